What follows belongs to an exercise in optimizing a design on an open flow for small area, a short achievable clock period and few clock cycles per item; a production flow would make more cautious choices. In this exercise RTL edits were held to simulation tests only and were not proved equivalent to the original. Order is by start time. A run may have started before the one above it ended, and the first run may already hold edits. The series may have gaps, and a smaller design here may also do less where the tests do not look.

### flow/run.sh
#!/bin/bash
# synth_recipe.tcl (not shown) runs the flow's synth.tcl, then flattens the netlist and writes it again
# the make line also repeats each setting of config.mk as NAME=value (left out here)
make -C /OpenROAD-flow-scripts/flow DESIGN_CONFIG=/design/flow/config.mk WORK_HOME=/design/flow/orfs CLKGATE_MAP_FILE= SYNTH_SCRIPT=/design/flow/synth_recipe.tcl finish
### flow/config.mk
export PLATFORM = sky130hd
export DESIGN_NAME = JAM
export DESIGN_NICKNAME = JAM
export VERILOG_FILES = /design/flow/design.v
export SDC_FILE = /design/flow/constraint.sdc
export NUM_CORES = 4
export LEC_CHECK = 0
export CAP_MARGIN = 20
export CORE_MARGIN = 2
export CORE_UTILIZATION = 40
export SLEW_MARGIN = 20
### flow/constraint.sdc
create_clock -name core_clock -period 20.0 [get_ports {CLK}]
set_input_delay 4.0000 -clock core_clock [delete_from_list [all_inputs] [get_ports {CLK}]]
set_output_delay 4.0000 -clock core_clock [all_outputs]
set_load 0.01 [all_outputs]
### flow/design.v
module JAM(
	input wire CLK,
	input wire RST,
	input wire [6:0] Cost,
	output reg [2:0] W,
	output reg [2:0] J,
	output reg [3:0] MatchCount,
	output reg [9:0] MinCost,
	output reg  Valid 
);
	localparam size = 8;
	reg [2:0] P 		[size-1:0];
	reg [7:0] READ_DATA;
	reg [2:0] REG_P	[size-1:0];
	reg [2:0] NEXT_P 	[size-1:0];
	reg [7:0] NEXT_READ_DATA;
	reg [2:0] swap_position1,swap_position2;
	reg [2:0] value;
	reg [2:0] NEXT_W; 
	reg Data_Finish;
	parameter 	Loading_Data 		= 0,
							Calculate_Cost	= 1,
							Refresh_Data		= 2,
							Data_Out				= 3;
	reg [9:0] Data_Cost;
	reg [6:0] Data [size-1:0];
	reg [1:0] state;
	integer j;
	always@(posedge CLK or posedge RST) begin : proc_state
		if(RST) begin
			state <= Loading_Data;
			for(j=0;j<size;j=j+1) P[j] <= $unsigned(j);
			W <= 0;
			MatchCount <= 1;
			MinCost <= 1023;
		end else begin
			case(state)
				Loading_Data 			:begin
					if(W==7)begin
						state <= Calculate_Cost;
					end
					else begin
						W <= W + 1;
					end
					Data[W] <= Cost;
				end
				Calculate_Cost 			:begin
					if( Data_Cost < MinCost)begin
						MinCost <= Data_Cost;
						MatchCount <= 1;
					end
					else if(Data_Cost==MinCost)begin
						MatchCount <= MatchCount+1;
					end
					if(P[0]==7&&P[1]==6&&P[2]==5&&P[3]==4&&P[4]==3&&P[5]==2&&P[6]==1) state <= Data_Out;
					else state <= Refresh_Data;
					for(j=0;j<size;j=j+1) P[j] <= NEXT_P[j];
					READ_DATA <= NEXT_READ_DATA;
					W <= 7;
				end
				Refresh_Data			:begin
					W <= NEXT_W;
					Data[W] <= Cost;
					if(Data_Finish) state <= Calculate_Cost;
					else state <= Refresh_Data;
				end
				default state <= Data_Out;
			endcase
		end
	end
	always@(*) begin
		Valid <= state==Data_Out?1:0;
	end
	always@(*)begin
		case(state)
			Loading_Data: J <= W;
			default J <= P[W];
		endcase
	end
	always@(*)  begin : proc_Data_Cost
		Data_Cost = Data[0]+Data[1]+Data[2]+Data[3]+Data[4]+Data[5]+Data[6]+Data[7];
	end
	integer i;
	always@(*)  begin : proc_NEXT_P 
		swap_position1 = 0;
		for(i=0;i<(size-1);i=i+1)begin
			if(P[i] < P[i+1])
				swap_position1 = $unsigned(i);
		end
		swap_position2 = (size-1);
		value = (size-1);
		for(i=0;i<size;i=i+1)begin
			if(i>swap_position1)begin
				if( P[i] > P[swap_position1] && P[i] <= value)begin
					swap_position2 = $unsigned(i);
					value = P[swap_position2];
				end
			end
		end
	end
	always @(*) begin
		for(i=0;i<size;i=i+1)begin
			if(i==swap_position1) REG_P[i] <= P[swap_position2];
			else if(i==swap_position2) REG_P[i] <= P[swap_position1];
			else REG_P[i] <= P[i];
		end
		for(i=0;i<size;i=i+1)begin 
			if(i>swap_position1)
				NEXT_P[i] <= REG_P[ size-i+swap_position1 ];
			else
				NEXT_P[i] <= REG_P[i];
		end
		for(i=0;i<size;i=i+1)	NEXT_READ_DATA[i] <= NEXT_P[i]==P[i]?0:1;
	end
	integer k;
	always@(*)  begin :proc_Next_Read
		Data_Finish = 1;
		NEXT_W = W;
		if(READ_DATA[7] && 7<W) begin
			NEXT_W = 7;
			Data_Finish = 0;
		end
		else if(READ_DATA[6] && 6<W) begin
			NEXT_W = 6;
			Data_Finish = 0;
		end
		else if(READ_DATA[5] && 5<W) begin
			NEXT_W = 5;
			Data_Finish = 0;
		end
		else if(READ_DATA[4] && 4<W) begin
			NEXT_W = 4;
			Data_Finish = 0;
		end
		else if(READ_DATA[3] && 3<W) begin
			NEXT_W = 3;
			Data_Finish = 0;
		end
		else if(READ_DATA[2] && 2<W) begin
			NEXT_W = 2;
			Data_Finish = 0;
		end
		else if(READ_DATA[1] && 1<W) begin
			NEXT_W = 1;
			Data_Finish = 0;
		end
		else if(READ_DATA[0] && 0<W) begin
			NEXT_W = 0;
			Data_Finish = 0;
		end
	end
endmodule 
==> results.sh, run 1 <==
export IMPL_required_ns=20.09
export IMPL_cp_max_fo=14
export IMPL_r2r_slack_ns=1.01
export IMPL_clock_sinks=106
export IMPL_arrival_ns=19.08
export IMPL_async_flop_share=0.4057
export IMPL_min_period_over_period=0.9497
export IMPL_coreArea_um2=27930
export IMPL_vias=11490
export IMPL_status="finished clean"
export IMPL_min_from="MinCost[0]"
export IMPL_period_minus_slack_ns=18.99
export IMPL_htreeDepth=3
export IMPL_grt_ovfl_total=0
export IMPL_cts_setup_buffers=0
export IMPL_hold_class="register to register"
export IMPL_fin_skew_ns=0.02505
export IMPL_path_clk_slew_ns=0.08
export IMPL_antenna_cells=0
export IMPL_drive_gt1_frac=0.1339
export IMPL_max_stage_delay_ns=0.76
export IMPL_grt_pass1_vias=10980
export IMPL_clockBufferDepth=2
export IMPL_viasPerCell=6.617
export IMPL_io_pins=30
export IMPL_postCtsHoldBufs=0
export IMPL_grt_pass1_wl_mm=72.53
export IMPL_hpwlAfterDp_mm=37.41
export IMPL_clock_tree_root_cell="clkbuf_16"
export IMPL_end_kind="register"
export IMPL_die_area_um2=29820
export IMPL_yosys_warnings=5
export IMPL_rsz0062_at_grt="false"
export IMPL_gp_congestion=1.074
export IMPL_wl_per_cell_um=28.34
export IMPL_rr_startpoint="P[5][1]"
export IMPL_cts_buffers=9
export IMPL_synth_ff_type="edfxtp_1"
export IMPL_crit_slowest_cell="o311ai_0"
export IMPL_io_buffers=29
export IMPL_slew_viol_final=0
export IMPL_syn_to_final_growth_pct=11.80
export IMPL_setup_tns_ns=0
export IMPL_final_nets=1492
export IMPL_setup_viol=0
export IMPL_hold_path_depth=2
export IMPL_final_common_cell="inv_1"
export IMPL_grt_antenna_before_repair=0
export IMPL_netlist_area_um2=11380
export IMPL_fmax_mhz=52.65
export IMPL_start_util=0.4074
export IMPL_yosysSeqAreaShare=0.2633
export IMPL_slew_headroom=0.3327
export IMPL_ant_nets=0
export IMPL_min_to="MinCost[0]"
export IMPL_grt_usage=0.3232
export IMPL_drt_iter0_drc=1812
export IMPL_rows=61
export IMPL_wl_mm=49.22
export IMPL_netlist_instances=1310
export IMPL_timing_rr_end="READ_DATA[5]"
export IMPL_cts_tree="done"
export IMPL_cp_start_kind="register"
export IMPL_synth_edf_count=63
export IMPL_hold_violations=0
export IMPL_clk_latency_ns=0.37
export IMPL_ys_types=94
export IMPL_reg2reg_depth=84
export IMPL_critPathKind="register to register"
export IMPL_syn_avg_cell_area_um2=8.688
export IMPL_die_w_um=172.7
export IMPL_most_common_layout_cells="inv_1, a21oi_1, nand2_1, o21ai_0, nor2_1"
export IMPL_ctsResizeCount=0
export IMPL_ys_ff_latch=106
export IMPL_fp_dieH_um=172.7
export IMPL_maxCapViolations=0
export IMPL_firstDrtPassIters=9
export IMPL_drc=0
export IMPL_grt_max_degree=45
export IMPL_tightest_slew_ns=1.001
==> worst max path at each step <==
| stage | from | to | slack (ns) | cells after the start |
|---|---|---|---|---|
| 6_report | P[5][1] | READ_DATA[5] | 1.01 | 84 |
| 5_1_grt | P[5][2] | READ_DATA[5] | 0.08 | 85 |
| 4_1_cts | P[5][1] | READ_DATA[5] | 1.03 | 83 |
| 3_5_place_dp | P[5][1] | READ_DATA[5] | 1.07 | 83 |
| 3_3_place_gp | P[5][1] | READ_DATA[5] | 1.44 | 81 |
| 2_1_floorplan | P[3][1] | READ_DATA[5] | 2.21 | 89 |
==> critical path, delay by kind of cell (launching register included) <==
kind	cells	cell delay [ns]
fa+ha+maj	10	2.74
flops	1	0.75
compound gates	44	8.90
simple gates	16	3.50
buf+inv	9	1.14
xor+xnor	1	0.08
mux	4	1.58
==> cell type report <==
type                            count  area [um^2]
Clock buffer                        9        225.2
Clock inverter                      7        86.33
Fill cell                        2796        15210
Inverter                          120        452.9
Multi-Input combinational cell   1022         7704
Sequential cell                   106         2997
Tap cell                          378        473.0
Timing Repair Buffer               95        785.8
==> registers in the layout, indices dropped and copies added, names as in the netlist <==
register / count
P: 24
state: 2
Data: 56
W: 3
MatchCount: 4
READ_DATA: 7
MinCost: 10
==> cell usage after synthesis, types with 22 or more instances <==
| cell | count | area, um^2 |
|---|---|---|
| inv_1 | 114 | 427.9 |
| a21oi_1 | 105 | 525.5 |
| nand2_1 | 92 | 345.3 |
| nor2_1 | 89 | 334.1 |
| o21ai_0 | 89 | 445.4 |
| ha_1 | 88 | 1101 |
| edfxtp_1 | 63 | 1892 |
| clkbuf_1 | 46 | 172.7 |
| fa_1 | 41 | 820.8 |
| nor3_1 | 36 | 180.2 |
| nand3_1 | 35 | 175.2 |
| a21o_1 | 31 | 232.7 |
| mux2_2 | 29 | 326.6 |
| mux2i_1 | 24 | 240.2 |
| o211ai_1 | 24 | 180.2 |
| dfstp_2 | 23 | 604.3 |
| a31oi_1 | 22 | 137.6 |
==> metrics by stage <==
stage | setup slack, ns | util | instances | hold slack, ns | cell area [um^2]
CTS | 1.027 | 0.4548 | 1737 | 0.4968 | 12700
finish | 1.005 | 0.4555 | 1737 | 0.4905 | 12720
global route | 0.07957 | 0.4555 | 1737 | 0.5188 | 12720
detailed placement | 1.071 | 0.4436 | 1721 | 0.4843 | 12390
global placement | 1.436 | 0.4436 | 1721 | 0.4789 | 12390
floorplan | 2.207 | - | 1310 | 0.4911 | 11380
==> metal layers <==
| metal | vias to the layer above | global-route usage | wire, um |
|---|---|---|---|
| met4 | 0 | 0.1871 | 3459 |
| met1 | 5498 | 0.4494 | 20820 |
| met5 | - | 0 | 0 |
| met2 | 765 | 0.4618 | 19790 |
| met3 | 219 | 0.07014 | 5139 |
| li1 | 5011 | - | - |
==> logic make-up after synthesis <==
kind of cell,Yosys count,share of synthesized area
multiplexers,53,0.04980
flip-flops,106,0.2633
AO/OA/AOI/OAI,466,0.2868
adder cells (fa/ha/maj),129,0.1689
XOR/XNOR,23,0.01770
buffers and inverters,182,0.06201
AND/OR/NAND/NOR,351,0.1515
Testbench counts, summed over its fixed seeds: cycles 3,511,920, items 24.
Power of run 1 is not shown: default switching activity piles up to over one toggle a cycle in this logic, so the estimate is an artifact.
==> run 2: changes to the inputs <==
==> flow/design.v (replaced) <==
module JAM(
	input wire CLK,
	input wire RST,
	input wire [6:0] Cost,
	output reg [2:0] W,
	output reg [2:0] J,
	output reg [3:0] MatchCount,
	output reg [9:0] MinCost,
	output reg  Valid
);
	localparam [2:0] ST_P1 = 3'd0, ST_P2 = 3'd1, ST_X = 3'd2,
	                 ST_SRCH = 3'd3, ST_POP = 3'd4, ST_DONE = 3'd5;
	reg [2:0] st;
	reg [5:0] cnt;
	reg [6:0] v [0:7];      
	reg [6:0] u [0:7];      
	reg [2:0] s [0:7];      
	reg [4:0] key [0:7];    
	reg [2:0] id [0:7];     
	reg [2:0] jsel [0:6];   
	reg [6:0] mn, m2;
	reg [2:0] am;
	reg [2:0] d;
	reg [2:0] j;
	reg [7:0] mask;
	reg [9:0] S;
	integer k;
	wire [2:0] dm1 = d - 3'd1;
	wire       pop = (st == ST_POP);
	wire [2:0] lvl = pop ? dm1 : d;
	wire [2:0] row = id[lvl];
	wire [2:0] col = pop ? jsel[dm1] : j;
	always @(*) begin
		case (st)
			ST_P1:   begin W = cnt[2:0]; J = cnt[5:3]; end
			ST_P2:   begin W = cnt[5:3]; J = cnt[2:0]; end
			default: begin W = row;      J = col;      end
		endcase
	end
	always @(*) Valid = (st == ST_DONE);
	wire [6:0] x  = (st == ST_P1) ? Cost : (Cost - v[cnt[2:0]]);
	wire       first = (cnt[2:0] == 3'd0);
	wire       lt1 = x < mn;
	wire       lt2 = x < m2;
	wire [6:0] gap  = m2 - mn;
	wire [4:0] kn   = (gap > 7'd31) ? 5'd31 : gap[4:0];
	wire [2:0] rn   = (st == ST_X) ? 3'd7 : (cnt[5:3] - 3'd1);
	wire       ins  = (st == ST_X) || (st == ST_P2 && first && cnt[5:3] != 3'd0);
	wire       addm = (st == ST_X) || (st == ST_P2 && first) || (st == ST_P1 && first && cnt != 6'd0);
	reg [7:0] ge;
	reg [2:0] id_n [0:7];
	reg [4:0] key_n [0:7];
	always @(*) begin
		for (k = 0; k < 8; k = k + 1)
			ge[k] = (k < rn) && (key[k] >= kn);
		for (k = 0; k < 8; k = k + 1) begin
			if (ge[k]) begin
				id_n[k] = id[k]; key_n[k] = key[k];
			end else if (k == 0) begin
				id_n[k] = rn; key_n[k] = kn;
			end else if (ge[k-1]) begin
				id_n[k] = rn; key_n[k] = kn;
			end else begin
				id_n[k] = id[k-1]; key_n[k] = key[k-1];
			end
		end
	end
	function [3:0] nextcol;
		input [7:0] m;
		input [2:0] s0;
		input [2:0] c0;
		input       from0;
		reg [7:0] rm;
		reg [2:0] off;
		reg [2:0] q;
		reg       f;
		integer n;
		begin
			rm = (m >> s0) | (m << (4'd8 - s0));
			off = c0 - s0;
			f = 1'b0;
			q = 3'd0;
			for (n = 7; n >= 0; n = n - 1)
				if (!rm[n] && (from0 || n > off)) begin
					f = 1'b1;
					q = n;
				end
			nextcol = {f, q + s0};
		end
	endfunction
	wire [7:0] onej   = 8'd1 << col;
	wire [7:0] mask_l = pop ? (mask & ~onej) : mask;     
	wire [3:0] nx     = nextcol(mask_l, s[row], col, 1'b0);
	wire [2:0] dp1    = d + 3'd1;
	wire [3:0] fc     = nextcol(mask | onej, s[id[dp1]], 3'd0, 1'b1);
	wire [7:0] uv  = u[row] + v[col];
	wire [9:0] A   = pop ? (S + {2'b00, uv}) : (S - {2'b00, uv});
	wire [9:0] nw  = pop ? (A - {3'b000, Cost}) : (A + {3'b000, Cost});
	wire [10:0] thr = {1'b0, MinCost} - {1'b0, A};
	wire gt = thr[10] || ({3'b000, Cost} > thr[9:0]);
	wire eq = !thr[10] && ({3'b000, Cost} == thr[9:0]);
	wire leaf = (d == 3'd7);
	always @(posedge CLK or posedge RST) begin
		if (RST) begin
			st <= ST_P1;
			cnt <= 6'd0;
			d <= 3'd0;
			mask <= 8'd0;
			MinCost <= 10'h3ff;
			MatchCount <= 4'd0;
		end else begin
			case (st)
				ST_P1: begin
					cnt <= cnt + 6'd1;
					if (cnt == 6'd63) st <= ST_P2;
				end
				ST_P2: begin
					cnt <= cnt + 6'd1;
					if (cnt == 6'd63) st <= ST_X;
				end
				ST_X: begin
					st <= ST_SRCH;
				end
				ST_SRCH: begin
					if (!gt && !leaf) begin
						mask <= mask | onej;
						d <= dp1;
					end else if (!nx[3]) begin
						st <= ST_POP;
					end
					if (!gt && leaf) begin
						if (eq) MatchCount <= MatchCount + 4'd1;
						else begin
							MinCost <= nw;
							MatchCount <= 4'd1;
						end
					end
				end
				ST_POP: begin
					if (d == 3'd0) st <= ST_DONE;
					else begin
						d <= dm1;
						mask <= mask_l;
						if (nx[3]) st <= ST_SRCH;
					end
				end
				default: ;
			endcase
		end
	end
	always @(posedge CLK) begin
		if (st == ST_P1 || st == ST_P2) begin
			if (first) begin
				mn <= x; m2 <= 7'h7f; am <= 3'd0;
			end else if (lt1) begin
				mn <= x; m2 <= mn; am <= cnt[2:0];
			end else if (lt2) begin
				m2 <= x;
			end
		end
		if (st == ST_P1 && cnt[2:0] == 3'd7)
			v[cnt[5:3]] <= lt1 ? x : mn;
		if (st == ST_P1 && cnt == 6'd0)
			S <= 10'd0;
		else if (addm)
			S <= S + {3'b000, mn};
		if (ins) begin
			u[rn] <= mn;
			s[rn] <= am;
			for (k = 0; k < 8; k = k + 1) begin
				id[k] <= id_n[k];
				key[k] <= key_n[k];
			end
		end
		if (st == ST_X)
			j <= (id_n[0] == 3'd7) ? am : s[id_n[0]];
		if (st == ST_SRCH) begin
			if (!gt && !leaf) begin
				jsel[d] <= j;
				S <= nw;
				j <= fc[2:0];
			end else if (nx[3]) begin
				j <= nx[2:0];
			end
		end
		if (st == ST_POP && d != 3'd0) begin
			S <= nw;
			j <= nx[2:0];
		end
	end
endmodule
==> run 2 against run 1 <==
Against the previous run: register-to-register slack better by 8.5 ns; clock skew is 0.0039 ns higher; area after synthesis is 71% higher; global-route usage is 12 points lower.
==> results.sh, run 2 <==
export IMPL_status="finished clean"
export IMPL_hold_class="register to register"
export IMPL_wl_mm=52.70
export IMPL_grt_pass1_vias=14790
export IMPL_yosysMostFrequentCell="nand2_1"
export IMPL_grt_antenna_before_repair=1
export IMPL_drive_gt1_frac=0.09091
export IMPL_ant_nets=0
export IMPL_ys_ff_latch=280
export IMPL_hold_violations=0
export IMPL_io_pins=30
export IMPL_viasPerCell=5.802
export IMPL_firstDrtPassIters=8
export IMPL_path_clk_slew_ns=0.07
export IMPL_end_kind="register"
export IMPL_postLayoutCellArea_um2=21480
export IMPL_synth_top_cell_area_share=0.3597
export IMPL_multi_input_area_um2=10620
export IMPL_critPathKind="register to register"
export IMPL_worst_slack_ns=9.512
export IMPL_yosysTopAreaCell="edfxtp_1"
export IMPL_cts_tree="done"
export IMPL_register_area_um2=8120
export IMPL_grt_ovfl_total=0
export IMPL_async_flop_share=0.1214
export IMPL_start_util=0.4065
export IMPL_cts_buffers=30
export IMPL_crit_slowest_cell="xnor2_1"
export IMPL_vias=15190
export IMPL_yosys_warnings=5
export IMPL_ys_top_cells_by_count="nand2_1, edfxtp_1, nor2_1, o21ai_0, ha_1"
export IMPL_clock_tree_root_cell="clkbuf_16"
export IMPL_synth_ff_type="edfxtp_1"
export IMPL_syn_avg_cell_area_um2=9.819
export IMPL_cp_start_kind="register"
export IMPL_fin_skew_ns=0.02895
export IMPL_worstSetupStartpoint="d[0]"
export IMPL_crit_buf_inv=2
export IMPL_tightest_slew_ns=1.094
export IMPL_fillers=4486
export IMPL_arrival_ns=10.95
export IMPL_ys_types=101
export IMPL_fp_dieH_um=224.5
export IMPL_postCtsHoldBufs=0
export IMPL_drc=0
export IMPL_min_period_over_period=0.5244
export IMPL_synth_edf_count=233
export IMPL_min_from="MatchCount[3]"
export IMPL_final_common_cell="nand2_1"
export IMPL_period_minus_slack_ns=10.49
export IMPL_setup_viol=0
export IMPL_setup_tns_ns=0
export IMPL_die_area_um2=50410
export IMPL_maxCapViolations=0
export IMPL_fmax_mhz=95.35
export IMPL_slew_headroom=0.2653
export IMPL_ctsResizeCount=0
export IMPL_clockBufferDepth=3
export IMPL_dpl_cell_area_um2=20410
export IMPL_netlist_area_um2=19450
export IMPL_max_stage_delay_ns=0.85
export IMPL_holdWs_ns=0.4890
export IMPL_required_ns=20.46
export IMPL_most_common_layout_cells="nand2_1, edfxtp_1, o21ai_0, nor2_1, ha_1"
export IMPL_coreArea_um2=47850
export IMPL_clock_sinks=280
export IMPL_die_w_um=224.5
export IMPL_grt_max_degree=38
export IMPL_rows=80
export IMPL_antenna_cells=0
export IMPL_cp_max_fo=28
export IMPL_gp_congestion=0.8708
export IMPL_htreeDepth=1
export IMPL_rr_startpoint="d[0]"
export IMPL_netlist_instances=1981
export IMPL_grt_usage=0.2081
export IMPL_final_nets=2123
export IMPL_cts_setup_buffers=0
export IMPL_post_place_ws_ns=9.654
export IMPL_rsz0062_at_grt="false"
export IMPL_yosysSeqAreaShare=0.4175
export IMPL_wl_per_cell_um=20.14
export IMPL_ys_top_cells_by_area="edfxtp_1, ha_1, nand2_1"
export IMPL_syn_to_final_growth_pct=10.42
export IMPL_grt_pass1_wl_mm=82.60
export IMPL_cp_top_family="compound AO/OA/AOI/OAI gates"
export IMPL_hpwlAfterDp_mm=39.03
export IMPL_clk_latency_ns=0.60
export IMPL_slew_viol_final=0
export IMPL_io_buffers=29
export IMPL_drt_iter0_drc=1227
-- run 2: cell types whose count changed after synthesis, moves of 33 or more --
| cell | previous run | this run |
|---|---|---|
| edfxtp_1 | 63 | 233 |
| ha_1 | 88 | 126 |
| nand2_1 | 92 | 246 |
| o21ai_0 | 89 | 139 |
| nand2b_1 | 9 | 48 |
| mux2i_1 | 24 | 72 |
| nor2_1 | 89 | 139 |
| nand3_1 | 35 | 68 |
| xnor2_1 | 19 | 54 |
-- run 2: logic make-up after synthesis --
logic type,synth area share
adders and majority gates,0.09237
muxes,0.07931
and+or+nand+nor,0.1615
xor gates and xnor gates,0.03705
buffers and inverters,0.04091
AOI/OAI and AO/OA,0.1714
DFF,0.4175
-- run 2: per-layer routing --
metal / global-route usage / share of wire / vias to the layer above
li1: - / - / 7319
met5: 0 / 0 / -
met4: 0.06259 / 0.027 / 0
met3: 0.02613 / 0.056 / 75
met2: 0.3547 / 0.48 / 428
met1: 0.2769 / 0.44 / 7363
-- run 2: area by class of cell --
cell class	instances	area share
inverters	104	0.01829
multi-input cells	1503	0.4945
flip-flops and latches	280	0.3781
well taps	615	0.03583
clock inverters	18	0.01293
repair buffers	59	0.02400
clock buffers	38	0.03635
-- run 2: per-stage QoR --
stage,utilization,std cells
after global placement,0.4266,2561
after floorplan,-,1981
after detailed placement,0.4266,2561
final,0.4489,2617
after global routing,0.4489,2617
after CTS,0.4488,2617
-- run 2: path summary, 6_finish.rpt --
kind                                  to  slack, ns  depth (start not counted)
min in group asynchronous  MatchCount[2]       3.84                          3
hold / removal             MatchCount[3]       0.49                          1
hold reg to reg            MatchCount[3]       0.49                          1
setup / recovery                register       9.51                         36
max in group asynchronous           d[0]      15.77                          3
setup reg to reg                register       9.51                         36
-- run 2: worst reg2reg max path: cells and delay by family, from the launching register on --
| family | cells | cell delay (ns) |
|---|---|---|
| adders and majority gates | 6 | 1.96 |
| DFF | 1 | 0.67 |
| xor gates and xnor gates | 2 | 1.04 |
| and+or+nand+nor | 10 | 1.97 |
| AOI/OAI and AO/OA | 15 | 4.21 |
| buffers and inverters | 2 | 0.33 |
| muxes | 1 | 0.20 |
Testbench counts for the RTL of run 2, summed over its fixed seeds: cycles 5,747, items 24.
Power of run 2 is not shown: the default activity estimate is doubtful for this run.
==> run 3: changes to the inputs <==
==> flow/design.v (replaced) <==
module JAM(
	input wire CLK,
	input wire RST,
	input wire [6:0] Cost,
	output reg [2:0] W,
	output reg [2:0] J,
	output reg [3:0] MatchCount,
	output reg [9:0] MinCost,
	output reg  Valid
);
	localparam [2:0] ST_P1 = 3'd0, ST_P2 = 3'd1, ST_X = 3'd2,
	                 ST_SRCH = 3'd3, ST_POP = 3'd4, ST_DONE = 3'd5;
	reg [2:0] st;
	reg [5:0] cnt;
	reg [6:0] v [0:7];      
	reg [2:0] sid [0:7];
	reg [6:0] su  [0:7];
	reg [2:0] ss  [0:7];
	reg [2:0] sj  [0:7];
	reg [4:0] sk  [0:7];    
	reg [6:0] mn, m2;
	reg [2:0] am;
	reg [2:0] d;
	reg [2:0] j;
	reg [7:0] mask;
	reg [9:0] S;
	integer k;
	wire p1  = (st == ST_P1);
	wire p2  = (st == ST_P2);
	wire sx  = (st == ST_X);
	wire srch = (st == ST_SRCH);
	wire pop = (st == ST_POP);
	wire [2:0] col = pop ? sj[7] : j;
	always @(*) begin
		case (st)
			ST_P1:   begin W = cnt[2:0]; J = cnt[5:3]; end
			ST_P2:   begin W = cnt[5:3]; J = cnt[2:0]; end
			ST_POP:  begin W = sid[7];   J = col;      end
			default: begin W = sid[0];   J = col;      end
		endcase
	end
	always @(*) Valid = (st == ST_DONE);
	wire [6:0] vc  = v[p2 ? cnt[2:0] : col];
	wire [6:0] vp  = p2 ? vc : 7'd0;
	wire [6:0] x   = Cost - vp;
	wire [7:0] mnv = mn + vp;
	wire [7:0] m2v = m2 + vp;
	wire       first = (cnt[2:0] == 3'd0);
	wire       lt1 = {1'b0, Cost} < mnv;
	wire       lt2 = {1'b0, Cost} < m2v;
	wire [6:0] gap  = m2 - mn;
	wire [4:0] kn   = (gap > 7'd31) ? 5'd31 : gap[4:0];
	wire [2:0] rn   = sx ? 3'd7 : (cnt[5:3] - 3'd1);
	wire       ins  = sx || (p2 && first && cnt[5:3] != 3'd0);
	wire       addm = sx || (p2 && first) || (p1 && first && cnt != 6'd0);
	reg [7:0] ge;
	reg [7:0] put;    
	reg [7:0] shr;    
	always @(*) begin
		for (k = 0; k < 8; k = k + 1)
			ge[k] = (k < rn) && (sk[k] >= kn);
		for (k = 0; k < 8; k = k + 1) begin
			put[k] = !ge[k] && (k == 0 || ge[k-1]);
			shr[k] = !ge[k] && !put[k];
		end
	end
	function [3:0] nextcol;
		input [7:0] m;
		input [2:0] s0;
		input [2:0] c0;
		input       from0;
		reg [7:0] rm;
		reg [2:0] off;
		reg [2:0] q;
		reg       f;
		integer n;
		begin
			rm = (m >> s0) | (m << (4'd8 - s0));
			off = c0 - s0;
			f = 1'b0;
			q = 3'd0;
			for (n = 7; n >= 0; n = n - 1)
				if (!rm[n] && (from0 || n > off)) begin
					f = 1'b1;
					q = n;
				end
			nextcol = {f, q + s0};
		end
	endfunction
	wire [7:0] onej   = 8'd1 << col;
	wire [7:0] mask_l = pop ? (mask & ~onej) : mask;     
	wire [3:0] nx     = nextcol(mask_l, pop ? ss[7] : ss[0], col, 1'b0);
	wire [3:0] fc     = nextcol(mask | onej, ss[1], 3'd0, 1'b1);
	wire [7:0]  uvx = (pop ? su[7] : su[0]) + vc;
	wire [10:0] thr = {1'b0, MinCost} - {1'b0, S} + {3'b000, uvx};
	wire [9:0]  F   = pop ? (S + {2'b00, uvx}) : (S - {2'b00, uvx});
	wire [9:0]  nw  = pop ? (F - {3'b000, Cost}) : (F + {3'b000, Cost});
	wire gt   = {4'b0000, Cost} > thr;
	wire eq   = {4'b0000, Cost} == thr;
	wire leaf = (d == 3'd7);
	wire down = srch && !gt && !leaf;
	wire back = pop && (d != 3'd0);
	always @(posedge CLK or posedge RST) begin
		if (RST) begin
			st <= ST_P1;
			cnt <= 6'd0;
			d <= 3'd0;
			mask <= 8'd0;
			MinCost <= 10'h3ff;
			MatchCount <= 4'd0;
		end else begin
			case (st)
				ST_P1: begin
					cnt <= cnt + 6'd1;
					if (cnt == 6'd63) st <= ST_P2;
				end
				ST_P2: begin
					cnt <= cnt + 6'd1;
					if (cnt == 6'd63) st <= ST_X;
				end
				ST_X: begin
					st <= ST_SRCH;
				end
				ST_SRCH: begin
					if (down) begin
						mask <= mask | onej;
						d <= d + 3'd1;
					end else begin
						if (!nx[3]) st <= ST_POP;
						if (!gt) begin
							if (eq) MatchCount <= MatchCount + 4'd1;
							else begin
								MinCost <= nw;
								MatchCount <= 4'd1;
							end
						end
					end
				end
				ST_POP: begin
					if (d == 3'd0) st <= ST_DONE;
					else begin
						d <= d - 3'd1;
						mask <= mask_l;
						if (nx[3]) st <= ST_SRCH;
					end
				end
				default: ;
			endcase
		end
	end
	always @(posedge CLK) begin
		if (p1 || p2) begin
			if (first) begin
				mn <= x; m2 <= 7'h7f; am <= 3'd0;
			end else if (lt1) begin
				mn <= x; m2 <= mn; am <= cnt[2:0];
			end else if (lt2) begin
				m2 <= x;
			end
		end
		if (p1 && cnt[2:0] == 3'd7)
			v[cnt[5:3]] <= lt1 ? x : mn;
		if (p1 && cnt == 6'd0)
			S <= 10'd0;
		else if (addm)
			S <= S + {3'b000, mn};
		else if (down || back)
			S <= nw;
		for (k = 0; k < 8; k = k + 1) begin
			if (ins) begin
				if (put[k]) begin
					sid[k] <= rn; su[k] <= mn; ss[k] <= am; sk[k] <= kn;
				end else if (shr[k]) begin
					sid[k] <= sid[(k+7)%8]; su[k] <= su[(k+7)%8];
					ss[k] <= ss[(k+7)%8];   sk[k] <= sk[(k+7)%8];
				end
			end else if (down) begin
				sid[k] <= sid[(k+1)%8]; su[k] <= su[(k+1)%8];
				ss[k] <= ss[(k+1)%8];
				sj[k] <= (k == 7) ? j : sj[(k+1)%8];
			end else if (back) begin
				sid[k] <= sid[(k+7)%8]; su[k] <= su[(k+7)%8];
				ss[k] <= ss[(k+7)%8];   sj[k] <= sj[(k+7)%8];
			end
		end
		if (sx)
			j <= put[0] ? am : ss[0];
		else if (down)
			j <= fc[2:0];
		else if ((srch && nx[3]) || back)
			j <= nx[2:0];
	end
endmodule
==> run 3 against run 2 <==
Against the previous run: first-iteration DRC count grew 26%; global-route usage up 2.0 points; register-to-register slack better by 1.0 ns; non-clock buffer count down 5; hold slack hardly changed; largest cell class unchanged.
==> results.sh, run 3 <==
export IMPL_holdWs_ns=0.4890
export IMPL_yosysMostFrequentCell="edfxtp_1"
export IMPL_synth_top_family_by_area="compound AO/OA/AOI/OAI gates"
export IMPL_synth_compound_area_frac=0.1768
export IMPL_final_common_cell="edfxtp_1"
export IMPL_most_common_layout_cells="edfxtp_1, nand2_1, nor2_1, inv_1, a21oi_1"
export IMPL_maxCapViolations=0
export IMPL_fin_skew_ns=0.03619
export IMPL_yosys_warnings=7
export IMPL_critPathKind="register to register"
export IMPL_slew_headroom=0.2963
export IMPL_cp_max_fo=81
export IMPL_setup_viol=0
export IMPL_status="finished clean"
export IMPL_drive_gt1_frac=0.08591
export IMPL_drt_iter0_drc=1546
export IMPL_io_pins=30
export IMPL_ant_nets=0
export IMPL_period_minus_slack_ns=9.487
export IMPL_max_stage_delay_ns=0.81
export IMPL_final_nets=2181
export IMPL_wl_per_cell_um=21.41
export IMPL_yosys_area_share_adder=0.1090
export IMPL_syn_avg_cell_area_um2=9.631
export IMPL_synth_mux_area_frac=0.06700
export IMPL_grt_max_degree=82
export IMPL_min_period_over_period=0.4744
export IMPL_ctsResizeCount=0
export IMPL_setup_tns_ns=0
export IMPL_netlist_area_um2=19630
export IMPL_hpwlAfterDp_mm=40.51
export IMPL_clock_sinks=283
export IMPL_synth_top_cell_area_share=0.3657
export IMPL_postLayoutCellArea_um2=21550
export IMPL_fillers=4600
export IMPL_crit_slowest_cell="dfrtp_1"
export IMPL_grt_pass1_wl_mm=89.49
export IMPL_grt_ovfl_total=0
export IMPL_tightest_slew_ns=1.049
export IMPL_cts_setup_buffers=0
export IMPL_die_w_um=225.5
export IMPL_coreArea_um2=48650
export IMPL_synth_xor_area_frac=0.03659
export IMPL_start_util=0.4035
export IMPL_clockBufferDepth=3
export IMPL_synth_edf_count=239
export IMPL_end_kind="register"
export IMPL_antenna_cells=0
export IMPL_hold_violations=0
export IMPL_slew_viol_final=0
export IMPL_cts_tree="done"
export IMPL_rows=81
export IMPL_syn_to_final_growth_pct=9.817
export IMPL_grt_pass1_vias=15510
export IMPL_grt_antenna_before_repair=0
export IMPL_hold_class="register to register"
export IMPL_viasPerCell=5.842
export IMPL_postCtsHoldBufs=0
export IMPL_clock_tree_root_cell="clkbuf_16"
export IMPL_vias=15530
export IMPL_die_area_um2=50860
export IMPL_rsz0062_at_grt="false"
export IMPL_async_flop_share=0.1201
export IMPL_ys_top_cells_by_count="edfxtp_1, nand2_1, nor2_1"
export IMPL_htreeDepth=2
export IMPL_firstDrtPassIters=5
export IMPL_cp_start_kind="register"
export IMPL_wl_mm=56.92
export IMPL_cts_buffers=35
export IMPL_ys_types=81
export IMPL_ys_top_cells_by_area="edfxtp_1, ha_1, a21oi_1"
export IMPL_drc=0
export IMPL_required_ns=20.27
export IMPL_ys_ff_latch=283
export IMPL_path_clk_slew_ns=0.06
export IMPL_grt_usage=0.2276
export IMPL_io_buffers=29
export IMPL_crit_buf_inv=4
export IMPL_cp_top_family="multiplexers"
export IMPL_gp_congestion=0.9243
export IMPL_netlist_instances=2038
export IMPL_arrival_ns=9.76
export IMPL_clk_latency_ns=0.57
export IMPL_dpl_cell_area_um2=20470
export IMPL_synth_ff_type="edfxtp_1"
export IMPL_fmax_mhz=105.4
export IMPL_yosysTopAreaCell="edfxtp_1"
export IMPL_yosysSeqAreaShare=0.4198
export IMPL_fp_dieH_um=225.5
export IMPL_final_util=0.4431
export IMPL_synth_simple_area_share=0.1367
## run 3: changes by cell type after synthesis, sizes merged, moves of 13 or more
cell / delta
a21oi: +43
clkbuf: +24
ha: +13
inv: +62
mux2i: -25
nand2: -53
nand3: -46
nor2: +44
o21ai: -44
o22ai: +76
## run 3: area by class of cell
cell class / instances / area (um^2) / area share
well taps: 622 / 778.2 / 0.03611
flip-flops and latches: 283 / 8240 / 0.3823
repair buffers: 54 / 478.0 / 0.02217
clock buffers: 48 / 934.6 / 0.04336
inverters: 163 / 614.3 / 0.02850
multi-input cells: 1476 / 10370 / 0.4812
clock inverters: 13 / 136.4 / 0.006327
## run 3: routing by layer
metal | track usage | wire [um]
met1 | 0.3135 | 25630
met2 | 0.3623 | 25780
met3 | 0.03611 | 3509
met4 | 0.08289 | 2001
met5 | 0 | 0
## run 3: worst min-delay path, stage by stage (launching register included)
cell,delay [ns]
dfstp_2,0.38
inv_1,0.05
mux2i_1,0.06
## run 3: logic make-up (layout without fill, tap and decap cells)
group	after synthesis	after routing
AND/OR/NAND/NOR	582	582
AO/OA/AOI/OAI	549	549
flip-flops	283	283
buffers and inverters	279	278
adder cells (fa/ha/maj)	159	159
multiplexers	104	104
XOR/XNOR	82	82
## run 3: stage by stage
step / instances / setup slack, ns
after floorplan: 2038 / 12.15
after global placement: 2598 / 10.46
after detailed placement: 2598 / 10.23
after CTS: 2659 / 10.18
after global routing: 2659 / 9.779
final: 2659 / 10.51
## run 3: final timing paths
kind	start	endpoint	slack (ns)	cells after the start
worst max-delay path	st[0]	j[0]	10.51	27
worst min-delay path	MinCost[8]	MinCost[8]	0.49	2
worst max register to register	st[0]	j[0]	10.51	27
worst min register to register	MinCost[8]	MinCost[8]	0.49	2
max in group asynchronous	RST	MinCost[0]	15.75	3
min in group asynchronous	RST	cnt[3]	3.87	3
Testbench counts for the RTL of run 3, summed over its fixed seeds: cycles 5,747, items 24.
Power of run 3 is not shown: default switching activity piles up to over one toggle a cycle in this logic, so the estimate is an artifact.
==> run 4: changes to the inputs <==
--- a/flow/design.v
+++ b/flow/design.v
@@ -25,3 +25,3 @@
 	reg [7:0] mask;
-	reg [9:0] S;
+	reg [9:0] D;        
 	integer k;
@@ -94,5 +94,4 @@
 	wire [7:0]  uvx = (pop ? su[7] : su[0]) + vc;
-	wire [10:0] thr = {1'b0, MinCost} - {1'b0, S} + {3'b000, uvx};
-	wire [9:0]  F   = pop ? (S + {2'b00, uvx}) : (S - {2'b00, uvx});
-	wire [9:0]  nw  = pop ? (F - {3'b000, Cost}) : (F + {3'b000, Cost});
+	wire [10:0] thr = {1'b0, D} + {3'b000, uvx};
+	wire [9:0]  DmU = D - {2'b00, uvx};
 	wire gt   = {4'b0000, Cost} > thr;
@@ -108,3 +107,3 @@
 			mask <= 8'd0;
-			MinCost <= 10'h3ff;
+			D <= 10'h3ff;
 			MatchCount <= 4'd0;
@@ -125,2 +124,3 @@
 					if (down) begin
+						D <= thr[9:0] - {3'b000, Cost};
 						mask <= mask | onej;
@@ -132,3 +132,3 @@
 							else begin
-								MinCost <= nw;
+								D <= {3'b000, Cost} - {2'b00, uvx};
 								MatchCount <= 4'd1;
@@ -141,2 +141,3 @@
 					else begin
+						D <= DmU + {3'b000, Cost};
 						d <= d - 3'd1;
@@ -163,7 +164,7 @@
 		if (p1 && cnt == 6'd0)
-			S <= 10'd0;
+			MinCost <= 10'd0;
 		else if (addm)
-			S <= S + {3'b000, mn};
-		else if (down || back)
-			S <= nw;
+			MinCost <= MinCost + {3'b000, mn};
+		else if (pop && d == 3'd0)
+			MinCost <= MinCost + D;
 		for (k = 0; k < 8; k = k + 1) begin
==> run 4 against run 3 <==
Against the previous run: setup slack improved by 0.94 ns; cell area rose by 1.0%; clock skew about the same; largest cell class unchanged; hold slack gained 0.014 ns; critical endpoint is now sid[2][1].
==> results.sh, run 4 <==
export IMPL_cts_buffers=35
export IMPL_hpwlAfterDp_mm=41.13
export IMPL_synth_top_cell_area_share=0.3653
export IMPL_drc=0
export IMPL_dpl_cell_area_um2=20600
export IMPL_grt_max_degree=71
export IMPL_antenna_cells=0
export IMPL_grt_antenna_before_repair=0
export IMPL_grt_pass1_wl_mm=88.10
export IMPL_postLayoutCellArea_um2=21780
export IMPL_drive_gt1_frac=0.09198
export IMPL_maxCapViolations=0
export IMPL_yosysTopAreaCell="edfxtp_1"
export IMPL_synth_ff_type="edfxtp_1"
export IMPL_cts_setup_buffers=0
export IMPL_grt_usage=0.2219
export IMPL_end_kind="register"
export IMPL_min_period_over_period=0.4275
export IMPL_drt_iter0_drc=1419
export IMPL_ys_top_cells_by_area="edfxtp_1, ha_1, nor2_1"
export IMPL_rsz0062_at_grt="false"
export IMPL_io_pins=30
export IMPL_setup_viol=0
export IMPL_synth_edf_count=239
export IMPL_netlist_area_um2=19650
export IMPL_setup_tns_ns=0
export IMPL_most_common_layout_cells="edfxtp_1, nor2_1, nand2_1, a21oi_1, ha_1"
export IMPL_crit_slowest_cell="dfrtp_1"
export IMPL_status="finished clean"
export IMPL_worst_slack_ns=11.45
export IMPL_path_clk_slew_ns=0.06
export IMPL_clockBufferDepth=3
export IMPL_final_nets=2180
export IMPL_netlist_instances=2022
export IMPL_required_ns=20.33
export IMPL_wl_per_cell_um=20.92
export IMPL_gp_congestion=0.8851
export IMPL_syn_avg_cell_area_um2=9.716
export IMPL_fp_dieH_um=225.6
export IMPL_synth_top_family_by_area="compound AO/OA/AOI/OAI gates"
export IMPL_vias=15740
export IMPL_critPathKind="register to register"
export IMPL_async_flop_share=0.1201
export IMPL_htreeDepth=2
export IMPL_postCtsHoldBufs=0
export IMPL_syn_to_final_growth_pct=10.86
export IMPL_yosys_area_share_adder=0.1115
export IMPL_max_stage_delay_ns=0.97
export IMPL_coreArea_um2=48750
export IMPL_grt_pass1_vias=15530
export IMPL_synth_mux_area_frac=0.08114
export IMPL_rows=81
export IMPL_die_area_um2=50900
export IMPL_cp_start_kind="register"
export IMPL_die_w_um=225.6
export IMPL_arrival_ns=8.88
export IMPL_reg2reg_depth=27
export IMPL_slew_viol_final=0
export IMPL_slew_headroom=0.2547
export IMPL_ctsResizeCount=0
export IMPL_ys_top_cells_by_count="edfxtp_1, nor2_1, nand2_1"
export IMPL_synth_xor_area_frac=0.03433
export IMPL_fmax_mhz=117.0
export IMPL_synth_simple_area_share=0.1292
export IMPL_hold_violations=0
export IMPL_ant_nets=0
export IMPL_yosysSeqAreaShare=0.4194
export IMPL_cts_tree="done"
export IMPL_clk_latency_ns=0.57
export IMPL_cp_max_fo=70
export IMPL_viasPerCell=5.836
export IMPL_ys_types=85
export IMPL_period_minus_slack_ns=8.549
export IMPL_post_place_ws_ns=11.23
export IMPL_fin_skew_ns=0.03659
export IMPL_hold_path_depth=1
export IMPL_wl_mm=56.43
export IMPL_hold_class="register to register"
export IMPL_final_common_cell="edfxtp_1"
export IMPL_clock_sinks=283
export IMPL_start_util=0.4030
export IMPL_crit_top_cell="ha_1"
export IMPL_synth_compound_area_frac=0.1784
export IMPL_firstDrtPassIters=5
export IMPL_yosys_warnings=7
export IMPL_tightest_slew_ns=1.087
export IMPL_ys_ff_latch=283
export IMPL_io_buffers=29
export IMPL_clock_tree_root_cell="clkbuf_16"
export IMPL_grt_ovfl_total=0
==> run 4: cell count changes in the layout (fill, tap and decap cells not counted), moves of 15 or more <==
cell     delta
mux2_2     +16
nor2_1     +56
inv_1      -40
a31oi_1    -15
nand2_1    -17
mux2i_1    +32
==> run 4: logic make-up (layout without fill, tap and decap cells) <==
group / after synthesis / in the layout
multiplexers: 144 / 144
adder cells (fa/ha/maj): 163 / 163
AND/OR/NAND/NOR: 570 / 570
XOR/XNOR: 77 / 77
buffers and inverters: 235 / 246
AO/OA/AOI/OAI: 550 / 550
flip-flops: 283 / 283
==> run 4: layer usage <==
layer | global-route usage | routed length, um | share of wire | up-vias
li1 | - | - | - | 7339
met1 | 0.2944 | 24710 | 0.44 | 7711
met2 | 0.3715 | 26950 | 0.48 | 581
met3 | 0.02576 | 3024 | 0.054 | 110
met4 | 0.08567 | 1747 | 0.031 | 0
met5 | 0 | 0 | 0 | -
==> run 4: path summary, 6_finish.rpt <==
check	end	slack, ns	startpoint
worst max register to register	sid[2][1]	11.45	st[0]
min in group asynchronous	cnt[0]	3.89	RST
worst min-delay path	d[2]	0.50	d[2]
worst min register to register	d[2]	0.50	d[2]
max in group asynchronous	asynchronous set/reset pin	15.68	RST
worst max-delay path	sid[2][1]	11.45	st[0]
==> run 4: critical path, delay by kind of cell, from the launching register on <==
family | cells | cell delay [ns]
flip-flops | 1 | 0.97
adder cells (fa/ha/maj) | 4 | 1.34
XOR/XNOR | 2 | 0.33
multiplexers | 2 | 0.89
buffers and inverters | 3 | 1.02
AO/OA/AOI/OAI | 11 | 2.96
AND/OR/NAND/NOR | 5 | 0.74
==> run 4: cell type report <==
class | count | area, um^2
fillers | 4643 | 26970
inverters | 127 | 476.7
clock buffers | 42 | 902.1
repair buffers | 57 | 524.3
flip-flops and latches | 283 | 8240
well taps | 664 | 830.8
clock inverters | 20 | 224.0
multi-input cells | 1504 | 10580
==> run 4: metrics by stage <==
stage	hold slack [ns]	util	std cells
floorplan	0.4671	-	2022
global placement	0.4843	0.4222	2633
detailed placement	0.4934	0.4225	2634
CTS	0.5054	0.4456	2696
global route	0.5286	0.4468	2697
finish	0.5029	0.4468	2697
Testbench counts for the RTL of run 4, summed over its fixed seeds: cycles 5,747, items 24.
Power of run 4 is left out for the same reason.
==> run 5: changes to the inputs <==
--- a/flow/design.v
+++ b/flow/design.v
@@ -11,3 +11,4 @@
 	localparam [2:0] ST_P1 = 3'd0, ST_P2 = 3'd1, ST_X = 3'd2,
-	                 ST_SRCH = 3'd3, ST_POP = 3'd4, ST_DONE = 3'd5;
+	                 ST_SRCH = 3'd3, ST_POP = 3'd4, ST_FIN = 3'd5,
+	                 ST_DONE = 3'd6;
 	reg [2:0] st;
@@ -26,2 +27,3 @@
 	reg [9:0] D;        
+	reg rl, rr;         
 	integer k;
@@ -32,3 +34,7 @@
 	wire pop = (st == ST_POP);
-	wire [2:0] col = pop ? sj[7] : j;
+	wire [2:0] sid0 = rl ? sid[1] : rr ? sid[7] : sid[0];
+	wire [6:0] su0  = rl ? su[1]  : rr ? su[7]  : su[0];
+	wire [2:0] ss0  = rl ? ss[1]  : rr ? ss[7]  : ss[0];
+	wire [2:0] ss1  = rl ? ss[2]  : rr ? ss[0]  : ss[1];
+	wire [2:0] sj7  = rl ? sj[0]  : rr ? sj[6]  : sj[7];
 	always @(*) begin
@@ -37,4 +43,3 @@
 			ST_P2:   begin W = cnt[5:3]; J = cnt[2:0]; end
-			ST_POP:  begin W = sid[7];   J = col;      end
-			default: begin W = sid[0];   J = col;      end
+			default: begin W = sid0;     J = j;        end
 		endcase
@@ -42,4 +47,4 @@
 	always @(*) Valid = (st == ST_DONE);
-	wire [6:0] vc  = v[p2 ? cnt[2:0] : col];
-	wire [6:0] vp  = p2 ? vc : 7'd0;
+	wire [6:0] vc  = v[j];
+	wire [6:0] vp  = p2 ? v[cnt[2:0]] : 7'd0;
 	wire [6:0] x   = Cost - vp;
@@ -89,7 +94,7 @@
 	endfunction
-	wire [7:0] onej   = 8'd1 << col;
+	wire [7:0] onej   = 8'd1 << j;
 	wire [7:0] mask_l = pop ? (mask & ~onej) : mask;     
-	wire [3:0] nx     = nextcol(mask_l, pop ? ss[7] : ss[0], col, 1'b0);
-	wire [3:0] fc     = nextcol(mask | onej, ss[1], 3'd0, 1'b1);
-	wire [7:0]  uvx = (pop ? su[7] : su[0]) + vc;
+	wire [3:0] nx     = nextcol(mask_l, ss0, j, 1'b0);
+	wire [3:0] fc     = nextcol(mask | onej, ss1, 3'd0, 1'b1);
+	wire [7:0]  uvx = su0 + vc;
 	wire [10:0] thr = {1'b0, D} + {3'b000, uvx};
@@ -100,3 +105,4 @@
 	wire down = srch && !gt && !leaf;
-	wire back = pop && (d != 3'd0);
+	wire top  = (d == 3'd0);
+	wire back = !top && !nx[3] && ((srch && !down) || pop);
 	always @(posedge CLK or posedge RST) begin
@@ -109,3 +115,7 @@
 			MatchCount <= 4'd0;
+			rl <= 1'b0;
+			rr <= 1'b0;
 		end else begin
+			rl <= down;
+			rr <= back;
 			case (st)
@@ -128,3 +138,4 @@
 					end else begin
-						if (!nx[3]) st <= ST_POP;
+						if (!nx[3]) st <= top ? ST_FIN : ST_POP;
+						if (back) d <= d - 3'd1;
 						if (!gt) begin
@@ -139,10 +150,9 @@
 				ST_POP: begin
-					if (d == 3'd0) st <= ST_DONE;
-					else begin
-						D <= DmU + {3'b000, Cost};
-						d <= d - 3'd1;
-						mask <= mask_l;
-						if (nx[3]) st <= ST_SRCH;
-					end
-				end
+					D <= DmU + {3'b000, Cost};
+					mask <= mask_l;
+					if (nx[3]) st <= ST_SRCH;
+					else if (top) st <= ST_FIN;
+					else d <= d - 3'd1;
+				end
+				ST_FIN: st <= ST_DONE;
 				default: ;
@@ -167,3 +177,3 @@
 			MinCost <= MinCost + {3'b000, mn};
-		else if (pop && d == 3'd0)
+		else if (st == ST_FIN)
 			MinCost <= MinCost + D;
@@ -177,7 +187,6 @@
 				end
-			end else if (down) begin
+			end else if (rl) begin
 				sid[k] <= sid[(k+1)%8]; su[k] <= su[(k+1)%8];
-				ss[k] <= ss[(k+1)%8];
-				sj[k] <= (k == 7) ? j : sj[(k+1)%8];
-			end else if (back) begin
+				ss[k] <= ss[(k+1)%8];   sj[k] <= sj[(k+1)%8];
+			end else if (rr) begin
 				sid[k] <= sid[(k+7)%8]; su[k] <= su[(k+7)%8];
@@ -186,2 +195,4 @@
 		end
+		if (down)
+			sj[0] <= j;
 		if (sx)
@@ -190,3 +201,5 @@
 			j <= fc[2:0];
-		else if ((srch && nx[3]) || back)
+		else if (back)
+			j <= sj7;
+		else if (srch || pop)
 			j <= nx[2:0];
==> run 5 against run 4 <==
Against the previous run: core utilization down 0.53 points; count of clock-buffer cells in the layout up 2; flip-flop and latch count up 5; hold slack worse by 0.014 ns; synthesized cell count up 0.79%; clock skew down 0.0064 ns; sequential share of layout area about the same; critical endpoint is now j[2].
==> results.sh, run 5 <==
export IMPL_firstDrtPassIters=5
export IMPL_grt_pass1_wl_mm=87.95
export IMPL_arrival_ns=8.36
export IMPL_timing_rr_end="j[2]"
export IMPL_synth_mux_area_frac=0.09329
export IMPL_netlist_area_um2=20040
export IMPL_min_to="MatchCount[3]"
export IMPL_final_common_cell="nor2_1"
export IMPL_synth_compound_area_frac=0.1750
export IMPL_crit_buf_inv=4
export IMPL_ant_nets=0
export IMPL_clock_tree_root_cell="clkbuf_16"
export IMPL_ys_ff_latch=288
export IMPL_grt_max_degree=90
export IMPL_clockBufferDepth=3
export IMPL_fillers=4733
export IMPL_register_area_um2=8322
export IMPL_setup_viol=0
export IMPL_gp_congestion=0.8542
export IMPL_yosysSeqAreaShare=0.4152
export IMPL_synth_xor_area_frac=0.03191
export IMPL_yosys_warnings=7
export IMPL_postCtsHoldBufs=0
export IMPL_die_w_um=227.8
export IMPL_cts_buffers=35
export IMPL_drc=0
export IMPL_fp_dieH_um=227.8
export IMPL_synth_ff_type="edfxtp_1"
export IMPL_rr_startpoint="rr"
export IMPL_syn_avg_cell_area_um2=9.832
export IMPL_synth_edf_count=236
export IMPL_min_period_over_period=0.3983
export IMPL_end_kind="register"
export IMPL_start_util=0.4027
export IMPL_hold_path_depth=1
export IMPL_tightest_slew_ns=1.215
export IMPL_htreeDepth=2
export IMPL_drive_gt1_frac=0.09438
export IMPL_cts_setup_buffers=0
export IMPL_most_common_layout_cells="nor2_1, edfxtp_1, nand2_1, ha_1, a21oi_1"
export IMPL_post_place_ws_ns=11.55
export IMPL_grt_ovfl_total=0
export IMPL_ys_top_cells_by_area="edfxtp_1, ha_1, nor2_1"
export IMPL_grt_usage=0.2141
export IMPL_wl_mm=56.46
export IMPL_syn_to_final_growth_pct=9.641
export IMPL_grt_pass1_vias=15320
export IMPL_hold_class="register to register"
export IMPL_synth_simple_area_share=0.1289
export IMPL_status="finished clean"
export IMPL_cts_tree="done"
export IMPL_r2r_slack_ns=12.81
export IMPL_setup_tns_ns=0
export IMPL_rows=82
export IMPL_coreArea_um2=49760
export IMPL_antenna_cells=0
export IMPL_slew_viol_final=0
export IMPL_critPathKind="input pin to register"
export IMPL_viasPerCell=5.822
export IMPL_io_pins=30
export IMPL_clock_sinks=288
export IMPL_yosysTopAreaCell="edfxtp_1"
export IMPL_cp_depth=14
export IMPL_ys_top_cells_by_count="nor2_1, edfxtp_1, nand2_1"
export IMPL_yosysMostFrequentCell="nor2_1"
export IMPL_crit_chain="clkdlybuf4s50_1 -> inv_1 -> ha_1 -> nor2b_1 -> o21ai_0 -> a21oi_1 -> o221ai_1 -> nor4_1 -> nor3_1 -> nand2_1 -> inv_1 -> buf_4 -> a2111o_1 -> a21boi_1"
export IMPL_fin_skew_ns=0.03024
export IMPL_crit_top_cell="inv_1"
export IMPL_async_flop_share=0.1250
export IMPL_max_stage_delay_ns=0.72
export IMPL_maxCapViolations=0
export IMPL_period_minus_slack_ns=7.967
export IMPL_drt_iter0_drc=1343
export IMPL_clk_latency_ns=0.56
export IMPL_holdWs_ns=0.4884
export IMPL_fmax_mhz=125.5
export IMPL_final_util=0.4415
export IMPL_die_area_um2=51900
export IMPL_grt_antenna_before_repair=0
export IMPL_io_buffers=29
export IMPL_wl_per_cell_um=20.78
export IMPL_cp_top_family="buffers and inverters"
export IMPL_required_ns=20.39
export IMPL_worst_slack_ns=12.03
export IMPL_rsz0062_at_grt="false"
export IMPL_ys_types=89
export IMPL_worstSetupStartpoint="Cost[1]"
export IMPL_multi_input_area_um2=10820
export IMPL_hpwlAfterDp_mm=40.91
export IMPL_hold_violations=0
export IMPL_min_from="MatchCount[3]"
export IMPL_final_nets=2192
export IMPL_synth_top_cell_area_share=0.3537
export IMPL_vias=15820
export IMPL_ctsResizeCount=0
export IMPL_synth_top_family_by_area="compound AO/OA/AOI/OAI gates"
export IMPL_cp_start_kind="input pin"
export IMPL_cp_max_fo=25
export IMPL_reg2reg_depth=23
export IMPL_netlist_instances=2038
export IMPL_path_clk_slew_ns=0.06
export IMPL_yosys_area_share_adder=0.1095
export IMPL_slew_headroom=0.1901
export IMPL_crit_slowest_cell="clkdlybuf4s50_1"
## run 5: worst max-delay path by stage
stage / slack [ns] / endpoint
floorplan: 13.49 / j[1]
finish: 12.03 / j[2]
global route: 11.65 / j[2]
CTS: 12.09 / j[2]
global placement: 11.68 / j[2]
detailed placement: 11.55 / j[2]
## run 5: final cells by class
| cell class | instances | share of cell area |
|---|---|---|
| clock buffers | 44 | 0.04237 |
| clock inverters | 19 | 0.004955 |
| inverters | 129 | 0.02204 |
| multi-input cells | 1513 | 0.4925 |
| flip-flops and latches | 288 | 0.3788 |
| well taps | 672 | 0.03827 |
| repair buffers | 52 | 0.02107 |
## run 5: kinds of logic (layout without fill, tap and decap cells)
| family | Yosys count | in the layout |
|---|---|---|
| simple gates | 579 | 579 |
| compound gates | 555 | 555 |
| flops | 288 | 288 |
| buf+inv | 237 | 244 |
| fa+ha+maj | 164 | 164 |
| mux | 142 | 142 |
| xor+xnor | 73 | 73 |
## run 5: metrics by stage
step	instance area, um^2	cells
after floorplan	20040	2038
after global placement	20930	2654
after detailed placement	20930	2654
after CTS	21970	2717
after global routing	21970	2717
final	21970	2717
## run 5: routing by layer
layer / vias to the layer above / GRT usage / wire [um]
li1: 7413 / - / -
met1: 7720 / 0.2944 / 24880
met2: 592 / 0.3515 / 26340
met3: 93 / 0.02813 / 3835
met4: 0 / 0.06641 / 1411
met5: - / 0 / 0
Testbench counts for the RTL of run 5, summed over its fixed seeds: cycles 5,747, items 24.
Power of run 5 is not shown: the default activity estimate is doubtful for this run.
==> run 6: changes to the inputs <==
==> flow/design.v (replaced) <==
module JAM(
	input wire CLK,
	input wire RST,
	input wire [6:0] Cost,
	output reg [2:0] W,
	output reg [2:0] J,
	output reg [3:0] MatchCount,
	output reg [9:0] MinCost,
	output reg  Valid
);
	localparam [2:0] ST_PRE = 3'd0, ST_PRE2 = 3'd1, ST_X = 3'd2,
	                 ST_SRCH = 3'd3, ST_ENDW = 3'd4, ST_FIN = 3'd5,
	                 ST_DONE = 3'd6;
	reg [2:0] st;
	reg [6:0] cnt;          
	reg [6:0] pc;           
	reg       pv;           
	reg [6:0] Creg;
	reg [6:0] v [0:7];      
	reg [2:0] sid [0:7];
	reg [6:0] su  [0:7];
	reg [2:0] ss  [0:7];
	reg [4:0] sk  [0:7];
	reg [2:0] sj  [0:7];
	reg [6:0] mn, m2;
	reg [2:0] am;
	reg [2:0] d;            
	reg       fpop;         
	reg       sf;           
	reg [7:0] mask;         
	reg       rl, rr;       
	reg       bv, bpop, bleaf;
	reg [2:0] bj, bfc;
	reg [7:0] buv;
	reg [9:0] D;            
	integer k;
	always @(*) Valid = (st == ST_DONE);
	wire       p1v   = pv && !pc[6];
	wire       p2v   = pv && pc[6];
	wire       first = (pc[2:0] == 3'd0);
	wire [6:0] x     = p2v ? (Creg - v[pc[2:0]]) : Creg;
	wire       lt1   = x < mn;
	wire       lt2   = x < m2;
	wire       sx   = (st == ST_X);
	wire [6:0] gap  = m2 - mn;
	wire [4:0] kn   = (gap > 7'd31) ? 5'd31 : gap[4:0];
	wire [2:0] rn   = sx ? 3'd7 : (pc[5:3] - 3'd1);
	wire       ins  = sx || (p2v && first && pc[5:3] != 3'd0);
	wire       addm = sx || (p2v && first && pc[5:3] == 3'd0) || ins ||
	                  (p1v && first && pc != 7'd0);
	reg [7:0] ge;
	reg [7:0] put;    
	reg [7:0] shr;    
	always @(*) begin
		for (k = 0; k < 8; k = k + 1)
			ge[k] = (k < rn) && (sk[k] >= kn);
		for (k = 0; k < 8; k = k + 1) begin
			put[k] = !ge[k] && (k == 0 || ge[k-1]);
			shr[k] = !ge[k] && !put[k];
		end
	end
	wire [2:0] sid0 = rl ? sid[1] : rr ? sid[7] : sid[0];
	wire [2:0] sid1 = rl ? sid[2] : rr ? sid[0] : sid[1];
	wire [2:0] sid7 = rl ? sid[0] : rr ? sid[6] : sid[7];
	wire [6:0] su0  = rl ? su[1]  : rr ? su[7]  : su[0];
	wire [2:0] ss0  = rl ? ss[1]  : rr ? ss[7]  : ss[0];
	wire [2:0] ss1  = rl ? ss[2]  : rr ? ss[0]  : ss[1];
	wire [2:0] sj7  = rl ? sj[0]  : rr ? sj[6]  : sj[7];
	function [3:0] nextcol;
		input [7:0] m;
		input [2:0] s0;
		input [2:0] c0;
		input       from0;
		reg [7:0] rm;
		reg [2:0] off;
		reg [2:0] q;
		reg       f;
		integer n;
		begin
			rm = (m >> s0) | (m << (4'd8 - s0));
			off = c0 - s0;
			f = 1'b0;
			q = 3'd0;
			for (n = 7; n >= 0; n = n - 1)
				if (!rm[n] && (from0 || n > off)) begin
					f = 1'b1;
					q = n;
				end
			nextcol = {f, q + s0};
		end
	endfunction
	wire       srch   = (st == ST_SRCH);
	wire [7:0] onej   = 8'd1 << J;
	wire [7:0] mask_l = fpop ? (mask & ~onej) : mask;
	wire [3:0] nx     = nextcol(mask_l, ss0, J, 1'b0);
	wire [3:0] fc     = nextcol(mask | onej, ss1, 3'd0, 1'b1);
	wire       top    = (d == 3'd0);
	wire       fleaf  = (d == 3'd7);
	wire [10:0] thr  = {1'b0, D} + {3'b000, buv};
	wire        gt   = {4'b0000, Creg} > thr;
	wire        eq   = {4'b0000, Creg} == thr;
	wire        bs   = bv && !bpop;
	wire        down = srch && bs && !bleaf && !gt;     
	wire        issue = srch && !down && !sf;           
	wire        wait_ = issue && !fpop && !nx[3] && !fleaf;
	wire        goback = srch && !down && (sf || (issue && !nx[3] && (fleaf || fpop)));
	wire        finish = goback && top;
	wire        back   = goback && !top;
	always @(posedge CLK or posedge RST) begin
		if (RST) begin
			st <= ST_PRE;
			cnt <= 7'd0;
			pv <= 1'b0;
			W <= 3'd0;
			J <= 3'd0;
			d <= 3'd0;
			mask <= 8'd0;
			fpop <= 1'b0;
			sf <= 1'b0;
			bv <= 1'b0;
			rl <= 1'b0;
			rr <= 1'b0;
			D <= 10'h3ff;
			MatchCount <= 4'd0;
		end else begin
			rl <= down;
			rr <= back;
			pv <= (st == ST_PRE);
			bv <= issue;
			case (st)
				ST_PRE: begin
					cnt <= cnt + 7'd1;
					if (cnt[6] == 1'b0 && cnt[5:0] != 6'd63) begin
						W <= cnt[2:0] + 3'd1;
						J <= cnt[5:3] + {2'b00, cnt[2:0] == 3'd7};
					end else begin
						W <= cnt[5:3] + {2'b00, cnt[2:0] == 3'd7};
						J <= cnt[2:0] + 3'd1;
					end
					if (cnt == 7'd127) st <= ST_PRE2;
				end
				ST_PRE2: st <= ST_X;
				ST_X: begin
					W <= put[0] ? 3'd7 : sid[0];
					J <= put[0] ? am : ss[0];
					st <= ST_SRCH;
				end
				ST_SRCH: begin
					sf <= wait_;
					if (down) begin
						d <= d + 3'd1;
						mask <= mask | (8'd1 << bj);
						J <= bfc;
						W <= sid1;
						fpop <= 1'b0;
					end else if (goback) begin
						if (top) st <= ST_ENDW;
						else begin
							d <= d - 3'd1;
							J <= sj7;
							W <= sid7;
							fpop <= 1'b1;
						end
						if (issue) mask <= mask_l;
					end else if (issue) begin
						mask <= mask_l;
						if (nx[3]) begin
							J <= nx[2:0];
							fpop <= 1'b0;
						end
					end
				end
				ST_ENDW: st <= ST_FIN;
				ST_FIN: st <= ST_DONE;
				default: ;
			endcase
			if (bv && bpop)
				D <= D - {2'b00, buv} + {3'b000, Creg};
			else if (down)
				D <= thr[9:0] - {3'b000, Creg};
			else if (bs && bleaf && !gt) begin
				if (eq) MatchCount <= MatchCount + 4'd1;
				else begin
					D <= {3'b000, Creg} - {2'b00, buv};
					MatchCount <= 4'd1;
				end
			end
		end
	end
	always @(posedge CLK) begin
		Creg <= Cost;
		pc <= cnt;
		bpop <= fpop;
		bleaf <= fleaf && !fpop;
		bj <= J;
		bfc <= fc[2:0];
		buv <= su0 + v[J];
		if (p1v || p2v) begin
			if (first) begin
				mn <= x; m2 <= 7'h7f; am <= 3'd0;
			end else if (lt1) begin
				mn <= x; m2 <= mn; am <= pc[2:0];
			end else if (lt2) begin
				m2 <= x;
			end
		end
		if (p1v && pc[2:0] == 3'd7)
			v[pc[5:3]] <= lt1 ? x : mn;
		if (p1v && pc == 7'd0)
			MinCost <= 10'd0;
		else if (addm)
			MinCost <= MinCost + {3'b000, mn};
		else if (st == ST_FIN)
			MinCost <= MinCost + D;
		for (k = 0; k < 8; k = k + 1) begin
			if (ins) begin
				if (put[k]) begin
					sid[k] <= rn; su[k] <= mn; ss[k] <= am; sk[k] <= kn;
				end else if (shr[k]) begin
					sid[k] <= sid[(k+7)%8]; su[k] <= su[(k+7)%8];
					ss[k] <= ss[(k+7)%8];   sk[k] <= sk[(k+7)%8];
				end
			end else if (rl) begin
				sid[k] <= sid[(k+1)%8]; su[k] <= su[(k+1)%8];
				ss[k] <= ss[(k+1)%8];   sj[k] <= sj[(k+1)%8];
			end else if (rr) begin
				sid[k] <= sid[(k+7)%8]; su[k] <= su[(k+7)%8];
				ss[k] <= ss[(k+7)%8];   sj[k] <= sj[(k+7)%8];
			end
		end
		if (down)
			sj[0] <= bj;
	end
endmodule
==> run 6 against run 5 <==
Against the previous run: clock skew fell by 0.0062 ns; register-to-register slack improved by 1.2 ns; non-clock buffer count rose by 13; die area rose by 3.3%; core utilization rose by 0.46 points; wire length rose by 1.0%; cell area rose by 4.2%; hold slack got worse by 0.026 ns; global-route usage fell by 0.19 points; critical path depth fell by 12; flip-flop and latch count rose by 35; sequential share of layout area rose by 1.7 points; critical path type is now register to primary output; highest routed layer unchanged.
==> results.sh, run 6 <==
export IMPL_netlist_area_um2=20710
export IMPL_antenna_cells=0
export IMPL_register_area_um2=9047
export IMPL_grt_ovfl_total=0
export IMPL_wl_mm=57.02
export IMPL_cts_buffers=36
export IMPL_drive_gt1_frac=0.09108
export IMPL_critPathKind="register to primary output"
export IMPL_die_w_um=231.6
export IMPL_yosysTopAreaCell="edfxtp_1"
export IMPL_io_pins=30
export IMPL_most_common_layout_cells="nor2_1, edfxtp_1, nand2_1, ha_1, inv_1"
export IMPL_grt_usage=0.2123
export IMPL_status="finished clean"
export IMPL_slew_viol_final=0
export IMPL_syn_to_final_growth_pct=10.49
export IMPL_tightest_slew_ns=1.100
export IMPL_coreArea_um2=51300
export IMPL_ys_ff_latch=323
export IMPL_hold_violations=0
export IMPL_grt_antenna_before_repair=0
export IMPL_htreeDepth=2
export IMPL_yosysMostFrequentCell="nor2_1"
export IMPL_grt_max_degree=79
export IMPL_clockBufferDepth=3
export IMPL_r2r_slack_ns=14.00
export IMPL_yosys_warnings=7
export IMPL_async_flop_share=0.1455
export IMPL_maxCapViolations=0
export IMPL_required_ns=16.00
export IMPL_firstDrtPassIters=6
export IMPL_gp_congestion=0.9001
export IMPL_end_kind="primary output"
export IMPL_wl_met2_mm=26.38
export IMPL_final_common_cell="nor2_1"
export IMPL_period_minus_slack_ns=6.084
export IMPL_grt_pass1_wl_mm=89.36
export IMPL_io_buffers=29
export IMPL_clock_tree_root_cell="clkbuf_16"
export IMPL_min_period_over_period=0.3042
export IMPL_wl_met3_mm=3.510
export IMPL_netlist_instances=2090
export IMPL_synth_edf_count=233
export IMPL_ys_top_cells_by_area="edfxtp_1, ha_1, dfrtp_1"
export IMPL_die_area_um2=53620
export IMPL_setup_viol=0
export IMPL_ant_nets=0
export IMPL_multi_input_area_um2=10730
export IMPL_vias=15970
export IMPL_drt_iter0_drc=1648
export IMPL_wl_per_cell_um=20.45
export IMPL_slew_headroom=0.2640
export IMPL_cp_max_fo=17
export IMPL_yosysSeqAreaShare=0.4367
export IMPL_ctsResizeCount=0
export IMPL_start_util=0.4038
export IMPL_highest_layer="met4"
export IMPL_cts_tree="done"
export IMPL_final_nets=2242
export IMPL_viasPerCell=5.728
export IMPL_arrival_ns=2.08
export IMPL_clock_sinks=323
export IMPL_fmax_mhz=164.4
export IMPL_clk_latency_ns=0.56
export IMPL_rsz0062_at_grt="false"
export IMPL_fp_dieH_um=231.6
export IMPL_fin_skew_ns=0.02403
export IMPL_cts_setup_buffers=0
export IMPL_rows=83
export IMPL_fillers=4839
export IMPL_ys_top_cells_by_count="nor2_1, edfxtp_1, nand2_1"
export IMPL_hold_class="register to register"
export IMPL_setup_tns_ns=0
export IMPL_met1_length_mm=25.83
export IMPL_ys_types=88
export IMPL_cp_start_kind="register"
export IMPL_drc=0
export IMPL_postCtsHoldBufs=0
export IMPL_synth_top_cell_area_share=0.3378
export IMPL_path_clk_slew_ns=0.06
export IMPL_grt_pass1_vias=15550
export IMPL_synth_ff_type="edfxtp_1"
export IMPL_syn_avg_cell_area_um2=9.911
export IMPL_hpwlAfterDp_mm=40.83
==> run 6: cell types whose count changed after synthesis, moves of 9 or more <==
cell,change
a21o_1,+9
a21oi_1,-22
a22oi_1,+9
a31oi_1,+11
dfrtp_1,+11
dfxtp_1,+27
ha_1,-12
mux2_2,-10
nand2_1,+37
nor2_1,-37
nor2b_1,+10
nor3_1,+24
o21bai_1,-10
o22ai_1,-16
==> run 6: final cells by class <==
cell class	instances	area share
multi-input combinational	1521	0.4688
sequential	323	0.3953
clock buffer	48	0.04401
tap	680	0.03717
timing repair buffer	65	0.02449
inverter	135	0.02214
clock inverter	16	0.008036
==> run 6: critical path: stages, from the launching register on <==
cell	delay, ns
dfrtp_1	0.57
nor3b_1	0.31
clkdlybuf4s50_1	0.66
==> run 6: per-stage QoR <==
step	std cells	area [um^2]	hold slack, ns	util	worst slack, ns
floorplan	2092	20720	0.3454	-	14.85
global placement	2724	21690	0.4324	0.4228	14.26
detailed placement	2724	21690	0.4348	0.4228	14.06
CTS	2788	22880	0.4554	0.4461	13.92
global route	2788	22890	0.4769	0.4461	13.62
finish	2788	22890	0.4628	0.4461	13.92
==> run 6: logic make-up after synthesis <==
| family | share of synthesized area |
|---|---|
| flops | 0.4367 |
| simple gates | 0.1349 |
| buf+inv | 0.04591 |
| other cells | 0.0001810 |
| fa+ha+maj | 0.09774 |
| compound gates | 0.1668 |
| mux | 0.09109 |
| xor+xnor | 0.02664 |
==> run 6: per-layer routing <==
metal | GRT usage | vias up
li1 | - | 7573
met1 | 0.2947 | 7764
met2 | 0.3443 | 536
met3 | 0.03334 | 98
met4 | 0.05769 | 0
met5 | 0 | -
==> run 6: final timing paths <==
| check | to | cells after the start | start |
|---|---|---|---|
| max in group asynchronous | rl | 3 | RST |
| min in group asynchronous | MatchCount[3] | 3 | RST |
| worst min register to register | pc[6] | 0 | cnt[6] |
| worst max register to register | ss[6][0] | 21 | mn[0] |
| worst max-delay path | Valid | 2 | st[0] |
| worst min-delay path | pc[6] | 0 | cnt[6] |
Testbench counts for the RTL of run 6, summed over its fixed seeds: cycles 6,770, items 24.
Power of run 6 is not shown: the default activity estimate is doubtful for this run.
==> run 7: changes to the inputs <==
--- a/flow/design.v
+++ b/flow/design.v
@@ -4,4 +4,4 @@
 	input wire [6:0] Cost,
-	output reg [2:0] W,
-	output reg [2:0] J,
+	output wire [2:0] W,
+	output wire [2:0] J,
 	output reg [3:0] MatchCount,
@@ -11,4 +11,8 @@
 	localparam [2:0] ST_PRE = 3'd0, ST_PRE2 = 3'd1, ST_X = 3'd2,
-	                 ST_SRCH = 3'd3, ST_ENDW = 3'd4, ST_FIN = 3'd5,
-	                 ST_DONE = 3'd6;
+	                 ST_X2 = 3'd7, ST_SRCH = 3'd3, ST_ENDW = 3'd4,
+	                 ST_FIN = 3'd5, ST_DONE = 3'd6;
+	reg [2:0] aw, aj;
+	reg [2:0] won, jon;
+	assign W = ~won;
+	assign J = ~jon;
 	reg [2:0] st;
@@ -31,2 +35,3 @@
 	reg       rl, rr;       
+	reg       rln, rrn;     
 	reg       bv, bpop, bleaf;
@@ -36,3 +41,2 @@
 	integer k;
-	always @(*) Valid = (st == ST_DONE);
 	wire       p1v   = pv && !pc[6];
@@ -47,5 +51,8 @@
 	wire [2:0] rn   = sx ? 3'd7 : (pc[5:3] - 3'd1);
-	wire       ins  = sx || (p2v && first && pc[5:3] != 3'd0);
-	wire       addm = sx || (p2v && first && pc[5:3] == 3'd0) || ins ||
-	                  (p1v && first && pc != 7'd0);
+	wire       tk   = sx || (p2v && first && pc[5:3] != 3'd0);
+	wire       addm = sx || (p2v && first) || (p1v && first && pc != 7'd0);
+	reg        iv;
+	reg [4:0]  ik;
+	reg [6:0]  iu;
+	reg [2:0]  ia, ir;
 	reg [7:0] ge;
@@ -55,3 +62,3 @@
 		for (k = 0; k < 8; k = k + 1)
-			ge[k] = (k < rn) && (sk[k] >= kn);
+			ge[k] = (k < ir) && (sk[k] >= ik);
 		for (k = 0; k < 8; k = k + 1) begin
@@ -68,2 +75,7 @@
 	wire [2:0] sj7  = rl ? sj[0]  : rr ? sj[6]  : sj[7];
+	function [2:0] low8;    
+		input [7:0] a;
+		low8 = a[0] ? 3'd0 : a[1] ? 3'd1 : a[2] ? 3'd2 : a[3] ? 3'd3 :
+		       a[4] ? 3'd4 : a[5] ? 3'd5 : a[6] ? 3'd6 : 3'd7;
+	endfunction
 	function [3:0] nextcol;
@@ -73,18 +85,16 @@
 		input       from0;
-		reg [7:0] rm;
-		reg [2:0] off;
-		reg [2:0] q;
-		reg       f;
-		integer n;
+		reg [7:0] fr, hi, lo, a;
 		begin
-			rm = (m >> s0) | (m << (4'd8 - s0));
-			off = c0 - s0;
-			f = 1'b0;
-			q = 3'd0;
-			for (n = 7; n >= 0; n = n - 1)
-				if (!rm[n] && (from0 || n > off)) begin
-					f = 1'b1;
-					q = n;
-				end
-			nextcol = {f, q + s0};
+			fr = ~m;
+			lo = fr & ~(8'hff << s0);                  
+			if (from0)
+				hi = fr & (8'hff << s0);               
+			else if (c0 >= s0)
+				hi = fr & (8'hfe << c0);               
+			else begin
+				hi = 8'd0;
+				lo = lo & (8'hfe << c0);               
+			end
+			a = (|hi) ? hi : lo;
+			nextcol = {|a, low8(a)};
 		end
@@ -92,5 +102,5 @@
 	wire       srch   = (st == ST_SRCH);
-	wire [7:0] onej   = 8'd1 << J;
+	wire [7:0] onej   = 8'd1 << aj;
 	wire [7:0] mask_l = fpop ? (mask & ~onej) : mask;
-	wire [3:0] nx     = nextcol(mask_l, ss0, J, 1'b0);
+	wire [3:0] nx     = nextcol(mask_l, ss0, aj, 1'b0);
 	wire [3:0] fc     = nextcol(mask | onej, ss1, 3'd0, 1'b1);
@@ -108,2 +118,31 @@
 	wire        back   = goback && !top;
+	reg [2:0] aw_n, aj_n;
+	always @(*) begin
+		aw_n = aw;
+		aj_n = aj;
+		case (st)
+			ST_PRE:
+				if (cnt[6] == 1'b0 && cnt[5:0] != 6'd63) begin
+					aw_n = cnt[2:0] + 3'd1;
+					aj_n = cnt[5:3] + {2'b00, cnt[2:0] == 3'd7};
+				end else begin
+					aw_n = cnt[5:3] + {2'b00, cnt[2:0] == 3'd7};
+					aj_n = cnt[2:0] + 3'd1;
+				end
+			ST_X2: begin
+				aw_n = put[0] ? ir : sid[0];
+				aj_n = put[0] ? ia : ss[0];
+			end
+			ST_SRCH:
+				if (down) begin
+					aj_n = bfc;
+					aw_n = sid1;
+				end else if (back) begin
+					aj_n = sj7;
+					aw_n = sid7;
+				end else if (issue && nx[3])
+					aj_n = nx[2:0];
+			default: ;
+		endcase
+	end
 	always @(posedge CLK or posedge RST) begin
@@ -113,4 +152,6 @@
 			pv <= 1'b0;
-			W <= 3'd0;
-			J <= 3'd0;
+			aw <= 3'd0;
+			aj <= 3'd0;
+			won <= 3'b111;
+			jon <= 3'b111;
 			d <= 3'd0;
@@ -122,2 +163,6 @@
 			rr <= 1'b0;
+			rln <= 1'b1;
+			rrn <= 1'b1;
+			iv <= 1'b0;
+			Valid <= 1'b0;
 			D <= 10'h3ff;
@@ -125,4 +170,12 @@
 		end else begin
+			aw <= aw_n;
+			aj <= aj_n;
+			won <= ~aw_n;
+			jon <= ~aj_n;
 			rl <= down;
 			rr <= back;
+			rln <= !down;
+			rrn <= !back;
+			iv <= tk;
+			Valid <= (st == ST_FIN) || (st == ST_DONE);
 			pv <= (st == ST_PRE);
@@ -132,9 +185,2 @@
 					cnt <= cnt + 7'd1;
-					if (cnt[6] == 1'b0 && cnt[5:0] != 6'd63) begin
-						W <= cnt[2:0] + 3'd1;
-						J <= cnt[5:3] + {2'b00, cnt[2:0] == 3'd7};
-					end else begin
-						W <= cnt[5:3] + {2'b00, cnt[2:0] == 3'd7};
-						J <= cnt[2:0] + 3'd1;
-					end
 					if (cnt == 7'd127) st <= ST_PRE2;
@@ -142,5 +188,4 @@
 				ST_PRE2: st <= ST_X;
-				ST_X: begin
-					W <= put[0] ? 3'd7 : sid[0];
-					J <= put[0] ? am : ss[0];
+				ST_X: st <= ST_X2;
+				ST_X2: begin
 					st <= ST_SRCH;
@@ -152,4 +197,2 @@
 						mask <= mask | (8'd1 << bj);
-						J <= bfc;
-						W <= sid1;
 						fpop <= 1'b0;
@@ -159,4 +202,2 @@
 							d <= d - 3'd1;
-							J <= sj7;
-							W <= sid7;
 							fpop <= 1'b1;
@@ -167,3 +208,2 @@
 						if (nx[3]) begin
-							J <= nx[2:0];
 							fpop <= 1'b0;
@@ -192,7 +232,10 @@
 		pc <= cnt;
+		if (tk) begin
+			ik <= kn; iu <= mn; ia <= am; ir <= rn;
+		end
 		bpop <= fpop;
 		bleaf <= fleaf && !fpop;
-		bj <= J;
+		bj <= aj;
 		bfc <= fc[2:0];
-		buv <= su0 + v[J];
+		buv <= su0 + v[aj];
 		if (p1v || p2v) begin
@@ -215,5 +258,5 @@
 		for (k = 0; k < 8; k = k + 1) begin
-			if (ins) begin
+			if (iv) begin
 				if (put[k]) begin
-					sid[k] <= rn; su[k] <= mn; ss[k] <= am; sk[k] <= kn;
+					sid[k] <= ir; su[k] <= iu; ss[k] <= ia; sk[k] <= ik;
 				end else if (shr[k]) begin
@@ -222,6 +265,6 @@
 				end
-			end else if (rl) begin
+			end else if (!rln) begin
 				sid[k] <= sid[(k+1)%8]; su[k] <= su[(k+1)%8];
 				ss[k] <= ss[(k+1)%8];   sj[k] <= sj[(k+1)%8];
-			end else if (rr) begin
+			end else if (!rrn) begin
 				sid[k] <= sid[(k+7)%8]; su[k] <= su[(k+7)%8];
==> run 7 against run 6 <==
Against the previous run: sequential share of layout area up 1.4 points; flip-flop and latch count up 28; wire length down 0.83%; core utilization up 0.17 points; non-clock buffer count down 17; synthesized cell count down 1.2%; still clean on timing, DRC and antenna; global-route usage down 1.1 points; die area up 5.4%; via count down 1.0%; highest routed layer is now met5; setup slack better by 0.35 ns; critical path depth up 16.
==> results.sh, run 7 <==
export IMPL_cts_buffers=41
export IMPL_setup_tns_ns=0
export IMPL_ys_top_cells_by_count="edfxtp_1, a21oi_1, nand2_1"
export IMPL_clock_sinks=351
export IMPL_ys_ff_latch=351
export IMPL_drt_iter0_drc=1340
export IMPL_rsz0062_at_grt="false"
export IMPL_yosys_warnings=7
export IMPL_yosysSeqAreaShare=0.4521
export IMPL_ys_types=86
export IMPL_min_period_over_period=0.2865
export IMPL_tightest_slew_ns=1.094
export IMPL_syn_avg_cell_area_um2=10.58
export IMPL_die_area_um2=56500
export IMPL_grt_usage=0.2012
export IMPL_netlist_instances=2064
export IMPL_gp_congestion=0.8788
export IMPL_setup_viol=0
export IMPL_hold_path_depth=0
export IMPL_viasPerCell=5.705
export IMPL_clock_tree_root_cell="clkbuf_16"
export IMPL_die_w_um=237.7
export IMPL_grt_max_degree=103
export IMPL_grt_antenna_before_repair=1
export IMPL_arrival_ns=5.92
export IMPL_synth_edf_count=254
export IMPL_status="finished clean"
export IMPL_yosysMostFrequentCell="edfxtp_1"
export IMPL_dp_cells=2694
export IMPL_ys_top_cells_by_area="edfxtp_1, ha_1, mux2i_1"
export IMPL_wl_per_cell_um=20.41
export IMPL_fin_cells=2770
export IMPL_postCtsHoldBufs=0
export IMPL_vias=15800
export IMPL_io_pins=30
export IMPL_fmax_mhz=174.5
export IMPL_firstDrtPassIters=6
export IMPL_start_util=0.4051
export IMPL_clockBufferDepth=3
export IMPL_synth_top_cell_area_share=0.3492
export IMPL_required_ns=20.19
export IMPL_cp_max_fo=21
export IMPL_fin_skew_ns=0.01548
export IMPL_io_buffers=29
export IMPL_reg2reg_depth=18
export IMPL_drc=0
export IMPL_fillers=4992
export IMPL_critPathKind="register to register"
export IMPL_final_common_cell="edfxtp_1"
export IMPL_grt_pass1_wl_mm=89.12
export IMPL_synth_ff_type="edfxtp_1"
export IMPL_fp_dieH_um=237.7
export IMPL_maxCapViolations=0
export IMPL_syn_to_final_growth_pct=10.54
export IMPL_ctsResizeCount=0
export IMPL_period_minus_slack_ns=5.730
export IMPL_slew_headroom=0.2709
export IMPL_clk_latency_ns=0.56
export IMPL_async_flop_share=0.1624
export IMPL_slew_viol_final=0
export IMPL_cts_tree="done"
export IMPL_most_common_layout_cells="edfxtp_1, nand2_1, a21oi_1, nor2_1, inv_1"
export IMPL_hold_violations=0
export IMPL_grt_pass1_vias=15690
export IMPL_cts_setup_buffers=0
export IMPL_hpwlAfterDp_mm=39.68
export IMPL_final_nets=2196
export IMPL_path_clk_slew_ns=0.06
export IMPL_grt_ovfl_total=0
export IMPL_ant_nets=0
export IMPL_end_kind="register"
export IMPL_wl_mm=56.55
export IMPL_yosysTopAreaCell="edfxtp_1"
export IMPL_antenna_cells=0
export IMPL_htreeDepth=2
export IMPL_final_util=0.4478
export IMPL_drive_gt1_frac=0.1109
export IMPL_cp_start_kind="register"
export IMPL_netlist_area_um2=21840
export IMPL_coreArea_um2=53920
export IMPL_hold_class="register to register"
export IMPL_rows=85
-- run 7: cell count changes after synthesis, sizes merged, moves of 21 or more --
cell	before	now
nor2	234	139
a211oi	9	66
mux2i	74	126
nor2b	28	77
o22ai	70	32
nand2	191	155
a21oi	121	156
mux2	38	64
nor3	41	18
edfxtp	233	254
-- run 7: layout make-up --
class,count,area (um^2),area share
Tap cell,696,870.8,0.03606
Inverter,138,518.0,0.02145
Clock buffer,50,1112,0.04606
Multi-Input combinational cell,1461,11020,0.4564
Clock inverter,26,306.5,0.01269
Timing Repair Buffer,48,432.9,0.01793
Sequential cell,351,9886,0.4094
-- run 7: kinds of logic after synthesis --
group | after synthesis | synth area share
flip-flops | 351 | 0.4521
adder cells (fa/ha/maj) | 146 | 0.08878
buffers and inverters | 252 | 0.04496
AO/OA/AOI/OAI | 547 | 0.1628
XOR/XNOR | 56 | 0.02245
AND/OR/NAND/NOR | 494 | 0.1091
multiplexers | 218 | 0.1198
-- run 7: path summary, 6_finish.rpt --
check / slack [ns] / startpoint / endpoint
min in group asynchronous: 4.00 / RST / d[1]
min: 0.44 / am[1] / ia[1]
max in group asynchronous: 15.40 / RST / iv
max: 14.27 / pc[1] / m2[1]
min reg2reg: 0.44 / am[1] / ia[1]
max reg2reg: 14.27 / pc[1] / m2[1]
-- run 7: per-layer routing --
| metal | track usage | share of wire | up-vias | routed length [um] |
|---|---|---|---|---|
| li1 | - | - | 7556 | - |
| met1 | 0.2733 | 0.45 | 7721 | 25600 |
| met2 | 0.3265 | 0.47 | 418 | 26360 |
| met3 | 0.02880 | 0.051 | 107 | 2862 |
| met4 | 0.07509 | 0.030 | 2 | 1713 |
| met5 | 0 | 0.00019 | - | 11 |
-- run 7: worst max-delay path, stage by stage, from the launching register on --
cell and delay [ns]:
dfxtp_1 0.88, mux4_2 0.34, mux2_2 0.15, ha_1 0.14, inv_1 0.06, fa_1 0.40, a21o_1 0.18, a21oi_1 0.25
o21bai_1 0.10, a21oi_1 0.18, xor2_1 0.15, nor2_1 0.06, xnor2_1 0.41, ha_1 0.34, a21oi_1 0.14, o31a_1 0.73
or2_2 0.37, a21oi_1 0.07, nor2_1 0.41
-- run 7: stage by stage --
| stage | hold slack [ns] | cell area [um^2] | setup WS [ns] |
|---|---|---|---|
| 5_1_grt | 0.4576 | 24150 | 13.77 |
| 3_5_place_dp | 0.4305 | 22730 | 14.06 |
| 3_3_place_gp | 0.4474 | 22730 | 14.17 |
| 4_1_cts | 0.4491 | 24150 | 14.07 |
| 6_report | 0.4384 | 24150 | 14.27 |
| 2_1_floorplan | 0.3422 | 21840 | 14.63 |
Testbench counts for the RTL of run 7, summed over its fixed seeds: cycles 6,794, items 24.
Power of run 7 is not shown: the default activity estimate is doubtful for this run.
==> run 8: changes to the inputs <==
--- a/flow/design.v
+++ b/flow/design.v
@@ -13,6 +13,2 @@
 	                 ST_FIN = 3'd5, ST_DONE = 3'd6;
-	reg [2:0] aw, aj;
-	reg [2:0] won, jon;
-	assign W = ~won;
-	assign J = ~jon;
 	reg [2:0] st;
@@ -22,2 +18,6 @@
 	reg [6:0] Creg;
+	reg [2:0] aw, aj;
+	reg [2:0] won, jon;
+	assign W = ~won;
+	assign J = ~jon;
 	reg [6:0] v [0:7];      
@@ -26,3 +26,3 @@
 	reg [2:0] ss  [0:7];
-	reg [4:0] sk  [0:7];
+	reg [3:0] sk  [0:7];
 	reg [2:0] sj  [0:7];
@@ -32,10 +32,10 @@
 	reg       fpop;         
-	reg       sf;           
+	reg       ffirst;       
 	reg [7:0] mask;         
-	reg       rl, rr;       
-	reg       rln, rrn;     
-	reg       bv, bpop, bleaf;
-	reg [2:0] bj, bfc;
+	reg       bv, bpop, bleaf, bpd;
 	reg [7:0] buv;
 	reg [9:0] D;            
+	reg [2:0] xd, xj, xw;
+	reg [7:0] xmask;
+	reg       xpop, xfirst, xfin;
 	integer k;
@@ -49,3 +49,3 @@
 	wire [6:0] gap  = m2 - mn;
-	wire [4:0] kn   = (gap > 7'd31) ? 5'd31 : gap[4:0];
+	wire [3:0] kn   = (gap > 7'd15) ? 4'd15 : gap[3:0];
 	wire [2:0] rn   = sx ? 3'd7 : (pc[5:3] - 3'd1);
@@ -54,3 +54,3 @@
 	reg        iv;
-	reg [4:0]  ik;
+	reg [3:0]  ik;
 	reg [6:0]  iu;
@@ -68,9 +68,2 @@
 	end
-	wire [2:0] sid0 = rl ? sid[1] : rr ? sid[7] : sid[0];
-	wire [2:0] sid1 = rl ? sid[2] : rr ? sid[0] : sid[1];
-	wire [2:0] sid7 = rl ? sid[0] : rr ? sid[6] : sid[7];
-	wire [6:0] su0  = rl ? su[1]  : rr ? su[7]  : su[0];
-	wire [2:0] ss0  = rl ? ss[1]  : rr ? ss[7]  : ss[0];
-	wire [2:0] ss1  = rl ? ss[2]  : rr ? ss[0]  : ss[1];
-	wire [2:0] sj7  = rl ? sj[0]  : rr ? sj[6]  : sj[7];
 	function [2:0] low8;    
@@ -102,8 +95,19 @@
 	wire       srch   = (st == ST_SRCH);
+	wire [2:0] dp     = d + 3'd1;
+	wire [2:0] dm     = d - 3'd1;
 	wire [7:0] onej   = 8'd1 << aj;
 	wire [7:0] mask_l = fpop ? (mask & ~onej) : mask;
-	wire [3:0] nx     = nextcol(mask_l, ss0, aj, 1'b0);
-	wire [3:0] fc     = nextcol(mask | onej, ss1, 3'd0, 1'b1);
+	wire [3:0] nx     = nextcol(mask_l, ss[d], aj, 1'b0);
+	wire [3:0] fc     = nextcol(mask | onej, ss[dp], 3'd0, 1'b1);
 	wire       top    = (d == 3'd0);
-	wire       fleaf  = (d == 3'd7);
+	wire       fleaf  = (d == 3'd7) && !fpop;
+	wire       c_fin  = !nx[3] && top;
+	wire [2:0] c_d    = nx[3] ? d : dm;
+	wire [2:0] c_j    = nx[3] ? nx[2:0] : sj[dm];
+	wire [2:0] c_w    = nx[3] ? sid[d] : sid[dm];
+	wire       c_pop  = !nx[3];
+	wire [7:0] g_mask = mask | onej;
+	wire [2:0] g_j    = fc[2:0];
+	wire [2:0] g_w    = sid[dp];
+	wire       pd     = ffirst && !fpop && !fleaf;
 	wire [10:0] thr  = {1'b0, D} + {3'b000, buv};
@@ -112,12 +116,11 @@
 	wire        bs   = bv && !bpop;
-	wire        down = srch && bs && !bleaf && !gt;     
-	wire        issue = srch && !down && !sf;           
-	wire        wait_ = issue && !fpop && !nx[3] && !fleaf;
-	wire        goback = srch && !down && (sf || (issue && !nx[3] && (fleaf || fpop)));
-	wire        finish = goback && top;
-	wire        back   = goback && !top;
-	reg [2:0] aw_n, aj_n;
+	wire        down = bs && !bleaf && !gt;
+	wire        miss = bs && !bleaf && (down != bpd);
+	wire        issue = srch && !miss;
+	reg [2:0] d_n, aj_n, aw_n;
+	reg [7:0] mask_n;
+	reg       pop_n, first_n, fin_n;
 	always @(*) begin
-		aw_n = aw;
-		aj_n = aj;
+		d_n = d; aj_n = aj; aw_n = aw; mask_n = mask;
+		pop_n = fpop; first_n = ffirst; fin_n = 1'b0;
 		case (st)
@@ -134,13 +137,17 @@
 				aj_n = put[0] ? ia : ss[0];
-			end
-			ST_SRCH:
-				if (down) begin
-					aj_n = bfc;
-					aw_n = sid1;
-				end else if (back) begin
-					aj_n = sj7;
-					aw_n = sid7;
-				end else if (issue && nx[3])
-					aj_n = nx[2:0];
-			default: ;
+				first_n = 1'b1;
+			end
+			default:
+				if ((srch || st == ST_ENDW) && miss) begin
+					d_n = xd; aj_n = xj; aw_n = xw; mask_n = xmask;
+					pop_n = xpop; first_n = xfirst; fin_n = xfin;
+				end else if (issue) begin
+					if (pd) begin
+						d_n = dp; aj_n = g_j; aw_n = g_w; mask_n = g_mask;
+						pop_n = 1'b0; first_n = 1'b1;
+					end else begin
+						d_n = c_d; aj_n = c_j; aw_n = c_w; mask_n = mask_l;
+						pop_n = c_pop; first_n = 1'b0; fin_n = c_fin;
+					end
+				end
 		endcase
@@ -159,8 +166,4 @@
 			fpop <= 1'b0;
-			sf <= 1'b0;
+			ffirst <= 1'b0;
 			bv <= 1'b0;
-			rl <= 1'b0;
-			rr <= 1'b0;
-			rln <= 1'b1;
-			rrn <= 1'b1;
 			iv <= 1'b0;
@@ -174,10 +177,10 @@
 			jon <= ~aj_n;
-			rl <= down;
-			rr <= back;
-			rln <= !down;
-			rrn <= !back;
+			d <= d_n;
+			mask <= mask_n;
+			fpop <= pop_n;
+			ffirst <= first_n;
+			pv <= (st == ST_PRE);
+			bv <= issue;
 			iv <= tk;
 			Valid <= (st == ST_FIN) || (st == ST_DONE);
-			pv <= (st == ST_PRE);
-			bv <= issue;
 			case (st)
@@ -188,28 +191,7 @@
 				ST_PRE2: st <= ST_X;
-				ST_X: st <= ST_X2;
-				ST_X2: begin
-					st <= ST_SRCH;
-				end
-				ST_SRCH: begin
-					sf <= wait_;
-					if (down) begin
-						d <= d + 3'd1;
-						mask <= mask | (8'd1 << bj);
-						fpop <= 1'b0;
-					end else if (goback) begin
-						if (top) st <= ST_ENDW;
-						else begin
-							d <= d - 3'd1;
-							fpop <= 1'b1;
-						end
-						if (issue) mask <= mask_l;
-					end else if (issue) begin
-						mask <= mask_l;
-						if (nx[3]) begin
-							fpop <= 1'b0;
-						end
-					end
-				end
-				ST_ENDW: st <= ST_FIN;
-				ST_FIN: st <= ST_DONE;
+				ST_X:    st <= ST_X2;
+				ST_X2:   st <= ST_SRCH;
+				ST_SRCH: if (fin_n) st <= ST_ENDW;
+				ST_ENDW: st <= miss ? (fin_n ? ST_ENDW : ST_SRCH) : ST_FIN;
+				ST_FIN:  st <= ST_DONE;
 				default: ;
@@ -236,6 +218,14 @@
 		bpop <= fpop;
-		bleaf <= fleaf && !fpop;
-		bj <= aj;
-		bfc <= fc[2:0];
-		buv <= su0 + v[aj];
+		bleaf <= fleaf;
+		bpd <= pd;
+		buv <= su[d] + v[aj];
+		if (pd) begin
+			xd <= c_d; xj <= c_j; xw <= c_w; xmask <= mask_l;
+			xpop <= c_pop; xfirst <= 1'b0; xfin <= c_fin;
+		end else begin
+			xd <= dp; xj <= g_j; xw <= g_w; xmask <= g_mask;
+			xpop <= 1'b0; xfirst <= 1'b1; xfin <= 1'b0;
+		end
+		if (issue && !fpop)
+			sj[d] <= aj;
 		if (p1v || p2v) begin
@@ -257,4 +247,4 @@
 			MinCost <= MinCost + D;
-		for (k = 0; k < 8; k = k + 1) begin
-			if (iv) begin
+		if (iv)
+			for (k = 0; k < 8; k = k + 1) begin
 				if (put[k]) begin
@@ -265,12 +255,3 @@
 				end
-			end else if (!rln) begin
-				sid[k] <= sid[(k+1)%8]; su[k] <= su[(k+1)%8];
-				ss[k] <= ss[(k+1)%8];   sj[k] <= sj[(k+1)%8];
-			end else if (!rrn) begin
-				sid[k] <= sid[(k+7)%8]; su[k] <= su[(k+7)%8];
-				ss[k] <= ss[(k+7)%8];   sj[k] <= sj[(k+7)%8];
-			end
-		end
-		if (down)
-			sj[0] <= bj;
+			end
 	end
==> run 8 against run 7 <==
Against the previous run: still clean; global-route usage grew 0.39 points; final cell count shrank 5.3%; hold slack lost 0.012 ns; flip-flop and latch count grew 3; non-clock buffer count grew 8; via count shrank 5.9%; sequential share of layout area grew 1.5 points; first-iteration DRC count grew 14%; count of clock-buffer cells in the layout grew 3.
==> results.sh, run 8 <==
export IMPL_status="finished clean"
export IMPL_synth_compound_area_frac=0.1455
export IMPL_rows=83
export IMPL_fin_cells=2624
export IMPL_vias=14870
export IMPL_clockBufferDepth=3
export IMPL_grt_pass1_vias=14760
export IMPL_path_clk_slew_ns=0.06
export IMPL_maxCapViolations=0
export IMPL_tightest_slew_ns=1.073
export IMPL_yosys_warnings=6
export IMPL_hold_class="register to register"
export IMPL_fin_skew_ns=0.01732
export IMPL_cts_buffers=41
export IMPL_crit_top_cell="o21a_1"
export IMPL_synth_top_family_by_area="compound AO/OA/AOI/OAI gates"
export IMPL_final_common_cell="edfxtp_1"
export IMPL_viasPerCell=5.668
export IMPL_synth_ff_type="edfxtp_1"
export IMPL_synth_top_cell_area_share=0.3543
export IMPL_yosysTopAreaCell="edfxtp_1"
export IMPL_cp_start_kind="register"
export IMPL_ys_top_cells_by_count="edfxtp_1, nand2_1, nor2_1"
export IMPL_most_common_layout_cells="edfxtp_1, nand2_1, nor2_1, ha_1, inv_1"
export IMPL_setup_viol=0
export IMPL_highest_layer="met4"
export IMPL_drive_gt1_frac=0.1466
export IMPL_grt_antenna_before_repair=0
export IMPL_antenna_cells=0
export IMPL_start_util=0.4056
export IMPL_io_pins=30
export IMPL_max_stage_delay_ns=0.84
export IMPL_setup_tns_ns=0
export IMPL_grt_pass1_wl_mm=85.70
export IMPL_io_buffers=29
export IMPL_yosys_area_share_adder=0.09206
export IMPL_cts_tree="done"
export IMPL_multi_input_area_um2=10210
export IMPL_ys_types=85
export IMPL_grt_max_degree=54
export IMPL_dp_cells=2548
export IMPL_arrival_ns=6.34
export IMPL_fillers=4761
export IMPL_holdWs_ns=0.4267
export IMPL_clock_sinks=354
export IMPL_firstDrtPassIters=9
export IMPL_wl_per_cell_um=20.90
export IMPL_met1_length_mm=24.36
export IMPL_synth_xor_area_frac=0.02605
export IMPL_coreArea_um2=51410
export IMPL_wl_met3_mm=3.100
export IMPL_min_period_over_period=0.3084
export IMPL_syn_avg_cell_area_um2=10.96
export IMPL_drc=0
export IMPL_required_ns=20.17
export IMPL_cp_max_fo=28
export IMPL_die_w_um=232.3
export IMPL_grt_ovfl_total=0
export IMPL_ant_nets=0
export IMPL_ctsResizeCount=0
export IMPL_synth_mux_area_frac=0.1156
export IMPL_die_area_um2=53960
export IMPL_yosysSeqAreaShare=0.4717
export IMPL_fp_dieH_um=232.3
export IMPL_crit_buf_inv=1
export IMPL_async_flop_share=0.1497
export IMPL_wl_mm=54.85
export IMPL_netlist_area_um2=20850
export IMPL_hpwlAfterDp_mm=38.71
export IMPL_slew_headroom=0.2847
export IMPL_register_area_um2=9834
export IMPL_slew_viol_final=0
export IMPL_synth_simple_area_share=0.1086
export IMPL_crit_slowest_cell="dfxtp_1"
export IMPL_netlist_instances=1902
export IMPL_rsz0062_at_grt="false"
export IMPL_clock_tree_root_cell="clkbuf_16"
export IMPL_period_minus_slack_ns=6.168
export IMPL_r2r_slack_ns=13.83
export IMPL_fmax_mhz=162.1
export IMPL_htreeDepth=2
export IMPL_ys_top_cells_by_area="edfxtp_1, ha_1, mux2_2"
export IMPL_final_nets=2065
export IMPL_gp_congestion=0.8546
export IMPL_syn_to_final_growth_pct=11.19
export IMPL_cp_top_family="compound AO/OA/AOI/OAI gates"
export IMPL_yosysMostFrequentCell="edfxtp_1"
export IMPL_hold_violations=0
export IMPL_drt_iter0_drc=1523
export IMPL_postCtsHoldBufs=0
export IMPL_wl_met2_mm=26.31
export IMPL_critPathKind="register to register"
export IMPL_crit_chain="mux4_2 -> mux2_2 -> ha_1 -> inv_1 -> fa_1 -> mux2_2 -> ha_1 -> a21boi_0 -> o21a_1 -> o21a_1 -> o21a_1 -> o21a_1 -> o21ai_0 -> nand2b_1 -> and2_0 -> a21boi_0"
export IMPL_cts_setup_buffers=0
export IMPL_clk_latency_ns=0.56
export IMPL_grt_usage=0.2051
export IMPL_end_kind="register"
export IMPL_ys_ff_latch=354
export IMPL_synth_edf_count=246
[run 8: cell types whose count changed after synthesis, moves of 14 or more]
cell / change
o22ai_1: -29
mux2_2: +51
a22oi_1: +15
o21ai_0: -21
a211oi_1: -48
a21oi_1: -45
a222oi_1: +14
mux2i_1: -90
clkbuf_1: -24
nor2b_1: -52
inv_1: -14
a221oi_1: +26
dfxtp_1: +15
[run 8: cell families after synthesis]
group	count (synthesis)
compound gates	448
simple gates	494
buf+inv	215
mux	184
flops	354
xor+xnor	62
fa+ha+maj	145
[run 8: path summary, 6_finish.rpt]
path,start,to,cells after the start
setup / recovery,pc[1],m2[0],16
hold / removal,am[2],ia[2],0
setup reg to reg,pc[1],m2[0],16
hold reg to reg,am[2],ia[2],0
max in group asynchronous,RST,MatchCount[0],3
min in group asynchronous,RST,mask[2],3
[run 8: metal layers]
layer | vias up | global-route usage
li1 | 7054 | -
met1 | 7316 | 0.2775
met2 | 432 | 0.3424
met3 | 70 | 0.03291
met4 | 0 | 0.05208
met5 | - | 0
[run 8: through the flow]
stage                       util  instance area [um^2]  setup slack, ns
final                     0.4509                 23180            13.83
after global routing      0.4509                 23180            13.41
after CTS                 0.4508                 23180            13.83
after detailed placement  0.4250                 21850            13.87
after global placement    0.4248                 21840            14.00
after floorplan                -                 20850            14.47
[run 8: worst register-to-register path, delay by kind of cell, from the launching register on]
family / cells / cell delay, ns
buf+inv: 1 / 0.09
flops: 1 / 0.84
compound gates: 7 / 1.82
simple gates: 2 / 1.16
mux: 3 / 1.00
fa+ha+maj: 3 / 0.88
[run 8: cell type report]
class	instances	share of cell area
clock inverters	23	0.008798
inverters	125	0.02024
flip-flops and latches	354	0.4242
clock buffers	53	0.04847
well taps	680	0.03670
multi-input cells	1333	0.4403
repair buffers	56	0.02127
Testbench counts for the RTL of run 8, summed over its fixed seeds: cycles 6,048, items 24.
Power of run 8 is not shown: the default activity estimate is doubtful for this run.
==> run 9: changes to the inputs <==
--- a/flow/design.v
+++ b/flow/design.v
@@ -18,2 +18,3 @@
 	reg [6:0] Creg;
+	reg [6:0] vq;           
 	reg [2:0] aw, aj;
@@ -30,3 +31,3 @@
 	reg [2:0] am;
-	reg [2:0] d;            
+	reg [7:0] d;            
 	reg       fpop;         
@@ -37,3 +38,4 @@
 	reg [9:0] D;            
-	reg [2:0] xd, xj, xw;
+	reg [7:0] xd;
+	reg [2:0] xj, xw;
 	reg [7:0] xmask;
@@ -44,3 +46,3 @@
 	wire       first = (pc[2:0] == 3'd0);
-	wire [6:0] x     = p2v ? (Creg - v[pc[2:0]]) : Creg;
+	wire [6:0] x     = Creg - vq;
 	wire       lt1   = x < mn;
@@ -95,14 +97,29 @@
 	wire       srch   = (st == ST_SRCH);
-	wire [2:0] dp     = d + 3'd1;
-	wire [2:0] dm     = d - 3'd1;
+	wire [7:0] dp     = {d[6:0], 1'b0};        
+	wire [7:0] dm     = {1'b0, d[7:1]};        
+	reg [2:0] ss_d, ss_p, sid_d, sid_p, sid_m, sj_m;
+	reg [6:0] su_d;
+	always @(*) begin
+		ss_d = 3'd0; ss_p = 3'd0; sid_d = 3'd0; sid_p = 3'd0; sid_m = 3'd0;
+		sj_m = 3'd0; su_d = 7'd0;
+		for (k = 0; k < 8; k = k + 1) begin
+			ss_d  = ss_d  | (ss[k]  & {3{d[k]}});
+			ss_p  = ss_p  | (ss[k]  & {3{dp[k]}});
+			sid_d = sid_d | (sid[k] & {3{d[k]}});
+			sid_p = sid_p | (sid[k] & {3{dp[k]}});
+			sid_m = sid_m | (sid[k] & {3{dm[k]}});
+			sj_m  = sj_m  | (sj[k]  & {3{dm[k]}});
+			su_d  = su_d  | (su[k]  & {7{d[k]}});
+		end
+	end
 	wire [7:0] onej   = 8'd1 << aj;
 	wire [7:0] mask_l = fpop ? (mask & ~onej) : mask;
-	wire [3:0] nx     = nextcol(mask_l, ss[d], aj, 1'b0);
-	wire [3:0] fc     = nextcol(mask | onej, ss[dp], 3'd0, 1'b1);
-	wire       top    = (d == 3'd0);
-	wire       fleaf  = (d == 3'd7) && !fpop;
+	wire [3:0] nx     = nextcol(mask_l, ss_d, aj, 1'b0);
+	wire [3:0] fc     = nextcol(mask | onej, ss_p, 3'd0, 1'b1);
+	wire       top    = d[0];
+	wire       fleaf  = d[7] && !fpop;
 	wire       c_fin  = !nx[3] && top;
-	wire [2:0] c_d    = nx[3] ? d : dm;
-	wire [2:0] c_j    = nx[3] ? nx[2:0] : sj[dm];
-	wire [2:0] c_w    = nx[3] ? sid[d] : sid[dm];
+	wire [7:0] c_d    = nx[3] ? d : dm;
+	wire [2:0] c_j    = nx[3] ? nx[2:0] : sj_m;
+	wire [2:0] c_w    = nx[3] ? sid_d : sid_m;
 	wire       c_pop  = !nx[3];
@@ -110,3 +127,3 @@
 	wire [2:0] g_j    = fc[2:0];
-	wire [2:0] g_w    = sid[dp];
+	wire [2:0] g_w    = sid_p;
 	wire       pd     = ffirst && !fpop && !fleaf;
@@ -119,3 +136,4 @@
 	wire        issue = srch && !miss;
-	reg [2:0] d_n, aj_n, aw_n;
+	reg [7:0] d_n;
+	reg [2:0] aj_n, aw_n;
 	reg [7:0] mask_n;
@@ -163,3 +181,3 @@
 			jon <= 3'b111;
-			d <= 3'd0;
+			d <= 8'd1;
 			mask <= 8'd0;
@@ -214,2 +232,3 @@
 		pc <= cnt;
+		vq <= cnt[6] ? v[cnt[2:0]] : 7'd0;
 		if (tk) begin
@@ -220,3 +239,3 @@
 		bpd <= pd;
-		buv <= su[d] + v[aj];
+		buv <= su_d + v[aj];
 		if (pd) begin
@@ -228,4 +247,5 @@
 		end
-		if (issue && !fpop)
-			sj[d] <= aj;
+		for (k = 0; k < 8; k = k + 1)
+			if (issue && !fpop && d[k])
+				sj[k] <= aj;
 		if (p1v || p2v) begin
==> run 9 against run 8 <==
Against the previous run: still clean; global-route usage up 0.33 points; clock skew rose by 0.010 ns; fmax increased by 10%; critical path type is now register to primary output; largest cell class unchanged.
==> results.sh, run 9 <==
export IMPL_slew_headroom=0.2492
export IMPL_slew_viol_final=0
export IMPL_arrival_ns=1.59
export IMPL_multi_input_area_um2=10200
export IMPL_grt_usage=0.2085
export IMPL_synth_ff_type="edfxtp_1"
export IMPL_worst_slack_ns=14.41
export IMPL_firstDrtPassIters=9
export IMPL_crit_buf_inv=2
export IMPL_end_kind="primary output"
export IMPL_holdWs_ns=0.4229
export IMPL_post_place_ws_ns=14.69
export IMPL_critPathKind="register to primary output"
export IMPL_ant_nets=0
export IMPL_grt_max_degree=59
export IMPL_syn_avg_cell_area_um2=11.08
export IMPL_register_area_um2=10110
export IMPL_coreArea_um2=52450
export IMPL_hpwlAfterDp_mm=38.87
export IMPL_netlist_area_um2=21140
export IMPL_fmax_mhz=179.0
export IMPL_required_ns=16.00
export IMPL_viasPerCell=5.832
export IMPL_drt_iter0_drc=1481
export IMPL_rows=84
export IMPL_period_minus_slack_ns=5.587
export IMPL_io_buffers=29
export IMPL_start_util=0.4031
export IMPL_rsz0062_at_grt="false"
export IMPL_final_nets=2062
export IMPL_fillers=4783
export IMPL_async_flop_share=0.1576
export IMPL_io_pins=30
export IMPL_ys_top_cells_by_count="edfxtp_1, nand2_1, ha_1"
export IMPL_cp_start_kind="register"
export IMPL_cts_setup_buffers=0
export IMPL_final_common_cell="edfxtp_1"
export IMPL_antenna_cells=0
export IMPL_wl_mm=56.54
export IMPL_ys_top_cells_by_area="edfxtp_1, ha_1, dfxtp_1"
export IMPL_wl_per_cell_um=21.41
export IMPL_cts_tree="done"
export IMPL_grt_ovfl_total=0
export IMPL_fin_skew_ns=0.02744
export IMPL_die_area_um2=54710
export IMPL_postCtsHoldBufs=0
export IMPL_yosysTopAreaCell="edfxtp_1"
export IMPL_status="finished clean"
export IMPL_grt_pass1_vias=15100
export IMPL_grt_pass1_wl_mm=87.95
export IMPL_die_w_um=233.9
export IMPL_maxCapViolations=0
export IMPL_netlist_instances=1908
export IMPL_clockBufferDepth=3
export IMPL_hold_violations=0
export IMPL_crit_slowest_cell="dfstp_2"
export IMPL_htreeDepth=2
export IMPL_synth_edf_count=243
export IMPL_drive_gt1_frac=0.1500
export IMPL_path_clk_slew_ns=0.06
export IMPL_clock_sinks=368
export IMPL_min_period_over_period=0.2794
export IMPL_hold_class="register to register"
export IMPL_cp_max_fo=1
export IMPL_most_common_layout_cells="edfxtp_1, nand2_1, ha_1, inv_1, mux2_2"
export IMPL_cp_top_family="flip-flops"
export IMPL_vias=15400
export IMPL_ys_ff_latch=368
export IMPL_syn_to_final_growth_pct=11.58
export IMPL_tightest_slew_ns=1.126
export IMPL_fp_dieH_um=233.9
export IMPL_gp_congestion=0.8830
export IMPL_yosysMostFrequentCell="edfxtp_1"
export IMPL_clk_latency_ns=0.58
export IMPL_ctsResizeCount=0
export IMPL_grt_antenna_before_repair=0
export IMPL_cts_buffers=45
export IMPL_ys_types=90
export IMPL_yosysSeqAreaShare=0.4783
export IMPL_yosys_warnings=7
export IMPL_max_stage_delay_ns=0.51
export IMPL_drc=0
export IMPL_setup_viol=0
export IMPL_synth_top_cell_area_share=0.3452
export IMPL_clock_tree_root_cell="clkbuf_16"
export IMPL_crit_chain="inv_1 -> clkdlybuf4s50_1"
export IMPL_setup_tns_ns=0
[run 9: cell types whose count changed in the layout (fill, tap and decap cells not counted), moves of 10 or more]
cell / previous run / this run
xnor2_1: 48 / 38
nand4_1: 8 / 19
a221oi_1: 30 / 0
nor2_1: 146 / 106
a21oi_1: 110 / 92
dfxtp_1: 55 / 67
a22oi_1: 19 / 76
nand2_1: 168 / 153
[run 9: cell type report]
cell class              count  area share
clock inverters            24     0.01040
well taps                 688     0.03649
clock buffers              60     0.05097
inverters                 124     0.01973
multi-input cells        1319      0.4322
repair buffers             58     0.02154
flip-flops and latches    368      0.4286
[run 9: cell families (layout without fill, tap and decap cells)]
family / count (synthesis) / after routing / share of synthesized area
AO/OA/AOI/OAI: 479 / 479 / 0.1561
XOR/XNOR: 51 / 51 / 0.02113
adder cells (fa/ha/maj): 138 / 138 / 0.08652
buffers and inverters: 221 / 266 / 0.04161
flip-flops: 368 / 368 / 0.4783
multiplexers: 172 / 172 / 0.1046
AND/OR/NAND/NOR: 479 / 479 / 0.1118
[run 9: worst paths after layout]
check	slack, ns	start	depth (start not counted)	end
setup reg to reg	14.59	D[0]	16	st[2]
hold / removal	0.42	am[1]	0	ia[1]
setup / recovery	14.41	won[0]	2	W[0]
max in group asynchronous	15.42	RST	3	MatchCount[0]
hold reg to reg	0.42	am[1]	0	ia[1]
min in group asynchronous	4.03	RST	3	fpop
[run 9: worst register-to-register path, delay by kind of cell, from the launching register on]
| kind | cells | cell delay, ns |
|---|---|---|
| adders and majority gates | 3 | 0.75 |
| and+or+nand+nor | 7 | 2.48 |
| DFF | 1 | 0.56 |
| xor gates and xnor gates | 1 | 0.21 |
| AOI/OAI and AO/OA | 5 | 1.30 |
[run 9: layer usage]
layer,track usage,vias to the layer above,wire length (um)
met5,0,-,0
met4,0.06349,0,1409
met3,0.02639,91,3362
met2,0.3586,572,27690
met1,0.2743,7580,24080
li1,-,7160,-
[run 9: stage by stage]
step	cell area, um^2	util	instances
final	23590	0.4498	2641
after global routing	23590	0.4498	2641
after CTS	23580	0.4495	2641
after detailed placement	22130	0.4219	2557
after global placement	22130	0.4219	2557
after floorplan	21140	-	1908
Testbench counts for the RTL of run 9, summed over its fixed seeds: cycles 6,048, items 24.
Power of run 9 is not shown: the default activity estimate is doubtful for this run.
==> run 10: changes to the inputs <==
--- a/flow/config.mk
+++ b/flow/config.mk
@@ -7,2 +7,3 @@
 export LEC_CHECK = 0
+export ABC_AREA = 1
 export CAP_MARGIN = 20
==> run 10 against run 9 <==
Against the previous run: still clean on timing, DRC and antenna; hold slack improved by 0.010 ns; wire length increased by 3.2%; critical path depth unchanged; register-to-register slack improved by 0.36 ns; die area decreased by 1.5%; synthesized cell count increased by 26%; largest cell class is now sequential cells; highest routed layer unchanged.
==> results.sh, run 10 <==
export IMPL_ant_nets=0
export IMPL_viasPerCell=5.433
export IMPL_hpwlAfterDp_mm=41.67
export IMPL_fp_dieH_um=232.1
export IMPL_max_stage_delay_ns=0.55
export IMPL_required_ns=16.00
export IMPL_start_util=0.4050
export IMPL_die_w_um=232.1
export IMPL_syn_avg_cell_area_um2=8.679
export IMPL_crit_chain="inv_1 -> clkdlybuf4s50_1"
export IMPL_final_common_cell="nand2_1"
export IMPL_cp_max_fo=1
export IMPL_yosys_warnings=7
export IMPL_cts_setup_buffers=0
export IMPL_r2r_slack_ns=14.95
export IMPL_netlist_area_um2=20820
export IMPL_slew_viol_final=0
export IMPL_ys_ff_latch=368
export IMPL_vias=16980
export IMPL_grt_pass1_vias=16260
export IMPL_htreeDepth=2
export IMPL_wl_mm=58.36
export IMPL_synth_compound_area_frac=0.1528
export IMPL_yosys_area_share_adder=0.08738
export IMPL_clock_sinks=368
export IMPL_drc=0
export IMPL_grt_use_met2=0.3534
export IMPL_cts_tree="done"
export IMPL_rsz0062_at_grt="false"
export IMPL_hold_class="register to register"
export IMPL_async_flop_share=0.1576
export IMPL_wl_per_cell_um=18.67
export IMPL_synth_top_cell_area_share=0.3505
export IMPL_synth_edf_count=243
export IMPL_clk_latency_ns=0.57
export IMPL_synth_ff_type="edfxtp_1"
export IMPL_cp_start_kind="register"
export IMPL_hold_violations=0
export IMPL_ctsResizeCount=0
export IMPL_gp_congestion=0.9020
export IMPL_fillers=4929
export IMPL_final_nets=2558
export IMPL_coreArea_um2=51410
export IMPL_synth_top_family_by_area="simple AND/OR/NAND/NOR gates"
export IMPL_min_period_over_period=0.2810
export IMPL_tightest_slew_ns=1.023
export IMPL_slew_headroom=0.3172
export IMPL_rows=83
export IMPL_rr_startpoint="D[0]"
export IMPL_grtUsageMet3=0.03119
export IMPL_yosysTopAreaCell="edfxtp_1"
export IMPL_ys_top_cells_by_count="nand2_1, o21ai_0, inv_1"
export IMPL_antenna_cells=0
export IMPL_path_clk_slew_ns=0.06
export IMPL_end_kind="primary output"
export IMPL_ys_types=60
export IMPL_drive_gt1_frac=0.07114
export IMPL_setup_tns_ns=0
export IMPL_crit_slowest_cell="dfstp_2"
export IMPL_setup_viol=0
export IMPL_arrival_ns=1.62
export IMPL_drt_iter0_drc=1644
export IMPL_synth_simple_area_share=0.1849
export IMPL_grt_pass1_wl_mm=91.53
export IMPL_fmax_mhz=177.9
export IMPL_cts_buffers=42
export IMPL_grt_max_degree=59
export IMPL_most_common_layout_cells="nand2_1, o21ai_0, inv_1, edfxtp_1, nor2_1"
export IMPL_grt_usage=0.2174
export IMPL_die_area_um2=53890
export IMPL_firstDrtPassIters=6
export IMPL_yosysMostFrequentCell="nand2_1"
export IMPL_maxCapViolations=0
export IMPL_grt_antenna_before_repair=0
export IMPL_period_minus_slack_ns=5.620
export IMPL_critPathKind="register to primary output"
export IMPL_busiest_layer="met2"
export IMPL_status="finished clean"
export IMPL_ys_top_cells_by_area="edfxtp_1, nand2_1, ha_1"
export IMPL_worstSetupStartpoint="jon[2]"
export IMPL_io_buffers=29
export IMPL_clockBufferDepth=3
export IMPL_io_pins=30
export IMPL_synth_mux_area_frac=0
export IMPL_grt_ovfl_total=0
export IMPL_syn_to_final_growth_pct=11.41
export IMPL_fin_skew_ns=0.02386
export IMPL_netlist_instances=2399
export IMPL_grtUsageMet1=0.3006
export IMPL_yosysSeqAreaShare=0.4856
export IMPL_min_from="cnt[2]"
export IMPL_postCtsHoldBufs=0
export IMPL_clock_tree_root_cell="clkbuf_16"
export IMPL_synth_xor_area_frac=0.01935
-- run 10: critical path, delay by kind of cell (launching register included) --
family                 cells  cell delay, ns
buffers and inverters      2            0.51
DFF                        1            0.55
-- run 10: area by class of cell --
type	count	area, um^2	area share
Clock inverter	17	170.2	0.007336
Multi-Input combinational cell	1663	9274	0.3998
Inverter	282	1059	0.04563
Clock buffer	61	1246	0.05372
Timing Repair Buffer	55	485.5	0.02093
Sequential cell	368	10110	0.4359
Tap cell	680	850.8	0.03668
-- run 10: cell families after synthesis --
family	Yosys count
AND/OR/NAND/NOR	926
AO/OA/AOI/OAI	554
buffers and inverters	368
flip-flops	368
adder cells (fa/ha/maj)	137
XOR/XNOR	46
-- run 10: path summary, 6_finish.rpt --
path,endpoint,depth (start not counted)
setup / recovery,J[2],2
hold / removal,pc[2],0
setup reg to reg,jon[1],26
hold reg to reg,pc[2],0
max in group asynchronous,cnt[3],3
min in group asynchronous,Valid,3
-- run 10: through the flow --
step,util,worst slack (ns),hold slack (ns),area [um^2],instances
detailed placement,0.4234,14.76,0.4189,21760,3048
global placement,0.4232,14.77,0.4118,21760,3048
CTS,0.4509,14.36,0.4341,23180,3126
global route,0.4512,14.33,0.4555,23200,3126
floorplan,-,14.60,0.3422,20820,2399
finish,0.4512,14.38,0.4328,23200,3126
-- run 10: per-layer routing --
| layer | vias to the layer above | routed length, um | part of all wire |
|---|---|---|---|
| li1 | 8179 | - | - |
| met1 | 8164 | 26160 | 0.45 |
| met2 | 547 | 27080 | 0.46 |
| met3 | 92 | 3678 | 0.063 |
| met4 | 0 | 1439 | 0.025 |
| met5 | - | 0 | 0 |
Power of run 10 is not shown: the default activity estimate is doubtful for this run.
==> run 11: changes to the inputs <==
--- a/flow/config.mk
+++ b/flow/config.mk
@@ -10,3 +10,3 @@
 export CORE_MARGIN = 2
-export CORE_UTILIZATION = 40
+export CORE_UTILIZATION = 65
 export SLEW_MARGIN = 20
==> run 11 against run 10 <==
Against the previous run: critical path depth stayed put; highest routed layer unchanged; largest cell class unchanged; critical endpoint is now W[0]; via count is 2.7% higher; register-to-register slack better by 0.06 ns; wire length is 2.6% lower; critical path type unchanged; area after synthesis stayed put.
==> results.sh, run 11 <==
export IMPL_grt_antenna_before_repair=0
export IMPL_cp_max_fo=1
export IMPL_grt_pass1_vias=16910
export IMPL_fin_skew_ns=0.01695
export IMPL_period_minus_slack_ns=5.567
export IMPL_tightest_slew_ns=1.106
export IMPL_worst_slack_ns=14.43
export IMPL_slew_viol_final=0
export IMPL_drive_gt1_frac=0.06645
export IMPL_die_w_um=183.0
export IMPL_htreeDepth=2
export IMPL_critPathKind="register to primary output"
export IMPL_viasPerCell=6.141
export IMPL_most_common_layout_cells="nand2_1, o21ai_0, inv_1, edfxtp_1, nor2_1"
export IMPL_ys_top_cells_by_count="nand2_1, o21ai_0, inv_1"
export IMPL_worstSetupStartpoint="won[0]"
export IMPL_cts_setup_buffers=0
export IMPL_cp_top_family="flip-flops"
export IMPL_grt_pass1_wl_mm=91.13
export IMPL_async_flop_share=0.1576
export IMPL_synth_edf_count=243
export IMPL_cts_buffers=39
export IMPL_fmax_mhz=179.6
export IMPL_cp_start_kind="register"
export IMPL_min_from="am[0]"
export IMPL_fp_dieH_um=183.0
export IMPL_rr_startpoint="D[0]"
export IMPL_status="finished clean"
export IMPL_ant_nets=0
export IMPL_synth_top_cell_area_share=0.3505
export IMPL_required_ns=16.00
export IMPL_io_buffers=29
export IMPL_crit_chain="inv_1 -> clkdlybuf4s50_1"
export IMPL_max_stage_delay_ns=0.52
export IMPL_yosysMostFrequentCell="nand2_1"
export IMPL_drt_iter0_drc=1883
export IMPL_maxCapViolations=0
export IMPL_wl_per_cell_um=20.02
export IMPL_yosys_warnings=7
export IMPL_clockBufferDepth=3
export IMPL_ys_types=60
export IMPL_min_period_over_period=0.2783
export IMPL_end_kind="primary output"
export IMPL_hold_class="register to register"
export IMPL_firstDrtPassIters=5
export IMPL_ys_top_cells_by_area="edfxtp_1, nand2_1, ha_1"
export IMPL_cts_tree="done"
export IMPL_final_nets=2553
export IMPL_coreArea_um2=31560
export IMPL_grt_usage=0.3479
export IMPL_drc=0
export IMPL_grt_max_degree=59
export IMPL_syn_avg_cell_area_um2=8.679
export IMPL_yosysTopAreaCell="edfxtp_1"
export IMPL_post_place_ws_ns=14.85
export IMPL_netlist_area_um2=20820
export IMPL_clk_latency_ns=0.54
export IMPL_hpwlAfterDp_mm=39.80
export IMPL_syn_to_final_growth_pct=8.780
export IMPL_wl_mm=56.85
export IMPL_io_pins=30
export IMPL_crit_buf_inv=2
export IMPL_rsz0062_at_grt="false"
export IMPL_start_util=0.6598
export IMPL_clock_tree_root_cell="clkbuf_16"
export IMPL_slew_headroom=0.2628
export IMPL_yosysSeqAreaShare=0.4856
export IMPL_crit_slowest_cell="dfstp_2"
export IMPL_vias=17440
export IMPL_postCtsHoldBufs=0
export IMPL_path_clk_slew_ns=0.06
export IMPL_antenna_cells=0
export IMPL_netlist_instances=2399
export IMPL_rows=65
export IMPL_grt_ovfl_total=0
export IMPL_gp_congestion=0.9622
export IMPL_die_area_um2=33480
export IMPL_fillers=2467
export IMPL_ys_ff_latch=368
export IMPL_clock_sinks=368
export IMPL_setup_viol=0
export IMPL_hold_violations=0
export IMPL_ctsResizeCount=0
export IMPL_final_common_cell="nand2_1"
export IMPL_arrival_ns=1.57
export IMPL_setup_tns_ns=0
export IMPL_synth_ff_type="edfxtp_1"
[run 11: cell counts after synthesis]
No cell type changed its count.
[run 11: logic make-up after synthesis]
logic type	share of synthesized area
adder cells (fa/ha/maj)	0.08738
AND/OR/NAND/NOR	0.1849
buffers and inverters	0.07001
XOR/XNOR	0.01935
flip-flops	0.4856
AO/OA/AOI/OAI	0.1528
[run 11: layout make-up]
| cell class | instances | area, um^2 | area share |
|---|---|---|---|
| inverter | 282 | 1059 | 0.04674 |
| tap | 402 | 503.0 | 0.02221 |
| timing repair buffer | 53 | 478.0 | 0.02110 |
| sequential | 368 | 10110 | 0.4464 |
| clock inverter | 19 | 131.4 | 0.005801 |
| multi-input combinational | 1663 | 9266 | 0.4091 |
| clock buffer | 53 | 1100 | 0.04856 |
[run 11: worst paths after layout]
path / to / depth (start not counted) / slack [ns]
worst max-delay path: W[0] / 2 / 14.43
worst min-delay path: ia[0] / 0 / 0.42
worst max register to register: aj[1] / 25 / 15.01
worst min register to register: ia[0] / 0 / 0.42
max in group asynchronous: mask[1] / 3 / 15.46
min in group asynchronous: aj[2] / 3 / 4.03
[run 11: layer usage]
layer,global-route usage,part of all wire,up-vias
met4,0.1389,0.040,0
met5,0,0,-
li1,-,-,8170
met3,0.04706,0.081,156
met2,0.5759,0.47,827
met1,0.4677,0.41,8287
[run 11: stage by stage]
step	instance area [um^2]	hold WS, ns	cells	util
6_report	22650	0.4176	2840	0.7177
5_1_grt	22650	0.4350	2840	0.7177
4_1_cts	22620	0.4223	2839	0.7168
3_5_place_dp	21390	0.4071	2767	0.6778
3_3_place_gp	21390	0.4023	2767	0.6778
2_1_floorplan	20820	0.3422	2399	-
Power of run 11 is not shown: the default activity estimate is doubtful for this run.
==> run 12: changes to the inputs <==
--- a/flow/design.v
+++ b/flow/design.v
@@ -27,3 +27,3 @@
 	reg [2:0] ss  [0:7];
-	reg [3:0] sk  [0:7];
+	reg       skh [0:7];    
 	reg [2:0] sj  [0:7];
@@ -64,3 +64,3 @@
 		for (k = 0; k < 8; k = k + 1)
-			ge[k] = (k < ir) && (sk[k] >= ik);
+			ge[k] = (k < ir) && ({skh[k], sj[k]} >= ik);
 		for (k = 0; k < 8; k = k + 1) begin
@@ -270,6 +270,8 @@
 				if (put[k]) begin
-					sid[k] <= ir; su[k] <= iu; ss[k] <= ia; sk[k] <= ik;
+					sid[k] <= ir; su[k] <= iu; ss[k] <= ia;
+					{skh[k], sj[k]} <= ik;
 				end else if (shr[k]) begin
 					sid[k] <= sid[(k+7)%8]; su[k] <= su[(k+7)%8];
-					ss[k] <= ss[(k+7)%8];   sk[k] <= sk[(k+7)%8];
+					ss[k] <= ss[(k+7)%8];
+					skh[k] <= skh[(k+7)%8]; sj[k] <= sj[(k+7)%8];
 				end
--- a/flow/config.mk
+++ b/flow/config.mk
@@ -10,3 +10,3 @@
 export CORE_MARGIN = 2
-export CORE_UTILIZATION = 65
+export CORE_UTILIZATION = 40
 export SLEW_MARGIN = 20
==> run 12 against run 11 <==
Against the previous run: still clean on timing, DRC and antenna; count of clock-buffer cells in the layout down 4; critical path depth did not move; hold slack gained 0.0092 ns; first-iteration DRC count decreased by 6.4%; synthesized cell count is 3.1% higher; die area increased by 58%; flip-flop and latch count shrank 21; setup slack better by 0.0061 ns; via count shrank 0.19%; register-to-register slack better by 0.15 ns; critical path type unchanged.
==> results.sh, run 12 <==
export IMPL_max_stage_delay_ns=0.52
export IMPL_ys_types=61
export IMPL_required_ns=16.00
export IMPL_io_pins=30
export IMPL_ctsResizeCount=0
export IMPL_holdWs_ns=0.4268
export IMPL_gp_congestion=0.9242
export IMPL_clockBufferDepth=3
export IMPL_coreArea_um2=50270
export IMPL_drive_gt1_frac=0.06335
export IMPL_rows=82
export IMPL_min_period_over_period=0.2780
export IMPL_final_common_cell="nand2_1"
export IMPL_start_util=0.4066
export IMPL_crit_buf_inv=2
export IMPL_synth_ff_type="edfxtp_1"
export IMPL_status="finished clean"
export IMPL_setup_tns_ns=0
export IMPL_grt_usage=0.2255
export IMPL_hold_violations=0
export IMPL_fmax_mhz=179.8
export IMPL_io_buffers=29
export IMPL_htreeDepth=2
export IMPL_synth_simple_area_share=0.1919
export IMPL_crit_chain="inv_1 -> clkdlybuf4s50_1"
export IMPL_clock_sinks=347
export IMPL_grt_pass1_wl_mm=94.25
export IMPL_tightest_slew_ns=1.135
export IMPL_grt_pass1_vias=16820
export IMPL_netlist_area_um2=20440
export IMPL_vias=17410
export IMPL_slew_viol_final=0
export IMPL_setup_viol=0
export IMPL_cp_start_kind="register"
export IMPL_synth_top_cell_area_share=0.2953
export IMPL_clock_tree_root_cell="clkbuf_16"
export IMPL_grt_ovfl_total=0
export IMPL_cts_tree="done"
export IMPL_worstSetupStartpoint="jon[0]"
export IMPL_slew_headroom=0.2355
export IMPL_yosysSeqAreaShare=0.4535
export IMPL_ant_nets=0
export IMPL_cts_setup_buffers=0
export IMPL_crit_slowest_cell="dfstp_2"
export IMPL_fillers=4960
export IMPL_cp_top_family="flip-flops"
export IMPL_hpwlAfterDp_mm=42.24
export IMPL_synth_xor_area_frac=0.01885
export IMPL_fp_dieH_um=230.1
export IMPL_ys_top_cells_by_area="edfxtp_1, nand2_1, dfxtp_1"
export IMPL_die_area_um2=52930
export IMPL_die_w_um=230.1
export IMPL_yosys_warnings=7
export IMPL_cp_max_fo=1
export IMPL_yosysTopAreaCell="edfxtp_1"
export IMPL_hold_class="register to register"
export IMPL_async_flop_share=0.1671
export IMPL_drc=0
export IMPL_final_nets=2628
export IMPL_clk_latency_ns=0.54
export IMPL_synth_top_family_by_area="simple AND/OR/NAND/NOR gates"
export IMPL_rr_startpoint="D[0]"
export IMPL_syn_to_final_growth_pct=10.42
export IMPL_min_from="am[2]"
export IMPL_firstDrtPassIters=6
export IMPL_synth_compound_area_frac=0.1678
export IMPL_wl_mm=59.75
export IMPL_rsz0062_at_grt="false"
export IMPL_period_minus_slack_ns=5.561
export IMPL_ys_ff_latch=347
export IMPL_yosysMostFrequentCell="nand2_1"
export IMPL_yosys_area_share_adder=0.08900
export IMPL_end_kind="primary output"
export IMPL_grt_antenna_before_repair=0
export IMPL_arrival_ns=1.56
export IMPL_synth_mux_area_frac=0.0009794
export IMPL_wl_per_cell_um=18.78
export IMPL_postCtsHoldBufs=0
export IMPL_path_clk_slew_ns=0.06
export IMPL_netlist_instances=2474
export IMPL_critPathKind="register to primary output"
export IMPL_antenna_cells=0
export IMPL_syn_avg_cell_area_um2=8.262
export IMPL_fin_skew_ns=0.01750
export IMPL_most_common_layout_cells="nand2_1, inv_1, o21ai_0, edfxtp_1, nor2_1"
export IMPL_ys_top_cells_by_count="nand2_1, inv_1, o21ai_0"
export IMPL_grt_max_degree=59
export IMPL_viasPerCell=5.470
export IMPL_synth_edf_count=201
export IMPL_cts_buffers=38
export IMPL_drt_iter0_drc=1763
export IMPL_maxCapViolations=0
run 12: cell count changes in the layout (fill, tap and decap cells not counted), sizes merged, moves of 5 or more:
cell,previous run,this run
nor2,190,179
edfxtp,243,201
nand3,84,91
o22ai,29,46
a21oi,110,140
nand2,593,609
a221oi,20,15
o211ai,21,27
dfxtp,67,88
a22o,11,4
inv,278,318
run 12: final cells by class:
| type | instances | area (um^2) | share of cell area |
|---|---|---|---|
| clock buffer | 49 | 1066 | 0.04723 |
| clock inverter | 19 | 117.6 | 0.005211 |
| inverter | 322 | 1209 | 0.05355 |
| multi-input combinational | 1718 | 9582 | 0.4245 |
| sequential | 347 | 9270 | 0.4107 |
| tap | 672 | 840.8 | 0.03725 |
| timing repair buffer | 55 | 485.5 | 0.02151 |
run 12: kinds of logic after synthesis:
group           after synthesis
mux                           2
simple gates                935
compound gates              600
flops                       347
buf+inv                     409
fa+ha+maj                   137
xor+xnor                     44
run 12: path summary, 6_finish.rpt:
check	endpoint	cells past startpoint	slack, ns
min in group asynchronous	mask[6]	3	4.00
setup reg to reg	aw[0]	27	15.16
hold / removal	ia[2]	0	0.43
max in group asynchronous	pv	3	15.46
setup / recovery	J[0]	2	14.44
hold reg to reg	ia[2]	0	0.43
run 12: stage by stage:
step	utilization	instances	setup slack [ns]	instance area [um^2]
2_1_floorplan	-	2474	14.60	20440
4_1_cts	0.4489	3182	14.41	22570
5_1_grt	0.4490	3182	14.40	22570
3_3_place_gp	0.4252	3113	14.81	21370
6_report	0.4490	3182	14.44	22570
3_5_place_dp	0.4253	3114	14.85	21380
run 12: routing by layer:
| layer | GRT usage | share of wire |
|---|---|---|
| met2 | 0.3582 | 0.45 |
| met5 | 0 | 0 |
| met4 | 0.06089 | 0.021 |
| met1 | 0.3221 | 0.45 |
| met3 | 0.03113 | 0.076 |
Testbench counts for the RTL of run 12, summed over its fixed seeds: cycles 6,048, items 24.
Power of run 12 is not shown: the default activity estimate is doubtful for this run.
==> run 13: changes to the inputs <==
--- a/flow/config.mk
+++ b/flow/config.mk
@@ -10,3 +10,3 @@
 export CORE_MARGIN = 2
-export CORE_UTILIZATION = 40
+export CORE_UTILIZATION = 75
 export SLEW_MARGIN = 20
==> run 13 against run 12 <==
Against the previous run: sequential share of layout area increased by 0.73 points; via count up 6.8%; fmax hardly changed; critical path depth unchanged; die area down 46%; global-route usage increased by 19 points; still clean on timing, DRC and antenna; hold slack lost 0.0076 ns; cell area down 1.7%; flip-flop and latch count did not move; first-iteration DRC count up 53%; final cell count is 10% lower.
==> results.sh, run 13 <==
export IMPL_slew_headroom=0.2440
export IMPL_hold_class="register to register"
export IMPL_yosysTopAreaCell="edfxtp_1"
export IMPL_post_place_ws_ns=14.80
export IMPL_path_clk_slew_ns=0.07
export IMPL_wl_per_cell_um=20.93
export IMPL_netlist_area_um2=20440
export IMPL_clockBufferDepth=3
export IMPL_drt_iter0_drc=2696
export IMPL_rows=60
export IMPL_period_minus_slack_ns=5.559
export IMPL_arrival_ns=1.56
export IMPL_postCtsHoldBufs=0
export IMPL_firstDrtPassIters=8
export IMPL_maxCapViolations=0
export IMPL_vias=18600
export IMPL_clk_latency_ns=0.53
export IMPL_yosysMostFrequentCell="nand2_1"
export IMPL_cp_max_fo=1
export IMPL_yosys_warnings=7
export IMPL_cts_tree="done"
export IMPL_io_pins=30
export IMPL_setup_tns_ns=0
export IMPL_antenna_cells=0
export IMPL_ys_top_cells_by_area="edfxtp_1, nand2_1, dfxtp_1"
export IMPL_tightest_slew_ns=1.131
export IMPL_clock_sinks=347
export IMPL_critPathKind="register to primary output"
export IMPL_die_w_um=169.1
export IMPL_syn_avg_cell_area_um2=8.262
export IMPL_syn_to_final_growth_pct=8.490
export IMPL_final_nets=2625
export IMPL_multi_input_area_um2=9580
export IMPL_synth_top_cell_area_share=0.2953
export IMPL_grt_pass1_wl_mm=92.92
export IMPL_netlist_instances=2474
export IMPL_synth_edf_count=201
export IMPL_grt_antenna_before_repair=0
export IMPL_ant_nets=0
export IMPL_htreeDepth=2
export IMPL_drive_gt1_frac=0.06218
export IMPL_cp_top_family="flip-flops"
export IMPL_gp_congestion=0.9806
export IMPL_yosysSeqAreaShare=0.4535
export IMPL_slew_viol_final=0
export IMPL_end_kind="primary output"
export IMPL_final_common_cell="nand2_1"
export IMPL_most_common_layout_cells="nand2_1, inv_1, o21ai_0, edfxtp_1, nor2_1"
export IMPL_die_area_um2=28590
export IMPL_async_flop_share=0.1671
export IMPL_grt_max_degree=50
export IMPL_ys_ff_latch=347
export IMPL_cp_start_kind="register"
export IMPL_fin_skew_ns=0.01464
export IMPL_cts_buffers=38
export IMPL_ys_types=61
export IMPL_rsz0062_at_grt="false"
export IMPL_worst_slack_ns=14.44
export IMPL_grt_usage=0.4171
export IMPL_setup_viol=0
export IMPL_grt_ovfl_total=0
export IMPL_holdWs_ns=0.4193
export IMPL_crit_slowest_cell="dfstp_2"
export IMPL_viasPerCell=6.526
export IMPL_fmax_mhz=179.9
export IMPL_wl_mm=59.66
export IMPL_grt_pass1_vias=17870
export IMPL_fillers=1733
export IMPL_ys_top_cells_by_count="nand2_1, inv_1, o21ai_0"
export IMPL_crit_chain="inv_1 -> clkdlybuf4s50_1"
export IMPL_register_area_um2=9270
export IMPL_max_stage_delay_ns=0.52
export IMPL_fp_dieH_um=169.1
export IMPL_hpwlAfterDp_mm=40.93
export IMPL_crit_buf_inv=2
export IMPL_ctsResizeCount=0
export IMPL_cts_setup_buffers=0
export IMPL_status="finished clean"
export IMPL_io_buffers=29
export IMPL_hold_violations=0
export IMPL_coreArea_um2=26880
export IMPL_clock_tree_root_cell="clkbuf_16"
export IMPL_start_util=0.7606
export IMPL_min_period_over_period=0.2780
export IMPL_synth_ff_type="edfxtp_1"
export IMPL_required_ns=16.00
export IMPL_drc=0
run 13: cell counts after synthesis:
No cell type changed its count.
run 13: cell families (layout without fill, tap and decap cells):
family / Yosys count / in the layout / synth area share
adder cells (fa/ha/maj): 137 / 137 / 0.08900
AND/OR/NAND/NOR: 935 / 935 / 0.1919
flip-flops: 347 / 347 / 0.4535
buffers and inverters: 409 / 444 / 0.07798
multiplexers: 2 / 2 / 0.0009794
AO/OA/AOI/OAI: 600 / 600 / 0.1678
XOR/XNOR: 44 / 44 / 0.01885
run 13: area by class of cell:
class	count	area share
clock buffer	52	0.04621
tap	341	0.01924
sequential	347	0.4180
clock inverter	18	0.009140
timing repair buffer	52	0.02088
inverter	322	0.05450
multi-input combinational	1718	0.4320
run 13: layer usage:
metal  track usage  part of all wire  up-vias
met5             0                 0        -
met4        0.2453             0.062        0
met3       0.08604              0.11      281
met2        0.6921              0.47     1321
met1        0.5079              0.35     8606
li1              -                 -     8390
run 13: path summary, 6_finish.rpt:
kind	startpoint	to	slack, ns	cells after the start
setup reg to reg	D[0]	aj[1]	14.62	24
min in group asynchronous	RST	mask[5]	3.70	2
hold reg to reg	am[1]	ia[1]	0.42	0
max in group asynchronous	RST	aj[2]	15.39	3
setup / recovery	won[1]	W[1]	14.44	2
hold / removal	am[1]	ia[1]	0.42	0
run 13: metrics by stage:
step           instance area, um^2  cells    util
2_1_floorplan                20440   2474       -
3_3_place_gp                 20950   2780  0.7793
3_5_place_dp                 20950   2780  0.7793
4_1_cts                      22170   2850  0.8250
5_1_grt                      22180   2850  0.8251
6_report                     22180   2850  0.8251
Power of run 13 is not shown: the default activity estimate is doubtful for this run.
==> run 14: changes to the inputs <==
--- a/flow/design.v
+++ b/flow/design.v
@@ -52,3 +52,2 @@
 	wire [3:0] kn   = (gap > 7'd15) ? 4'd15 : gap[3:0];
-	wire [2:0] rn   = sx ? 3'd7 : (pc[5:3] - 3'd1);
 	wire       tk   = sx || (p2v && first && pc[5:3] != 3'd0);
@@ -58,3 +57,4 @@
 	reg [6:0]  iu;
-	reg [2:0]  ia, ir;
+	reg [2:0]  ia;
+	wire [2:0] ir = pc[5:3] - 3'd1;    
 	reg [7:0] ge;
@@ -234,3 +234,3 @@
 		if (tk) begin
-			ik <= kn; iu <= mn; ia <= am; ir <= rn;
+			ik <= kn; iu <= mn; ia <= am;
 		end
--- a/flow/config.mk
+++ b/flow/config.mk
@@ -10,3 +10,3 @@
 export CORE_MARGIN = 2
-export CORE_UTILIZATION = 75
+export CORE_UTILIZATION = 65
 export SLEW_MARGIN = 20
==> run 14 against run 13 <==
Against the previous run: still clean; global-route usage fell by 6.3 points; die area rose by 14%; register-to-register slack improved by 0.21 ns; wire length fell by 2.9%; count of clock-buffer cells in the layout fell by 1.
==> results.sh, run 14 <==
export IMPL_ys_types=58
export IMPL_grt_max_degree=41
export IMPL_min_period_over_period=0.2771
export IMPL_hold_class="register to register"
export IMPL_ctsResizeCount=0
export IMPL_fp_dieH_um=180.5
export IMPL_grt_usage=0.3545
export IMPL_cts_tree="done"
export IMPL_coreArea_um2=30670
export IMPL_syn_avg_cell_area_um2=8.288
export IMPL_worstSetupStartpoint="won[2]"
export IMPL_syn_to_final_growth_pct=8.849
export IMPL_ys_top_cells_by_area="edfxtp_1, nand2_1, dfxtp_1"
export IMPL_period_minus_slack_ns=5.542
export IMPL_wl_per_cell_um=20.20
export IMPL_final_nets=2589
export IMPL_cts_setup_buffers=0
export IMPL_maxCapViolations=0
export IMPL_viasPerCell=6.127
export IMPL_die_area_um2=32580
export IMPL_die_w_um=180.5
export IMPL_required_ns=16.00
export IMPL_synth_top_cell_area_share=0.2936
export IMPL_ys_top_cells_by_count="nand2_1, inv_1, o21ai_0"
export IMPL_timing_rr_end="won[0]"
export IMPL_setup_tns_ns=0
export IMPL_setup_viol=0
export IMPL_most_common_layout_cells="nand2_1, inv_1, o21ai_0, edfxtp_1, nor2_1"
export IMPL_fin_cells=2867
export IMPL_dp_cells=2797
export IMPL_yosysMostFrequentCell="nand2_1"
export IMPL_drt_iter0_drc=1859
export IMPL_htreeDepth=2
export IMPL_rows=64
export IMPL_grt_ovfl_total=0
export IMPL_cp_start_kind="register"
export IMPL_yosysTopAreaCell="edfxtp_1"
export IMPL_drc=0
export IMPL_clk_latency_ns=0.53
export IMPL_hpwlAfterDp_mm=40.88
export IMPL_end_kind="primary output"
export IMPL_gp_congestion=0.9724
export IMPL_slew_headroom=0.1636
export IMPL_clock_tree_root_cell="clkbuf_16"
export IMPL_status="finished clean"
export IMPL_synth_edf_count=198
export IMPL_wl_mm=57.92
export IMPL_cp_max_fo=1
export IMPL_path_clk_slew_ns=0.06
export IMPL_cts_buffers=38
export IMPL_r2r_slack_ns=14.83
export IMPL_slew_viol_final=0
export IMPL_clockBufferDepth=3
export IMPL_fillers=2381
export IMPL_firstDrtPassIters=7
export IMPL_start_util=0.6602
export IMPL_crit_end="W[2]"
export IMPL_async_flop_share=0.1686
export IMPL_grt_pass1_vias=17100
export IMPL_drive_gt1_frac=0.06273
export IMPL_antenna_cells=0
export IMPL_vias=17570
export IMPL_grt_antenna_before_repair=0
export IMPL_tightest_slew_ns=1.251
export IMPL_io_pins=30
export IMPL_reg2reg_depth=24
export IMPL_postCtsHoldBufs=0
export IMPL_rsz0062_at_grt="false"
export IMPL_hold_violations=0
export IMPL_final_common_cell="nand2_1"
export IMPL_ys_ff_latch=344
export IMPL_io_buffers=29
export IMPL_ant_nets=0
export IMPL_netlist_instances=2443
export IMPL_netlist_area_um2=20250
export IMPL_critPathKind="register to primary output"
export IMPL_rr_startpoint="D[0]"
export IMPL_fmax_mhz=180.4
export IMPL_clock_sinks=344
export IMPL_fin_skew_ns=0.02083
export IMPL_grt_pass1_wl_mm=91.30
export IMPL_synth_ff_type="edfxtp_1"
export IMPL_yosys_warnings=7
export IMPL_arrival_ns=1.54
export IMPL_yosysSeqAreaShare=0.4534
[run 14: cell types whose count changed after synthesis, moves of 5 or more]
cell / previous run / this run
o21ai_0: 261 / 255
inv_1: 301 / 273
nor2_1: 167 / 162
nand3_1: 88 / 78
xnor2_1: 15 / 21
o22ai_1: 46 / 53
nand2_2: 13 / 7
o21ai_1: 31 / 43
[run 14: metrics by stage]
stage,cell area (um^2),hold WS (ns),utilization,setup slack (ns)
after global routing,22040,0.4221,0.7186,14.27
after floorplan,20250,0.3917,-,14.60
after CTS,22020,0.4065,0.7179,14.44
final,22040,0.4106,0.7186,14.46
after detailed placement,20780,0.4062,0.6776,14.61
after global placement,20780,0.4023,0.6776,14.62
[run 14: cell families after synthesis]
logic type,count (synthesis),synth area share
buffers and inverters,391,0.07570
AND/OR/NAND/NOR,902,0.1843
flip-flops,344,0.4534
AO/OA/AOI/OAI,618,0.1748
XOR/XNOR,51,0.02206
adder cells (fa/ha/maj),137,0.08985
[run 14: layout make-up]
class / count / area, um^2 / share of cell area
Sequential cell: 344 / 9180 / 0.4165
Clock buffer: 51 / 1041 / 0.04723
Timing Repair Buffer: 51 / 462.9 / 0.02100
Inverter: 300 / 1126 / 0.05109
Tap cell: 396 / 495.5 / 0.02248
Multi-Input combinational cell: 1708 / 9540 / 0.4329
Clock inverter: 17 / 193.9 / 0.008799
[run 14: critical path, cell delays in order (launching register included)]
cell             delay, ns
dfstp_2               0.51
inv_1                 0.03
clkdlybuf4s50_1       0.47
[run 14: routing by layer]
metal  wire, um  track usage  up-vias
li1           -            -     8287
met1      22930       0.4559     8232
met2      27120       0.5945      870
met3       4905      0.04588      178
met4       2970       0.1732        0
met5          0            0        -
[run 14: how the worst min path moves through the flow]
| stage | to | from | slack (ns) | cells after the start |
|---|---|---|---|---|
| after detailed placement | ia[0] | am[0] | 0.41 | 0 |
| after CTS | ia[2] | am[2] | 0.41 | 0 |
| after global placement | ia[2] | am[2] | 0.40 | 0 |
| final | ia[2] | am[2] | 0.41 | 0 |
| after global routing | ia[2] | am[2] | 0.42 | 0 |
| after floorplan | pc[0] | cnt[0] | 0.39 | 0 |
Testbench counts for the RTL of run 14, summed over its fixed seeds: cycles 6,048, items 24.
Power of run 14 is not shown: the default activity estimate is doubtful for this run.
==> run 15: changes to the inputs <==
--- a/flow/design.v
+++ b/flow/design.v
@@ -19,6 +19,10 @@
 	reg [6:0] vq;           
-	reg [2:0] aw, aj;
-	reg [2:0] won, jon;
-	assign W = ~won;
-	assign J = ~jon;
+	reg [2:0] awi, aji;
+	reg [2:0] wo, jo;
+	wire [2:0] aw = ~awi;
+	wire [2:0] aj = ~aji;
+	assign W = wo;
+	assign J = jo;
+	reg [9:0] acc;
+	reg [3:0] mc;
 	reg [6:0] v [0:7];      
@@ -177,6 +181,6 @@
 			pv <= 1'b0;
-			aw <= 3'd0;
-			aj <= 3'd0;
-			won <= 3'b111;
-			jon <= 3'b111;
+			awi <= 3'b111;
+			aji <= 3'b111;
+			wo <= 3'd0;
+			jo <= 3'd0;
 			d <= 8'd1;
@@ -189,8 +193,8 @@
 			D <= 10'h3ff;
-			MatchCount <= 4'd0;
+			mc <= 4'd0;
 		end else begin
-			aw <= aw_n;
-			aj <= aj_n;
-			won <= ~aw_n;
-			jon <= ~aj_n;
+			awi <= ~aw_n;
+			aji <= ~aj_n;
+			wo <= aw_n;
+			jo <= aj_n;
 			d <= d_n;
@@ -221,6 +225,6 @@
 			else if (bs && bleaf && !gt) begin
-				if (eq) MatchCount <= MatchCount + 4'd1;
+				if (eq) mc <= mc + 4'd1;
 				else begin
 					D <= {3'b000, Creg} - {2'b00, buv};
-					MatchCount <= 4'd1;
+					mc <= 4'd1;
 				end
@@ -262,7 +266,9 @@
 		if (p1v && pc == 7'd0)
-			MinCost <= 10'd0;
+			acc <= 10'd0;
 		else if (addm)
-			MinCost <= MinCost + {3'b000, mn};
-		else if (st == ST_FIN)
-			MinCost <= MinCost + D;
+			acc <= acc + {3'b000, mn};
+		if (st == ST_FIN) begin
+			MinCost <= acc + D;
+			MatchCount <= mc;
+		end
 		if (iv)
==> run 15 against run 14 <==
Against the previous run: still clean on timing, DRC and antenna; setup slack improved by 0.14 ns; synthesized cell count increased by 1.9%; register-to-register slack got worse by 0.08 ns; critical path depth decreased by 1; clock skew decreased by 0.0032 ns; non-clock buffer count decreased by 2; cell area increased by 3.8%; global-route usage increased by 0.61 points; core utilization increased by 0.28 points; final cell count increased by 2.1%; first-iteration DRC count increased by 11%; highest routed layer unchanged.
==> results.sh, run 15 <==
export IMPL_vias=18230
export IMPL_arrival_ns=1.41
export IMPL_path_clk_slew_ns=0.06
export IMPL_htreeDepth=2
export IMPL_fmax_mhz=184.9
export IMPL_fp_dieH_um=183.7
export IMPL_crit_buf_inv=1
export IMPL_yosys_warnings=7
export IMPL_cp_top_family="buffers and inverters"
export IMPL_ys_top_cells_by_area="edfxtp_1, nand2_1, dfxtp_1"
export IMPL_synth_ff_type="edfxtp_1"
export IMPL_ys_types=66
export IMPL_netlist_instances=2490
export IMPL_drc=0
export IMPL_status="finished clean"
export IMPL_slew_viol_final=0
export IMPL_max_stage_delay_ns=0.54
export IMPL_dp_cells=2854
export IMPL_ant_nets=0
export IMPL_ys_top_cells_by_count="nand2_1, inv_1, o21ai_0"
export IMPL_yosysMostFrequentCell="nand2_1"
export IMPL_wl_mm=60.09
export IMPL_multi_input_area_um2=9881
export IMPL_coreArea_um2=31720
export IMPL_period_minus_slack_ns=5.407
export IMPL_syn_to_final_growth_pct=8.987
export IMPL_rsz0062_at_grt="false"
export IMPL_io_pins=30
export IMPL_rows=65
export IMPL_clockBufferDepth=3
export IMPL_register_area_um2=9600
export IMPL_slew_headroom=0.3042
export IMPL_end_kind="primary output"
export IMPL_tightest_slew_ns=1.037
export IMPL_io_buffers=29
export IMPL_maxCapViolations=0
export IMPL_fin_cells=2927
export IMPL_crit_chain="clkdlybuf4s50_1"
export IMPL_drive_gt1_frac=0.06416
export IMPL_ctsResizeCount=0
export IMPL_drt_iter0_drc=2070
export IMPL_grt_pass1_wl_mm=93.71
export IMPL_grt_pass1_vias=17370
export IMPL_firstDrtPassIters=6
export IMPL_start_util=0.6619
export IMPL_wl_per_cell_um=20.53
export IMPL_die_area_um2=33750
export IMPL_gp_congestion=0.9396
export IMPL_hpwlAfterDp_mm=42.01
export IMPL_yosysSeqAreaShare=0.4573
export IMPL_grt_usage=0.3606
export IMPL_hold_class="register to register"
export IMPL_r2r_slack_ns=14.75
export IMPL_synth_top_cell_area_share=0.3032
export IMPL_final_nets=2648
export IMPL_grt_ovfl_total=0
export IMPL_final_common_cell="nand2_1"
export IMPL_yosysTopAreaCell="edfxtp_1"
export IMPL_synth_edf_count=212
export IMPL_cp_max_fo=1
export IMPL_antenna_cells=0
export IMPL_cts_buffers=39
export IMPL_fillers=2434
export IMPL_viasPerCell=6.228
export IMPL_cp_start_kind="register"
export IMPL_grt_max_degree=59
export IMPL_cts_tree="done"
export IMPL_fin_skew_ns=0.01761
export IMPL_setup_viol=0
export IMPL_min_period_over_period=0.2704
export IMPL_critPathKind="register to primary output"
export IMPL_die_w_um=183.7
export IMPL_clk_latency_ns=0.54
export IMPL_most_common_layout_cells="nand2_1, inv_1, o21ai_0, edfxtp_1, nor2_1"
export IMPL_async_flop_share=0.1620
export IMPL_final_util=0.7214
export IMPL_clock_sinks=358
export IMPL_grt_antenna_before_repair=0
export IMPL_crit_slowest_cell="clkdlybuf4s50_1"
export IMPL_setup_tns_ns=0
export IMPL_netlist_area_um2=20990
export IMPL_hold_violations=0
export IMPL_clock_tree_root_cell="clkbuf_16"
export IMPL_ys_ff_latch=358
export IMPL_cts_setup_buffers=0
export IMPL_postCtsHoldBufs=0
export IMPL_required_ns=16.00
export IMPL_syn_avg_cell_area_um2=8.431
export IMPL_holdWs_ns=0.4301
[run 15: changes by cell type after synthesis, moves of 6 or more]
cell,change
o21ai_1,-26
inv_2,-10
edfxtp_1,+14
nand2_1,-25
clkbuf_1,-6
nand3_1,+24
inv_1,+12
buf_2,+7
nor2_1,+16
ha_1,+7
o21ai_0,+11
[run 15: logic make-up (layout without fill, tap and decap cells)]
logic type | count (synthesis) | count (layout) | share of synthesized area
AND/OR/NAND/NOR | 934 | 934 | 0.1882
flip-flops | 358 | 358 | 0.4573
adder cells (fa/ha/maj) | 145 | 145 | 0.09178
buffers and inverters | 392 | 427 | 0.07337
XOR/XNOR | 51 | 51 | 0.02128
AO/OA/AOI/OAI | 610 | 610 | 0.1681
[run 15: per-stage QoR]
step,setup WS (ns),cell area (um^2)
2_1_floorplan,14.60,20990
3_3_place_gp,14.79,21550
3_5_place_dp,14.67,21550
4_1_cts,14.58,22850
5_1_grt,14.32,22880
6_report,14.59,22880
[run 15: worst paths after layout]
kind | end | cells after the start | from
setup / recovery | MinCost[4] | 1 | MinCost[4]
hold / removal | ia[2] | 0 | am[2]
setup reg to reg | st[0] | 24 | D[0]
hold reg to reg | ia[2] | 0 | am[2]
max in group asynchronous | mc[1] | 3 | RST
min in group asynchronous | Valid | 3 | RST
[run 15: area by class of cell]
cell class	instances	area share
Sequential cell	358	0.4196
Timing Repair Buffer	49	0.01958
Multi-Input combinational cell	1740	0.4318
Tap cell	402	0.02198
Clock buffer	59	0.04998
Clock inverter	13	0.006726
Inverter	306	0.05031
[run 15: layer usage]
metal | share of wire | global-route usage | vias to the layer above
met5 | 0 | 0 | -
met4 | 0.043 | 0.1546 | 0
met3 | 0.095 | 0.05923 | 191
met2 | 0.46 | 0.5878 | 988
met1 | 0.40 | 0.4797 | 8534
li1 | - | - | 8516
Testbench counts for the RTL of run 15, summed over its fixed seeds: cycles 6,048, items 24.
Power of run 15 is not shown: the default activity estimate is doubtful for this run.
==> run 16: changes to the inputs <==
--- a/flow/design.v
+++ b/flow/design.v
@@ -15,14 +15,10 @@
 	reg [6:0] cnt;          
-	reg [6:0] pc;           
 	reg       pv;           
 	reg [6:0] Creg;
+	wire [6:0] pc = cnt - 7'd1;    
 	reg [6:0] vq;           
-	reg [2:0] awi, aji;
-	reg [2:0] wo, jo;
-	wire [2:0] aw = ~awi;
-	wire [2:0] aj = ~aji;
-	assign W = wo;
-	assign J = jo;
-	reg [9:0] acc;
-	reg [3:0] mc;
+	reg [2:0] aw, aj;
+	reg [2:0] won, jon;
+	assign W = ~won;
+	assign J = ~jon;
 	reg [6:0] v [0:7];      
@@ -42,5 +38,5 @@
 	reg [9:0] D;            
-	reg [7:0] xd;
+	reg [1:0] xs;           
 	reg [2:0] xj, xw;
-	reg [7:0] xmask;
+	reg [2:0] bj;           
 	reg       xpop, xfirst, xfin;
@@ -62,3 +58,3 @@
 	reg [2:0]  ia;
-	wire [2:0] ir = pc[5:3] - 3'd1;    
+	wire [2:0] ir = (st == ST_X2) ? 3'd7 : (pc[5:3] - 3'd1);    
 	reg [7:0] ge;
@@ -125,3 +121,3 @@
 	wire       c_fin  = !nx[3] && top;
-	wire [7:0] c_d    = nx[3] ? d : dm;
+	wire [7:0] c_d    = (nx[3] || top) ? d : dm;
 	wire [2:0] c_j    = nx[3] ? nx[2:0] : sj_m;
@@ -163,3 +159,6 @@
 				if ((srch || st == ST_ENDW) && miss) begin
-					d_n = xd; aj_n = xj; aw_n = xw; mask_n = xmask;
+					d_n = xs[1] ? (xs[0] ? {d[5:0], 2'b00} : {d[6:0], 1'b0})
+					            : (xs[0] ? {2'b00, d[7:2]} : {1'b0, d[7:1]});
+					aj_n = xj; aw_n = xw;
+					mask_n = bpd ? (mask & ~(8'd1 << bj)) : (mask | (8'd1 << bj));
 					pop_n = xpop; first_n = xfirst; fin_n = xfin;
@@ -181,6 +180,6 @@
 			pv <= 1'b0;
-			awi <= 3'b111;
-			aji <= 3'b111;
-			wo <= 3'd0;
-			jo <= 3'd0;
+			aw <= 3'd0;
+			aj <= 3'd0;
+			won <= 3'b111;
+			jon <= 3'b111;
 			d <= 8'd1;
@@ -193,8 +192,8 @@
 			D <= 10'h3ff;
-			mc <= 4'd0;
+			MatchCount <= 4'd0;
 		end else begin
-			awi <= ~aw_n;
-			aji <= ~aj_n;
-			wo <= aw_n;
-			jo <= aj_n;
+			aw <= aw_n;
+			aj <= aj_n;
+			won <= ~aw_n;
+			jon <= ~aj_n;
 			d <= d_n;
@@ -225,6 +224,6 @@
 			else if (bs && bleaf && !gt) begin
-				if (eq) mc <= mc + 4'd1;
+				if (eq) MatchCount <= MatchCount + 4'd1;
 				else begin
 					D <= {3'b000, Creg} - {2'b00, buv};
-					mc <= 4'd1;
+					MatchCount <= 4'd1;
 				end
@@ -235,3 +234,2 @@
 		Creg <= Cost;
-		pc <= cnt;
 		vq <= cnt[6] ? v[cnt[2:0]] : 7'd0;
@@ -243,8 +241,9 @@
 		bpd <= pd;
+		bj <= aj;
 		buv <= su_d + v[aj];
 		if (pd) begin
-			xd <= c_d; xj <= c_j; xw <= c_w; xmask <= mask_l;
+			xs <= {1'b0, !(nx[3] || top)}; xj <= c_j; xw <= c_w;
 			xpop <= c_pop; xfirst <= 1'b0; xfin <= c_fin;
 		end else begin
-			xd <= dp; xj <= g_j; xw <= g_w; xmask <= g_mask;
+			xs <= {1'b1, !(nx[3] || top)}; xj <= g_j; xw <= g_w;
 			xpop <= 1'b0; xfirst <= 1'b1; xfin <= 1'b0;
@@ -266,9 +265,7 @@
 		if (p1v && pc == 7'd0)
-			acc <= 10'd0;
+			MinCost <= 10'd0;
 		else if (addm)
-			acc <= acc + {3'b000, mn};
-		if (st == ST_FIN) begin
-			MinCost <= acc + D;
-			MatchCount <= mc;
-		end
+			MinCost <= MinCost + {3'b000, mn};
+		else if (st == ST_FIN)
+			MinCost <= MinCost + D;
 		if (iv)
==> run 16 against run 15 <==
Against the previous run: synthesized cell count shrank 0.52%; area after synthesis shrank 3.6%; die area shrank 3.5%; still clean on timing, DRC and antenna.
==> results.sh, run 16 <==
export IMPL_syn_to_final_growth_pct=8.927
export IMPL_clockBufferDepth=3
export IMPL_antenna_cells=0
export IMPL_grt_antenna_before_repair=0
export IMPL_arrival_ns=1.55
export IMPL_critPathKind="register to primary output"
export IMPL_ys_ff_latch=325
export IMPL_io_buffers=29
export IMPL_setup_tns_ns=0
export IMPL_coreArea_um2=30590
export IMPL_ys_top_cells_by_count="nand2_1, inv_1, o21ai_0"
export IMPL_cp_max_fo=1
export IMPL_slew_headroom=0.2831
export IMPL_rsz0062_at_grt="false"
export IMPL_syn_avg_cell_area_um2=8.171
export IMPL_wl_per_cell_um=20.55
export IMPL_drc=0
export IMPL_yosysTopAreaCell="edfxtp_1"
export IMPL_cts_buffers=37
export IMPL_slew_viol_final=0
export IMPL_grt_pass1_vias=17280
export IMPL_synth_edf_count=198
export IMPL_grt_pass1_wl_mm=93.77
export IMPL_fp_dieH_um=180.5
export IMPL_viasPerCell=6.212
export IMPL_clock_tree_root_cell="clkbuf_16"
export IMPL_fin_skew_ns=0.01649
export IMPL_yosys_warnings=7
export IMPL_cts_tree="done"
export IMPL_rows=64
export IMPL_firstDrtPassIters=8
export IMPL_min_period_over_period=0.2775
export IMPL_highest_layer="met4"
export IMPL_min_from="am[2]"
export IMPL_yosysMostFrequentCell="nand2_1"
export IMPL_required_ns=16.00
export IMPL_period_minus_slack_ns=5.550
export IMPL_ant_nets=0
export IMPL_crit_chain="inv_1 -> clkdlybuf4s50_1"
export IMPL_start_util=0.6616
export IMPL_final_nets=2627
export IMPL_fmax_mhz=180.2
export IMPL_yosysSeqAreaShare=0.4348
export IMPL_htreeDepth=2
export IMPL_async_flop_share=0.1785
export IMPL_drive_gt1_frac=0.06063
export IMPL_final_common_cell="nand2_1"
export IMPL_crit_slowest_cell="dfstp_2"
export IMPL_worstSetupStartpoint="won[1]"
export IMPL_cts_setup_buffers=0
export IMPL_met1_length_mm=23.66
export IMPL_ctsResizeCount=0
export IMPL_io_pins=30
export IMPL_rr_startpoint="cnt[1]"
export IMPL_wl_mm=59.67
export IMPL_netlist_area_um2=20240
export IMPL_path_clk_slew_ns=0.06
export IMPL_hold_class="register to register"
export IMPL_status="finished clean"
export IMPL_maxCapViolations=0
export IMPL_tightest_slew_ns=1.071
export IMPL_hpwlAfterDp_mm=42.07
export IMPL_gp_congestion=0.9404
export IMPL_die_area_um2=32570
export IMPL_clock_sinks=325
export IMPL_ys_types=64
export IMPL_postCtsHoldBufs=0
export IMPL_cp_start_kind="register"
export IMPL_most_common_layout_cells="nand2_1, inv_1, o21ai_0, nor2_1, edfxtp_1"
export IMPL_clk_latency_ns=0.54
export IMPL_grt_ovfl_total=0
export IMPL_wl_met3_mm=5.287
export IMPL_netlist_instances=2477
export IMPL_drt_iter0_drc=2181
export IMPL_synth_ff_type="edfxtp_1"
export IMPL_die_w_um=180.5
export IMPL_end_kind="primary output"
export IMPL_ys_top_cells_by_area="edfxtp_1, nand2_1, ha_1"
export IMPL_grt_usage=0.3652
export IMPL_vias=18030
export IMPL_grt_max_degree=59
export IMPL_synth_top_cell_area_share=0.2938
export IMPL_setup_viol=0
export IMPL_max_stage_delay_ns=0.51
export IMPL_hold_violations=0
export IMPL_wl_met2_mm=27.82
run 16: routing by layer:
layer,GRT usage,vias up
met2,0.6012,971
met1,0.4786,8449
met5,0,-
met4,0.1723,0
met3,0.05234,212
li1,-,8401
run 16: path summary, 6_finish.rpt:
check | slack [ns] | endpoint | depth (start not counted)
worst max-delay path | 14.45 | W[1] | 2
worst min-delay path | 0.42 | ia[2] | 0
worst max register to register | 14.77 | MinCost[8] | 21
worst min register to register | 0.42 | ia[2] | 0
max in group asynchronous | 15.47 | cnt[1] | 3
min in group asynchronous | 4.02 | MatchCount[0] | 3
run 16: final cells by class:
class                   instances  area [um^2]
inverters                     334         1257
multi-input cells            1733         9788
clock inverters                23        282.8
repair buffers                 47        425.4
well taps                     396        495.5
clock buffers                  45        997.2
flip-flops and latches        325         8800
fillers                      2349         8543
run 16: cells by family after synthesis:
| kind of cell | Yosys count | share of synthesized area |
|---|---|---|
| adders and majority gates | 140 | 0.09174 |
| muxes | 2 | 0.001051 |
| buffers and inverters | 419 | 0.08173 |
| and+or+nand+nor | 925 | 0.1935 |
| DFF | 325 | 0.4348 |
| xor gates and xnor gates | 52 | 0.02250 |
| AOI/OAI and AO/OA | 614 | 0.1747 |
run 16: metrics by stage:
| stage | hold slack, ns | setup slack [ns] | instance area [um^2] | instances | utilization |
|---|---|---|---|---|---|
| floorplan | 0.3874 | 14.60 | 20240 | 2477 | - |
| global placement | 0.4015 | 14.90 | 20760 | 2835 | 0.6788 |
| detailed placement | 0.4065 | 14.86 | 20760 | 2835 | 0.6788 |
| CTS | 0.4192 | 14.45 | 22040 | 2903 | 0.7206 |
| global route | 0.4223 | 14.30 | 22050 | 2903 | 0.7207 |
| finish | 0.4239 | 14.45 | 22050 | 2903 | 0.7207 |
run 16: critical path: cells and delay by family, from the launching register on:
kind     cells  cell delay [ns]
flops        1             0.51
buf+inv      2             0.50
Testbench counts for the RTL of run 16, summed over its fixed seeds: cycles 6,048, items 24.
Power of run 16 is not shown: the default activity estimate is doubtful for this run.
==> run 17: changes to the inputs <==
--- a/flow/design.v
+++ b/flow/design.v
@@ -33,3 +33,2 @@
 	reg       fpop;         
-	reg       ffirst;       
 	reg [7:0] mask;         
@@ -41,3 +40,3 @@
 	reg [2:0] bj;           
-	reg       xpop, xfirst, xfin;
+	reg       xpop, xfin;
 	integer k;
@@ -128,3 +127,3 @@
 	wire [2:0] g_w    = sid_p;
-	wire       pd     = ffirst && !fpop && !fleaf;
+	wire       pd     = !fpop && !fleaf && (aj == ss_d || D[9:7] != 3'd0);
 	wire [10:0] thr  = {1'b0, D} + {3'b000, buv};
@@ -139,6 +138,6 @@
 	reg [7:0] mask_n;
-	reg       pop_n, first_n, fin_n;
+	reg       pop_n, fin_n;
 	always @(*) begin
 		d_n = d; aj_n = aj; aw_n = aw; mask_n = mask;
-		pop_n = fpop; first_n = ffirst; fin_n = 1'b0;
+		pop_n = fpop; fin_n = 1'b0;
 		case (st)
@@ -155,3 +154,2 @@
 				aj_n = put[0] ? ia : ss[0];
-				first_n = 1'b1;
 			end
@@ -163,3 +161,3 @@
 					mask_n = bpd ? (mask & ~(8'd1 << bj)) : (mask | (8'd1 << bj));
-					pop_n = xpop; first_n = xfirst; fin_n = xfin;
+					pop_n = xpop; fin_n = xfin;
 				end else if (issue) begin
@@ -167,6 +165,6 @@
 						d_n = dp; aj_n = g_j; aw_n = g_w; mask_n = g_mask;
-						pop_n = 1'b0; first_n = 1'b1;
+						pop_n = 1'b0;
 					end else begin
 						d_n = c_d; aj_n = c_j; aw_n = c_w; mask_n = mask_l;
-						pop_n = c_pop; first_n = 1'b0; fin_n = c_fin;
+						pop_n = c_pop; fin_n = c_fin;
 					end
@@ -187,3 +185,2 @@
 			fpop <= 1'b0;
-			ffirst <= 1'b0;
 			bv <= 1'b0;
@@ -201,3 +198,2 @@
 			fpop <= pop_n;
-			ffirst <= first_n;
 			pv <= (st == ST_PRE);
@@ -245,6 +241,6 @@
 			xs <= {1'b0, !(nx[3] || top)}; xj <= c_j; xw <= c_w;
-			xpop <= c_pop; xfirst <= 1'b0; xfin <= c_fin;
+			xpop <= c_pop; xfin <= c_fin;
 		end else begin
 			xs <= {1'b1, !(nx[3] || top)}; xj <= g_j; xw <= g_w;
-			xpop <= 1'b0; xfirst <= 1'b1; xfin <= 1'b0;
+			xpop <= 1'b0; xfin <= 1'b0;
 		end
==> run 17 against run 16 <==
Against the previous run: fmax down 2.0%; cell area down 0.41%; final cell count about the same; clock skew up 0.0021 ns; via count about the same; first-iteration DRC count down 1.9%; wire length down 0.31%; non-clock buffer count up 6; hold slack better by 0.023 ns; global-route usage down 0.29 points; synthesized cell count down 0.20%; flip-flop and latch count down 1.
==> results.sh, run 17 <==
export IMPL_synth_ff_type="edfxtp_1"
export IMPL_post_place_ws_ns=14.55
export IMPL_synth_edf_count=198
export IMPL_most_common_layout_cells="nand2_1, inv_1, o21ai_0, nor2_1, edfxtp_1"
export IMPL_netlist_instances=2472
export IMPL_path_clk_slew_ns=0.06
export IMPL_status="finished clean"
export IMPL_final_nets=2629
export IMPL_hold_class="register to register"
export IMPL_ys_top_cells_by_count="nand2_1, inv_1, o21ai_0"
export IMPL_vias=18040
export IMPL_slew_viol_final=0
export IMPL_crit_chain="inv_1 -> ha_1 -> nand2_1 -> xor2_1 -> inv_1 -> nor2_1 -> inv_1 -> o311ai_1 -> nand2_1 -> o21ai_0 -> ha_1 -> a21oi_1 -> o21ai_0 -> a21oi_1 -> nor2_1 -> o21ai_0 -> nand2_1 -> nand2_1 -> nand2_1 -> a21oi_1 -> or2_0 -> nand3_1 -> o21ai_0 -> a21oi_1"
export IMPL_fin_skew_ns=0.01856
export IMPL_crit_slowest_cell="dfrtp_1"
export IMPL_clock_sinks=324
export IMPL_ys_top_cells_by_area="edfxtp_1, nand2_1, ha_1"
export IMPL_hold_violations=0
export IMPL_hpwlAfterDp_mm=42.45
export IMPL_grtUsageMet1=0.4662
export IMPL_setup_tns_ns=0
export IMPL_ys_ff_latch=324
export IMPL_syn_avg_cell_area_um2=8.166
export IMPL_required_ns=20.41
export IMPL_io_pins=30
export IMPL_grt_pass1_wl_mm=93.23
export IMPL_clock_tree_root_cell="clkbuf_16"
export IMPL_yosysSeqAreaShare=0.4347
export IMPL_arrival_ns=6.08
export IMPL_drc=0
export IMPL_crit_top_cell="nand2_1"
export IMPL_period_minus_slack_ns=5.663
export IMPL_start_util=0.6599
export IMPL_yosys_warnings=7
export IMPL_cts_setup_buffers=0
export IMPL_busiest_layer="met2"
export IMPL_grt_max_degree=58
export IMPL_synth_top_cell_area_share=0.2945
export IMPL_cts_tree="done"
export IMPL_firstDrtPassIters=7
export IMPL_io_buffers=29
export IMPL_grt_antenna_before_repair=0
export IMPL_yosysTopAreaCell="edfxtp_1"
export IMPL_slew_headroom=0.2167
export IMPL_maxCapViolations=0
export IMPL_htreeDepth=2
export IMPL_setup_viol=0
export IMPL_rows=64
export IMPL_tightest_slew_ns=1.171
export IMPL_grtUsageMet3=0.05922
export IMPL_fp_dieH_um=180.2
export IMPL_critPathKind="register to register"
export IMPL_grt_ovfl_total=0
export IMPL_worst_slack_ns=14.34
export IMPL_clk_latency_ns=0.53
export IMPL_die_area_um2=32480
export IMPL_min_period_over_period=0.2832
export IMPL_final_common_cell="nand2_1"
export IMPL_drive_gt1_frac=0.06497
export IMPL_antenna_cells=0
export IMPL_max_stage_delay_ns=0.81
export IMPL_rsz0062_at_grt="false"
export IMPL_grt_use_met2=0.5852
export IMPL_die_w_um=180.2
export IMPL_cts_buffers=37
export IMPL_grt_usage=0.3623
export IMPL_postCtsHoldBufs=0
export IMPL_crit_buf_inv=3
export IMPL_clockBufferDepth=3
export IMPL_wl_mm=59.49
export IMPL_cp_start_kind="register"
export IMPL_fmax_mhz=176.6
export IMPL_cp_max_fo=20
export IMPL_ant_nets=0
export IMPL_end_kind="register"
export IMPL_grt_pass1_vias=17320
export IMPL_yosysMostFrequentCell="nand2_1"
export IMPL_gp_congestion=0.9995
export IMPL_drt_iter0_drc=2139
export IMPL_cp_top_family="compound AO/OA/AOI/OAI gates"
export IMPL_wl_per_cell_um=20.48
export IMPL_ctsResizeCount=0
export IMPL_viasPerCell=6.211
export IMPL_syn_to_final_growth_pct=8.758
export IMPL_coreArea_um2=30590
export IMPL_netlist_area_um2=20190
export IMPL_async_flop_share=0.1759
export IMPL_ys_types=70
-- run 17: changes by cell type after synthesis, sizes merged, moves of 6 or more --
| cell | before | now |
|---|---|---|
| a21oi | 139 | 153 |
| o22ai | 52 | 42 |
| nand3 | 77 | 68 |
| nor2 | 218 | 225 |
| inv | 327 | 321 |
| nor3 | 17 | 23 |
-- run 17: path summary, 6_finish.rpt --
check                        from  depth (start not counted)  slack, ns          to
max reg2reg                cnt[1]                         24      14.34  MinCost[9]
max                        cnt[1]                         24      14.34  MinCost[9]
min reg2reg                 iu[0]                          0       0.45    su[0][0]
min                         iu[0]                          0       0.45    su[0][0]
max in group asynchronous     RST                          3      15.47      cnt[6]
min in group asynchronous     RST                          3       4.02        d[3]
-- run 17: layout make-up --
type	count	area, um^2
fill	2355	8635
clock inverter	10	101.3
timing repair buffer	53	470.5
sequential	324	8775
inverter	328	1234
tap	396	495.5
multi-input combinational	1736	9804
clock buffer	58	1075
-- run 17: stage by stage --
step           cells  cell area (um^2)  hold slack, ns    util
3_5_place_dp    2837             20780          0.4367  0.6792
5_1_grt         2905             21950          0.4708  0.7177
2_1_floorplan   2472             20190          0.4003       -
3_3_place_gp    2837             20780          0.4306  0.6792
6_report        2905             21950          0.4469  0.7177
4_1_cts         2905             21950          0.4500  0.7177
-- run 17: per-layer routing --
layer / up-vias / routed length, um
met5: - / 0
met4: 0 / 3638
li1: 8396 / -
met2: 1031 / 27090
met1: 8395 / 23040
met3: 221 / 5718
-- run 17: cells by family (layout without fill, tap and decap cells) --
group	after synthesis	count (layout)	share of synthesized area
simple gates	921	921	0.1894
compound gates	625	625	0.1817
buf+inv	412	449	0.08008
flops	324	324	0.4347
fa+ha+maj	140	140	0.09198
xor+xnor	48	48	0.02120
mux	2	2	0.0009917
-- run 17: worst register-to-register path, cell delays in order (launching register included) --
cell,delay [ns]
dfrtp_1,0.81
inv_1,0.47
ha_1,0.37
nand2_1,0.10
xor2_1,0.28
inv_1,0.12
nor2_1,0.12
inv_1,0.08
o311ai_1,0.46
nand2_1,0.44
o21ai_0,0.32
ha_1,0.33
a21oi_1,0.20
o21ai_0,0.10
a21oi_1,0.21
nor2_1,0.07
o21ai_0,0.24
nand2_1,0.10
nand2_1,0.09
nand2_1,0.06
a21oi_1,0.15
or2_0,0.13
nand3_1,0.08
o21ai_0,0.17
a21oi_1,0.05
Testbench counts for the RTL of run 17, summed over its fixed seeds: cycles 5,980, items 24.
Power of run 17 is not shown: the default activity estimate is doubtful for this run.
==> run 18: changes to the inputs <==
--- a/flow/design.v
+++ b/flow/design.v
@@ -17,3 +17,3 @@
 	reg [6:0] Creg;
-	wire [6:0] pc = cnt - 7'd1;    
+	reg [6:0] pc;           
 	reg [6:0] vq;           
@@ -230,2 +230,3 @@
 		Creg <= Cost;
+		pc <= cnt;
 		vq <= cnt[6] ? v[cnt[2:0]] : 7'd0;
==> run 18 against run 17 <==
Against the previous run: still clean on timing, DRC and antenna; area after synthesis increased by 0.37%; cell area increased by 0.44%; register-to-register slack improved by 0.68 ns; critical path depth decreased by 22; count of clock-buffer cells in the layout decreased by 10; first-iteration DRC count decreased by 2.1%; hold slack got worse by 0.035 ns; wire length increased by 0.35%; flip-flop and latch count increased by 7; fmax increased by 2.3%; setup slack improved by 0.13 ns.
==> results.sh, run 18 <==
export IMPL_status="finished clean"
export IMPL_io_pins=30
export IMPL_cts_setup_buffers=0
export IMPL_ant_nets=0
export IMPL_rows=64
export IMPL_fmax_mhz=180.6
export IMPL_hold_class="register to register"
export IMPL_setup_tns_ns=0
export IMPL_ys_top_cells_by_count="nand2_1, inv_1, o21ai_0"
export IMPL_crit_slowest_cell="dfstp_2"
export IMPL_crit_chain="inv_1 -> clkdlybuf4s50_1"
export IMPL_rsz0062_at_grt="false"
export IMPL_wl_per_cell_um=20.62
export IMPL_grt_antenna_before_repair=2
export IMPL_clockBufferDepth=3
export IMPL_grt_ovfl_total=0
export IMPL_gp_congestion=0.9704
export IMPL_slew_headroom=0.2248
export IMPL_async_flop_share=0.1722
export IMPL_fin_cells=2895
export IMPL_min_from="am[1]"
export IMPL_arrival_ns=1.54
export IMPL_hpwlAfterDp_mm=41.92
export IMPL_dp_cells=2828
export IMPL_setup_viol=0
export IMPL_synth_ff_type="edfxtp_1"
export IMPL_maxCapViolations=0
export IMPL_netlist_instances=2468
export IMPL_postCtsHoldBufs=0
export IMPL_yosysSeqAreaShare=0.4400
export IMPL_end_kind="primary output"
export IMPL_grt_pass1_wl_mm=93.41
export IMPL_fp_dieH_um=180.6
export IMPL_start_util=0.6606
export IMPL_final_common_cell="nand2_1"
export IMPL_worstSetupStartpoint="jon[0]"
export IMPL_grt_pass1_vias=17360
export IMPL_drt_iter0_drc=2094
export IMPL_tightest_slew_ns=1.160
export IMPL_yosysTopAreaCell="edfxtp_1"
export IMPL_ys_top_cells_by_area="edfxtp_1, nand2_1, ha_1"
export IMPL_coreArea_um2=30670
export IMPL_hold_violations=0
export IMPL_rr_startpoint="D[0]"
export IMPL_path_clk_slew_ns=0.06
export IMPL_drc=0
export IMPL_ctsResizeCount=0
export IMPL_syn_avg_cell_area_um2=8.209
export IMPL_ys_types=66
export IMPL_cts_tree="done"
export IMPL_critPathKind="register to primary output"
export IMPL_slew_viol_final=0
export IMPL_synth_edf_count=198
export IMPL_htreeDepth=2
export IMPL_wl_mm=59.69
export IMPL_most_common_layout_cells="nand2_1, inv_1, o21ai_0, edfxtp_1, nor2_1"
export IMPL_ys_ff_latch=331
export IMPL_netlist_area_um2=20260
export IMPL_clk_latency_ns=0.53
export IMPL_required_ns=16.00
export IMPL_yosysMostFrequentCell="nand2_1"
export IMPL_clock_tree_root_cell="clkbuf_16"
export IMPL_synth_top_cell_area_share=0.2935
export IMPL_final_nets=2617
export IMPL_firstDrtPassIters=6
export IMPL_io_buffers=29
export IMPL_grt_max_degree=39
export IMPL_clock_sinks=331
export IMPL_cp_max_fo=1
export IMPL_max_stage_delay_ns=0.51
export IMPL_period_minus_slack_ns=5.538
export IMPL_die_w_um=180.6
export IMPL_viasPerCell=6.173
export IMPL_fin_skew_ns=0.02505
export IMPL_yosys_warnings=7
export IMPL_drive_gt1_frac=0.06288
export IMPL_min_period_over_period=0.2769
export IMPL_grt_usage=0.3628
export IMPL_vias=17870
export IMPL_die_area_um2=32600
export IMPL_syn_to_final_growth_pct=8.837
export IMPL_cts_buffers=37
export IMPL_cp_start_kind="register"
[run 18: changes by cell type after synthesis, sizes merged, moves of 6 or more]
cell,delta
clkbuf,+11
inv,-10
dfxtp,+7
a31oi,-6
a22o,+7
o221ai,-6
nor2,-27
nand2,+13
nand3,+18
a22oi,+6
[run 18: cells by family (layout without fill, tap and decap cells)]
logic type	Yosys count	count (layout)	share of synthesized area
AO/OA/AOI/OAI	611	611	0.1761
XOR/XNOR	44	44	0.01939
adder cells (fa/ha/maj)	137	137	0.08979
buffers and inverters	406	435	0.07812
flip-flops	331	331	0.4400
multiplexers	2	2	0.0009881
other	0	2	0
AND/OR/NAND/NOR	937	937	0.1956
[run 18: final timing paths]
| check | cells past startpoint | to | slack [ns] |
|---|---|---|---|
| setup / recovery | 2 | J[0] | 14.46 |
| hold / removal | 0 | ia[1] | 0.41 |
| setup reg to reg | 24 | register | 15.02 |
| hold reg to reg | 0 | ia[1] | 0.41 |
| max in group asynchronous | 3 | D[4] | 15.21 |
| min in group asynchronous | 2 | asynchronous set/reset pin | 3.85 |
[run 18: area by class of cell]
type                            instances  area (um^2)
Antenna cell                            2        5.005
Clock buffer                           48         1040
Clock inverter                         17        146.4
Fill cell                            2387         8618
Inverter                              316         1189
Multi-Input combinational cell       1731         9783
Sequential cell                       331         8915
Tap cell                              396        495.5
Timing Repair Buffer                   54        478.0
[run 18: worst max-delay path, delay by kind of cell, from the launching register on]
family	cells	cell delay, ns
flops	1	0.51
buf+inv	2	0.51
[run 18: layer usage]
| metal | track usage | routed length, um | up-vias |
|---|---|---|---|
| met4 | 0.1610 | 2604 | 0 |
| met3 | 0.05861 | 5390 | 213 |
| met5 | 0 | 0 | - |
| met2 | 0.6130 | 28240 | 997 |
| li1 | - | - | 8391 |
| met1 | 0.4613 | 23450 | 8269 |
[run 18: through the flow]
step	instance area (um^2)	setup WS, ns	utilization	hold slack [ns]
floorplan	20260	14.63	-	0.3422
global placement	20850	14.64	0.6797	0.4065
detailed placement	20850	14.62	0.6799	0.4045
CTS	22040	14.45	0.7186	0.4136
global route	22050	14.41	0.7188	0.4183
finish	22050	14.46	0.7190	0.4115
Testbench counts for the RTL of run 18, summed over its fixed seeds: cycles 5,980, items 24.
Power of run 18 is not shown: the default activity estimate is doubtful for this run.

separate check: timing with driven ports:
Ports are ideal in the flow. The routed layouts listed here were re-timed in OpenROAD. Step 1, drivers: a clkbuf_16 drives CLK and a buf_2 each remaining input, both assumed. Step 2 times the ports against the registers' clock, not the clock port: input delays grow and output delays shrink by t, the midpoint of the rising clock arrivals with the driver on. Three values: ideal, step 1, step 2; two values: the first two.
run	t, ns	slack for setup (ns)	clock arrival spread, ns	pins driven straight from the clock port
run 1	0.405	1.005 / 1.005 / 1.005	0.025 / 0.026	1
run 2	0.637	9.512 / 9.512 / 9.512	0.029 / 0.029	1
run 3	0.610	10.513 / 10.513 / 10.513	0.036 / 0.036	1
run 4	0.609	11.451 / 11.451 / 11.412	0.037 / 0.037	1
run 5	0.599	12.033 / 12.066 / 11.468	0.030 / 0.031	1
run 6	0.602	13.916 / 13.863 / 14.002	0.026 / 0.026	1
run 7	0.617	14.270 / 14.270 / 14.270	0.017 / 0.017	1
run 8	0.605	13.832 / 13.832 / 13.832	0.020 / 0.019	1
run 9	0.627	14.413 / 14.352 / 14.590	0.029 / 0.029	1
run 10	0.619	14.380 / 14.324 / 14.839	0.024 / 0.024	1
run 11	0.589	14.433 / 14.378 / 14.901	0.019 / 0.019	1
run 12	0.591	14.439 / 14.381 / 14.897	0.018 / 0.017	1
run 13	0.580	14.441 / 14.389 / 14.624	0.016 / 0.016	1
run 14	0.575	14.458 / 14.403 / 14.658	0.020 / 0.021	1
run 15	0.585	14.593 / 14.540 / 14.751	0.019 / 0.019	1
run 16	0.585	14.450 / 14.398 / 14.767	0.017 / 0.017	1
run 17	0.581	14.337 / 14.337 / 14.337	0.019 / 0.018	1
run 18	0.573	14.462 / 14.410 / 14.672	0.026 / 0.026	1
After both steps setup and hold are still met in every run listed. For run 5, which loses most, drivers alone change the setup slack by +0.033 ns; drivers and shift together by -0.565 ns. Setup slack includes reset recovery checks.
